This is an optimization exercise on Yosys and OpenROAD, whose aim is small area, not a production implementation.
RTL that was checked went through simulation tests only; none was proved equivalent to the original.
Order is by start time. A run may have started before the one above it ended, and the first run may already hold edits.
Some runs may be left out. An edit can pass the tests and still lose a function that they never use.
Only the layout flow was run in run 5; the RTL was not checked for function there.
Power figures rest on the tool's default switching activity, not on a simulated workload.

==> flow/config.mk <==
export PLATFORM = sky130hd
export DESIGN_NAME = SemaforoDePrueba
export DESIGN_NICKNAME = SemaforoDePrueba
export VERILOG_FILES = /design/flow/design.v
export SDC_FILE = /design/flow/constraint.sdc
export NUM_CORES = 4
export LEC_CHECK = 0
export CAP_MARGIN = 20
export CORE_MARGIN = 2
export CORE_UTILIZATION = 40
export SLEW_MARGIN = 20
==> flow/constraint.sdc <==
create_clock -name core_clock -period 10.0 [get_ports {clk}]
set_input_delay 2.0000 -clock core_clock [delete_from_list [all_inputs] [get_ports {clk}]]
set_output_delay 2.0000 -clock core_clock [all_outputs]
set_load 0.01 [all_outputs]
==> flow/design.v <==
`timescale 1ns / 1ps
module FFT(
    input clk,
	 input data,
	 input rst,
    output reg sal
    );
   always @(posedge clk, posedge rst) begin
		if (rst)
			sal <= 1'b0;
		else if (data)
			sal <= !sal;
		else
			sal <= sal;
   end
endmodule
`timescale 1ns / 1ps
module Counter10bits(
    input clk,
    input rst1,
	 input rst2,
    output reg [9:0] cuenta,
    input enable
    );
always @(posedge clk, posedge rst2)
	if(rst2)
	cuenta<=10'b0;
	else if(enable)
			cuenta<= rst1 ? 10'b0 : cuenta+10'd1;
		else	
			cuenta<=cuenta;
endmodule
`timescale 1ns / 1ps
module Counter_HReal(clk,rst1,rst2,cuenta,enable,sal);
input clk, rst1, rst2,enable;
output [9:0] cuenta;
output sal;
FFT FT(clk, enable,rst2,sal);
Counter10bits CC(clk,rst1,rst2,cuenta, sal);
endmodule
`timescale 1ns / 1ps
module Up_Counte_12bitsNegEdge(
    input clk,
    input rst1,
	 input rst2,
    output reg [9:0] cuenta,
    input enable
    );
always @(posedge clk, posedge rst2)
	if(rst2)
	cuenta<=10'b0;
	else if(enable)
			cuenta<= rst1 ? 10'b0 : cuenta+10'd1;
		else	
			cuenta<=cuenta;
endmodule
`timescale 1ns / 1ps
module FFJK( input CLK, input RST, input J, input K, output reg Q);
	wire D;
	assign D = ( J& ~Q ) | ( ~K & Q);
	always @ (posedge CLK, posedge RST)
		if (RST)
			Q <= 1'b1;
		else
			Q <= D;
endmodule
`timescale 1ns / 1ps
module VGA_Controller(input rst, input clk,output [9:0] X_Axis, output [9:0] Y_Axis, output H_SYNC, output V_SYNC);
wire RS_V, RSP_V, RSPQ_V;
wire DE_H, DEB_H, DEBC_H;
wire enable;
assign enable = !rst;
wire sal;
Counter_HReal  Counter_H(clk , DEBC_H, rst, X_Axis,enable,sal);
Up_Counte_12bitsNegEdge   Counter_V(clk , RSPQ_V, rst, Y_Axis,DE_H);
assign RS_V = (Y_Axis == 493);
assign RSP_V = (Y_Axis == 497);
assign RSPQ_V = (Y_Axis == 528);
assign DE_H = (X_Axis == 661)&&sal;
assign DEB_H = (X_Axis == 756);
assign DEBC_H = (X_Axis == 800);
FFJK  HSYNC(clk,rst,DEB_H,DE_H,H_SYNC);
FFJK  VSYNC(clk,rst,RSP_V,RS_V,V_SYNC);
endmodule
`timescale 1ns / 1ps
module Mux16x1(input [15:0]Ent, input [3:0] Sel, output reg Sal);
   always @(Sel or Ent)
      case (Sel)
         4'b0000: Sal = Ent[15];
         4'b0001: Sal = Ent[14];
         4'b0010: Sal = Ent[13];
         4'b0011: Sal = Ent[12];
         4'b0100: Sal = Ent[11];
         4'b0101: Sal = Ent[10];
         4'b0110: Sal = Ent[9];
         4'b0111: Sal = Ent[8];
         4'b1000: Sal = Ent[7];
         4'b1001: Sal = Ent[6];
         4'b1010: Sal = Ent[5];
         4'b1011: Sal = Ent[4];
         4'b1100: Sal = Ent[3];
         4'b1101: Sal = Ent[2];
         4'b1110: Sal = Ent[1];
         4'b1111: Sal = Ent[0];
      endcase
endmodule
`timescale 1ns / 1ps
module FontRomNum16x16(input wire [7:0]Address,output [15:0]DataOut);
reg [15:0] MemoryRom [255:0];
initial $readmemh("NumFontRom16x16.hex", MemoryRom, 0,255);
assign DataOut = MemoryRom[Address];
endmodule
`timescale 1ns / 1ps
module NumerosTiempo(PosV, PosH, Numero, RojoA, RojoB, EnaTimerA, EnaTimerB);
input [3:0] Numero;
input [9:0]PosV,PosH;
input RojoA, RojoB;
output EnaTimerA, EnaTimerB;
wire [15:0]DataOut;
wire SalMux;
FontRomNum16x16 Tipografia({Numero, PosV[3:0]}, DataOut);
Mux16x1 Mux(DataOut, PosH[3:0], SalMux);
assign PosH5 = (PosH[9:4] == 6'd5);
assign PosH24 = (PosH[9:4] == 6'd24);
assign PosV28 = (PosV[9:4] == 6'd28);
assign EnaTimerA = PosH5&&SalMux&&PosV28&&RojoB;
assign EnaTimerB = PosH24&&SalMux&&PosV28&&RojoA;
endmodule
`timescale 1ns / 1ps
module ObjetosTipografiaNoIcono(input [3:0]Numero,  input [9:0] x, input [9:0] y, input VA, input AA, input RA, input VB, input AB, input RB,output wire R ,output wire G, output wire B);
reg [2:0] RGB;
wire EnaTimerA, EnaTimerB;
NumerosTiempo Numeros(y, x, Numero, RA, RB, EnaTimerA, EnaTimerB);
assign R = RGB[2];
assign G = RGB[1];
assign B = RGB[0];
parameter [9:0] 
	x1 = 10'd70,
	x2 = 10'd80,
	x3 = 10'd120,
	x4 = 10'd130,
	x5 = 10'd210,
	x6 = 10'd220,
	x7 = 10'd260,
	x8 = 10'd270,
	x9 = 10'd374,
	x10 = 10'd384,
	x11 = 10'd424,
	x12 = 10'd434,
	x13 = 10'd514,
	x14 = 10'd524,
	x15 = 10'd564,
	x16 = 10'd574,
	y1 = 10'd50,
	y2 = 10'd60,
	y3 = 10'd100,
	y4 = 10'd110,
	y5 = 10'd190,
	y6 = 10'd200,
	y7 = 10'd280,
	y8 = 10'd290,
	y9 = 10'd370,
	y10 = 10'd380,
	y11 = 10'd420,
	y12 = 10'd430,
	ya = 10'd20,
	yb = 10'd40;
assign SemaforoA = ((y>y1)&&(y<y12)&&(((x>=x1)&&(x<=x2 ))||((x>x7 )&&(x<x8 ))))||((y>y3)&&(y<y10)&&(((x>x3 )&&(x<x4 ))||((x>x5 )&&(x<x6 ))))||((x>x2 )&&(x<x7 )&&(((y>y1)&&(y<y2))||((y>y11)&&(y<y12))))||((x>=x4 )&&(x<=x5 )&&(((y>y3)&&(y<y4))||((y>y5)&&(y<y6))||((y>y7)&&(y<y8))||((y>y9)&&(y<y10))));
assign SemaforoB = ((y>y1)&&(y<y12)&&(((x>=x9)&&(x<=x10))||((x>x15)&&(x<x16))))||((y>y3)&&(y<y10)&&(((x>x11)&&(x<x12))||((x>x13)&&(x<x14))))||((x>x10)&&(x<x15)&&(((y>y1)&&(y<y2))||((y>y11)&&(y<y12))))||((x>=x12)&&(x<=x13)&&(((y>y3)&&(y<y4))||((y>y5)&&(y<y6))||((y>y7)&&(y<y8))||((y>y9)&&(y<y10))));
assign VerdeA = (x>x4)&&(x<x5)&&(y>y4)&&(y<y5)&&VA;
assign AmarilloA = (x>x4)&&(x<x5)&&(y>y6)&&(y<y7)&&AA;
assign RojoA = (x>x4)&&(x<x5)&&(y>y8)&&(y<y9)&&RA;
assign VerdeB = (x>x12)&&(x<x13)&&(y>y4)&&(y<y5)&&VB;
assign AmarilloB = (x>x12)&&(x<x13)&&(y>y6)&&(y<y7)&&AB;
assign RojoB = (x>x12)&&(x<x13)&&(y>y8)&&(y<y9)&&RB;
assign Boton1 = (x>x2)&&(x<x7)&&(y>ya)&&(y<yb);
assign Boton2 = (x>x10)&&(x<x15)&&(y>ya)&&(y<yb);
always @*
if (SemaforoA)
	RGB <= 3'b101;
else if (SemaforoB)
	RGB <= 3'b110;
else if (VerdeA)
	RGB <= 3'b010;
else if (AmarilloA)
	RGB <= 3'b011;
else if (RojoA)
	RGB <= 3'b100;
else if (VerdeB)
	RGB <= 3'b010;
else if (AmarilloB)
	RGB <= 3'b011;
else if (RojoB)
	RGB <= 3'b100;
else if (Boton1)
	RGB <= 3'b001;
else if (Boton2)
	RGB <= 3'b001;
else if (EnaTimerA)
	RGB <= 3'b001;
else if (EnaTimerB)
	RGB <= 3'b001;
else
	RGB <= 3'b000;
endmodule
`timescale 1ns / 1ps
module Pantalla1 (clk,rst,VSYNC, HSYNC, R, G, B, VA, AA, RA, VB, AB, RB, Numero);
input  VA, AA, RA, VB, AB, RB;
input [3:0]Numero;
input clk, rst;
output wire VSYNC, HSYNC, R, G, B;
wire [9:0] CONTH, CONTV;
VGA_Controller VGAC(rst, clk, CONTH,CONTV,HSYNC,VSYNC);
ObjetosTipografiaNoIcono Semaforos(Numero,CONTH,CONTV,VA,AA,RA,VB,AB,RB,R,G,B);
endmodule
`timescale 1ns / 1ps
module CDescent(clk,rst,sel,ena,salidaz2,datos, cuenta);
input clk,rst,ena,sel;
output wire salidaz2;
input [3:0] datos;
output reg [3:0] cuenta;
always @(posedge clk, posedge rst)
	if(rst)
		cuenta<=4'b0000;
	else if(ena)
		cuenta<=cuenta-4'b001;
	else if(sel)
		cuenta <= datos;
	else
		cuenta<=cuenta;
assign salidaz2=~|cuenta;
endmodule
`timescale 1ns / 1ps
module FSMContador(
    input INICIO,
    input Z,
	 input reset,
	 input clk,
    output wire  ENA,
    output wire SET,
    output wire FIN
    );
parameter[1:0] 
	S0 = 2'b00,
	S1 = 2'b01,
	S2 = 2'b10,
	S3 = 2'b11;
reg [1:0] E_Presente, E_Siguiente;
assign ENA = (E_Presente == S2);
assign SET = (E_Presente == S1);
assign FIN = (E_Presente == S3);
always @(posedge clk, posedge reset)
	if (reset)
		E_Presente <= S0;
	else
		E_Presente <= E_Siguiente;
always @*
	begin
		case (E_Presente)
			S0: begin
				if (INICIO)
					E_Siguiente <= S1;
				else
					E_Siguiente <= S0;
				end
			S1: begin	
					E_Siguiente <= S2;
				end
			S2: begin
					if (Z)
						E_Siguiente <= S3;
					else
						E_Siguiente <= S2;
				  end
			S3: begin
					E_Siguiente <= S0;
				end
		endcase
	end
endmodule
`timescale 1ns / 1ps
module ContSegund(clk,rst1,ena1,salidaz1);
input clk,rst1,ena1;
output wire salidaz1;
reg [25:0] cuenta;
always @(posedge clk, posedge rst1)
	if(rst1)
		cuenta<=26'b0;
	else if(salidaz1)
		cuenta<=26'b0;
	else if (ena1)
		cuenta<=cuenta+26'b1;
			else 
		cuenta<=cuenta;
assign salidaz1=(cuenta==26'd24999);
endmodule
`timescale 1ns / 1ps
module ContadorFSM(clk, rst, inicio, fin, datos, cuenta);
output wire [3:0] cuenta;
input clk, rst, inicio;
input [3:0] datos;
output fin;
wire ZDesce, ZSec, enable, set;
CDescent CFSM(clk,rst,set,ZSec,ZDesce,datos, cuenta);
FSMContador FSMC(inicio,ZDesce,rst,clk,enable, set, fin);
ContSegund CPV(clk,rst,enable,ZSec);
endmodule
`timescale 1ns / 1ps
 module MacroFSM(
    input clk,
    input rst,
	 input FIN,
	 input iFFT,
    input SensorA,
    input SensorB,
    input PasoA,
    input PasoB,
	 output reg [3:0] data,
	 output wire oFFT,
    output wire VerdeA,
    output wire VerdeB,
    output wire AmarilloA,
    output wire AmarilloB,
    output wire RojoA,
    output wire RojoB,
	 output wire INICIO
    );
parameter[2:0] 
	S0 = 3'b000,
	S1 = 3'b001,
	S2 = 3'b010,
	S3 = 3'b011,
	S4 = 3'b100,
	S5 = 3'b101,
	S6 = 3'b110,
	S7 = 3'b111;
reg [2:0] E_Presente, E_Siguiente;
wire AVerde;
wire BVerde;
assign AVerde = iFFT&&(~PasoA && SensorA);
assign BVerde = iFFT&&(~PasoB && SensorB && ~SensorA)&&!(~PasoA && SensorA);
	always @(E_Presente)
	case (E_Presente)
		3'b001: data=4'b1010;
		3'b011: data=4'b0010;
		3'b101: data=4'b1010;
		3'b111: data=4'b0010;
	  default: data=4'b0000;
	endcase
assign oFFT = ((E_Presente == S1)||(E_Presente == S5))||(((E_Presente == S3)||(E_Presente == S7))&&iFFT);
assign INICIO = (E_Presente == S1)||(E_Presente == S5)||(E_Presente == S3)||(E_Presente == S7);
assign VerdeA = (E_Presente == S1);
assign VerdeB = (E_Presente == S5);
assign AmarilloA = (E_Presente == S3);
assign AmarilloB = (E_Presente == S7);
assign RojoA = (E_Presente == S0)||(E_Presente == S4)||(E_Presente == S5)||(E_Presente == S7);
assign RojoB = (E_Presente == S0)||(E_Presente == S4)||(E_Presente == S1)||(E_Presente == S3);
always @(posedge clk, posedge rst)
	if (rst)
		E_Presente <= S0;
	else
		E_Presente <= E_Siguiente;
always @*
	begin
		case (E_Presente)
			S0: begin 
					E_Siguiente <= S1;
					end
			S1: begin
				if (FIN)
					begin
					E_Siguiente <= S2;
					end
				else
					E_Siguiente <= S1;
					end
			S2: begin
					if (AVerde)
						begin
						E_Siguiente <= S1;
						end
					else
						E_Siguiente <= S3;
				  end
			S3: begin
					if (FIN)
						E_Siguiente <= S4;
					else
						E_Siguiente <= S3;
				end
			S4: begin
						E_Siguiente <= S5;
					end
			S5: begin
					if (FIN)
						begin
						E_Siguiente <= S6;
						end
					else
						E_Siguiente <= S5;
					end
			S6: begin
					if (BVerde)
						begin 
						E_Siguiente <= S5;
						end
					else
						begin
						E_Siguiente <= S7;	
						end
				  end
			S7: begin
					if (FIN)
						E_Siguiente <= S0;
					else
						begin
						E_Siguiente <= S7;
						end
				end
		endcase
	end
endmodule
`timescale 1ns / 1ps
module SemaforoGrande(clk,rst,enable,SensorA, SensorB, PasoA, PasoB, VerdeA, VerdeB,AmarilloA,AmarilloB, RojoA,RojoB, cuenta);
input clk, rst, enable,SensorA, SensorB, PasoA, PasoB;
output VerdeA, VerdeB, AmarilloA, AmarilloB, RojoA, RojoB;
wire [3:0] datos;
wire oFFT, FIN, INICIO;
reg iFFT, oFFT_d;
output [3:0] cuenta;
always @(posedge clk, posedge rst)
	if (rst)
		begin
			iFFT <= 1'b0;
			oFFT_d <= 1'b0;
		end
	else
		begin
			oFFT_d <= oFFT;
			if (enable && oFFT && !oFFT_d)
				iFFT <= !iFFT;
		end
ContadorFSM ContadorTodo(clk, rst, INICIO, FIN, datos, cuenta);
MacroFSM FSM(clk,rst,FIN,iFFT,SensorA,SensorB,PasoA,PasoB,datos,oFFT,VerdeA,VerdeB,AmarilloA,AmarilloB,RojoA,RojoB,INICIO);
endmodule
`timescale 1ns / 1ps
module SemaforoDePrueba(clk,rst,VSYNC, HSYNC, R, G, B,SensorA,SensorB,PasoA,PasoB);
wire VA, AA, RA, VB, AB, RB;
input clk, rst;
wire enable;
assign enable = 1'b1;
input SensorA,SensorB,PasoA,PasoB;
output VSYNC, HSYNC;
output R, G, B;
wire [3:0]Numero;
Pantalla1 VGA(clk,rst,VSYNC, HSYNC, R, G, B, VA, AA, RA, VB, AB, RB, Numero);
SemaforoGrande LightBox(clk,rst,enable,SensorA,SensorB,PasoA,PasoB,VA,VB,AA,AB,RA,RB,Numero);
endmodule
==> flow/NumFontRom16x16.hex <==

0000
0000
7c7c
c6c6
c6c6
cece
dede
f6f6
e6e6
c6c6
c6c6
7c7c
0000
0000
0000
0000

0000
0000
7c7c
c6c6
c6c6
cece
dede
f6f6
e6e6
c6c6
c6c6
7c7c
0000
0000
0000
0000

0000
0000
7c18
c638
c678
ce18
de18
f618
e618
c618
c618
7c7e
0000
0000
0000
0000

0000
0000
7c7c
c6c6
c606
ce0c
de18
f630
e660
c6c0
c6c6
7cfe
0000
0000
0000
0000

0000
0000
7c7c
c6c6
c606
ce06
de3c
f606
e606
c606
c6c6
7c7c
0000
0000
0000
0000

0000
0000
7c0c
c61c
c63c
ce6c
decc
f6fe
e60c
c60c
c60c
7c1e
0000
0000
0000
0000

0000
0000
7cfe
c6c0
c6c0
cec0
defc
f606
e606
c606
c6c6
7c7c
0000
0000
0000
0000

0000
0000
7c38
c660
c6c0
cec0
defc
f6c6
e6c6
c6c6
c6c6
7c7c
0000
0000
0000
0000

0000
0000
7cfe
c6c6
c606
ce06
de0c
f618
e630
c630
c630
7c30
0000
0000
0000
0000

0000
0000
7c7c
c6c6
c6c6
cec6
de7c
f6c6
e6c6
c6c6
c6c6
7c7c
0000
0000
0000
0000

0000
0000
7c7c
c6c6
c6c6
cec6
de7e
f606
e606
c606
c60c
7c78
0000
0000
0000
0000

0000
0000
187c
38c6
78c6
18ce
18de
18f6
18e6
18c6
18c6
7e7c
0000
0000
0000
0000

0000
0000
187c
38c6
78c6
18ce
18de
18f6
18e6
18c6
18c6
7e7c
0000
0000
0000
0000

0000
0000
187c
38c6
78c6
18ce
18de
18f6
18e6
18c6
18c6
7e7c
0000
0000
0000
0000

0000
0000
187c
38c6
78c6
18ce
18de
18f6
18e6
18c6
18c6
7e7c
0000
0000
0000
0000

0000
0000
187c
38c6
78c6
18ce
18de
18f6
18e6
18c6
18c6
7e7c
0000
0000
0000
0000
==> flow/run.sh <==
#!/bin/bash
# synth_recipe.tcl (not shown) runs the flow's synth.tcl, then flattens the netlist and writes it again
# the make line also repeats each setting of config.mk as NAME=value (left out here)
make -C /OpenROAD-flow-scripts/flow DESIGN_CONFIG=/design/flow/config.mk WORK_HOME=/design/flow/orfs CLKGATE_MAP_FILE= SYNTH_SCRIPT=/design/flow/synth_recipe.tcl finish
==> results.sh, run 1 <==
export IMPL_status="no timing/DRC/antenna violations"
export IMPL_vias_per_cell=6.278
export IMPL_synth_area_um2=5350
export IMPL_wl_per_cell_um=18.13
export IMPL_synth_common_cells="nor2_1 (67), nand2_1 (65), dfrtp_1 (58)"
export IMPL_drtAntennaViolNets=0
export IMPL_p_clk_frac=0.429
export IMPL_start_util=0.4072
export IMPL_synth_top_area_share=0.2713
export IMPL_gr_usage_met1=0.2721
export IMPL_fp_dieW_um=119.7
export IMPL_rows=42
export IMPL_drt_pass1_iterations=5
export IMPL_seqPwrFrac=0.380
export IMPL_htreeDepth=3
export IMPL_p_leak_uw=0.002208
export IMPL_clk_latency_ns=0.34
export IMPL_cp_start_kind="flip-flop"
export IMPL_synth_area_leaders="dfrtp_1 (27%), ha_1 (5.6%), nor2_1 (4.7%)"
export IMPL_drive_gt1_frac=0.06184
export IMPL_core_area_um2=13140
export IMPL_worstPathArrival_ns=4.66
export IMPL_setup_tns_ns=0
export IMPL_max_cap_violations=0
export IMPL_min_path_type="reg -> reg"
export IMPL_crit_type="reg -> out"
export IMPL_cts_clk_slew_worst_paths_ns=0.05
export IMPL_die_h_um=119.7
export IMPL_setup_viol=0
export IMPL_drt_iter0_drc=549
export IMPL_p_per_area_nw_per_um2=137.3
export IMPL_critical_path_top_delay_family="compound AO/OA/AOI/OAI gates"
export IMPL_syn_inst=681
export IMPL_power_total_uw=795.0
export IMPL_ioPinCount=11
export IMPL_synthArstFlopShare=1.000
export IMPL_rsz0062_at_grt="false"
export IMPL_ys_ff_latch=60
export IMPL_overflow=0
export IMPL_synth_fp_nets=711
export IMPL_grt_pass1_vias=4918
export IMPL_top_usage_layer="met2"
export IMPL_ir_drop_mv=0.1160
export IMPL_vias=5267
export IMPL_worstMarginPinSlew_ns=1.069
export IMPL_syn_area_per_cell_um2=7.856
export IMPL_fin_crit_sh=0.6659
export IMPL_die_area_um2=14320
export IMPL_synth_area_leader_cell="dfrtp_1"
export IMPL_grt_max_degree=61
export IMPL_grt_usage=0.2153
export IMPL_slew_headroom=0.2871
export IMPL_cp_max_fo=39
export IMPL_fmax_ghz=0.1502
export IMPL_cp_slowest_stage_delay_ns=1.04
export IMPL_synthFlopType="dfrtp_1"
export IMPL_cts_tree="done"
export IMPL_cts_made_buffers=9
export IMPL_cts_setup_buffers=0
export IMPL_synth_edf_count=0
export IMPL_port_buffers=10
export IMPL_gp_congestion=0.9565
export IMPL_yosys_cell_count_top_type="nor2_1"
export IMPL_hold_buffers=0
export IMPL_skew_ns=0.004851
export IMPL_root_buffer="clkbuf_16"
export IMPL_diodes=0
export IMPL_p_int_uw=537.9
export IMPL_yosys_warnings=25
export IMPL_cp_num_buf_inv=2
export IMPL_hold_viol=0
export IMPL_fin_crit_ns=6.659
export IMPL_clockBufferDepth=2
export IMPL_grt_pass1_wl_um=24940
export IMPL_hpwl_um=10680
export IMPL_drv_slew=0
export IMPL_cp_cell_sequence="inv_1 -> ha_1 -> nor2b_1 -> a311oi_1 -> a2111oi_0 -> o311a_1 -> a221oi_2 -> a41oi_1 -> or4b_1 -> clkdlybuf4s50_1"
export IMPL_worstSetupEndpointType="output port"
export IMPL_synth_seq_area_share=0.2811
export IMPL_drc=0
export IMPL_worst_path_max_delay_cell="dfrtp_1"
export IMPL_swShare=0.3234
export IMPL_area_delta_synth_final_pct=8.185
export IMPL_post_cts_resized=0
export IMPL_clock_sinks=60
export IMPL_share_comb_of_total_power=0.191
export IMPL_wl_um=15210
export IMPL_critPathRequiredTime_ns=8.00
export IMPL_ys_types=82
export IMPL_fin_nets=688
export IMPL_grt_met2_usage=0.3461
export IMPL_antenna_found_initial=0
export IMPL_use_met3=0.05133
export IMPL_power_switching_uw=257.1
==> logic make-up after synthesis <==
| kind of cell | count (synthesis) | synth area share |
|---|---|---|
| fa+ha+maj | 25 | 0.05823 |
| mux | 10 | 0.01964 |
| buf+inv | 74 | 0.06291 |
| compound gates | 187 | 0.2409 |
| simple gates | 289 | 0.2783 |
| flops | 60 | 0.2811 |
| xor+xnor | 36 | 0.05893 |
==> cell usage in the layout (no fill, tap or decap), drive strengths merged, types with 4 or more instances in the layout <==
master / synthesis / final
nor3b: 4 / 4
xnor2: 22 / 22
nor2b: 18 / 18
xor2: 14 / 14
o2111ai: 4 / 4
clkdlybuf4s50: 0 / 10
nor4: 11 / 11
or2: 5 / 5
mux2i: 6 / 6
nor2: 68 / 68
nand3: 31 / 31
and3: 4 / 4
a211oi: 7 / 7
or3: 6 / 6
nand2: 65 / 65
nand4: 20 / 20
a311oi: 5 / 5
mux2: 4 / 4
a21oi: 29 / 29
ha: 24 / 24
nand3b: 6 / 6
or4: 6 / 6
o31ai: 7 / 7
clkbuf: 30 / 11
buf: 18 / 4
a2111oi: 6 / 6
nand2b: 13 / 13
o211ai: 6 / 6
a31oi: 10 / 10
nor4b: 6 / 6
inv: 25 / 26
nor3: 15 / 15
o21ai: 51 / 51
a41oi: 4 / 4
a21o: 6 / 6
dfrtp: 58 / 58
and2: 4 / 4
o311ai: 8 / 8
==> state kept, by name (all words and copies together), names as in the netlist <==
register and flops:
VGA.VGAC.Counter_V.cuenta 10, LightBox.ContadorTodo.FSMC.E_Presente 2, LightBox.FSM.E_Presente 3, LightBox.ContadorTodo.CPV.cuenta 26, VGA.VGAC.HSYNC.Q 1, VGA.VGAC.Counter_H.CC.cuenta 10, LightBox.oFFT_d 1, VGA.VGAC.Counter_H.FT.sal 1
LightBox.ContadorTodo.CFSM.cuenta 4, LightBox.iFFT 1, VGA.VGAC.VSYNC.Q 1
==> layer usage <==
metal  part of all wire  wire, um
met3              0.067      1013
met5                  0         0
met4              0.039       593
met1               0.42      6445
met2               0.47      7155
==> final cells by class <==
type,count,area (um^2)
Fill cell,1332,7350
Multi-Input combinational cell,547,3510
Sequential cell,60,1504
Clock buffer,11,242.7
Tap cell,176,220.2
Timing Repair Buffer,14,130.1
Inverter,26,97.59
Clock inverter,5,83.83
==> path summary, 6_finish.rpt <==
path	startpoint	endpoint	slack, ns	depth (start not counted)
max in group asynchronous	rst	VGA.VGAC.Counter_V.cuenta[2]	7.24	3
setup / recovery	VGA.VGAC.Counter_V.cuenta[2]	B	3.34	10
setup reg to reg	VGA.VGAC.Counter_V.cuenta[2]	VGA.VGAC.Counter_V.cuenta[9]	7.17	6
hold / removal	LightBox.ContadorTodo.CPV.cuenta[25]	LightBox.ContadorTodo.CPV.cuenta[25]	0.47	1
hold reg to reg	LightBox.ContadorTodo.CPV.cuenta[25]	LightBox.ContadorTodo.CPV.cuenta[25]	0.47	1
min in group asynchronous	rst	LightBox.ContadorTodo.FSMC.E_Presente[1]	2.27	3
==> power by group through the flow <==
stage	Clock [uW]	Combinational, uW	Sequential [uW]
after global placement	0	148	304
final	341	152	302
after global routing	359	167	307
after detailed placement	0	148	305
after floorplan	0	136	273
after CTS	351	149	301
==> per-stage QoR <==
| step | util | setup slack (ns) | hold slack, ns | cells | area, um^2 |
|---|---|---|---|---|---|
| 3_3_place_gp | 0.4157 | 3.941 | 0.4626 | 823 | 5461 |
| 3_5_place_dp | 0.4157 | 3.774 | 0.4668 | 823 | 5461 |
| 6_report | 0.4406 | 3.341 | 0.4710 | 839 | 5788 |
| 2_1_floorplan | - | 5.308 | 0.4465 | 681 | 5350 |
| 5_1_grt | 0.4406 | 3.097 | 0.4936 | 839 | 5788 |
| 4_1_cts | 0.4406 | 3.410 | 0.4766 | 839 | 5788 |
==> inputs of run 2 (changes only) <==
==> flow/design.v (replaced) <==
`timescale 1ns / 1ps
module SemaforoDePrueba(clk,rst,VSYNC, HSYNC, R, G, B,SensorA,SensorB,PasoA,PasoB);
input clk, rst;
input SensorA,SensorB,PasoA,PasoB;
output VSYNC, HSYNC;
output R, G, B;
reg [10:0] H;
reg [9:0] Y;
reg hs, vs;
wire [9:0] x = H[10:1];
wire hwrap = H[10] & H[9] & H[6] & H[0];    
wire hline = (H == 11'd1323);               
wire ywrap = Y[9] & Y[4];                   
wire hset  = (x == 10'd756);
always @(posedge clk, posedge rst)
  if (rst) begin
    H <= 11'd0; Y <= 10'd0; hs <= 1'b1; vs <= 1'b1;
  end else begin
    H <= hwrap ? 11'd0 : H + 11'd1;
    if (hline) Y <= ywrap ? 10'd0 : Y + 10'd1;
    if (hline) hs <= 1'b0; else if (hset) hs <= 1'b1;
    if (Y == 10'd493) vs <= 1'b0; else if (Y == 10'd497) vs <= 1'b1;
  end
assign HSYNC = hs;
assign VSYNC = vs;
reg [1:0] p;
reg F;
reg [3:0] K;
reg [14:0] cnt;
wire digit = ~K[3] | (~K[2] & ~K[1]);       
wire zsec = cnt[14] & cnt[13] & cnt[8] & cnt[7] & cnt[5] & cnt[2] & cnt[1] & cnt[0];  
wire cen = digit | (K == 4'd15);
wire betw = (K == 4'd13);
wire ext = F & (p[1] ? (~PasoB & SensorB & ~SensorA) : (~PasoA & SensorA));
always @(posedge clk, posedge rst)
  if (rst) begin
    p <= 2'b11; F <= 1'b0; K <= 4'd13; cnt <= 15'd0;
  end else begin
    cnt <= zsec ? 15'd0 : cnt + {14'd0, cen};
    if (digit) begin
      if (zsec) K <= K - 4'd1;
    end else if (K == 4'd11)
      K <= p[0] ? 4'd1 : 4'd9;
    else
      K <= K - 4'd1;
    if (betw) begin
      F <= p[0];
      if (p[0]) p <= {~p[1], 1'b0};
      else p[0] <= ~ext;
    end
  end
wire VA = ~betw & ~p[1] & ~p[0];
wire AA = ~betw & ~p[1] & p[0];
wire VB = ~betw & p[1] & ~p[0];
wire AB = ~betw & p[1] & p[0];
wire RA = betw ? p[0] : p[1];
wire RB = betw ? p[0] : ~p[1];
wire [3:0] d = digit ? K : 4'd0;
function [7:0] lrow; input [3:0] r;
  case (r)
    4'd2: lrow = 8'h7c;
    4'd3: lrow = 8'hc6;
    4'd4: lrow = 8'hc6;
    4'd5: lrow = 8'hce;
    4'd6: lrow = 8'hde;
    4'd7: lrow = 8'hf6;
    4'd8: lrow = 8'he6;
    4'd9: lrow = 8'hc6;
    4'd10: lrow = 8'hc6;
    4'd11: lrow = 8'h7c;
    default: lrow = 8'h00;
  endcase
endfunction
function [7:0] rrow; input [3:0] d; input [3:0] r;
  case ({d,r})
    8'h02: rrow = 8'h7c;
    8'h03: rrow = 8'hc6;
    8'h04: rrow = 8'hc6;
    8'h05: rrow = 8'hce;
    8'h06: rrow = 8'hde;
    8'h07: rrow = 8'hf6;
    8'h08: rrow = 8'he6;
    8'h09: rrow = 8'hc6;
    8'h0a: rrow = 8'hc6;
    8'h0b: rrow = 8'h7c;
    8'h12: rrow = 8'h18;
    8'h13: rrow = 8'h38;
    8'h14: rrow = 8'h78;
    8'h15: rrow = 8'h18;
    8'h16: rrow = 8'h18;
    8'h17: rrow = 8'h18;
    8'h18: rrow = 8'h18;
    8'h19: rrow = 8'h18;
    8'h1a: rrow = 8'h18;
    8'h1b: rrow = 8'h7e;
    8'h22: rrow = 8'h7c;
    8'h23: rrow = 8'hc6;
    8'h24: rrow = 8'h06;
    8'h25: rrow = 8'h0c;
    8'h26: rrow = 8'h18;
    8'h27: rrow = 8'h30;
    8'h28: rrow = 8'h60;
    8'h29: rrow = 8'hc0;
    8'h2a: rrow = 8'hc6;
    8'h2b: rrow = 8'hfe;
    8'h32: rrow = 8'h7c;
    8'h33: rrow = 8'hc6;
    8'h34: rrow = 8'h06;
    8'h35: rrow = 8'h06;
    8'h36: rrow = 8'h3c;
    8'h37: rrow = 8'h06;
    8'h38: rrow = 8'h06;
    8'h39: rrow = 8'h06;
    8'h3a: rrow = 8'hc6;
    8'h3b: rrow = 8'h7c;
    8'h42: rrow = 8'h0c;
    8'h43: rrow = 8'h1c;
    8'h44: rrow = 8'h3c;
    8'h45: rrow = 8'h6c;
    8'h46: rrow = 8'hcc;
    8'h47: rrow = 8'hfe;
    8'h48: rrow = 8'h0c;
    8'h49: rrow = 8'h0c;
    8'h4a: rrow = 8'h0c;
    8'h4b: rrow = 8'h1e;
    8'h52: rrow = 8'hfe;
    8'h53: rrow = 8'hc0;
    8'h54: rrow = 8'hc0;
    8'h55: rrow = 8'hc0;
    8'h56: rrow = 8'hfc;
    8'h57: rrow = 8'h06;
    8'h58: rrow = 8'h06;
    8'h59: rrow = 8'h06;
    8'h5a: rrow = 8'hc6;
    8'h5b: rrow = 8'h7c;
    8'h62: rrow = 8'h38;
    8'h63: rrow = 8'h60;
    8'h64: rrow = 8'hc0;
    8'h65: rrow = 8'hc0;
    8'h66: rrow = 8'hfc;
    8'h67: rrow = 8'hc6;
    8'h68: rrow = 8'hc6;
    8'h69: rrow = 8'hc6;
    8'h6a: rrow = 8'hc6;
    8'h6b: rrow = 8'h7c;
    8'h72: rrow = 8'hfe;
    8'h73: rrow = 8'hc6;
    8'h74: rrow = 8'h06;
    8'h75: rrow = 8'h06;
    8'h76: rrow = 8'h0c;
    8'h77: rrow = 8'h18;
    8'h78: rrow = 8'h30;
    8'h79: rrow = 8'h30;
    8'h7a: rrow = 8'h30;
    8'h7b: rrow = 8'h30;
    8'h82: rrow = 8'h7c;
    8'h83: rrow = 8'hc6;
    8'h84: rrow = 8'hc6;
    8'h85: rrow = 8'hc6;
    8'h86: rrow = 8'h7c;
    8'h87: rrow = 8'hc6;
    8'h88: rrow = 8'hc6;
    8'h89: rrow = 8'hc6;
    8'h8a: rrow = 8'hc6;
    8'h8b: rrow = 8'h7c;
    8'h92: rrow = 8'h7c;
    8'h93: rrow = 8'hc6;
    8'h94: rrow = 8'hc6;
    8'h95: rrow = 8'hc6;
    8'h96: rrow = 8'h7e;
    8'h97: rrow = 8'h06;
    8'h98: rrow = 8'h06;
    8'h99: rrow = 8'h06;
    8'h9a: rrow = 8'h0c;
    8'h9b: rrow = 8'h78;
    8'ha2: rrow = 8'h7c;
    8'ha3: rrow = 8'hc6;
    8'ha4: rrow = 8'hc6;
    8'ha5: rrow = 8'hce;
    8'ha6: rrow = 8'hde;
    8'ha7: rrow = 8'hf6;
    8'ha8: rrow = 8'he6;
    8'ha9: rrow = 8'hc6;
    8'haa: rrow = 8'hc6;
    8'hab: rrow = 8'h7c;
    8'hb2: rrow = 8'h7c;
    8'hb3: rrow = 8'hc6;
    8'hb4: rrow = 8'hc6;
    8'hb5: rrow = 8'hce;
    8'hb6: rrow = 8'hde;
    8'hb7: rrow = 8'hf6;
    8'hb8: rrow = 8'he6;
    8'hb9: rrow = 8'hc6;
    8'hba: rrow = 8'hc6;
    8'hbb: rrow = 8'h7c;
    8'hc2: rrow = 8'h7c;
    8'hc3: rrow = 8'hc6;
    8'hc4: rrow = 8'hc6;
    8'hc5: rrow = 8'hce;
    8'hc6: rrow = 8'hde;
    8'hc7: rrow = 8'hf6;
    8'hc8: rrow = 8'he6;
    8'hc9: rrow = 8'hc6;
    8'hca: rrow = 8'hc6;
    8'hcb: rrow = 8'h7c;
    8'hd2: rrow = 8'h7c;
    8'hd3: rrow = 8'hc6;
    8'hd4: rrow = 8'hc6;
    8'hd5: rrow = 8'hce;
    8'hd6: rrow = 8'hde;
    8'hd7: rrow = 8'hf6;
    8'hd8: rrow = 8'he6;
    8'hd9: rrow = 8'hc6;
    8'hda: rrow = 8'hc6;
    8'hdb: rrow = 8'h7c;
    8'he2: rrow = 8'h7c;
    8'he3: rrow = 8'hc6;
    8'he4: rrow = 8'hc6;
    8'he5: rrow = 8'hce;
    8'he6: rrow = 8'hde;
    8'he7: rrow = 8'hf6;
    8'he8: rrow = 8'he6;
    8'he9: rrow = 8'hc6;
    8'hea: rrow = 8'hc6;
    8'heb: rrow = 8'h7c;
    8'hf2: rrow = 8'h7c;
    8'hf3: rrow = 8'hc6;
    8'hf4: rrow = 8'hc6;
    8'hf5: rrow = 8'hce;
    8'hf6: rrow = 8'hde;
    8'hf7: rrow = 8'hf6;
    8'hf8: rrow = 8'he6;
    8'hf9: rrow = 8'hc6;
    8'hfa: rrow = 8'hc6;
    8'hfb: rrow = 8'h7c;
    default: rrow = 8'h00;
  endcase
endfunction
wire [9:0] y = Y;
wire [7:0] lr = lrow(y[3:0]);
wire [7:0] rr = rrow(d, y[3:0]);
wire fpix = x[3] ? rr[~x[2:0]] : lr[~x[2:0]];
wire timA = (x[9:4] == 6'd5) & (y[9:4] == 6'd28) & fpix & RB;
wire timB = (x[9:4] == 6'd24) & (y[9:4] == 6'd28) & fpix & RA;
wire SemA = ((y>50)&&(y<430)&&(((x>=70)&&(x<=80))||((x>260)&&(x<270))))||((y>100)&&(y<380)&&(((x>120)&&(x<130))||((x>210)&&(x<220))))||((x>80)&&(x<260)&&(((y>50)&&(y<60))||((y>420)&&(y<430))))||((x>=130)&&(x<=210)&&(((y>100)&&(y<110))||((y>190)&&(y<200))||((y>280)&&(y<290))||((y>370)&&(y<380))));
wire SemB = ((y>50)&&(y<430)&&(((x>=374)&&(x<=384))||((x>564)&&(x<574))))||((y>100)&&(y<380)&&(((x>424)&&(x<434))||((x>514)&&(x<524))))||((x>384)&&(x<564)&&(((y>50)&&(y<60))||((y>420)&&(y<430))))||((x>=434)&&(x<=514)&&(((y>100)&&(y<110))||((y>190)&&(y<200))||((y>280)&&(y<290))||((y>370)&&(y<380))));
wire LVA = (x>130)&&(x<210)&&(y>110)&&(y<190)&&VA;
wire LAA = (x>130)&&(x<210)&&(y>200)&&(y<280)&&AA;
wire LRA = (x>130)&&(x<210)&&(y>290)&&(y<370)&&RA;
wire LVB = (x>434)&&(x<514)&&(y>110)&&(y<190)&&VB;
wire LAB = (x>434)&&(x<514)&&(y>200)&&(y<280)&&AB;
wire LRB = (x>434)&&(x<514)&&(y>290)&&(y<370)&&RB;
wire Bot = (y>20)&&(y<40)&&(((x>80)&&(x<260))||((x>384)&&(x<564)));
assign R = SemA | SemB | LRA | LRB;
assign G = SemB | LVA | LAA | LVB | LAB;
assign B = SemA | LAA | LAB | Bot | timA | timB;
endmodule
removed: flow/NumFontRom16x16.hex
==> results.sh, run 2 <==
export IMPL_status="no timing/DRC/antenna violations"
export IMPL_hpwl_um=9832
export IMPL_min_path_type="reg -> reg"
export IMPL_crit_type="reg -> out"
export IMPL_diodes=0
export IMPL_yosys_warnings=1
export IMPL_drtAntennaViolNets=0
export IMPL_fmax_ghz=0.1601
export IMPL_ys_ff_latch=45
export IMPL_grt_max_degree=55
export IMPL_synth_top_area_share=0.2030
export IMPL_clock_sinks=45
export IMPL_synthArstFlopShare=1.000
export IMPL_slew_headroom=0.2847
export IMPL_ys_types=82
export IMPL_synth_fp_nets=646
export IMPL_synth_area_leaders="dfrtp_1 (20%), ha_1 (5.3%), o21ai_0 (4.7%)"
export IMPL_fin_crit_sh=0.6248
export IMPL_largestRegisters="cnt (15), H (11), Y (10)"
export IMPL_cts_setup_buffers=0
export IMPL_worstPathArrival_ns=4.25
export IMPL_setup_viol=0
export IMPL_final_cell_mix="nand2_1 (57), nor2_1 (54), o21ai_0 (44)"
export IMPL_start_util=0.4103
export IMPL_synth_seq_area_share=0.2423
export IMPL_wl_um=14220
export IMPL_max_cap_violations=0
export IMPL_synth_area_leader_cell="dfrtp_1"
export IMPL_vias=4787
export IMPL_grt_pass1_wl_um=23470
export IMPL_worstMarginPinSlew_ns=1.073
export IMPL_syn_inst=620
export IMPL_overflow=0
export IMPL_synthFlopType="dfrtp_1"
export IMPL_synth_area_um2=4684
export IMPL_synth_edf_count=0
export IMPL_drc=0
export IMPL_post_cts_resized=0
export IMPL_grt_usage=0.2273
export IMPL_worstSetupEndpointType="output port"
export IMPL_cp_start_kind="flip-flop"
export IMPL_antenna_found_initial=0
export IMPL_vias_per_cell=6.540
export IMPL_fin_util=0.4277
export IMPL_setup_tns_ns=0
export IMPL_fin_nets=614
export IMPL_largest_register="cnt"
export IMPL_drt_iter0_drc=563
export IMPL_gp_congestion=0.8921
export IMPL_wl_per_cell_um=19.42
export IMPL_grt_pass1_vias=4483
export IMPL_area_delta_synth_final_pct=4.247
export IMPL_r2r_slack_ns=7.21
export IMPL_syn_area_per_cell_um2=7.556
export IMPL_drt_pass1_iterations=5
export IMPL_core_area_um2=11420
export IMPL_rows=39
export IMPL_hold_viol=0
export IMPL_mostFrequentLayoutCell="nand2_1"
export IMPL_cts_clk_slew_worst_paths_ns=0.07
export IMPL_yosys_cell_count_top_type="nand2_1"
export IMPL_fp_dieW_um=112.2
export IMPL_hold_buffers=0
export IMPL_rr_worst_depth=8
export IMPL_htreeDepth=2
export IMPL_drv_slew=0
export IMPL_port_buffers=10
export IMPL_skew_ns=0.007586
export IMPL_root_buffer="clkbuf_16"
export IMPL_cts_made_buffers=5
export IMPL_die_h_um=112.2
export IMPL_die_area_um2=12590
export IMPL_largest_reg_flops=15
export IMPL_ioPinCount=11
export IMPL_fin_crit_ns=6.248
export IMPL_rsz0062_at_grt="false"
export IMPL_clk_latency_ns=0.30
export IMPL_synth_common_cells="nand2_1 (57), nor2_1 (54), o21ai_0 (44)"
export IMPL_cts_tree="done"
export IMPL_drive_gt1_frac=0.06452
export IMPL_clockBufferDepth=2
export IMPL_critPathRequiredTime_ns=8.00
export IMPL_holdPathStages=2
export IMPL_cp_max_fo=36
[run 2: metrics by stage]
step / std cells / hold slack [ns] / worst slack (ns) / instance area, um^2
CTS: 732 / 0.4855 / 3.794 / 4877
global placement: 724 / 0.4611 / 4.200 / 4722
global route: 732 / 0.5154 / 3.484 / 4883
finish: 732 / 0.4862 / 3.752 / 4883
floorplan: 620 / 0.4384 / 5.645 / 4684
detailed placement: 724 / 0.4683 / 4.144 / 4722
[run 2: cell type report]
type                       count  area (um^2)
clock buffer                   6        138.9
clock inverter                 2        16.27
fill                        1173         6535
inverter                      20        76.32
multi-input combinational    503         3216
sequential                    45         1135
tap                          143        178.9
timing repair buffer          13        122.6
[run 2: cells by family after synthesis]
family	after synthesis	share of synthesized area
mux	10	0.02190
xor+xnor	19	0.03552
flops	45	0.2423
simple gates	259	0.2837
fa+ha+maj	20	0.05342
compound gates	195	0.2898
buf+inv	72	0.07345
[run 2: layer usage]
layer	vias up	GRT usage	share of wire
met1	2296	0.3096	0.45
met5	-	0	0
met4	0	0.08943	0.029
met3	36	0.03348	0.050
met2	203	0.3647	0.47
li1	2252	-	-
[run 2: worst max-delay path: stages (launching register included)]
cell and delay [ns]:
dfrtp_1 1.06, inv_2 0.32, ha_1 0.31, mux2_2 0.32, nand2_1 0.09, a21oi_1 0.07
a2bb2oi_1 0.13, o31ai_1 0.37, a2111oi_0 0.21, o41ai_2 0.45, clkdlybuf4s50_1 0.60
[run 2: worst paths after layout]
path                       start  endpoint
min                            F         F
max                         Y[2]         B
max in group asynchronous    rst   cnt[10]
max reg2reg                 K[0]   cnt[13]
min in group asynchronous    rst      H[2]
min reg2reg                    F         F
Power of run 2 is not shown: the default activity estimate is doubtful for this run.
==> inputs of run 3 (changes only) <==
==> flow/flow/run.sh (new file) <==
#!/bin/bash
# Standard ORFS flow, with the combinational logic of the standard synthesis
# re-mapped for area by a stronger ABC script (registers are left untouched).
set -euo pipefail
HERE=$(pwd)
R=$HERE/orfs/results/$FLOW_PLATFORM/SemaforoDePrueba/base
LIBF=$FLOW_HOME/platforms/$FLOW_PLATFORM/lib/sky130_fd_sc_hd__tt_025C_1v80.lib
bash standard.sh synth > std_synth.log 2>&1
cp $R/1_2_yosys.v std_1_2_yosys.v
LIBF=$LIBF INV=$HERE/std_1_2_yosys.v ABCS=$HERE/flow/area.abc OUTV=$HERE/resynth_1_2_yosys.v \
  yosys -c flow/resynth.tcl > resynth.log 2>&1
# prove the re-mapped netlist equal to the standard one; keep the standard one otherwise
if LIBF=$LIBF A=$HERE/std_1_2_yosys.v B=$HERE/resynth_1_2_yosys.v yosys -c flow/eq.tcl > eq.log 2>&1; then
  cp resynth_1_2_yosys.v $R/1_2_yosys.v
fi
touch $R/1_2_yosys.v
bash standard.sh finish > std_finish.log 2>&1
==> flow/flow/area.abc (new file) <==
strash
&get -n
&deepsyn -T 30
&put
dch -f
amap
==> flow/flow/eq.tcl (new file) <==
yosys -import
set LIB $::env(LIBF)
read_liberty -ignore_miss_func $LIB
read_verilog -overwrite $::env(A)
yosys rename SemaforoDePrueba gold
read_verilog -overwrite $::env(B)
yosys rename SemaforoDePrueba gate
hierarchy -check
flatten gold gate
opt_clean
async2sync
yosys rename -hide w:_*
opt_clean -purge
equiv_make gold gate equiv
hierarchy -top equiv
equiv_simple -seq 2
equiv_induct
equiv_status -assert
==> flow/flow/resynth.tcl (new file) <==
yosys -import
set LIB $::env(LIBF)
read_liberty -ignore_miss_func $LIB
foreach c {dfrtp_1 dfrtp_2 dfrtp_4 dfstp_1 dfstp_2 dfstp_4 dfxtp_1 dfxtp_2 dfxtp_4 dfrbp_1 dfrbp_2 dfsbp_1 dfsbp_2 dfbbp_1 dfbbn_1 dfbbn_2 dfrtn_1 dfxbp_1 dfxbp_2 edfxtp_1 edfxbp_1 conb_1} {
  catch {blackbox sky130_fd_sc_hd__$c}
}
read_verilog -overwrite $::env(INV)
hierarchy -top SemaforoDePrueba
flatten
read_liberty -lib -overwrite -ignore_miss_func $LIB
opt_clean
techmap
opt_clean
abc -liberty $LIB -dont_use sky130_fd_sc_hd__probe_p_8 -dont_use sky130_fd_sc_hd__probec_p_8 -dont_use sky130_fd_sc_hd__lpflow_* -script $::env(ABCS)
opt_clean -purge
setundef -zero
hilomap -singleton -hicell sky130_fd_sc_hd__conb_1 HI -locell sky130_fd_sc_hd__conb_1 LO
insbuf -buf sky130_fd_sc_hd__buf_4 A X
opt_clean -purge
yosys rename -hide w:*:* w:*/*
stat -liberty $LIB
check -assert
write_verilog -noattr -nohex -nodec $::env(OUTV)
==> flow/standard.sh (new file) <==
#!/bin/bash
# synth_recipe.tcl (not shown) runs the flow's synth.tcl, then flattens the netlist and writes it again
# the make line also repeats each setting of config.mk as NAME=value (left out here)
make -C /OpenROAD-flow-scripts/flow DESIGN_CONFIG=/design/flow/config.mk WORK_HOME=/design/flow/orfs CLKGATE_MAP_FILE= SYNTH_SCRIPT=/design/flow/synth_recipe.tcl "${@:-finish}"
removed: flow/run.sh
==> results.sh, run 3 <==
export IMPL_fin_crit_ns=7.001
export IMPL_ioPinCount=11
export IMPL_dp_cells=600
export IMPL_root_buffer="clkbuf_8"
export IMPL_setup_viol=0
export IMPL_drt_iter0_drc=391
export IMPL_drive_gt1_frac=0.03380
export IMPL_clk_latency_ns=0.31
export IMPL_drv_slew=0
export IMPL_core_area_um2=8134
export IMPL_fin_cells=608
export IMPL_hold_buffers=0
export IMPL_gp_congestion=0.9945
export IMPL_drt_pass1_iterations=6
export IMPL_fp_dieW_um=94.98
export IMPL_r2r_slack_ns=6.14
export IMPL_drtAntennaViolNets=0
export IMPL_die_h_um=94.98
export IMPL_rsz0062_at_grt="false"
export IMPL_rr_worst_depth=17
export IMPL_r2r_start="K[0]"
export IMPL_post_cts_resized=0
export IMPL_vias=3688
export IMPL_final_cell_mix="nor2_1 (127), clkinv_1 (62), nand2_1 (43)"
export IMPL_cts_tree="done"
export IMPL_port_buffers=10
export IMPL_largest_reg_flops=15
export IMPL_cts_clk_slew_worst_paths_ns=0.10
export IMPL_area_delta_synth_final_pct=10.73
export IMPL_max_cap_violations=0
export IMPL_slew_headroom=0.3008
export IMPL_cp_start_kind="flip-flop"
export IMPL_fmax_ghz=0.1428
export IMPL_fin_crit_sh=0.7001
export IMPL_synth_area_um2=3311
export IMPL_status="no timing/DRC/antenna violations"
export IMPL_antenna_found_initial=0
export IMPL_start_util=0.4070
export IMPL_worstSetupEndpointType="output port"
export IMPL_hp_start="H[0]"
export IMPL_crit_type="reg -> out"
export IMPL_critPathRequiredTime_ns=8.00
export IMPL_min_path_type="reg -> reg"
export IMPL_synth_fp_nets=490
export IMPL_hold_viol=0
export IMPL_die_area_um2=9020
export IMPL_clockBufferDepth=2
export IMPL_largestRegisters="cnt (15), H (11), Y (10)"
export IMPL_vias_per_cell=6.066
export IMPL_setup_tns_ns=0
export IMPL_cp_max_fo=9
export IMPL_grt_pass1_wl_um=16650
export IMPL_worstMarginPinSlew_ns=1.038
export IMPL_holdPathStages=1
export IMPL_r2r_end="cnt[13]"
export IMPL_hpwl_um=7818
export IMPL_htreeDepth=2
export IMPL_fin_nets=508
export IMPL_wl_per_cell_um=17.00
export IMPL_cts_setup_buffers=0
export IMPL_worstPathArrival_ns=5.00
export IMPL_drc=0
export IMPL_mostFrequentLayoutCell="nor2_1"
export IMPL_overflow=0
export IMPL_grt_max_degree=46
export IMPL_largest_register="cnt"
export IMPL_holdWs_ns=0.4917
export IMPL_grt_pass1_vias=3333
export IMPL_wl_um=10330
export IMPL_yosys_warnings=1
export IMPL_syn_area_per_cell_um2=6.840
export IMPL_min_to="H[0]"
export IMPL_diodes=0
export IMPL_cts_made_buffers=5
export IMPL_syn_inst=484
export IMPL_grt_usage=0.2367
export IMPL_skew_ns=0.01259
export IMPL_rows=33
export IMPL_clock_sinks=45
run 3: through the flow:
| stage | setup slack, ns | instance area, um^2 | util |
|---|---|---|---|
| 3_3_place_gp | 3.383 | 3550 | 0.4364 |
| 4_1_cts | 3.219 | 3665 | 0.4505 |
| 2_1_floorplan | 5.073 | 3311 | - |
| 6_report | 2.999 | 3666 | 0.4507 |
| 3_5_place_dp | 3.584 | 3550 | 0.4364 |
| 5_1_grt | 2.650 | 3666 | 0.4507 |
run 3: layout make-up:
| cell class | instances | area (um^2) |
|---|---|---|
| clock inverters | 3 | 46.29 |
| repair buffers | 11 | 107.6 |
| clock buffers | 5 | 68.82 |
| fillers | 852 | 4468 |
| flip-flops and latches | 45 | 1135 |
| inverters | 63 | 237.7 |
| multi-input cells | 376 | 1939 |
| well taps | 105 | 131.4 |
run 3: worst max-delay path by stage:
stage / start / endpoint / depth (start not counted) / slack, ns
after floorplan: Y[1] / B / 16 / 5.07
after global placement: Y[1] / B / 17 / 3.38
after detailed placement: Y[1] / B / 17 / 3.58
after CTS: Y[1] / B / 17 / 3.22
after global routing: Y[1] / B / 17 / 2.65
final: Y[1] / B / 17 / 3.00
run 3: layer usage:
metal / GRT usage / vias to the layer above / part of all wire
met4: 0.08575 / 0 / 0.036
met3: 0.04389 / 48 / 0.087
met2: 0.3534 / 216 / 0.43
met1: 0.3401 / 1659 / 0.45
met5: 0 / - / 0
li1: - / 1765 / -
run 3: critical path, cell delays in order, from the launching register on:
cell and delay (ns):
dfrtp_1 0.47, clkinv_1 0.26, nor2_1 0.36, clkinv_1 0.23
nor2_1 0.23, clkinv_1 0.12, o21ai_0 0.82, o21ai_0 0.38
nor3_1 0.24, o22ai_1 0.12, a31oi_1 0.23, o221a_1 0.21
nor3_1 0.05, o21ai_0 0.19, nand2_1 0.06, nand2b_1 0.14
nand2_1 0.08, clkdlybuf4s50_1 0.53
Power of run 3 is not shown: the default activity estimate is doubtful for this run.
==> inputs of run 4 (changes only) <==
==> flow/design.v (replaced) <==
`timescale 1ns / 1ps
module SemaforoDePrueba(clk,rst,VSYNC, HSYNC, R, G, B,SensorA,SensorB,PasoA,PasoB);
input clk, rst;
input SensorA,SensorB,PasoA,PasoB;
output VSYNC, HSYNC;
output R, G, B;
reg [10:0] H;
reg [9:0] Y;
reg hs, vs;
wire [9:0] x = H[10:1];
wire hwrap = H[10] & H[9] & H[6] & H[0];    
wire hline = (H == 11'd1323);               
wire ywrap = Y[9] & Y[4];                   
wire hset  = (x == 10'd756);
always @(posedge clk, posedge rst)
  if (rst) begin
    H <= 11'd0; Y <= 10'd0; hs <= 1'b1; vs <= 1'b1;
  end else begin
    H <= hwrap ? 11'd0 : H + 11'd1;
    if (hline) Y <= ywrap ? 10'd0 : Y + 10'd1;
    if (hline) hs <= 1'b0; else if (hset) hs <= 1'b1;
    if (Y == 10'd493) vs <= 1'b0; else if (Y == 10'd497) vs <= 1'b1;
  end
assign HSYNC = hs;
assign VSYNC = vs;
localparam [14:0] T = 15'h77b9;
reg [1:0] p;
reg F;
reg [3:0] K;
reg [14:0] cnt;
wire digit = ~K[3] | (~K[2] & ~K[1]);       
wire isT = (cnt[14:8] == T[14:8]) && (cnt[6:0] == T[6:0]);   
wire [14:0] nx = {cnt[13:0], ~(cnt[14] ^ cnt[13])};
wire betw = (K == 4'd13);
wire betl = betw | (K == 4'd10);
wire ext = F & (p[1] ? (~PasoB & SensorB & ~SensorA) : (~PasoA & SensorA));
always @(posedge clk, posedge rst)
  if (rst) begin
    p <= 2'b11; F <= 1'b0; K <= 4'd10; cnt <= 15'd0;
  end else begin
    cnt <= betw ? T : (isT ? 15'd0 : nx);
    if (digit) begin
      if (isT) K <= K - 4'd1;
    end else if (K == 4'd11)
      K <= p[0] ? 4'd1 : 4'd9;
    else if (K == 4'd10)
      K <= 4'd13;
    else
      K <= K - 4'd1;
    if (betw) begin
      F <= p[0];
      if (p[0]) p <= {~p[1], 1'b0};
      else p[0] <= ~ext;
    end
  end
wire VA = ~betl & ~p[1] & ~p[0];
wire AA = ~betl & ~p[1] & p[0];
wire VB = ~betl & p[1] & ~p[0];
wire AB = ~betl & p[1] & p[0];
wire RA = betl ? p[0] : p[1];
wire RB = betl ? p[0] : ~p[1];
wire [3:0] d = digit ? K : 4'd0;
function [7:0] grow; input [3:0] dd; input [3:0] r;
  case ({dd,r})
    8'h02: grow = 8'h7c;
    8'h03: grow = 8'hc6;
    8'h04: grow = 8'hc6;
    8'h05: grow = 8'hce;
    8'h06: grow = 8'hde;
    8'h07: grow = 8'hf6;
    8'h08: grow = 8'he6;
    8'h09: grow = 8'hc6;
    8'h0a: grow = 8'hc6;
    8'h0b: grow = 8'h7c;
    8'h12: grow = 8'h18;
    8'h13: grow = 8'h38;
    8'h14: grow = 8'h78;
    8'h15: grow = 8'h18;
    8'h16: grow = 8'h18;
    8'h17: grow = 8'h18;
    8'h18: grow = 8'h18;
    8'h19: grow = 8'h18;
    8'h1a: grow = 8'h18;
    8'h1b: grow = 8'h7e;
    8'h22: grow = 8'h7c;
    8'h23: grow = 8'hc6;
    8'h24: grow = 8'h06;
    8'h25: grow = 8'h0c;
    8'h26: grow = 8'h18;
    8'h27: grow = 8'h30;
    8'h28: grow = 8'h60;
    8'h29: grow = 8'hc0;
    8'h2a: grow = 8'hc6;
    8'h2b: grow = 8'hfe;
    8'h32: grow = 8'h7c;
    8'h33: grow = 8'hc6;
    8'h34: grow = 8'h06;
    8'h35: grow = 8'h06;
    8'h36: grow = 8'h3c;
    8'h37: grow = 8'h06;
    8'h38: grow = 8'h06;
    8'h39: grow = 8'h06;
    8'h3a: grow = 8'hc6;
    8'h3b: grow = 8'h7c;
    8'h42: grow = 8'h0c;
    8'h43: grow = 8'h1c;
    8'h44: grow = 8'h3c;
    8'h45: grow = 8'h6c;
    8'h46: grow = 8'hcc;
    8'h47: grow = 8'hfe;
    8'h48: grow = 8'h0c;
    8'h49: grow = 8'h0c;
    8'h4a: grow = 8'h0c;
    8'h4b: grow = 8'h1e;
    8'h52: grow = 8'hfe;
    8'h53: grow = 8'hc0;
    8'h54: grow = 8'hc0;
    8'h55: grow = 8'hc0;
    8'h56: grow = 8'hfc;
    8'h57: grow = 8'h06;
    8'h58: grow = 8'h06;
    8'h59: grow = 8'h06;
    8'h5a: grow = 8'hc6;
    8'h5b: grow = 8'h7c;
    8'h62: grow = 8'h38;
    8'h63: grow = 8'h60;
    8'h64: grow = 8'hc0;
    8'h65: grow = 8'hc0;
    8'h66: grow = 8'hfc;
    8'h67: grow = 8'hc6;
    8'h68: grow = 8'hc6;
    8'h69: grow = 8'hc6;
    8'h6a: grow = 8'hc6;
    8'h6b: grow = 8'h7c;
    8'h72: grow = 8'hfe;
    8'h73: grow = 8'hc6;
    8'h74: grow = 8'h06;
    8'h75: grow = 8'h06;
    8'h76: grow = 8'h0c;
    8'h77: grow = 8'h18;
    8'h78: grow = 8'h30;
    8'h79: grow = 8'h30;
    8'h7a: grow = 8'h30;
    8'h7b: grow = 8'h30;
    8'h82: grow = 8'h7c;
    8'h83: grow = 8'hc6;
    8'h84: grow = 8'hc6;
    8'h85: grow = 8'hc6;
    8'h86: grow = 8'h7c;
    8'h87: grow = 8'hc6;
    8'h88: grow = 8'hc6;
    8'h89: grow = 8'hc6;
    8'h8a: grow = 8'hc6;
    8'h8b: grow = 8'h7c;
    8'h92: grow = 8'h7c;
    8'h93: grow = 8'hc6;
    8'h94: grow = 8'hc6;
    8'h95: grow = 8'hc6;
    8'h96: grow = 8'h7e;
    8'h97: grow = 8'h06;
    8'h98: grow = 8'h06;
    8'h99: grow = 8'h06;
    8'h9a: grow = 8'h0c;
    8'h9b: grow = 8'h78;
    8'ha2: grow = 8'h7c;
    8'ha3: grow = 8'hc6;
    8'ha4: grow = 8'hc6;
    8'ha5: grow = 8'hce;
    8'ha6: grow = 8'hde;
    8'ha7: grow = 8'hf6;
    8'ha8: grow = 8'he6;
    8'ha9: grow = 8'hc6;
    8'haa: grow = 8'hc6;
    8'hab: grow = 8'h7c;
    8'hb2: grow = 8'h7c;
    8'hb3: grow = 8'hc6;
    8'hb4: grow = 8'hc6;
    8'hb5: grow = 8'hce;
    8'hb6: grow = 8'hde;
    8'hb7: grow = 8'hf6;
    8'hb8: grow = 8'he6;
    8'hb9: grow = 8'hc6;
    8'hba: grow = 8'hc6;
    8'hbb: grow = 8'h7c;
    8'hc2: grow = 8'h7c;
    8'hc3: grow = 8'hc6;
    8'hc4: grow = 8'hc6;
    8'hc5: grow = 8'hce;
    8'hc6: grow = 8'hde;
    8'hc7: grow = 8'hf6;
    8'hc8: grow = 8'he6;
    8'hc9: grow = 8'hc6;
    8'hca: grow = 8'hc6;
    8'hcb: grow = 8'h7c;
    8'hd2: grow = 8'h7c;
    8'hd3: grow = 8'hc6;
    8'hd4: grow = 8'hc6;
    8'hd5: grow = 8'hce;
    8'hd6: grow = 8'hde;
    8'hd7: grow = 8'hf6;
    8'hd8: grow = 8'he6;
    8'hd9: grow = 8'hc6;
    8'hda: grow = 8'hc6;
    8'hdb: grow = 8'h7c;
    8'he2: grow = 8'h7c;
    8'he3: grow = 8'hc6;
    8'he4: grow = 8'hc6;
    8'he5: grow = 8'hce;
    8'he6: grow = 8'hde;
    8'he7: grow = 8'hf6;
    8'he8: grow = 8'he6;
    8'he9: grow = 8'hc6;
    8'hea: grow = 8'hc6;
    8'heb: grow = 8'h7c;
    8'hf2: grow = 8'h7c;
    8'hf3: grow = 8'hc6;
    8'hf4: grow = 8'hc6;
    8'hf5: grow = 8'hce;
    8'hf6: grow = 8'hde;
    8'hf7: grow = 8'hf6;
    8'hf8: grow = 8'he6;
    8'hf9: grow = 8'hc6;
    8'hfa: grow = 8'hc6;
    8'hfb: grow = 8'h7c;
    default: grow = 8'h00;
  endcase
endfunction
wire [9:0] y = Y;
wire [3:0] dd = x[3] ? d : 4'd0;
wire [7:0] gr = grow(dd, y[3:0]);
wire fpix = gr[~x[2:0]];
wire isB = x[9] | (x[8] & (x[7] | x[6]));             
wire [5:0] lh = isB ? x[9:4] - 6'd19 : x[9:4];
wire [9:0] xl = {lh, x[3:0]};
wire Sem = ((y>50)&&(y<430)&&(((xl>=70)&&(xl<=80))||((xl>260)&&(xl<270))))||((y>100)&&(y<380)&&(((xl>120)&&(xl<130))||((xl>210)&&(xl<220))))||((xl>80)&&(xl<260)&&(((y>50)&&(y<60))||((y>420)&&(y<430))))||((xl>=130)&&(xl<=210)&&(((y>100)&&(y<110))||((y>190)&&(y<200))||((y>280)&&(y<290))||((y>370)&&(y<380))));
wire lampx = (xl>130)&&(xl<210);
wire LV = lampx && (y>110)&&(y<190) && (isB ? VB : VA);
wire LA = lampx && (y>200)&&(y<280) && (isB ? AB : AA);
wire LR = lampx && (y>290)&&(y<370) && (isB ? RB : RA);
wire Bot = (y>20)&&(y<40)&&(xl>80)&&(xl<260);
wire Tim = (lh == 6'd5) && (y[9:4] == 6'd28) && fpix && (isB ? RA : RB);
assign R = Sem | LR;
assign G = (Sem & isB) | LV | LA;
assign B = (Sem & ~isB) | LA | Bot | Tim;
endmodule
==> flow/flow/area.abc (replaced) <==
strash
&get -n
&deepsyn -T 60
&put
dch -f
amap
==> results.sh, run 4 <==
export IMPL_core_area_um2=7292
export IMPL_fin_util=0.4660
export IMPL_drive_gt1_frac=0.04045
export IMPL_rsz0062_at_grt="false"
export IMPL_pre_cts_slack_ns=3.627
export IMPL_antenna_found_initial=0
export IMPL_cp_max_fo=9
export IMPL_gp_congestion=0.9921
export IMPL_clockBufferDepth=2
export IMPL_drtAntennaViolNets=0
export IMPL_hp_start="cnt[11]"
export IMPL_skew_ns=0.008705
export IMPL_hpwl_um=6698
export IMPL_hold_viol=0
export IMPL_rows=31
export IMPL_crit_type="reg -> out"
export IMPL_die_h_um=91.08
export IMPL_setup_tns_ns=0
export IMPL_hold_buffers=0
export IMPL_largest_register="cnt"
export IMPL_cp_start_kind="flip-flop"
export IMPL_grt_pass1_vias=2950
export IMPL_diodes=0
export IMPL_synth_fp_nets=430
export IMPL_overflow=0
export IMPL_cts_tree="done"
export IMPL_cts_made_buffers=5
export IMPL_slew_headroom=0.3630
export IMPL_cts_setup_buffers=0
export IMPL_vias=3148
export IMPL_area_delta_synth_final_pct=12.05
export IMPL_vias_per_cell=5.787
export IMPL_fin_nets=450
export IMPL_fin_crit_ns=6.840
export IMPL_grt_usage=0.2151
export IMPL_syn_area_per_cell_um2=7.153
export IMPL_worstPathArrival_ns=4.84
export IMPL_post_cts_resized=0
export IMPL_die_area_um2=8295
export IMPL_final_cell_mix="nor2_1 (94), clkinv_1 (74), dfrtp_1 (39), o21ai_0 (39), nor3_1 (25)"
export IMPL_drv_slew=0
export IMPL_max_cap_violations=0
export IMPL_mostFrequentLayoutCell="nor2_1"
export IMPL_critPathRequiredTime_ns=8.00
export IMPL_ioPinCount=11
export IMPL_yosys_warnings=1
export IMPL_worstSetupEndpointType="output port"
export IMPL_setup_viol=0
export IMPL_largestRegisters="cnt (15), H (11), Y (10)"
export IMPL_r2r_slack_ns=7.29
export IMPL_cts_clk_slew_worst_paths_ns=0.10
export IMPL_fp_dieW_um=91.08
export IMPL_rr_worst_depth=10
export IMPL_syn_inst=424
export IMPL_grt_max_degree=46
export IMPL_min_path_type="reg -> reg"
export IMPL_holdPathStages=1
export IMPL_start_util=0.4159
export IMPL_drt_iter0_drc=184
export IMPL_root_buffer="clkbuf_8"
export IMPL_drt_pass1_iterations=4
export IMPL_status="no timing/DRC/antenna violations"
export IMPL_wl_per_cell_um=16.15
export IMPL_r2r_end="Y[7]"
export IMPL_htreeDepth=2
export IMPL_drc=0
export IMPL_min_to="cnt[12]"
export IMPL_wl_um=8784
export IMPL_grt_pass1_wl_um=14630
export IMPL_largest_reg_flops=15
export IMPL_clk_latency_ns=0.31
export IMPL_r2r_start="H[5]"
export IMPL_fin_ws_ns=3.160
export IMPL_clock_sinks=45
export IMPL_synth_area_um2=3033
export IMPL_port_buffers=10
export IMPL_fmax_ghz=0.1462
export IMPL_worstMarginPinSlew_ns=0.9468
export IMPL_fin_crit_sh=0.6840
## run 4: area by class of cell
type	instances	area, um^2
Multi-Input combinational cell	304	1618
Sequential cell	45	1134
Fill cell	754	3894
Timing Repair Buffer	13	122.6
Tap cell	99	123.9
Clock buffer	5	68.82
Inverter	75	282.8
Clock inverter	3	48.80
## run 4: how the worst max path moves through the flow
stage / end / start / depth (start not counted) / slack, ns
2_1_floorplan: B / Y[2] / 17 / 4.77
3_3_place_gp: B / H[4] / 18 / 3.59
3_5_place_dp: B / Y[2] / 18 / 3.63
4_1_cts: B / H[4] / 18 / 3.25
5_1_grt: B / Y[2] / 18 / 2.77
6_report: B / Y[2] / 18 / 3.16
## run 4: metal layers
layer	GRT usage	wire, um	vias up	part of all wire
li1	-	-	1540	-
met1	0.2971	4053	1469	0.46
met2	0.3506	4084	117	0.46
met3	0.02905	414	22	0.047
met4	0.06566	231	0	0.026
met5	0	0	-	0
## run 4: per-stage QoR
stage	instances	cell area (um^2)	hold slack, ns
global placement	536	3279	0.4452
global route	544	3398	0.5090
floorplan	424	3033	0.4348
detailed placement	536	3279	0.4523
CTS	544	3397	0.4760
finish	544	3398	0.4688
## run 4: worst max-delay path, stage by stage, from the launching register on
cell and delay [ns]:
dfrtp_1 0.52, clkinv_1 0.32, nor2_1 0.24, clkinv_1 0.15
o21ai_0 0.19, nor2_1 0.06, o21ai_0 0.27, nand2_1 0.14
o211ai_1 0.18, nand4_1 0.16, or2_0 0.23, o21ai_0 0.39
o22ai_1 0.19, o221ai_1 0.12, o311ai_0 0.18, a311oi_1 0.30
o22a_1 0.19, o221ai_1 0.16, clkdlybuf4s50_1 0.53
Power of run 4 is not shown: the default activity estimate is doubtful for this run.
==> inputs of run 5 (changes only) <==
==> flow/design.v (replaced) <==
`timescale 1ns / 1ps
module SemaforoDePrueba(clk,rst,VSYNC, HSYNC, R, G, B,SensorA,SensorB,PasoA,PasoB);
input clk, rst;
input SensorA,SensorB,PasoA,PasoB;
output VSYNC, HSYNC;
output R, G, B;
reg [10:0] H;
reg [9:0] Y;
reg hs, vs;
wire [9:0] x = H[10:1];
wire hwrap = H[10] & H[9] & H[6] & H[0];    
wire hline = (H == 11'd1323);               
wire ywrap = Y[9] & Y[4];                   
wire hset  = (x == 10'd756);
always @(posedge clk, posedge rst)
  if (rst) begin
    H <= 11'd0; Y <= 10'd0; hs <= 1'b1; vs <= 1'b1;
  end else begin
    H <= hwrap ? 11'd0 : H + 11'd1;
    if (hline) Y <= ywrap ? 10'd0 : Y + 10'd1;
    if (hline) hs <= 1'b0; else if (hset) hs <= 1'b1;
    if (Y == 10'd493) vs <= 1'b0; else if (Y == 10'd497) vs <= 1'b1;
  end
assign HSYNC = hs;
assign VSYNC = vs;
localparam [14:0] T = 15'h77b9;
reg [1:0] p;
reg F;
reg [3:0] K;
reg [14:0] cnt;
reg digit;
reg [3:0] Kn;
wire isT = (cnt[14:8] == T[14:8]) && (cnt[6:0] == T[6:0]);   
wire [14:0] nx = {cnt[13:0], ~(cnt[14] ^ cnt[13])};
wire betw = (K == 4'd13);
wire betl = betw | (K == 4'd10);
wire ext = F & (p[1] ? (~PasoB & SensorB & ~SensorA) : (~PasoA & SensorA));
always @* begin
  digit = 1'b0;
  case (K)
    4'd0: begin digit = 1'b1; Kn = 4'd15; end    
    4'd1: begin digit = 1'b1; Kn = 4'd0; end    
    4'd2: begin digit = 1'b1; Kn = 4'd1; end    
    4'd3: begin digit = 1'b1; Kn = 4'd2; end    
    4'd4: begin digit = 1'b1; Kn = 4'd3; end    
    4'd5: begin digit = 1'b1; Kn = 4'd4; end    
    4'd6: begin digit = 1'b1; Kn = 4'd5; end    
    4'd7: begin digit = 1'b1; Kn = 4'd6; end    
    4'd8: begin digit = 1'b1; Kn = 4'd7; end    
    4'd9: begin digit = 1'b1; Kn = 4'd8; end    
    4'd15: Kn = 4'd14;
    4'd14: Kn = 4'd13;
    4'd13: Kn = 4'd12;
    4'd10: Kn = 4'd13;
    4'd12: Kn = 4'd11;
    default: Kn = p[0] ? 4'd1 : 4'd9;
  endcase
end
always @(posedge clk, posedge rst)
  if (rst) begin
    p <= 2'b11; F <= 1'b0; K <= 4'd10; cnt <= 15'd0;
  end else begin
    cnt <= betw ? T : (isT ? 15'd0 : nx);
    if (~digit | isT) K <= Kn;
    if (betw) begin
      F <= p[0];
      if (p[0]) p <= {~p[1], 1'b0};
      else p[0] <= ~ext;
    end
  end
wire VA = ~betl & ~p[1] & ~p[0];
wire AA = ~betl & ~p[1] & p[0];
wire VB = ~betl & p[1] & ~p[0];
wire AB = ~betl & p[1] & p[0];
wire RA = betl ? p[0] : p[1];
wire RB = betl ? p[0] : ~p[1];
wire [9:0] y = Y;
reg fpix;
always @* begin
  case ({x[3], K, y[3:0], x[2:0]})
    12'd17: fpix = 1'b1;
    12'd18: fpix = 1'b1;
    12'd19: fpix = 1'b1;
    12'd20: fpix = 1'b1;
    12'd21: fpix = 1'b1;
    12'd24: fpix = 1'b1;
    12'd25: fpix = 1'b1;
    12'd29: fpix = 1'b1;
    12'd30: fpix = 1'b1;
    12'd32: fpix = 1'b1;
    12'd33: fpix = 1'b1;
    12'd37: fpix = 1'b1;
    12'd38: fpix = 1'b1;
    12'd40: fpix = 1'b1;
    12'd41: fpix = 1'b1;
    12'd44: fpix = 1'b1;
    12'd45: fpix = 1'b1;
    12'd46: fpix = 1'b1;
    12'd48: fpix = 1'b1;
    12'd49: fpix = 1'b1;
    12'd51: fpix = 1'b1;
    12'd52: fpix = 1'b1;
    12'd53: fpix = 1'b1;
    12'd54: fpix = 1'b1;
    12'd56: fpix = 1'b1;
    12'd57: fpix = 1'b1;
    12'd58: fpix = 1'b1;
    12'd59: fpix = 1'b1;
    12'd61: fpix = 1'b1;
    12'd62: fpix = 1'b1;
    12'd64: fpix = 1'b1;
    12'd65: fpix = 1'b1;
    12'd66: fpix = 1'b1;
    12'd69: fpix = 1'b1;
    12'd70: fpix = 1'b1;
    12'd72: fpix = 1'b1;
    12'd73: fpix = 1'b1;
    12'd77: fpix = 1'b1;
    12'd78: fpix = 1'b1;
    12'd80: fpix = 1'b1;
    12'd81: fpix = 1'b1;
    12'd85: fpix = 1'b1;
    12'd86: fpix = 1'b1;
    12'd89: fpix = 1'b1;
    12'd90: fpix = 1'b1;
    12'd91: fpix = 1'b1;
    12'd92: fpix = 1'b1;
    12'd93: fpix = 1'b1;
    12'd145: fpix = 1'b1;
    12'd146: fpix = 1'b1;
    12'd147: fpix = 1'b1;
    12'd148: fpix = 1'b1;
    12'd149: fpix = 1'b1;
    12'd152: fpix = 1'b1;
    12'd153: fpix = 1'b1;
    12'd157: fpix = 1'b1;
    12'd158: fpix = 1'b1;
    12'd160: fpix = 1'b1;
    12'd161: fpix = 1'b1;
    12'd165: fpix = 1'b1;
    12'd166: fpix = 1'b1;
    12'd168: fpix = 1'b1;
    12'd169: fpix = 1'b1;
    12'd172: fpix = 1'b1;
    12'd173: fpix = 1'b1;
    12'd174: fpix = 1'b1;
    12'd176: fpix = 1'b1;
    12'd177: fpix = 1'b1;
    12'd179: fpix = 1'b1;
    12'd180: fpix = 1'b1;
    12'd181: fpix = 1'b1;
    12'd182: fpix = 1'b1;
    12'd184: fpix = 1'b1;
    12'd185: fpix = 1'b1;
    12'd186: fpix = 1'b1;
    12'd187: fpix = 1'b1;
    12'd189: fpix = 1'b1;
    12'd190: fpix = 1'b1;
    12'd192: fpix = 1'b1;
    12'd193: fpix = 1'b1;
    12'd194: fpix = 1'b1;
    12'd197: fpix = 1'b1;
    12'd198: fpix = 1'b1;
    12'd200: fpix = 1'b1;
    12'd201: fpix = 1'b1;
    12'd205: fpix = 1'b1;
    12'd206: fpix = 1'b1;
    12'd208: fpix = 1'b1;
    12'd209: fpix = 1'b1;
    12'd213: fpix = 1'b1;
    12'd214: fpix = 1'b1;
    12'd217: fpix = 1'b1;
    12'd218: fpix = 1'b1;
    12'd219: fpix = 1'b1;
    12'd220: fpix = 1'b1;
    12'd221: fpix = 1'b1;
    12'd273: fpix = 1'b1;
    12'd274: fpix = 1'b1;
    12'd275: fpix = 1'b1;
    12'd276: fpix = 1'b1;
    12'd277: fpix = 1'b1;
    12'd280: fpix = 1'b1;
    12'd281: fpix = 1'b1;
    12'd285: fpix = 1'b1;
    12'd286: fpix = 1'b1;
    12'd288: fpix = 1'b1;
    12'd289: fpix = 1'b1;
    12'd293: fpix = 1'b1;
    12'd294: fpix = 1'b1;
    12'd296: fpix = 1'b1;
    12'd297: fpix = 1'b1;
    12'd300: fpix = 1'b1;
    12'd301: fpix = 1'b1;
    12'd302: fpix = 1'b1;
    12'd304: fpix = 1'b1;
    12'd305: fpix = 1'b1;
    12'd307: fpix = 1'b1;
    12'd308: fpix = 1'b1;
    12'd309: fpix = 1'b1;
    12'd310: fpix = 1'b1;
    12'd312: fpix = 1'b1;
    12'd313: fpix = 1'b1;
    12'd314: fpix = 1'b1;
    12'd315: fpix = 1'b1;
    12'd317: fpix = 1'b1;
    12'd318: fpix = 1'b1;
    12'd320: fpix = 1'b1;
    12'd321: fpix = 1'b1;
    12'd322: fpix = 1'b1;
    12'd325: fpix = 1'b1;
    12'd326: fpix = 1'b1;
    12'd328: fpix = 1'b1;
    12'd329: fpix = 1'b1;
    12'd333: fpix = 1'b1;
    12'd334: fpix = 1'b1;
    12'd336: fpix = 1'b1;
    12'd337: fpix = 1'b1;
    12'd341: fpix = 1'b1;
    12'd342: fpix = 1'b1;
    12'd345: fpix = 1'b1;
    12'd346: fpix = 1'b1;
    12'd347: fpix = 1'b1;
    12'd348: fpix = 1'b1;
    12'd349: fpix = 1'b1;
    12'd401: fpix = 1'b1;
    12'd402: fpix = 1'b1;
    12'd403: fpix = 1'b1;
    12'd404: fpix = 1'b1;
    12'd405: fpix = 1'b1;
    12'd408: fpix = 1'b1;
    12'd409: fpix = 1'b1;
    12'd413: fpix = 1'b1;
    12'd414: fpix = 1'b1;
    12'd416: fpix = 1'b1;
    12'd417: fpix = 1'b1;
    12'd421: fpix = 1'b1;
    12'd422: fpix = 1'b1;
    12'd424: fpix = 1'b1;
    12'd425: fpix = 1'b1;
    12'd428: fpix = 1'b1;
    12'd429: fpix = 1'b1;
    12'd430: fpix = 1'b1;
    12'd432: fpix = 1'b1;
    12'd433: fpix = 1'b1;
    12'd435: fpix = 1'b1;
    12'd436: fpix = 1'b1;
    12'd437: fpix = 1'b1;
    12'd438: fpix = 1'b1;
    12'd440: fpix = 1'b1;
    12'd441: fpix = 1'b1;
    12'd442: fpix = 1'b1;
    12'd443: fpix = 1'b1;
    12'd445: fpix = 1'b1;
    12'd446: fpix = 1'b1;
    12'd448: fpix = 1'b1;
    12'd449: fpix = 1'b1;
    12'd450: fpix = 1'b1;
    12'd453: fpix = 1'b1;
    12'd454: fpix = 1'b1;
    12'd456: fpix = 1'b1;
    12'd457: fpix = 1'b1;
    12'd461: fpix = 1'b1;
    12'd462: fpix = 1'b1;
    12'd464: fpix = 1'b1;
    12'd465: fpix = 1'b1;
    12'd469: fpix = 1'b1;
    12'd470: fpix = 1'b1;
    12'd473: fpix = 1'b1;
    12'd474: fpix = 1'b1;
    12'd475: fpix = 1'b1;
    12'd476: fpix = 1'b1;
    12'd477: fpix = 1'b1;
    12'd529: fpix = 1'b1;
    12'd530: fpix = 1'b1;
    12'd531: fpix = 1'b1;
    12'd532: fpix = 1'b1;
    12'd533: fpix = 1'b1;
    12'd536: fpix = 1'b1;
    12'd537: fpix = 1'b1;
    12'd541: fpix = 1'b1;
    12'd542: fpix = 1'b1;
    12'd544: fpix = 1'b1;
    12'd545: fpix = 1'b1;
    12'd549: fpix = 1'b1;
    12'd550: fpix = 1'b1;
    12'd552: fpix = 1'b1;
    12'd553: fpix = 1'b1;
    12'd556: fpix = 1'b1;
    12'd557: fpix = 1'b1;
    12'd558: fpix = 1'b1;
    12'd560: fpix = 1'b1;
    12'd561: fpix = 1'b1;
    12'd563: fpix = 1'b1;
    12'd564: fpix = 1'b1;
    12'd565: fpix = 1'b1;
    12'd566: fpix = 1'b1;
    12'd568: fpix = 1'b1;
    12'd569: fpix = 1'b1;
    12'd570: fpix = 1'b1;
    12'd571: fpix = 1'b1;
    12'd573: fpix = 1'b1;
    12'd574: fpix = 1'b1;
    12'd576: fpix = 1'b1;
    12'd577: fpix = 1'b1;
    12'd578: fpix = 1'b1;
    12'd581: fpix = 1'b1;
    12'd582: fpix = 1'b1;
    12'd584: fpix = 1'b1;
    12'd585: fpix = 1'b1;
    12'd589: fpix = 1'b1;
    12'd590: fpix = 1'b1;
    12'd592: fpix = 1'b1;
    12'd593: fpix = 1'b1;
    12'd597: fpix = 1'b1;
    12'd598: fpix = 1'b1;
    12'd601: fpix = 1'b1;
    12'd602: fpix = 1'b1;
    12'd603: fpix = 1'b1;
    12'd604: fpix = 1'b1;
    12'd605: fpix = 1'b1;
    12'd657: fpix = 1'b1;
    12'd658: fpix = 1'b1;
    12'd659: fpix = 1'b1;
    12'd660: fpix = 1'b1;
    12'd661: fpix = 1'b1;
    12'd664: fpix = 1'b1;
    12'd665: fpix = 1'b1;
    12'd669: fpix = 1'b1;
    12'd670: fpix = 1'b1;
    12'd672: fpix = 1'b1;
    12'd673: fpix = 1'b1;
    12'd677: fpix = 1'b1;
    12'd678: fpix = 1'b1;
    12'd680: fpix = 1'b1;
    12'd681: fpix = 1'b1;
    12'd684: fpix = 1'b1;
    12'd685: fpix = 1'b1;
    12'd686: fpix = 1'b1;
    12'd688: fpix = 1'b1;
    12'd689: fpix = 1'b1;
    12'd691: fpix = 1'b1;
    12'd692: fpix = 1'b1;
    12'd693: fpix = 1'b1;
    12'd694: fpix = 1'b1;
    12'd696: fpix = 1'b1;
    12'd697: fpix = 1'b1;
    12'd698: fpix = 1'b1;
    12'd699: fpix = 1'b1;
    12'd701: fpix = 1'b1;
    12'd702: fpix = 1'b1;
    12'd704: fpix = 1'b1;
    12'd705: fpix = 1'b1;
    12'd706: fpix = 1'b1;
    12'd709: fpix = 1'b1;
    12'd710: fpix = 1'b1;
    12'd712: fpix = 1'b1;
    12'd713: fpix = 1'b1;
    12'd717: fpix = 1'b1;
    12'd718: fpix = 1'b1;
    12'd720: fpix = 1'b1;
    12'd721: fpix = 1'b1;
    12'd725: fpix = 1'b1;
    12'd726: fpix = 1'b1;
    12'd729: fpix = 1'b1;
    12'd730: fpix = 1'b1;
    12'd731: fpix = 1'b1;
    12'd732: fpix = 1'b1;
    12'd733: fpix = 1'b1;
    12'd785: fpix = 1'b1;
    12'd786: fpix = 1'b1;
    12'd787: fpix = 1'b1;
    12'd788: fpix = 1'b1;
    12'd789: fpix = 1'b1;
    12'd792: fpix = 1'b1;
    12'd793: fpix = 1'b1;
    12'd797: fpix = 1'b1;
    12'd798: fpix = 1'b1;
    12'd800: fpix = 1'b1;
    12'd801: fpix = 1'b1;
    12'd805: fpix = 1'b1;
    12'd806: fpix = 1'b1;
    12'd808: fpix = 1'b1;
    12'd809: fpix = 1'b1;
    12'd812: fpix = 1'b1;
    12'd813: fpix = 1'b1;
    12'd814: fpix = 1'b1;
    12'd816: fpix = 1'b1;
    12'd817: fpix = 1'b1;
    12'd819: fpix = 1'b1;
    12'd820: fpix = 1'b1;
    12'd821: fpix = 1'b1;
    12'd822: fpix = 1'b1;
    12'd824: fpix = 1'b1;
    12'd825: fpix = 1'b1;
    12'd826: fpix = 1'b1;
    12'd827: fpix = 1'b1;
    12'd829: fpix = 1'b1;
    12'd830: fpix = 1'b1;
    12'd832: fpix = 1'b1;
    12'd833: fpix = 1'b1;
    12'd834: fpix = 1'b1;
    12'd837: fpix = 1'b1;
    12'd838: fpix = 1'b1;
    12'd840: fpix = 1'b1;
    12'd841: fpix = 1'b1;
    12'd845: fpix = 1'b1;
    12'd846: fpix = 1'b1;
    12'd848: fpix = 1'b1;
    12'd849: fpix = 1'b1;
    12'd853: fpix = 1'b1;
    12'd854: fpix = 1'b1;
    12'd857: fpix = 1'b1;
    12'd858: fpix = 1'b1;
    12'd859: fpix = 1'b1;
    12'd860: fpix = 1'b1;
    12'd861: fpix = 1'b1;
    12'd913: fpix = 1'b1;
    12'd914: fpix = 1'b1;
    12'd915: fpix = 1'b1;
    12'd916: fpix = 1'b1;
    12'd917: fpix = 1'b1;
    12'd920: fpix = 1'b1;
    12'd921: fpix = 1'b1;
    12'd925: fpix = 1'b1;
    12'd926: fpix = 1'b1;
    12'd928: fpix = 1'b1;
    12'd929: fpix = 1'b1;
    12'd933: fpix = 1'b1;
    12'd934: fpix = 1'b1;
    12'd936: fpix = 1'b1;
    12'd937: fpix = 1'b1;
    12'd940: fpix = 1'b1;
    12'd941: fpix = 1'b1;
    12'd942: fpix = 1'b1;
    12'd944: fpix = 1'b1;
    12'd945: fpix = 1'b1;
    12'd947: fpix = 1'b1;
    12'd948: fpix = 1'b1;
    12'd949: fpix = 1'b1;
    12'd950: fpix = 1'b1;
    12'd952: fpix = 1'b1;
    12'd953: fpix = 1'b1;
    12'd954: fpix = 1'b1;
    12'd955: fpix = 1'b1;
    12'd957: fpix = 1'b1;
    12'd958: fpix = 1'b1;
    12'd960: fpix = 1'b1;
    12'd961: fpix = 1'b1;
    12'd962: fpix = 1'b1;
    12'd965: fpix = 1'b1;
    12'd966: fpix = 1'b1;
    12'd968: fpix = 1'b1;
    12'd969: fpix = 1'b1;
    12'd973: fpix = 1'b1;
    12'd974: fpix = 1'b1;
    12'd976: fpix = 1'b1;
    12'd977: fpix = 1'b1;
    12'd981: fpix = 1'b1;
    12'd982: fpix = 1'b1;
    12'd985: fpix = 1'b1;
    12'd986: fpix = 1'b1;
    12'd987: fpix = 1'b1;
    12'd988: fpix = 1'b1;
    12'd989: fpix = 1'b1;
    12'd1041: fpix = 1'b1;
    12'd1042: fpix = 1'b1;
    12'd1043: fpix = 1'b1;
    12'd1044: fpix = 1'b1;
    12'd1045: fpix = 1'b1;
    12'd1048: fpix = 1'b1;
    12'd1049: fpix = 1'b1;
    12'd1053: fpix = 1'b1;
    12'd1054: fpix = 1'b1;
    12'd1056: fpix = 1'b1;
    12'd1057: fpix = 1'b1;
    12'd1061: fpix = 1'b1;
    12'd1062: fpix = 1'b1;
    12'd1064: fpix = 1'b1;
    12'd1065: fpix = 1'b1;
    12'd1068: fpix = 1'b1;
    12'd1069: fpix = 1'b1;
    12'd1070: fpix = 1'b1;
    12'd1072: fpix = 1'b1;
    12'd1073: fpix = 1'b1;
    12'd1075: fpix = 1'b1;
    12'd1076: fpix = 1'b1;
    12'd1077: fpix = 1'b1;
    12'd1078: fpix = 1'b1;
    12'd1080: fpix = 1'b1;
    12'd1081: fpix = 1'b1;
    12'd1082: fpix = 1'b1;
    12'd1083: fpix = 1'b1;
    12'd1085: fpix = 1'b1;
    12'd1086: fpix = 1'b1;
    12'd1088: fpix = 1'b1;
    12'd1089: fpix = 1'b1;
    12'd1090: fpix = 1'b1;
    12'd1093: fpix = 1'b1;
    12'd1094: fpix = 1'b1;
    12'd1096: fpix = 1'b1;
    12'd1097: fpix = 1'b1;
    12'd1101: fpix = 1'b1;
    12'd1102: fpix = 1'b1;
    12'd1104: fpix = 1'b1;
    12'd1105: fpix = 1'b1;
    12'd1109: fpix = 1'b1;
    12'd1110: fpix = 1'b1;
    12'd1113: fpix = 1'b1;
    12'd1114: fpix = 1'b1;
    12'd1115: fpix = 1'b1;
    12'd1116: fpix = 1'b1;
    12'd1117: fpix = 1'b1;
    12'd1169: fpix = 1'b1;
    12'd1170: fpix = 1'b1;
    12'd1171: fpix = 1'b1;
    12'd1172: fpix = 1'b1;
    12'd1173: fpix = 1'b1;
    12'd1176: fpix = 1'b1;
    12'd1177: fpix = 1'b1;
    12'd1181: fpix = 1'b1;
    12'd1182: fpix = 1'b1;
    12'd1184: fpix = 1'b1;
    12'd1185: fpix = 1'b1;
    12'd1189: fpix = 1'b1;
    12'd1190: fpix = 1'b1;
    12'd1192: fpix = 1'b1;
    12'd1193: fpix = 1'b1;
    12'd1196: fpix = 1'b1;
    12'd1197: fpix = 1'b1;
    12'd1198: fpix = 1'b1;
    12'd1200: fpix = 1'b1;
    12'd1201: fpix = 1'b1;
    12'd1203: fpix = 1'b1;
    12'd1204: fpix = 1'b1;
    12'd1205: fpix = 1'b1;
    12'd1206: fpix = 1'b1;
    12'd1208: fpix = 1'b1;
    12'd1209: fpix = 1'b1;
    12'd1210: fpix = 1'b1;
    12'd1211: fpix = 1'b1;
    12'd1213: fpix = 1'b1;
    12'd1214: fpix = 1'b1;
    12'd1216: fpix = 1'b1;
    12'd1217: fpix = 1'b1;
    12'd1218: fpix = 1'b1;
    12'd1221: fpix = 1'b1;
    12'd1222: fpix = 1'b1;
    12'd1224: fpix = 1'b1;
    12'd1225: fpix = 1'b1;
    12'd1229: fpix = 1'b1;
    12'd1230: fpix = 1'b1;
    12'd1232: fpix = 1'b1;
    12'd1233: fpix = 1'b1;
    12'd1237: fpix = 1'b1;
    12'd1238: fpix = 1'b1;
    12'd1241: fpix = 1'b1;
    12'd1242: fpix = 1'b1;
    12'd1243: fpix = 1'b1;
    12'd1244: fpix = 1'b1;
    12'd1245: fpix = 1'b1;
    12'd1297: fpix = 1'b1;
    12'd1298: fpix = 1'b1;
    12'd1299: fpix = 1'b1;
    12'd1300: fpix = 1'b1;
    12'd1301: fpix = 1'b1;
    12'd1304: fpix = 1'b1;
    12'd1305: fpix = 1'b1;
    12'd1309: fpix = 1'b1;
    12'd1310: fpix = 1'b1;
    12'd1312: fpix = 1'b1;
    12'd1313: fpix = 1'b1;
    12'd1317: fpix = 1'b1;
    12'd1318: fpix = 1'b1;
    12'd1320: fpix = 1'b1;
    12'd1321: fpix = 1'b1;
    12'd1324: fpix = 1'b1;
    12'd1325: fpix = 1'b1;
    12'd1326: fpix = 1'b1;
    12'd1328: fpix = 1'b1;
    12'd1329: fpix = 1'b1;
    12'd1331: fpix = 1'b1;
    12'd1332: fpix = 1'b1;
    12'd1333: fpix = 1'b1;
    12'd1334: fpix = 1'b1;
    12'd1336: fpix = 1'b1;
    12'd1337: fpix = 1'b1;
    12'd1338: fpix = 1'b1;
    12'd1339: fpix = 1'b1;
    12'd1341: fpix = 1'b1;
    12'd1342: fpix = 1'b1;
    12'd1344: fpix = 1'b1;
    12'd1345: fpix = 1'b1;
    12'd1346: fpix = 1'b1;
    12'd1349: fpix = 1'b1;
    12'd1350: fpix = 1'b1;
    12'd1352: fpix = 1'b1;
    12'd1353: fpix = 1'b1;
    12'd1357: fpix = 1'b1;
    12'd1358: fpix = 1'b1;
    12'd1360: fpix = 1'b1;
    12'd1361: fpix = 1'b1;
    12'd1365: fpix = 1'b1;
    12'd1366: fpix = 1'b1;
    12'd1369: fpix = 1'b1;
    12'd1370: fpix = 1'b1;
    12'd1371: fpix = 1'b1;
    12'd1372: fpix = 1'b1;
    12'd1373: fpix = 1'b1;
    12'd1425: fpix = 1'b1;
    12'd1426: fpix = 1'b1;
    12'd1427: fpix = 1'b1;
    12'd1428: fpix = 1'b1;
    12'd1429: fpix = 1'b1;
    12'd1432: fpix = 1'b1;
    12'd1433: fpix = 1'b1;
    12'd1437: fpix = 1'b1;
    12'd1438: fpix = 1'b1;
    12'd1440: fpix = 1'b1;
    12'd1441: fpix = 1'b1;
    12'd1445: fpix = 1'b1;
    12'd1446: fpix = 1'b1;
    12'd1448: fpix = 1'b1;
    12'd1449: fpix = 1'b1;
    12'd1452: fpix = 1'b1;
    12'd1453: fpix = 1'b1;
    12'd1454: fpix = 1'b1;
    12'd1456: fpix = 1'b1;
    12'd1457: fpix = 1'b1;
    12'd1459: fpix = 1'b1;
    12'd1460: fpix = 1'b1;
    12'd1461: fpix = 1'b1;
    12'd1462: fpix = 1'b1;
    12'd1464: fpix = 1'b1;
    12'd1465: fpix = 1'b1;
    12'd1466: fpix = 1'b1;
    12'd1467: fpix = 1'b1;
    12'd1469: fpix = 1'b1;
    12'd1470: fpix = 1'b1;
    12'd1472: fpix = 1'b1;
    12'd1473: fpix = 1'b1;
    12'd1474: fpix = 1'b1;
    12'd1477: fpix = 1'b1;
    12'd1478: fpix = 1'b1;
    12'd1480: fpix = 1'b1;
    12'd1481: fpix = 1'b1;
    12'd1485: fpix = 1'b1;
    12'd1486: fpix = 1'b1;
    12'd1488: fpix = 1'b1;
    12'd1489: fpix = 1'b1;
    12'd1493: fpix = 1'b1;
    12'd1494: fpix = 1'b1;
    12'd1497: fpix = 1'b1;
    12'd1498: fpix = 1'b1;
    12'd1499: fpix = 1'b1;
    12'd1500: fpix = 1'b1;
    12'd1501: fpix = 1'b1;
    12'd1553: fpix = 1'b1;
    12'd1554: fpix = 1'b1;
    12'd1555: fpix = 1'b1;
    12'd1556: fpix = 1'b1;
    12'd1557: fpix = 1'b1;
    12'd1560: fpix = 1'b1;
    12'd1561: fpix = 1'b1;
    12'd1565: fpix = 1'b1;
    12'd1566: fpix = 1'b1;
    12'd1568: fpix = 1'b1;
    12'd1569: fpix = 1'b1;
    12'd1573: fpix = 1'b1;
    12'd1574: fpix = 1'b1;
    12'd1576: fpix = 1'b1;
    12'd1577: fpix = 1'b1;
    12'd1580: fpix = 1'b1;
    12'd1581: fpix = 1'b1;
    12'd1582: fpix = 1'b1;
    12'd1584: fpix = 1'b1;
    12'd1585: fpix = 1'b1;
    12'd1587: fpix = 1'b1;
    12'd1588: fpix = 1'b1;
    12'd1589: fpix = 1'b1;
    12'd1590: fpix = 1'b1;
    12'd1592: fpix = 1'b1;
    12'd1593: fpix = 1'b1;
    12'd1594: fpix = 1'b1;
    12'd1595: fpix = 1'b1;
    12'd1597: fpix = 1'b1;
    12'd1598: fpix = 1'b1;
    12'd1600: fpix = 1'b1;
    12'd1601: fpix = 1'b1;
    12'd1602: fpix = 1'b1;
    12'd1605: fpix = 1'b1;
    12'd1606: fpix = 1'b1;
    12'd1608: fpix = 1'b1;
    12'd1609: fpix = 1'b1;
    12'd1613: fpix = 1'b1;
    12'd1614: fpix = 1'b1;
    12'd1616: fpix = 1'b1;
    12'd1617: fpix = 1'b1;
    12'd1621: fpix = 1'b1;
    12'd1622: fpix = 1'b1;
    12'd1625: fpix = 1'b1;
    12'd1626: fpix = 1'b1;
    12'd1627: fpix = 1'b1;
    12'd1628: fpix = 1'b1;
    12'd1629: fpix = 1'b1;
    12'd1681: fpix = 1'b1;
    12'd1682: fpix = 1'b1;
    12'd1683: fpix = 1'b1;
    12'd1684: fpix = 1'b1;
    12'd1685: fpix = 1'b1;
    12'd1688: fpix = 1'b1;
    12'd1689: fpix = 1'b1;
    12'd1693: fpix = 1'b1;
    12'd1694: fpix = 1'b1;
    12'd1696: fpix = 1'b1;
    12'd1697: fpix = 1'b1;
    12'd1701: fpix = 1'b1;
    12'd1702: fpix = 1'b1;
    12'd1704: fpix = 1'b1;
    12'd1705: fpix = 1'b1;
    12'd1708: fpix = 1'b1;
    12'd1709: fpix = 1'b1;
    12'd1710: fpix = 1'b1;
    12'd1712: fpix = 1'b1;
    12'd1713: fpix = 1'b1;
    12'd1715: fpix = 1'b1;
    12'd1716: fpix = 1'b1;
    12'd1717: fpix = 1'b1;
    12'd1718: fpix = 1'b1;
    12'd1720: fpix = 1'b1;
    12'd1721: fpix = 1'b1;
    12'd1722: fpix = 1'b1;
    12'd1723: fpix = 1'b1;
    12'd1725: fpix = 1'b1;
    12'd1726: fpix = 1'b1;
    12'd1728: fpix = 1'b1;
    12'd1729: fpix = 1'b1;
    12'd1730: fpix = 1'b1;
    12'd1733: fpix = 1'b1;
    12'd1734: fpix = 1'b1;
    12'd1736: fpix = 1'b1;
    12'd1737: fpix = 1'b1;
    12'd1741: fpix = 1'b1;
    12'd1742: fpix = 1'b1;
    12'd1744: fpix = 1'b1;
    12'd1745: fpix = 1'b1;
    12'd1749: fpix = 1'b1;
    12'd1750: fpix = 1'b1;
    12'd1753: fpix = 1'b1;
    12'd1754: fpix = 1'b1;
    12'd1755: fpix = 1'b1;
    12'd1756: fpix = 1'b1;
    12'd1757: fpix = 1'b1;
    12'd1809: fpix = 1'b1;
    12'd1810: fpix = 1'b1;
    12'd1811: fpix = 1'b1;
    12'd1812: fpix = 1'b1;
    12'd1813: fpix = 1'b1;
    12'd1816: fpix = 1'b1;
    12'd1817: fpix = 1'b1;
    12'd1821: fpix = 1'b1;
    12'd1822: fpix = 1'b1;
    12'd1824: fpix = 1'b1;
    12'd1825: fpix = 1'b1;
    12'd1829: fpix = 1'b1;
    12'd1830: fpix = 1'b1;
    12'd1832: fpix = 1'b1;
    12'd1833: fpix = 1'b1;
    12'd1836: fpix = 1'b1;
    12'd1837: fpix = 1'b1;
    12'd1838: fpix = 1'b1;
    12'd1840: fpix = 1'b1;
    12'd1841: fpix = 1'b1;
    12'd1843: fpix = 1'b1;
    12'd1844: fpix = 1'b1;
    12'd1845: fpix = 1'b1;
    12'd1846: fpix = 1'b1;
    12'd1848: fpix = 1'b1;
    12'd1849: fpix = 1'b1;
    12'd1850: fpix = 1'b1;
    12'd1851: fpix = 1'b1;
    12'd1853: fpix = 1'b1;
    12'd1854: fpix = 1'b1;
    12'd1856: fpix = 1'b1;
    12'd1857: fpix = 1'b1;
    12'd1858: fpix = 1'b1;
    12'd1861: fpix = 1'b1;
    12'd1862: fpix = 1'b1;
    12'd1864: fpix = 1'b1;
    12'd1865: fpix = 1'b1;
    12'd1869: fpix = 1'b1;
    12'd1870: fpix = 1'b1;
    12'd1872: fpix = 1'b1;
    12'd1873: fpix = 1'b1;
    12'd1877: fpix = 1'b1;
    12'd1878: fpix = 1'b1;
    12'd1881: fpix = 1'b1;
    12'd1882: fpix = 1'b1;
    12'd1883: fpix = 1'b1;
    12'd1884: fpix = 1'b1;
    12'd1885: fpix = 1'b1;
    12'd1937: fpix = 1'b1;
    12'd1938: fpix = 1'b1;
    12'd1939: fpix = 1'b1;
    12'd1940: fpix = 1'b1;
    12'd1941: fpix = 1'b1;
    12'd1944: fpix = 1'b1;
    12'd1945: fpix = 1'b1;
    12'd1949: fpix = 1'b1;
    12'd1950: fpix = 1'b1;
    12'd1952: fpix = 1'b1;
    12'd1953: fpix = 1'b1;
    12'd1957: fpix = 1'b1;
    12'd1958: fpix = 1'b1;
    12'd1960: fpix = 1'b1;
    12'd1961: fpix = 1'b1;
    12'd1964: fpix = 1'b1;
    12'd1965: fpix = 1'b1;
    12'd1966: fpix = 1'b1;
    12'd1968: fpix = 1'b1;
    12'd1969: fpix = 1'b1;
    12'd1971: fpix = 1'b1;
    12'd1972: fpix = 1'b1;
    12'd1973: fpix = 1'b1;
    12'd1974: fpix = 1'b1;
    12'd1976: fpix = 1'b1;
    12'd1977: fpix = 1'b1;
    12'd1978: fpix = 1'b1;
    12'd1979: fpix = 1'b1;
    12'd1981: fpix = 1'b1;
    12'd1982: fpix = 1'b1;
    12'd1984: fpix = 1'b1;
    12'd1985: fpix = 1'b1;
    12'd1986: fpix = 1'b1;
    12'd1989: fpix = 1'b1;
    12'd1990: fpix = 1'b1;
    12'd1992: fpix = 1'b1;
    12'd1993: fpix = 1'b1;
    12'd1997: fpix = 1'b1;
    12'd1998: fpix = 1'b1;
    12'd2000: fpix = 1'b1;
    12'd2001: fpix = 1'b1;
    12'd2005: fpix = 1'b1;
    12'd2006: fpix = 1'b1;
    12'd2009: fpix = 1'b1;
    12'd2010: fpix = 1'b1;
    12'd2011: fpix = 1'b1;
    12'd2012: fpix = 1'b1;
    12'd2013: fpix = 1'b1;
    12'd2065: fpix = 1'b1;
    12'd2066: fpix = 1'b1;
    12'd2067: fpix = 1'b1;
    12'd2068: fpix = 1'b1;
    12'd2069: fpix = 1'b1;
    12'd2072: fpix = 1'b1;
    12'd2073: fpix = 1'b1;
    12'd2077: fpix = 1'b1;
    12'd2078: fpix = 1'b1;
    12'd2080: fpix = 1'b1;
    12'd2081: fpix = 1'b1;
    12'd2085: fpix = 1'b1;
    12'd2086: fpix = 1'b1;
    12'd2088: fpix = 1'b1;
    12'd2089: fpix = 1'b1;
    12'd2092: fpix = 1'b1;
    12'd2093: fpix = 1'b1;
    12'd2094: fpix = 1'b1;
    12'd2096: fpix = 1'b1;
    12'd2097: fpix = 1'b1;
    12'd2099: fpix = 1'b1;
    12'd2100: fpix = 1'b1;
    12'd2101: fpix = 1'b1;
    12'd2102: fpix = 1'b1;
    12'd2104: fpix = 1'b1;
    12'd2105: fpix = 1'b1;
    12'd2106: fpix = 1'b1;
    12'd2107: fpix = 1'b1;
    12'd2109: fpix = 1'b1;
    12'd2110: fpix = 1'b1;
    12'd2112: fpix = 1'b1;
    12'd2113: fpix = 1'b1;
    12'd2114: fpix = 1'b1;
    12'd2117: fpix = 1'b1;
    12'd2118: fpix = 1'b1;
    12'd2120: fpix = 1'b1;
    12'd2121: fpix = 1'b1;
    12'd2125: fpix = 1'b1;
    12'd2126: fpix = 1'b1;
    12'd2128: fpix = 1'b1;
    12'd2129: fpix = 1'b1;
    12'd2133: fpix = 1'b1;
    12'd2134: fpix = 1'b1;
    12'd2137: fpix = 1'b1;
    12'd2138: fpix = 1'b1;
    12'd2139: fpix = 1'b1;
    12'd2140: fpix = 1'b1;
    12'd2141: fpix = 1'b1;
    12'd2195: fpix = 1'b1;
    12'd2196: fpix = 1'b1;
    12'd2202: fpix = 1'b1;
    12'd2203: fpix = 1'b1;
    12'd2204: fpix = 1'b1;
    12'd2209: fpix = 1'b1;
    12'd2210: fpix = 1'b1;
    12'd2211: fpix = 1'b1;
    12'd2212: fpix = 1'b1;
    12'd2219: fpix = 1'b1;
    12'd2220: fpix = 1'b1;
    12'd2227: fpix = 1'b1;
    12'd2228: fpix = 1'b1;
    12'd2235: fpix = 1'b1;
    12'd2236: fpix = 1'b1;
    12'd2243: fpix = 1'b1;
    12'd2244: fpix = 1'b1;
    12'd2251: fpix = 1'b1;
    12'd2252: fpix = 1'b1;
    12'd2259: fpix = 1'b1;
    12'd2260: fpix = 1'b1;
    12'd2265: fpix = 1'b1;
    12'd2266: fpix = 1'b1;
    12'd2267: fpix = 1'b1;
    12'd2268: fpix = 1'b1;
    12'd2269: fpix = 1'b1;
    12'd2270: fpix = 1'b1;
    12'd2321: fpix = 1'b1;
    12'd2322: fpix = 1'b1;
    12'd2323: fpix = 1'b1;
    12'd2324: fpix = 1'b1;
    12'd2325: fpix = 1'b1;
    12'd2328: fpix = 1'b1;
    12'd2329: fpix = 1'b1;
    12'd2333: fpix = 1'b1;
    12'd2334: fpix = 1'b1;
    12'd2341: fpix = 1'b1;
    12'd2342: fpix = 1'b1;
    12'd2348: fpix = 1'b1;
    12'd2349: fpix = 1'b1;
    12'd2355: fpix = 1'b1;
    12'd2356: fpix = 1'b1;
    12'd2362: fpix = 1'b1;
    12'd2363: fpix = 1'b1;
    12'd2369: fpix = 1'b1;
    12'd2370: fpix = 1'b1;
    12'd2376: fpix = 1'b1;
    12'd2377: fpix = 1'b1;
    12'd2384: fpix = 1'b1;
    12'd2385: fpix = 1'b1;
    12'd2389: fpix = 1'b1;
    12'd2390: fpix = 1'b1;
    12'd2392: fpix = 1'b1;
    12'd2393: fpix = 1'b1;
    12'd2394: fpix = 1'b1;
    12'd2395: fpix = 1'b1;
    12'd2396: fpix = 1'b1;
    12'd2397: fpix = 1'b1;
    12'd2398: fpix = 1'b1;
    12'd2449: fpix = 1'b1;
    12'd2450: fpix = 1'b1;
    12'd2451: fpix = 1'b1;
    12'd2452: fpix = 1'b1;
    12'd2453: fpix = 1'b1;
    12'd2456: fpix = 1'b1;
    12'd2457: fpix = 1'b1;
    12'd2461: fpix = 1'b1;
    12'd2462: fpix = 1'b1;
    12'd2469: fpix = 1'b1;
    12'd2470: fpix = 1'b1;
    12'd2477: fpix = 1'b1;
    12'd2478: fpix = 1'b1;
    12'd2482: fpix = 1'b1;
    12'd2483: fpix = 1'b1;
    12'd2484: fpix = 1'b1;
    12'd2485: fpix = 1'b1;
    12'd2493: fpix = 1'b1;
    12'd2494: fpix = 1'b1;
    12'd2501: fpix = 1'b1;
    12'd2502: fpix = 1'b1;
    12'd2509: fpix = 1'b1;
    12'd2510: fpix = 1'b1;
    12'd2512: fpix = 1'b1;
    12'd2513: fpix = 1'b1;
    12'd2517: fpix = 1'b1;
    12'd2518: fpix = 1'b1;
    12'd2521: fpix = 1'b1;
    12'd2522: fpix = 1'b1;
    12'd2523: fpix = 1'b1;
    12'd2524: fpix = 1'b1;
    12'd2525: fpix = 1'b1;
    12'd2580: fpix = 1'b1;
    12'd2581: fpix = 1'b1;
    12'd2587: fpix = 1'b1;
    12'd2588: fpix = 1'b1;
    12'd2589: fpix = 1'b1;
    12'd2594: fpix = 1'b1;
    12'd2595: fpix = 1'b1;
    12'd2596: fpix = 1'b1;
    12'd2597: fpix = 1'b1;
    12'd2601: fpix = 1'b1;
    12'd2602: fpix = 1'b1;
    12'd2604: fpix = 1'b1;
    12'd2605: fpix = 1'b1;
    12'd2608: fpix = 1'b1;
    12'd2609: fpix = 1'b1;
    12'd2612: fpix = 1'b1;
    12'd2613: fpix = 1'b1;
    12'd2616: fpix = 1'b1;
    12'd2617: fpix = 1'b1;
    12'd2618: fpix = 1'b1;
    12'd2619: fpix = 1'b1;
    12'd2620: fpix = 1'b1;
    12'd2621: fpix = 1'b1;
    12'd2622: fpix = 1'b1;
    12'd2628: fpix = 1'b1;
    12'd2629: fpix = 1'b1;
    12'd2636: fpix = 1'b1;
    12'd2637: fpix = 1'b1;
    12'd2644: fpix = 1'b1;
    12'd2645: fpix = 1'b1;
    12'd2651: fpix = 1'b1;
    12'd2652: fpix = 1'b1;
    12'd2653: fpix = 1'b1;
    12'd2654: fpix = 1'b1;
    12'd2704: fpix = 1'b1;
    12'd2705: fpix = 1'b1;
    12'd2706: fpix = 1'b1;
    12'd2707: fpix = 1'b1;
    12'd2708: fpix = 1'b1;
    12'd2709: fpix = 1'b1;
    12'd2710: fpix = 1'b1;
    12'd2712: fpix = 1'b1;
    12'd2713: fpix = 1'b1;
    12'd2720: fpix = 1'b1;
    12'd2721: fpix = 1'b1;
    12'd2728: fpix = 1'b1;
    12'd2729: fpix = 1'b1;
    12'd2736: fpix = 1'b1;
    12'd2737: fpix = 1'b1;
    12'd2738: fpix = 1'b1;
    12'd2739: fpix = 1'b1;
    12'd2740: fpix = 1'b1;
    12'd2741: fpix = 1'b1;
    12'd2749: fpix = 1'b1;
    12'd2750: fpix = 1'b1;
    12'd2757: fpix = 1'b1;
    12'd2758: fpix = 1'b1;
    12'd2765: fpix = 1'b1;
    12'd2766: fpix = 1'b1;
    12'd2768: fpix = 1'b1;
    12'd2769: fpix = 1'b1;
    12'd2773: fpix = 1'b1;
    12'd2774: fpix = 1'b1;
    12'd2777: fpix = 1'b1;
    12'd2778: fpix = 1'b1;
    12'd2779: fpix = 1'b1;
    12'd2780: fpix = 1'b1;
    12'd2781: fpix = 1'b1;
    12'd2834: fpix = 1'b1;
    12'd2835: fpix = 1'b1;
    12'd2836: fpix = 1'b1;
    12'd2841: fpix = 1'b1;
    12'd2842: fpix = 1'b1;
    12'd2848: fpix = 1'b1;
    12'd2849: fpix = 1'b1;
    12'd2856: fpix = 1'b1;
    12'd2857: fpix = 1'b1;
    12'd2864: fpix = 1'b1;
    12'd2865: fpix = 1'b1;
    12'd2866: fpix = 1'b1;
    12'd2867: fpix = 1'b1;
    12'd2868: fpix = 1'b1;
    12'd2869: fpix = 1'b1;
    12'd2872: fpix = 1'b1;
    12'd2873: fpix = 1'b1;
    12'd2877: fpix = 1'b1;
    12'd2878: fpix = 1'b1;
    12'd2880: fpix = 1'b1;
    12'd2881: fpix = 1'b1;
    12'd2885: fpix = 1'b1;
    12'd2886: fpix = 1'b1;
    12'd2888: fpix = 1'b1;
    12'd2889: fpix = 1'b1;
    12'd2893: fpix = 1'b1;
    12'd2894: fpix = 1'b1;
    12'd2896: fpix = 1'b1;
    12'd2897: fpix = 1'b1;
    12'd2901: fpix = 1'b1;
    12'd2902: fpix = 1'b1;
    12'd2905: fpix = 1'b1;
    12'd2906: fpix = 1'b1;
    12'd2907: fpix = 1'b1;
    12'd2908: fpix = 1'b1;
    12'd2909: fpix = 1'b1;
    12'd2960: fpix = 1'b1;
    12'd2961: fpix = 1'b1;
    12'd2962: fpix = 1'b1;
    12'd2963: fpix = 1'b1;
    12'd2964: fpix = 1'b1;
    12'd2965: fpix = 1'b1;
    12'd2966: fpix = 1'b1;
    12'd2968: fpix = 1'b1;
    12'd2969: fpix = 1'b1;
    12'd2973: fpix = 1'b1;
    12'd2974: fpix = 1'b1;
    12'd2981: fpix = 1'b1;
    12'd2982: fpix = 1'b1;
    12'd2989: fpix = 1'b1;
    12'd2990: fpix = 1'b1;
    12'd2996: fpix = 1'b1;
    12'd2997: fpix = 1'b1;
    12'd3003: fpix = 1'b1;
    12'd3004: fpix = 1'b1;
    12'd3010: fpix = 1'b1;
    12'd3011: fpix = 1'b1;
    12'd3018: fpix = 1'b1;
    12'd3019: fpix = 1'b1;
    12'd3026: fpix = 1'b1;
    12'd3027: fpix = 1'b1;
    12'd3034: fpix = 1'b1;
    12'd3035: fpix = 1'b1;
    12'd3089: fpix = 1'b1;
    12'd3090: fpix = 1'b1;
    12'd3091: fpix = 1'b1;
    12'd3092: fpix = 1'b1;
    12'd3093: fpix = 1'b1;
    12'd3096: fpix = 1'b1;
    12'd3097: fpix = 1'b1;
    12'd3101: fpix = 1'b1;
    12'd3102: fpix = 1'b1;
    12'd3104: fpix = 1'b1;
    12'd3105: fpix = 1'b1;
    12'd3109: fpix = 1'b1;
    12'd3110: fpix = 1'b1;
    12'd3112: fpix = 1'b1;
    12'd3113: fpix = 1'b1;
    12'd3117: fpix = 1'b1;
    12'd3118: fpix = 1'b1;
    12'd3121: fpix = 1'b1;
    12'd3122: fpix = 1'b1;
    12'd3123: fpix = 1'b1;
    12'd3124: fpix = 1'b1;
    12'd3125: fpix = 1'b1;
    12'd3128: fpix = 1'b1;
    12'd3129: fpix = 1'b1;
    12'd3133: fpix = 1'b1;
    12'd3134: fpix = 1'b1;
    12'd3136: fpix = 1'b1;
    12'd3137: fpix = 1'b1;
    12'd3141: fpix = 1'b1;
    12'd3142: fpix = 1'b1;
    12'd3144: fpix = 1'b1;
    12'd3145: fpix = 1'b1;
    12'd3149: fpix = 1'b1;
    12'd3150: fpix = 1'b1;
    12'd3152: fpix = 1'b1;
    12'd3153: fpix = 1'b1;
    12'd3157: fpix = 1'b1;
    12'd3158: fpix = 1'b1;
    12'd3161: fpix = 1'b1;
    12'd3162: fpix = 1'b1;
    12'd3163: fpix = 1'b1;
    12'd3164: fpix = 1'b1;
    12'd3165: fpix = 1'b1;
    12'd3217: fpix = 1'b1;
    12'd3218: fpix = 1'b1;
    12'd3219: fpix = 1'b1;
    12'd3220: fpix = 1'b1;
    12'd3221: fpix = 1'b1;
    12'd3224: fpix = 1'b1;
    12'd3225: fpix = 1'b1;
    12'd3229: fpix = 1'b1;
    12'd3230: fpix = 1'b1;
    12'd3232: fpix = 1'b1;
    12'd3233: fpix = 1'b1;
    12'd3237: fpix = 1'b1;
    12'd3238: fpix = 1'b1;
    12'd3240: fpix = 1'b1;
    12'd3241: fpix = 1'b1;
    12'd3245: fpix = 1'b1;
    12'd3246: fpix = 1'b1;
    12'd3249: fpix = 1'b1;
    12'd3250: fpix = 1'b1;
    12'd3251: fpix = 1'b1;
    12'd3252: fpix = 1'b1;
    12'd3253: fpix = 1'b1;
    12'd3254: fpix = 1'b1;
    12'd3261: fpix = 1'b1;
    12'd3262: fpix = 1'b1;
    12'd3269: fpix = 1'b1;
    12'd3270: fpix = 1'b1;
    12'd3277: fpix = 1'b1;
    12'd3278: fpix = 1'b1;
    12'd3284: fpix = 1'b1;
    12'd3285: fpix = 1'b1;
    12'd3289: fpix = 1'b1;
    12'd3290: fpix = 1'b1;
    12'd3291: fpix = 1'b1;
    12'd3292: fpix = 1'b1;
    12'd3345: fpix = 1'b1;
    12'd3346: fpix = 1'b1;
    12'd3347: fpix = 1'b1;
    12'd3348: fpix = 1'b1;
    12'd3349: fpix = 1'b1;
    12'd3352: fpix = 1'b1;
    12'd3353: fpix = 1'b1;
    12'd3357: fpix = 1'b1;
    12'd3358: fpix = 1'b1;
    12'd3360: fpix = 1'b1;
    12'd3361: fpix = 1'b1;
    12'd3365: fpix = 1'b1;
    12'd3366: fpix = 1'b1;
    12'd3368: fpix = 1'b1;
    12'd3369: fpix = 1'b1;
    12'd3372: fpix = 1'b1;
    12'd3373: fpix = 1'b1;
    12'd3374: fpix = 1'b1;
    12'd3376: fpix = 1'b1;
    12'd3377: fpix = 1'b1;
    12'd3379: fpix = 1'b1;
    12'd3380: fpix = 1'b1;
    12'd3381: fpix = 1'b1;
    12'd3382: fpix = 1'b1;
    12'd3384: fpix = 1'b1;
    12'd3385: fpix = 1'b1;
    12'd3386: fpix = 1'b1;
    12'd3387: fpix = 1'b1;
    12'd3389: fpix = 1'b1;
    12'd3390: fpix = 1'b1;
    12'd3392: fpix = 1'b1;
    12'd3393: fpix = 1'b1;
    12'd3394: fpix = 1'b1;
    12'd3397: fpix = 1'b1;
    12'd3398: fpix = 1'b1;
    12'd3400: fpix = 1'b1;
    12'd3401: fpix = 1'b1;
    12'd3405: fpix = 1'b1;
    12'd3406: fpix = 1'b1;
    12'd3408: fpix = 1'b1;
    12'd3409: fpix = 1'b1;
    12'd3413: fpix = 1'b1;
    12'd3414: fpix = 1'b1;
    12'd3417: fpix = 1'b1;
    12'd3418: fpix = 1'b1;
    12'd3419: fpix = 1'b1;
    12'd3420: fpix = 1'b1;
    12'd3421: fpix = 1'b1;
    12'd3473: fpix = 1'b1;
    12'd3474: fpix = 1'b1;
    12'd3475: fpix = 1'b1;
    12'd3476: fpix = 1'b1;
    12'd3477: fpix = 1'b1;
    12'd3480: fpix = 1'b1;
    12'd3481: fpix = 1'b1;
    12'd3485: fpix = 1'b1;
    12'd3486: fpix = 1'b1;
    12'd3488: fpix = 1'b1;
    12'd3489: fpix = 1'b1;
    12'd3493: fpix = 1'b1;
    12'd3494: fpix = 1'b1;
    12'd3496: fpix = 1'b1;
    12'd3497: fpix = 1'b1;
    12'd3500: fpix = 1'b1;
    12'd3501: fpix = 1'b1;
    12'd3502: fpix = 1'b1;
    12'd3504: fpix = 1'b1;
    12'd3505: fpix = 1'b1;
    12'd3507: fpix = 1'b1;
    12'd3508: fpix = 1'b1;
    12'd3509: fpix = 1'b1;
    12'd3510: fpix = 1'b1;
    12'd3512: fpix = 1'b1;
    12'd3513: fpix = 1'b1;
    12'd3514: fpix = 1'b1;
    12'd3515: fpix = 1'b1;
    12'd3517: fpix = 1'b1;
    12'd3518: fpix = 1'b1;
    12'd3520: fpix = 1'b1;
    12'd3521: fpix = 1'b1;
    12'd3522: fpix = 1'b1;
    12'd3525: fpix = 1'b1;
    12'd3526: fpix = 1'b1;
    12'd3528: fpix = 1'b1;
    12'd3529: fpix = 1'b1;
    12'd3533: fpix = 1'b1;
    12'd3534: fpix = 1'b1;
    12'd3536: fpix = 1'b1;
    12'd3537: fpix = 1'b1;
    12'd3541: fpix = 1'b1;
    12'd3542: fpix = 1'b1;
    12'd3545: fpix = 1'b1;
    12'd3546: fpix = 1'b1;
    12'd3547: fpix = 1'b1;
    12'd3548: fpix = 1'b1;
    12'd3549: fpix = 1'b1;
    12'd3601: fpix = 1'b1;
    12'd3602: fpix = 1'b1;
    12'd3603: fpix = 1'b1;
    12'd3604: fpix = 1'b1;
    12'd3605: fpix = 1'b1;
    12'd3608: fpix = 1'b1;
    12'd3609: fpix = 1'b1;
    12'd3613: fpix = 1'b1;
    12'd3614: fpix = 1'b1;
    12'd3616: fpix = 1'b1;
    12'd3617: fpix = 1'b1;
    12'd3621: fpix = 1'b1;
    12'd3622: fpix = 1'b1;
    12'd3624: fpix = 1'b1;
    12'd3625: fpix = 1'b1;
    12'd3628: fpix = 1'b1;
    12'd3629: fpix = 1'b1;
    12'd3630: fpix = 1'b1;
    12'd3632: fpix = 1'b1;
    12'd3633: fpix = 1'b1;
    12'd3635: fpix = 1'b1;
    12'd3636: fpix = 1'b1;
    12'd3637: fpix = 1'b1;
    12'd3638: fpix = 1'b1;
    12'd3640: fpix = 1'b1;
    12'd3641: fpix = 1'b1;
    12'd3642: fpix = 1'b1;
    12'd3643: fpix = 1'b1;
    12'd3645: fpix = 1'b1;
    12'd3646: fpix = 1'b1;
    12'd3648: fpix = 1'b1;
    12'd3649: fpix = 1'b1;
    12'd3650: fpix = 1'b1;
    12'd3653: fpix = 1'b1;
    12'd3654: fpix = 1'b1;
    12'd3656: fpix = 1'b1;
    12'd3657: fpix = 1'b1;
    12'd3661: fpix = 1'b1;
    12'd3662: fpix = 1'b1;
    12'd3664: fpix = 1'b1;
    12'd3665: fpix = 1'b1;
    12'd3669: fpix = 1'b1;
    12'd3670: fpix = 1'b1;
    12'd3673: fpix = 1'b1;
    12'd3674: fpix = 1'b1;
    12'd3675: fpix = 1'b1;
    12'd3676: fpix = 1'b1;
    12'd3677: fpix = 1'b1;
    12'd3729: fpix = 1'b1;
    12'd3730: fpix = 1'b1;
    12'd3731: fpix = 1'b1;
    12'd3732: fpix = 1'b1;
    12'd3733: fpix = 1'b1;
    12'd3736: fpix = 1'b1;
    12'd3737: fpix = 1'b1;
    12'd3741: fpix = 1'b1;
    12'd3742: fpix = 1'b1;
    12'd3744: fpix = 1'b1;
    12'd3745: fpix = 1'b1;
    12'd3749: fpix = 1'b1;
    12'd3750: fpix = 1'b1;
    12'd3752: fpix = 1'b1;
    12'd3753: fpix = 1'b1;
    12'd3756: fpix = 1'b1;
    12'd3757: fpix = 1'b1;
    12'd3758: fpix = 1'b1;
    12'd3760: fpix = 1'b1;
    12'd3761: fpix = 1'b1;
    12'd3763: fpix = 1'b1;
    12'd3764: fpix = 1'b1;
    12'd3765: fpix = 1'b1;
    12'd3766: fpix = 1'b1;
    12'd3768: fpix = 1'b1;
    12'd3769: fpix = 1'b1;
    12'd3770: fpix = 1'b1;
    12'd3771: fpix = 1'b1;
    12'd3773: fpix = 1'b1;
    12'd3774: fpix = 1'b1;
    12'd3776: fpix = 1'b1;
    12'd3777: fpix = 1'b1;
    12'd3778: fpix = 1'b1;
    12'd3781: fpix = 1'b1;
    12'd3782: fpix = 1'b1;
    12'd3784: fpix = 1'b1;
    12'd3785: fpix = 1'b1;
    12'd3789: fpix = 1'b1;
    12'd3790: fpix = 1'b1;
    12'd3792: fpix = 1'b1;
    12'd3793: fpix = 1'b1;
    12'd3797: fpix = 1'b1;
    12'd3798: fpix = 1'b1;
    12'd3801: fpix = 1'b1;
    12'd3802: fpix = 1'b1;
    12'd3803: fpix = 1'b1;
    12'd3804: fpix = 1'b1;
    12'd3805: fpix = 1'b1;
    12'd3857: fpix = 1'b1;
    12'd3858: fpix = 1'b1;
    12'd3859: fpix = 1'b1;
    12'd3860: fpix = 1'b1;
    12'd3861: fpix = 1'b1;
    12'd3864: fpix = 1'b1;
    12'd3865: fpix = 1'b1;
    12'd3869: fpix = 1'b1;
    12'd3870: fpix = 1'b1;
    12'd3872: fpix = 1'b1;
    12'd3873: fpix = 1'b1;
    12'd3877: fpix = 1'b1;
    12'd3878: fpix = 1'b1;
    12'd3880: fpix = 1'b1;
    12'd3881: fpix = 1'b1;
    12'd3884: fpix = 1'b1;
    12'd3885: fpix = 1'b1;
    12'd3886: fpix = 1'b1;
    12'd3888: fpix = 1'b1;
    12'd3889: fpix = 1'b1;
    12'd3891: fpix = 1'b1;
    12'd3892: fpix = 1'b1;
    12'd3893: fpix = 1'b1;
    12'd3894: fpix = 1'b1;
    12'd3896: fpix = 1'b1;
    12'd3897: fpix = 1'b1;
    12'd3898: fpix = 1'b1;
    12'd3899: fpix = 1'b1;
    12'd3901: fpix = 1'b1;
    12'd3902: fpix = 1'b1;
    12'd3904: fpix = 1'b1;
    12'd3905: fpix = 1'b1;
    12'd3906: fpix = 1'b1;
    12'd3909: fpix = 1'b1;
    12'd3910: fpix = 1'b1;
    12'd3912: fpix = 1'b1;
    12'd3913: fpix = 1'b1;
    12'd3917: fpix = 1'b1;
    12'd3918: fpix = 1'b1;
    12'd3920: fpix = 1'b1;
    12'd3921: fpix = 1'b1;
    12'd3925: fpix = 1'b1;
    12'd3926: fpix = 1'b1;
    12'd3929: fpix = 1'b1;
    12'd3930: fpix = 1'b1;
    12'd3931: fpix = 1'b1;
    12'd3932: fpix = 1'b1;
    12'd3933: fpix = 1'b1;
    12'd3985: fpix = 1'b1;
    12'd3986: fpix = 1'b1;
    12'd3987: fpix = 1'b1;
    12'd3988: fpix = 1'b1;
    12'd3989: fpix = 1'b1;
    12'd3992: fpix = 1'b1;
    12'd3993: fpix = 1'b1;
    12'd3997: fpix = 1'b1;
    12'd3998: fpix = 1'b1;
    12'd4000: fpix = 1'b1;
    12'd4001: fpix = 1'b1;
    12'd4005: fpix = 1'b1;
    12'd4006: fpix = 1'b1;
    12'd4008: fpix = 1'b1;
    12'd4009: fpix = 1'b1;
    12'd4012: fpix = 1'b1;
    12'd4013: fpix = 1'b1;
    12'd4014: fpix = 1'b1;
    12'd4016: fpix = 1'b1;
    12'd4017: fpix = 1'b1;
    12'd4019: fpix = 1'b1;
    12'd4020: fpix = 1'b1;
    12'd4021: fpix = 1'b1;
    12'd4022: fpix = 1'b1;
    12'd4024: fpix = 1'b1;
    12'd4025: fpix = 1'b1;
    12'd4026: fpix = 1'b1;
    12'd4027: fpix = 1'b1;
    12'd4029: fpix = 1'b1;
    12'd4030: fpix = 1'b1;
    12'd4032: fpix = 1'b1;
    12'd4033: fpix = 1'b1;
    12'd4034: fpix = 1'b1;
    12'd4037: fpix = 1'b1;
    12'd4038: fpix = 1'b1;
    12'd4040: fpix = 1'b1;
    12'd4041: fpix = 1'b1;
    12'd4045: fpix = 1'b1;
    12'd4046: fpix = 1'b1;
    12'd4048: fpix = 1'b1;
    12'd4049: fpix = 1'b1;
    12'd4053: fpix = 1'b1;
    12'd4054: fpix = 1'b1;
    12'd4057: fpix = 1'b1;
    12'd4058: fpix = 1'b1;
    12'd4059: fpix = 1'b1;
    12'd4060: fpix = 1'b1;
    12'd4061: fpix = 1'b1;
    default: fpix = 1'b0;
  endcase
end
wire isB = x[9] | (x[8] & (x[7] | x[6]));             
wire [5:0] lh = isB ? x[9:4] - 6'd19 : x[9:4];
wire [9:0] xl = {lh, x[3:0]};
wire Sem = ((y>50)&&(y<430)&&(((xl>=70)&&(xl<=80))||((xl>260)&&(xl<270))))||((y>100)&&(y<380)&&(((xl>120)&&(xl<130))||((xl>210)&&(xl<220))))||((xl>80)&&(xl<260)&&(((y>50)&&(y<60))||((y>420)&&(y<430))))||((xl>=130)&&(xl<=210)&&(((y>100)&&(y<110))||((y>190)&&(y<200))||((y>280)&&(y<290))||((y>370)&&(y<380))));
wire lampx = (xl>130)&&(xl<210);
wire LV = lampx && (y>110)&&(y<190) && (isB ? VB : VA);
wire LA = lampx && (y>200)&&(y<280) && (isB ? AB : AA);
wire LR = lampx && (y>290)&&(y<370) && (isB ? RB : RA);
wire Bot = (y>20)&&(y<40)&&(xl>80)&&(xl<260);
wire Tim = (lh == 6'd5) && (y[9:4] == 6'd28) && fpix && (isB ? RA : RB);
assign R = Sem | LR;
assign G = (Sem & isB) | LV | LA;
assign B = (Sem & ~isB) | LA | Bot | Tim;
endmodule
--- a/flow/flow/run.sh
+++ b/flow/flow/run.sh
@@ -14,4 +14,4 @@
   cp resynth_1_2_yosys.v $R/1_2_yosys.v
 fi
 touch $R/1_2_yosys.v
-bash standard.sh finish > std_finish.log 2>&1
+BUFFER_PORTS_ARGS="-buffer_cell sky130_fd_sc_hd__buf_1" bash standard.sh finish > std_finish.log 2>&1
--- a/flow/config.mk
+++ b/flow/config.mk
@@ -7,5 +7,6 @@
 export LEC_CHECK = 0
 export CAP_MARGIN = 20
 export CORE_MARGIN = 2
-export CORE_UTILIZATION = 40
+export CORE_UTILIZATION = 70
+export CTS_BUF_LIST = sky130_fd_sc_hd__clkbuf_8
 export SLEW_MARGIN = 20
==> results.sh, run 5 <==
export IMPL_antenna_found_initial=0
export IMPL_fin_crit_ns=6.359
export IMPL_hpwl_um=6437
export IMPL_rsz0062_at_grt="false"
export IMPL_grt_pass1_vias=3161
export IMPL_setup_viol=0
export IMPL_min_path_type="reg -> reg"
export IMPL_hold_viol=0
export IMPL_clk_latency_ns=0.31
export IMPL_setup_tns_ns=0
export IMPL_htreeDepth=2
export IMPL_cts_tree="done"
export IMPL_largest_reg_flops=15
export IMPL_root_buffer="clkbuf_8"
export IMPL_vias=3438
export IMPL_cpMostUsedCell="nor2_1"
export IMPL_cp_start_kind="flip-flop"
export IMPL_fp_dieW_um=69.33
export IMPL_worstPathArrival_ns=4.36
export IMPL_worst_path_max_delay_cell="o311ai_0"
export IMPL_cts_clk_slew_worst_paths_ns=0.09
export IMPL_largest_register="cnt"
export IMPL_fmax_ghz=0.1573
export IMPL_slew_headroom=0.3058
export IMPL_grt_max_degree=46
export IMPL_syn_inst=417
export IMPL_rows=23
export IMPL_crit_type="reg -> out"
export IMPL_yosys_warnings=1
export IMPL_grt_usage=0.3823
export IMPL_drt_pass1_iterations=8
export IMPL_final_cell_mix="nor2_1 (101), clkinv_1 (68), dfrtp_1 (39)"
export IMPL_cts_setup_buffers=0
export IMPL_ioPinCount=11
export IMPL_grt_pass1_wl_um=14770
export IMPL_port_buffers=10
export IMPL_cp_num_buf_inv=3
export IMPL_mostFrequentLayoutCell="nor2_1"
export IMPL_synth_fp_nets=423
export IMPL_clockBufferDepth=2
export IMPL_drive_gt1_frac=0.03670
export IMPL_cp_cell_sequence="clkinv_1 -> nor2_1 -> nor2_1 -> a21oi_1 -> o31ai_1 -> and3_1 -> nor2_1 -> clkinv_1 -> o311a_1 -> or3b_1 -> o311ai_0 -> o311ai_0 -> a21o_1 -> buf_1"
export IMPL_drt_iter0_drc=677
export IMPL_clock_sinks=45
export IMPL_status="no timing/DRC/antenna violations"
export IMPL_die_h_um=69.33
export IMPL_rr_worst_depth=12
export IMPL_skew_ns=0.006140
export IMPL_drv_slew=0
export IMPL_fin_crit_sh=0.6359
export IMPL_largestRegisters="cnt (15), H (11), Y (10)"
export IMPL_worstSetupEndpointType="output port"
export IMPL_drtAntennaViolNets=0
export IMPL_core_area_um2=4058
export IMPL_syn_area_per_cell_um2=7.165
export IMPL_worstMarginPinSlew_ns=1.033
export IMPL_start_util=0.7364
export IMPL_holdPathStages=2
export IMPL_cts_made_buffers=5
export IMPL_gp_congestion=1.007
export IMPL_fin_nets=441
export IMPL_critPathRequiredTime_ns=8.00
export IMPL_cp_slowest_stage_delay_ns=0.52
export IMPL_overflow=0
export IMPL_max_cap_violations=0
export IMPL_diodes=0
export IMPL_post_cts_resized=0
export IMPL_wl_um=8913
export IMPL_wl_per_cell_um=18.34
export IMPL_worst_path_stages=14
export IMPL_area_delta_synth_final_pct=7.496
export IMPL_drc=0
export IMPL_vias_per_cell=7.074
export IMPL_cp_max_fo=8
export IMPL_die_area_um2=4807
export IMPL_synth_area_um2=2988
export IMPL_hold_buffers=0
export IMPL_critical_path_top_delay_family="compound AO/OA/AOI/OAI gates"
[run 5: metal layers]
metal / up-vias / track usage / routed length [um]
li1: 1525 / - / -
met3: 82 / 0.09738 / 1064
met2: 313 / 0.5951 / 3898
met4: 0 / 0.1895 / 549
met1: 1518 / 0.4967 / 3402
met5: - / 0 / 0
[run 5: metrics by stage]
step                cell area (um^2)  cells  hold slack, ns  setup slack (ns)  utilization
floorplan                       2988    417          0.4340             5.020            -
global placement                3095    478          0.4532             4.497       0.7629
detailed placement              3095    478          0.4514             4.283       0.7629
CTS                             3212    486          0.4750             3.915       0.7916
global route                    3212    486          0.4917             3.553       0.7916
finish                          3212    486          0.4766             3.641       0.7916
[run 5: layout make-up]
class	count	area [um^2]
multi-input cells	303	1595
flip-flops and latches	45	1134
fillers	262	845.8
inverters	69	259.0
clock buffers	5	68.82
well taps	50	62.56
clock inverters	3	47.55
repair buffers	11	45.04
[run 5: final timing paths]
path / startpoint / end / slack (ns)
worst max register to register: H[3] / Y[8] / 6.92
max in group asynchronous: rst / Y[6] / 7.55
worst min-delay path: hs / hs / 0.48
worst min register to register: hs / hs / 0.48
min in group asynchronous: rst / H[9] / 1.86
worst max-delay path: H[3] / B / 3.64
[run 5: tightest hold or removal path, stage by stage (launching register included)]
cell and delay (ns):
dfstp_2 0.38, clkinv_1 0.04, o32ai_1 0.06
Power of run 5 is not shown: the default activity estimate is doubtful for this run.
==> inputs of run 6 (changes only) <==
--- a/flow/design.v
+++ b/flow/design.v
@@ -9,9 +9,11 @@
 reg hs, vs;
 wire [9:0] x = H[10:1];
 wire hwrap = H[10] & H[9] & H[6] & H[0];    
-wire hline = (H == 11'd1323);               
+wire hline = H[10] & H[8] & ~H[7] & ~H[6] & H[5] & ~H[4] & H[3] & ~H[2] & H[1] & H[0];   
 wire ywrap = Y[9] & Y[4];                   
-wire hset  = (x == 10'd756);
+wire hset  = H[7] & H[6] & H[5] & H[3];
+wire vclr  = Y[8] & Y[7] & Y[6] & Y[5] & ~Y[4] & Y[3] & Y[2] & Y[0];    
+wire vset  = Y[0] & ~Y[2];
 always @(posedge clk, posedge rst)
   if (rst) begin
     H <= 11'd0; Y <= 10'd0; hs <= 1'b1; vs <= 1'b1;
@@ -19,11 +21,12 @@
     H <= hwrap ? 11'd0 : H + 11'd1;
     if (hline) Y <= ywrap ? 10'd0 : Y + 10'd1;
     if (hline) hs <= 1'b0; else if (hset) hs <= 1'b1;
-    if (Y == 10'd493) vs <= 1'b0; else if (Y == 10'd497) vs <= 1'b1;
+    if (vclr) vs <= 1'b0; else if (vset) vs <= 1'b1;
   end
 assign HSYNC = hs;
 assign VSYNC = vs;
 localparam [14:0] T = 15'h77b9;
+localparam [14:0] T1 = 15'h7bdc;
 reg [1:0] p;
 reg F;
 reg [3:0] K;
@@ -33,7 +36,7 @@
 wire isT = (cnt[14:8] == T[14:8]) && (cnt[6:0] == T[6:0]);   
 wire [14:0] nx = {cnt[13:0], ~(cnt[14] ^ cnt[13])};
 wire betw = (K == 4'd13);
-wire betl = betw | (K == 4'd10);
+wire betl = betw;
 wire ext = F & (p[1] ? (~PasoB & SensorB & ~SensorA) : (~PasoA & SensorA));
 always @* begin
   digit = 1'b0;
@@ -51,16 +54,15 @@
     4'd15: Kn = 4'd14;
     4'd14: Kn = 4'd13;
     4'd13: Kn = 4'd12;
-    4'd10: Kn = 4'd13;
     4'd12: Kn = 4'd11;
     default: Kn = p[0] ? 4'd1 : 4'd9;
   endcase
 end
 always @(posedge clk, posedge rst)
   if (rst) begin
-    p <= 2'b11; F <= 1'b0; K <= 4'd10; cnt <= 15'd0;
+    p <= 2'b11; F <= 1'b1; K <= 4'd13; cnt <= 15'd0;
   end else begin
-    cnt <= betw ? T : (isT ? 15'd0 : nx);
+    cnt <= betw ? ((F & p[0]) ? T1 : T) : (isT ? 15'd0 : nx);
     if (~digit | isT) K <= Kn;
     if (betw) begin
       F <= p[0];
==> flow/flow/run.sh (replaced) <==
#!/bin/bash
# Standard ORFS flow, with the combinational logic of the standard synthesis
# re-mapped for area by a stronger ABC script (registers are left untouched).
# Four ABC seeds run side by side; the smallest netlist that is proven equal
# to the standard one is laid out.
set -euo pipefail
HERE=$(pwd)
R=$HERE/orfs/results/$FLOW_PLATFORM/SemaforoDePrueba/base
LIBF=$FLOW_HOME/platforms/$FLOW_PLATFORM/lib/sky130_fd_sc_hd__tt_025C_1v80.lib
bash standard.sh synth > std_synth.log 2>&1
cp $R/1_2_yosys.v std_1_2_yosys.v
for S in 1 2 3 4; do
  sed "s/-S 1/-S $S/" flow/area.abc > area_$S.abc
  ( LIBF=$LIBF INV=$HERE/std_1_2_yosys.v ABCS=$HERE/area_$S.abc OUTV=$HERE/resynth_$S.v \
      yosys -c flow/resynth.tcl > resynth_$S.log 2>&1 || true ) &
done
wait
best=""; besta=""
for S in 1 2 3 4; do
  [[ -f resynth_$S.v ]] || continue
  if LIBF=$LIBF A=$HERE/std_1_2_yosys.v B=$HERE/resynth_$S.v yosys -c flow/eq.tcl > eq_$S.log 2>&1; then
    a=$(grep "Chip area" resynth_$S.log | tail -1 | awk '{print $NF}')
    echo "seed $S: area $a, proven equal" >> pick.log
    if [[ -z "$besta" ]] || awk "BEGIN{exit !($a < $besta)}"; then best=$S; besta=$a; fi
  else
    echo "seed $S: not proven equal" >> pick.log
  fi
done
if [[ -n "$best" ]]; then
  echo "using seed $best" >> pick.log
  cp resynth_$best.v $R/1_2_yosys.v
else
  echo "using the standard netlist" >> pick.log
fi
touch $R/1_2_yosys.v
BUFFER_PORTS_ARGS="-buffer_cell sky130_fd_sc_hd__buf_1" bash standard.sh finish > std_finish.log 2>&1
==> flow/flow/area.abc (replaced) <==
strash
&get -n
&deepsyn -T 40 -S 1
&put
dch -f
amap
==> results.sh, run 6 <==
export IMPL_clk_latency_ns=0.31
export IMPL_max_cap_violations=0
export IMPL_multi_input_area_um2=1560
export IMPL_worstSetupEndpointType="output port"
export IMPL_dp_cells=468
export IMPL_drc=0
export IMPL_skew_ns=0.01427
export IMPL_dpl_cell_area_um2=3033
export IMPL_cts_made_buffers=5
export IMPL_die_area_um2=4703
export IMPL_synth_fp_nets=413
export IMPL_gr_usage_met1=0.4968
export IMPL_die_h_um=68.58
export IMPL_area_delta_synth_final_pct=7.887
export IMPL_worstPathArrival_ns=3.88
export IMPL_setup_viol=0
export IMPL_clock_sinks=45
export IMPL_worstMarginPinSlew_ns=0.9938
export IMPL_yosys_warnings=1
export IMPL_grt_usage=0.3788
export IMPL_r2r_slack_ns=7.19
export IMPL_use_met3=0.08117
export IMPL_core_area_um2=4000
export IMPL_holdWs_ns=0.4674
export IMPL_hold_buffers=0
export IMPL_rows=23
export IMPL_grt_pass1_vias=2916
export IMPL_fill_cells=308
export IMPL_crit_type="reg -> out"
export IMPL_vias=3185
export IMPL_fin_crit_sh=0.5877
export IMPL_top_usage_layer="met2"
export IMPL_largestRegisters="cnt (15), H (11), Y (10)"
export IMPL_wl_um=8058
export IMPL_critPathRequiredTime_ns=8.00
export IMPL_post_cts_resized=0
export IMPL_htreeDepth=2
export IMPL_vias_per_cell=6.691
export IMPL_drt_iter0_drc=485
export IMPL_cts_setup_buffers=0
export IMPL_r2r_end="Y[1]"
export IMPL_final_area_um2=3149
export IMPL_drt_pass1_iterations=7
export IMPL_rr_worst_depth=7
export IMPL_ioPinCount=11
export IMPL_port_buffers=10
export IMPL_grt_met2_usage=0.5986
export IMPL_grt_pass1_wl_um=13190
export IMPL_drv_slew=0
export IMPL_cp_start_kind="flip-flop"
export IMPL_drtAntennaViolNets=0
export IMPL_start_util=0.7297
export IMPL_root_buffer="clkbuf_8"
export IMPL_r2r_start="H[1]"
export IMPL_critical_path_startpoint="H[3]"
export IMPL_final_cell_mix="nor2_1 (86), clkinv_1 (61), nand2_1 (48)"
export IMPL_syn_area_per_cell_um2=7.172
export IMPL_wl_per_cell_um=16.93
export IMPL_endpoint="B"
export IMPL_antenna_found_initial=0
export IMPL_overflow=0
export IMPL_cp_max_fo=12
export IMPL_fin_crit_ns=5.877
export IMPL_diodes=0
export IMPL_hpwl_um=6020
export IMPL_mostFrequentLayoutCell="nor2_1"
export IMPL_largest_reg_flops=15
export IMPL_slew_headroom=0.3320
export IMPL_fin_nets=431
export IMPL_setup_tns_ns=0
export IMPL_syn_inst=407
export IMPL_gp_congestion=1.057
export IMPL_fin_cells=476
export IMPL_rsz0062_at_grt="false"
export IMPL_cts_clk_slew_worst_paths_ns=0.10
export IMPL_cts_tree="done"
export IMPL_largest_register="cnt"
export IMPL_clockBufferDepth=2
export IMPL_grt_max_degree=46
export IMPL_drive_gt1_frac=0.04225
export IMPL_synth_area_um2=2919
export IMPL_seqCellArea_um2=1136
export IMPL_fmax_ghz=0.1702
export IMPL_status="no timing/DRC/antenna violations"
export IMPL_fp_dieW_um=68.58
export IMPL_min_path_type="reg -> reg"
export IMPL_hold_viol=0
-- run 6: critical path, stage by stage (launching register included) --
cell	delay, ns
dfrtp_1	0.53
clkinv_1	0.35
nor2_1	0.28
nor2_1	0.12
a221oi_1	0.41
nor2_1	0.12
o311ai_0	0.39
o21ai_0	0.19
o21ai_0	0.21
nor4b_1	0.26
o221ai_1	0.17
o2111a_1	0.18
o221ai_1	0.20
buf_1	0.17
-- run 6: how the worst min path moves through the flow --
stage,depth (start not counted),end,startpoint,slack (ns)
4_1_cts,2,cnt[8],cnt[7],0.47
6_report,2,cnt[8],cnt[7],0.47
3_3_place_gp,2,cnt[8],cnt[7],0.42
2_1_floorplan,2,cnt[8],cnt[7],0.42
5_1_grt,2,cnt[4],cnt[3],0.51
3_5_place_dp,2,cnt[8],cnt[7],0.44
-- run 6: layout make-up --
cell class                 count  area share
clock buffer                   5     0.02185
clock inverter                 3     0.01510
inverter                      61     0.07271
multi-input combinational    301      0.4954
sequential                    45      0.3607
tap                           50     0.01986
timing repair buffer          11     0.01430
-- run 6: through the flow --
step	utilization	setup WS, ns
after floorplan	-	5.176
after global placement	0.7582	4.729
after detailed placement	0.7582	4.644
after CTS	0.7873	4.274
after global routing	0.7873	3.820
final	0.7873	4.123
-- run 6: metal layers --
layer  part of all wire  vias to the layer above
li1                   -                     1492
met1               0.40                     1421
met2               0.45                      229
met3               0.11                       43
met4              0.035                        0
met5                  0                        -
Power of run 6 is not shown: the default activity estimate is doubtful for this run.
==> inputs of run 7 (changes only) <==
--- a/flow/design.v
+++ b/flow/design.v
@@ -58,11 +58,12 @@
     default: Kn = p[0] ? 4'd1 : 4'd9;
   endcase
 end
+always @(posedge clk)
+  cnt <= betw ? ((F & p[0]) ? T1 : T) : (isT ? 15'd0 : nx);
 always @(posedge clk, posedge rst)
   if (rst) begin
-    p <= 2'b11; F <= 1'b1; K <= 4'd13; cnt <= 15'd0;
+    p <= 2'b11; F <= 1'b1; K <= 4'd13;
   end else begin
-    cnt <= betw ? ((F & p[0]) ? T1 : T) : (isT ? 15'd0 : nx);
     if (~digit | isT) K <= Kn;
     if (betw) begin
       F <= p[0];
--- a/flow/config.mk
+++ b/flow/config.mk
@@ -7,6 +7,8 @@
 export LEC_CHECK = 0
 export CAP_MARGIN = 20
 export CORE_MARGIN = 2
-export CORE_UTILIZATION = 70
-export CTS_BUF_LIST = sky130_fd_sc_hd__clkbuf_8
+export CORE_UTILIZATION = 80
+export CTS_BUF_LIST = sky130_fd_sc_hd__clkbuf_16
+export CTS_CLUSTER_DIAMETER = 200
+export CTS_CLUSTER_SIZE = 50
 export SLEW_MARGIN = 20
==> results.sh, run 7 <==
export IMPL_synth_area_um2=2925
export IMPL_syn_inst=421
export IMPL_yosys_warnings=1
export IMPL_die_h_um=64.47
export IMPL_lastStage="global placement without I/O (3_1_place_gp_skip_io)"
export IMPL_start_util=0.8564
export IMPL_status="stopped before the end"
export IMPL_rows=21
export IMPL_error_message="[ERROR GPL-0301] Utilization 102.111 % exceeds 100%."
export IMPL_fp_dieW_um=64.47
export IMPL_syn_area_per_cell_um2=6.948
export IMPL_synth_fp_nets=427
==> inputs of run 8 (changes only) <==
--- a/flow/config.mk
+++ b/flow/config.mk
@@ -7,8 +7,6 @@
 export LEC_CHECK = 0
 export CAP_MARGIN = 20
 export CORE_MARGIN = 2
-export CORE_UTILIZATION = 80
-export CTS_BUF_LIST = sky130_fd_sc_hd__clkbuf_16
-export CTS_CLUSTER_DIAMETER = 200
-export CTS_CLUSTER_SIZE = 50
+export CORE_UTILIZATION = 70
+export CTS_BUF_LIST = sky130_fd_sc_hd__clkbuf_8
 export SLEW_MARGIN = 20
==> results.sh, run 8 <==
export IMPL_drt_pass1_iterations=8
export IMPL_fp_dieW_um=68.18
export IMPL_fmax_ghz=0.1606
export IMPL_worstMarginPinSlew_ns=0.7726
export IMPL_cts_made_buffers=5
export IMPL_synth_area_um2=2883
export IMPL_overflow=0
export IMPL_dp_cells=469
export IMPL_cp_slowest_stage_delay_ns=0.62
export IMPL_vias_per_cell=6.964
export IMPL_final_area_um2=3104
export IMPL_rows=23
export IMPL_setup_viol=0
export IMPL_grt_max_degree=31
export IMPL_clk_latency_ns=0.31
export IMPL_setup_tns_ns=0
export IMPL_largest_reg_flops=15
export IMPL_drc=0
export IMPL_syn_inst=408
export IMPL_mostFrequentLayoutCell="nor2_1"
export IMPL_hold_buffers=0
export IMPL_fill_cells=298
export IMPL_pre_cts_slack_ns=4.275
export IMPL_wl_per_cell_um=17.40
export IMPL_hpwl_um=5991
export IMPL_drv_slew=0
export IMPL_cts_setup_buffers=0
export IMPL_cts_clk_slew_worst_paths_ns=0.09
export IMPL_drive_gt1_frac=0.04215
export IMPL_slew_headroom=0.4777
export IMPL_cp_start_kind="flip-flop"
export IMPL_die_h_um=68.18
export IMPL_start_util=0.7259
export IMPL_grt_usage=0.3729
export IMPL_cp_max_fo=13
export IMPL_post_cts_resized=0
export IMPL_fin_nets=432
export IMPL_grt_pass1_vias=2921
export IMPL_cpMostUsedCell="nor2_1"
export IMPL_rsz0062_at_grt="false"
export IMPL_fin_crit_sh=0.6227
export IMPL_largestRegisters="cnt (15), H (11), Y (10)"
export IMPL_diodes=0
export IMPL_wl_um=8301
export IMPL_worst_path_max_delay_cell="dfrtp_1"
export IMPL_root_buffer="clkbuf_8"
export IMPL_largest_register="cnt"
export IMPL_final_cell_mix="nor2_1 (84), clkinv_1 (52), nand2_1 (52)"
export IMPL_worstSetupEndpointType="output port"
export IMPL_clock_sinks=45
export IMPL_syn_area_per_cell_um2=7.066
export IMPL_vias=3322
export IMPL_grt_pass1_wl_um=13080
export IMPL_min_path_type="reg -> reg"
export IMPL_area_delta_synth_final_pct=7.682
export IMPL_gp_congestion=1.076
export IMPL_drt_iter0_drc=662
export IMPL_hold_viol=0
export IMPL_worstPathArrival_ns=4.23
export IMPL_fin_crit_ns=6.227
export IMPL_antenna_found_initial=0
export IMPL_yosys_warnings=1
export IMPL_max_cap_violations=0
export IMPL_htreeDepth=2
export IMPL_drtAntennaViolNets=0
export IMPL_ioPinCount=11
export IMPL_crit_type="reg -> out"
export IMPL_cp_cell_sequence="clkinv_1 -> nor2_1 -> clkinv_1 -> nor2_1 -> nor3_1 -> a211oi_1 -> nor3_1 -> nor3_1 -> o21ai_0 -> a2111oi_0 -> o31ai_1 -> nand3_1 -> nor2_1 -> nand2_1 -> o221a_1 -> nor2_1 -> nand2b_1 -> buf_1"
export IMPL_dpl_cell_area_um2=2990
export IMPL_synth_fp_nets=414
export IMPL_port_buffers=10
export IMPL_skew_ns=0.005556
export IMPL_core_area_um2=3971
export IMPL_fin_ws_ns=3.773
export IMPL_fin_cells=477
export IMPL_clockBufferDepth=2
export IMPL_status="no timing/DRC/antenna violations"
export IMPL_cts_tree="done"
export IMPL_critPathRequiredTime_ns=8.00
export IMPL_die_area_um2=4648
[run 8: through the flow]
stage / util / hold WS, ns
finish: 0.7817 / 0.4309
detailed placement: 0.7530 / 0.4161
CTS: 0.7817 / 0.4268
global route: 0.7817 / 0.4720
global placement: 0.7530 / 0.4051
floorplan: - / 0.4002
[run 8: worst max-delay path: cells and delay by family (launching register included)]
kind / cells / cell delay [ns]
simple gates: 10 / 1.29
compound gates: 5 / 1.33
buf+inv: 3 / 0.66
flops: 1 / 0.62
[run 8: worst paths after layout]
kind | start | end | slack [ns] | depth (start not counted)
worst max-delay path | Y[1] | B | 3.77 | 18
worst min-delay path | cnt[7] | cnt[8] | 0.43 | 2
worst max register to register | H[3] | Y[9] | 6.27 | 10
worst min register to register | cnt[7] | cnt[8] | 0.43 | 2
max in group asynchronous | rst | Y[5] | 7.85 | 2
min in group asynchronous | rst | Y[3] | 1.75 | 2
[run 8: layout make-up]
class / instances / area (um^2) / share of cell area
repair buffers: 11 / 45.04 / 0.01451
well taps: 50 / 62.56 / 0.02015
clock inverters: 3 / 45.04 / 0.01451
flip-flops and latches: 45 / 1061 / 0.3418
clock buffers: 5 / 68.82 / 0.02217
multi-input cells: 310 / 1623 / 0.5228
inverters: 53 / 198.9 / 0.06409
[run 8: metal layers]
layer,wire (um),share of wire,global-route usage
met5,0,0,0.02500
met4,386,0.047,0.1500
met3,990,0.12,0.1003
met2,3718,0.45,0.6019
met1,3206,0.39,0.4708
Power of run 8 is not shown: the default activity estimate is doubtful for this run.
==> inputs of run 9 (changes only) <==
--- a/flow/config.mk
+++ b/flow/config.mk
@@ -8,5 +8,7 @@
 export CAP_MARGIN = 20
 export CORE_MARGIN = 2
 export CORE_UTILIZATION = 70
-export CTS_BUF_LIST = sky130_fd_sc_hd__clkbuf_8
+export CTS_BUF_LIST = sky130_fd_sc_hd__clkbuf_16
+export CTS_CLUSTER_DIAMETER = 200
+export CTS_CLUSTER_SIZE = 50
 export SLEW_MARGIN = 20
==> results.sh, run 9 <==
export IMPL_status="no timing/DRC/antenna violations"
export IMPL_antenna_found_initial=0
export IMPL_dpl_cell_area_um2=3033
export IMPL_cts_clk_slew_worst_paths_ns=0.07
export IMPL_holdPathStages=1
export IMPL_min_path_type="reg -> reg"
export IMPL_clockBufferDepth=2
export IMPL_vias_per_cell=6.855
export IMPL_drv_slew=0
export IMPL_syn_inst=421
export IMPL_hold_viol=0
export IMPL_cts_made_buffers=5
export IMPL_hpwl_um=6115
export IMPL_synth_area_um2=2925
export IMPL_rows=23
export IMPL_grt_pass1_wl_um=13590
export IMPL_post_cts_resized=0
export IMPL_wl_per_cell_um=16.94
export IMPL_fin_cells=490
export IMPL_grt_max_degree=31
export IMPL_largest_reg_flops=15
export IMPL_fin_nets=445
export IMPL_syn_area_per_cell_um2=6.948
export IMPL_slew_headroom=0.5768
export IMPL_rsz0062_at_grt="false"
export IMPL_core_area_um2=4000
export IMPL_setup_viol=0
export IMPL_fin_crit_ns=5.854
export IMPL_diodes=0
export IMPL_start_util=0.7313
export IMPL_setup_tns_ns=0
export IMPL_final_cell_mix="nor2_1 (97), clkinv_1 (59), nand2_1 (47)"
export IMPL_htreeDepth=2
export IMPL_crit_type="reg -> out"
export IMPL_overflow=0
export IMPL_synth_fp_nets=427
export IMPL_port_buffers=10
export IMPL_fin_util=0.8008
export IMPL_skew_ns=0.006053
export IMPL_fmax_ghz=0.1708
export IMPL_die_area_um2=4712
export IMPL_drive_gt1_frac=0.04091
export IMPL_r2r_start="Y[2]"
export IMPL_dp_cells=482
export IMPL_r2r_slack_ns=7.30
export IMPL_max_cap_violations=0
export IMPL_drc=0
export IMPL_worstSetupEndpointType="output port"
export IMPL_mostFrequentLayoutCell="nor2_1"
export IMPL_largest_register="cnt"
export IMPL_drt_pass1_iterations=8
export IMPL_fp_dieW_um=68.65
export IMPL_wl_um=8300
export IMPL_die_h_um=68.65
export IMPL_hp_start="cnt[2]"
export IMPL_vias=3359
export IMPL_clock_sinks=45
export IMPL_gp_congestion=1.082
export IMPL_grt_pass1_vias=2972
export IMPL_area_delta_synth_final_pct=9.495
export IMPL_root_buffer="clkbuf_16"
export IMPL_worstPathArrival_ns=3.85
export IMPL_clk_latency_ns=0.28
export IMPL_fill_cells=270
export IMPL_fin_crit_sh=0.5854
export IMPL_grt_usage=0.3799
export IMPL_cp_start_kind="flip-flop"
export IMPL_ioPinCount=11
export IMPL_largestRegisters="cnt (15), H (11), Y (10)"
export IMPL_min_to="cnt[3]"
export IMPL_cts_setup_buffers=0
export IMPL_yosys_warnings=1
export IMPL_cp_max_fo=10
export IMPL_drt_iter0_drc=395
export IMPL_critPathRequiredTime_ns=8.00
export IMPL_cts_tree="done"
export IMPL_rr_worst_depth=10
export IMPL_drtAntennaViolNets=0
export IMPL_hold_buffers=0
export IMPL_final_area_um2=3203
export IMPL_worstMarginPinSlew_ns=0.6314
export IMPL_r2r_end="Y[8]"
==> run 9: final cells by class <==
cell class	instances	area (um^2)	area share
Timing Repair Buffer	11	45.04	0.01406
Multi-Input combinational cell	317	1648	0.5145
Clock buffer	5	125.1	0.03906
Inverter	59	221.5	0.06914
Clock inverter	3	40.04	0.01250
Sequential cell	45	1061	0.3313
Tap cell	50	62.56	0.01953
==> run 9: worst max-delay path by stage <==
stage	from	cells past startpoint	slack [ns]	endpoint
2_1_floorplan	H[2]	16	5.29	B
3_3_place_gp	H[2]	17	4.81	B
3_5_place_dp	H[2]	17	4.58	B
4_1_cts	H[2]	17	4.26	B
5_1_grt	H[2]	18	3.78	B
6_report	H[2]	17	4.15	B
==> run 9: metal layers <==
metal,up-vias,track usage,share of wire
li1,1556,-,-
met1,1517,0.4872,0.40
met2,241,0.6274,0.46
met3,45,0.07305,0.10
met4,0,0.1525,0.035
met5,-,0,0
==> run 9: through the flow <==
step           hold slack (ns)  worst slack (ns)
2_1_floorplan           0.4002             5.285
3_3_place_gp            0.4090             4.811
3_5_place_dp            0.4369             4.582
4_1_cts                 0.4601             4.255
5_1_grt                 0.4678             3.780
6_report                0.4635             4.146
==> run 9: critical path, cell delays in order (launching register included) <==
cell,delay [ns]
dfrtp_1,0.51
clkinv_1,0.23
nor2_1,0.44
a21oi_1,0.14
o32ai_1,0.32
nor2_1,0.12
a21oi_1,0.24
nor2_1,0.11
a2111oi_0,0.33
a211oi_1,0.13
o21ai_0,0.14
o21ai_0,0.14
a31oi_1,0.17
o21ai_0,0.10
nand3_1,0.10
nand2_1,0.08
o2111ai_1,0.09
buf_1,0.18
Power of run 9 is not shown: the default activity estimate is doubtful for this run.
==> inputs of run 10 (changes only) <==
==> flow/config.mk (replaced) <==
export PLATFORM = sky130hd
export DESIGN_NAME = SemaforoDePrueba
export DESIGN_NICKNAME = SemaforoDePrueba
export VERILOG_FILES = /design/flow/design.v
export SDC_FILE = /design/flow/constraint.sdc
export NUM_CORES = 4
export LEC_CHECK = 0
export CAP_MARGIN = 10
export CORE_MARGIN = 2
export CORE_UTILIZATION = 70
export CTS_BUF_LIST = sky130_fd_sc_hd__clkbuf_4 sky130_fd_sc_hd__clkbuf_8
export SLEW_MARGIN = 10
==> results.sh, run 10 <==
export IMPL_wl_um=8168
export IMPL_grt_pass1_vias=2972
export IMPL_syn_area_per_cell_um2=6.948
export IMPL_rows=23
export IMPL_yosys_warnings=1
export IMPL_synth_fp_nets=427
export IMPL_worstMarginPinSlew_ns=1.118
export IMPL_syn_inst=421
export IMPL_antenna_found_initial=0
export IMPL_die_area_um2=4712
export IMPL_area_delta_synth_final_pct=7.742
export IMPL_drt_pass1_iterations=7
export IMPL_r2r_start="H[1]"
export IMPL_crit_type="reg -> out"
export IMPL_clockBufferDepth=2
export IMPL_mostFrequentLayoutCell="nor2_1"
export IMPL_vias_per_cell=6.751
export IMPL_fill_cells=270
export IMPL_max_cap_violations=0
export IMPL_wl_per_cell_um=16.67
export IMPL_grt_pass1_wl_um=13510
export IMPL_fmax_ghz=0.1713
export IMPL_synth_area_um2=2925
export IMPL_min_path_type="reg -> reg"
export IMPL_rr_worst_depth=5
export IMPL_r2r_slack_ns=7.27
export IMPL_setup_viol=0
export IMPL_cts_made_buffers=5
export IMPL_drt_iter0_drc=402
export IMPL_htreeDepth=2
export IMPL_gp_congestion=1.082
export IMPL_status="no timing/DRC/antenna violations"
export IMPL_drtAntennaViolNets=0
export IMPL_fin_nets=445
export IMPL_wl_met2_um=3820
export IMPL_clock_sinks=45
export IMPL_drc=0
export IMPL_setup_tns_ns=0
export IMPL_r2r_end="Y[6]"
export IMPL_drive_gt1_frac=0.04091
export IMPL_core_area_um2=4000
export IMPL_ioPinCount=11
export IMPL_hold_buffers=0
export IMPL_final_cell_mix="nor2_1 (97), clkinv_1 (58), nand2_1 (47)"
export IMPL_seqCellArea_um2=1061
export IMPL_largestRegisters="cnt (15), H (11), Y (10)"
export IMPL_fp_dieW_um=68.65
export IMPL_hold_viol=0
export IMPL_fin_crit_sh=0.5838
export IMPL_drv_slew=0
export IMPL_largest_reg_flops=15
export IMPL_holdPathStages=2
export IMPL_hpwl_um=6115
export IMPL_vias=3308
export IMPL_slew_headroom=0.2491
export IMPL_wirelength_met1_um=3264
export IMPL_clk_latency_ns=0.30
export IMPL_highest_layer="met4"
export IMPL_worstSetupEndpointType="output port"
export IMPL_worstPathArrival_ns=3.84
export IMPL_cts_setup_buffers=0
export IMPL_start_util=0.7313
export IMPL_multi_input_area_um2=1643
export IMPL_cts_tree="done"
export IMPL_min_to="cnt[9]"
export IMPL_port_buffers=10
export IMPL_wl_met3_um=840
export IMPL_critPathRequiredTime_ns=8.00
export IMPL_die_h_um=68.65
export IMPL_cp_max_fo=10
export IMPL_post_cts_resized=0
export IMPL_hp_start="cnt[8]"
export IMPL_cts_clk_slew_worst_paths_ns=0.09
export IMPL_overflow=0
export IMPL_diodes=0
export IMPL_skew_ns=0.007850
export IMPL_grt_max_degree=31
export IMPL_largest_register="cnt"
export IMPL_fin_crit_ns=5.838
export IMPL_cp_start_kind="flip-flop"
export IMPL_rsz0062_at_grt="false"
export IMPL_root_buffer="clkbuf_8"
export IMPL_grt_usage=0.3785
==> run 10: changes by cell type in the layout (fill, tap and decap cells not counted) <==
cell       before  now
clkinv_1       59   58
nor3_2          1    0
nor3_1         22   23
clkbuf_8        0    6
clkbuf_16       5    0
==> run 10: how the worst max path moves through the flow <==
stage	startpoint	cells after the start	endpoint	slack, ns
after floorplan	H[2]	16	B	5.29
after global placement	H[2]	17	B	4.81
after detailed placement	H[2]	17	B	4.58
after CTS	H[2]	17	B	4.24
after global routing	H[2]	18	B	3.75
final	H[2]	17	B	4.16
==> run 10: critical path, stage by stage (launching register included) <==
cell       delay, ns
dfrtp_1         0.51
clkinv_1        0.22
nor2_1          0.45
a21oi_1         0.14
o32ai_1         0.32
nor2_1          0.13
a21oi_1         0.23
nor2_1          0.11
a2111oi_0       0.33
a211oi_1        0.13
o21ai_0         0.14
o21ai_0         0.14
a31oi_1         0.17
o21ai_0         0.10
nand3_1         0.10
nand2_1         0.08
o2111ai_1       0.08
buf_1           0.18
==> run 10: area by class of cell <==
| class | count | share of cell area |
|---|---|---|
| repair buffers | 11 | 0.01429 |
| well taps | 50 | 0.01985 |
| flip-flops and latches | 45 | 0.3366 |
| clock buffers | 6 | 0.02620 |
| multi-input cells | 317 | 0.5212 |
| inverters | 59 | 0.07027 |
| clock inverters | 2 | 0.01151 |
==> run 10: stage by stage <==
| step | cells | worst slack [ns] | hold slack [ns] | area [um^2] | utilization |
|---|---|---|---|---|---|
| detailed placement | 482 | 4.582 | 0.4369 | 3033 | 0.7582 |
| floorplan | 421 | 5.285 | 0.4002 | 2925 | - |
| CTS | 490 | 4.235 | 0.4474 | 3152 | 0.7879 |
| global placement | 482 | 4.811 | 0.4090 | 3033 | 0.7582 |
| finish | 490 | 4.162 | 0.4470 | 3152 | 0.7879 |
| global route | 490 | 3.752 | 0.4714 | 3152 | 0.7879 |
==> run 10: routing by layer <==
layer	vias to the layer above	GRT usage
met5	-	0
met1	1490	0.4769
met4	0	0.1400
met3	37	0.07305
met2	228	0.6406
li1	1553	-
Power of run 10 is not shown: the default activity estimate is doubtful for this run.
==> inputs of run 11 (changes only) <==
--- a/flow/design.v
+++ b/flow/design.v
@@ -26,7 +26,6 @@
 assign HSYNC = hs;
 assign VSYNC = vs;
 localparam [14:0] T = 15'h77b9;
-localparam [14:0] T1 = 15'h7bdc;
 reg [1:0] p;
 reg F;
 reg [3:0] K;
@@ -58,15 +57,16 @@
     default: Kn = p[0] ? 4'd1 : 4'd9;
   endcase
 end
-always @(posedge clk)
-  cnt <= betw ? ((F & p[0]) ? T1 : T) : (isT ? 15'd0 : nx);
+always @(posedge clk) begin
+  cnt <= (isT | (K == 4'd12)) ? 15'd0 : nx;
+  if (betw) F <= p[0];
+end
 always @(posedge clk, posedge rst)
   if (rst) begin
-    p <= 2'b11; F <= 1'b1; K <= 4'd13;
+    p <= 2'b11; K <= 4'd14;
   end else begin
     if (~digit | isT) K <= Kn;
     if (betw) begin
-      F <= p[0];
       if (p[0]) p <= {~p[1], 1'b0};
       else p[0] <= ~ext;
     end
--- a/flow/flow/run.sh
+++ b/flow/flow/run.sh
@@ -1,7 +1,7 @@
 #!/bin/bash
 # Standard ORFS flow, with the combinational logic of the standard synthesis
 # re-mapped for area by a stronger ABC script (registers are left untouched).
-# Four ABC seeds run side by side; the smallest netlist that is proven equal
+# Eight ABC seeds run, four at a time; the smallest netlist that is proven equal
 # to the standard one is laid out.
 set -euo pipefail
 HERE=$(pwd)
@@ -9,14 +9,16 @@
 LIBF=$FLOW_HOME/platforms/$FLOW_PLATFORM/lib/sky130_fd_sc_hd__tt_025C_1v80.lib
 bash standard.sh synth > std_synth.log 2>&1
 cp $R/1_2_yosys.v std_1_2_yosys.v
-for S in 1 2 3 4; do
-  sed "s/-S 1/-S $S/" flow/area.abc > area_$S.abc
-  ( LIBF=$LIBF INV=$HERE/std_1_2_yosys.v ABCS=$HERE/area_$S.abc OUTV=$HERE/resynth_$S.v \
-      yosys -c flow/resynth.tcl > resynth_$S.log 2>&1 || true ) &
+for B in "1 2 3 4" "5 6 7 8"; do
+  for S in $B; do
+    sed "s/-S 1/-S $S/" flow/area.abc > area_$S.abc
+    ( LIBF=$LIBF INV=$HERE/std_1_2_yosys.v ABCS=$HERE/area_$S.abc OUTV=$HERE/resynth_$S.v \
+        yosys -c flow/resynth.tcl > resynth_$S.log 2>&1 || true ) &
+  done
+  wait
 done
-wait
 best=""; besta=""
-for S in 1 2 3 4; do
+for S in 1 2 3 4 5 6 7 8; do
   [[ -f resynth_$S.v ]] || continue
   if LIBF=$LIBF A=$HERE/std_1_2_yosys.v B=$HERE/resynth_$S.v yosys -c flow/eq.tcl > eq_$S.log 2>&1; then
     a=$(grep "Chip area" resynth_$S.log | tail -1 | awk '{print $NF}')
==> flow/config.mk (replaced) <==
export PLATFORM = sky130hd
export DESIGN_NAME = SemaforoDePrueba
export DESIGN_NICKNAME = SemaforoDePrueba
export VERILOG_FILES = /design/flow/design.v
export SDC_FILE = /design/flow/constraint.sdc
export NUM_CORES = 4
export LEC_CHECK = 0
export CAP_MARGIN = 20
export CORE_MARGIN = 2
export CORE_UTILIZATION = 70
export CTS_BUF_LIST = sky130_fd_sc_hd__clkbuf_8
export SLEW_MARGIN = 20
==> results.sh, run 11 <==
export IMPL_critPathRequiredTime_ns=8.00
export IMPL_yosys_warnings=1
export IMPL_worstSetupEndpointType="output port"
export IMPL_largest_register="cnt"
export IMPL_max_cap_violations=0
export IMPL_cp_cell_sequence="inv_1 -> ha_1 -> nand2_1 -> a32o_1 -> or3_1 -> a41oi_1 -> a31oi_1 -> a311o_1 -> nand4_1 -> buf_1"
export IMPL_skew_ns=0.008935
export IMPL_r2r_start="H[3]"
export IMPL_largest_reg_flops=15
export IMPL_cp_slowest_stage_delay_ns=0.63
export IMPL_final_cell_mix="nand2_1 (40), o21ai_0 (40), nor2_1 (40)"
export IMPL_overflow=0
export IMPL_syn_inst=524
export IMPL_grt_usage=0.3387
export IMPL_cts_setup_buffers=0
export IMPL_endpoint="B"
export IMPL_synth_seq_area_share=0.2653
export IMPL_drive_gt1_frac=0.06200
export IMPL_port_buffers=10
export IMPL_setup_tns_ns=0
export IMPL_cp_max_fo=15
export IMPL_clock_sinks=45
export IMPL_wl_per_cell_um=18.40
export IMPL_fin_crit_ns=5.488
export IMPL_drc=0
export IMPL_clk_latency_ns=0.31
export IMPL_seqCellArea_um2=1065
export IMPL_hold_buffers=0
export IMPL_synth_area_um2=4014
export IMPL_drt_pass1_iterations=6
export IMPL_gp_congestion=1.068
export IMPL_min_path_type="reg -> reg"
export IMPL_status="no timing/DRC/antenna violations"
export IMPL_core_area_um2=5507
export IMPL_cts_clk_slew_worst_paths_ns=0.09
export IMPL_hpwl_um=7489
export IMPL_r2r_end="Y[7]"
export IMPL_post_cts_resized=0
export IMPL_synth_common_cells="nand2_1 (40), nor2_1 (40), o21ai_0 (40)"
export IMPL_fmax_ghz=0.1822
export IMPL_rows=27
export IMPL_fin_crit_sh=0.5488
export IMPL_rr_worst_depth=5
export IMPL_cp_start_kind="flip-flop"
export IMPL_grt_max_degree=38
export IMPL_htreeDepth=2
export IMPL_worst_path_stages=10
export IMPL_cts_tree="done"
export IMPL_grt_pass1_wl_um=17270
export IMPL_syn_area_per_cell_um2=7.660
export IMPL_drv_slew=0
export IMPL_die_area_um2=6356
export IMPL_area_delta_synth_final_pct=1.060
export IMPL_grt_pass1_vias=3605
export IMPL_synth_top_area_share=0.1372
export IMPL_clockBufferDepth=2
export IMPL_fill_cells=435
export IMPL_synth_fp_nets=543
export IMPL_setup_viol=0
export IMPL_worst_path_max_delay_cell="dfrtp_1"
export IMPL_drtAntennaViolNets=0
export IMPL_ioPinCount=11
export IMPL_synth_edf_count=1
export IMPL_rsz0062_at_grt="false"
export IMPL_die_h_um=79.73
export IMPL_synth_area_leader_cell="dfrtp_1"
export IMPL_slew_headroom=0.3132
export IMPL_synth_area_leaders="dfrtp_1 (14%), dfxtp_1 (7.5%), o21ai_0 (5.0%)"
export IMPL_worstMarginPinSlew_ns=1.030
export IMPL_synthFlopType="dfrtp_1"
export IMPL_diodes=0
export IMPL_vias_per_cell=6.998
export IMPL_ys_types=83
export IMPL_ys_ff_latch=45
export IMPL_critical_path_startpoint="H[2]"
export IMPL_wl_um=10520
export IMPL_fin_nets=518
export IMPL_cp_num_buf_inv=2
export IMPL_root_buffer="clkbuf_8"
export IMPL_worstPathArrival_ns=3.49
export IMPL_cts_made_buffers=5
export IMPL_largestRegisters="cnt (15), H (11), Y (10)"
export IMPL_crit_type="reg -> out"
export IMPL_start_util=0.7289
export IMPL_antenna_found_initial=0
export IMPL_synthArstFlopShare=0.6444
export IMPL_fp_dieW_um=79.73
export IMPL_vias=4003
export IMPL_multi_input_area_um2=2676
export IMPL_critical_path_top_delay_family="compound AO/OA/AOI/OAI gates"
export IMPL_hold_viol=0
export IMPL_r2r_slack_ns=7.01
export IMPL_drt_iter0_drc=479
==> run 11: kinds of logic after synthesis <==
group,synth area share
flops,0.2653
mux,0.01870
simple gates,0.3055
compound gates,0.2802
xor+xnor,0.02182
fa+ha+maj,0.04052
buf+inv,0.06795
==> run 11: how the worst min path moves through the flow <==
stage                      start     end  slack, ns  cells after the start
final                     cnt[7]  cnt[8]       0.45                      1
after global routing      cnt[4]  cnt[5]       0.48                      1
after CTS                 cnt[7]  cnt[8]       0.45                      1
after detailed placement  cnt[7]  cnt[8]       0.42                      1
after global placement    cnt[7]  cnt[8]       0.42                      1
after floorplan           cnt[7]  cnt[8]       0.41                      1
==> run 11: routing by layer <==
metal	share of wire	global-route usage
met3	0.080	0.05090
met1	0.44	0.4683
met2	0.43	0.5084
met4	0.046	0.1793
met5	0	0
==> run 11: final cells by class <==
type                    count  share of cell area
clock buffers               5             0.01696
clock inverters             3            0.007094
inverters                  20             0.01851
multi-input cells         415              0.6598
flip-flops and latches     45              0.2625
well taps                  72             0.02221
repair buffers             12             0.01295
==> run 11: stage by stage <==
| stage | hold slack, ns | setup slack (ns) | area, um^2 | instances | util |
|---|---|---|---|---|---|
| 3_5_place_dp | 0.4245 | 4.930 | 3959 | 564 | 0.7189 |
| 6_report | 0.4487 | 4.512 | 4056 | 572 | 0.7367 |
| 3_3_place_gp | 0.4218 | 5.006 | 3959 | 564 | 0.7189 |
| 4_1_cts | 0.4529 | 4.564 | 4056 | 572 | 0.7367 |
| 2_1_floorplan | 0.4057 | 5.444 | 4014 | 524 | - |
| 5_1_grt | 0.4832 | 4.291 | 4056 | 572 | 0.7367 |
==> run 11: worst register-to-register path, cell delays in order, from the launching register on <==
cell      delay [ns]
dfrtp_1         1.03
nand4b_1        0.25
or4_1           0.77
or3_4           0.45
o31a_1          0.31
o21ai_2         0.12
Power of run 11 is not shown: the default activity estimate is doubtful for this run.
==> inputs of run 12 (changes only) <==
--- a/flow/design.v
+++ b/flow/design.v
@@ -57,16 +57,15 @@
     default: Kn = p[0] ? 4'd1 : 4'd9;
   endcase
 end
-always @(posedge clk) begin
+always @(posedge clk)
   cnt <= (isT | (K == 4'd12)) ? 15'd0 : nx;
-  if (betw) F <= p[0];
-end
 always @(posedge clk, posedge rst)
   if (rst) begin
-    p <= 2'b11; K <= 4'd14;
+    p <= 2'b11; F <= 1'b0; K <= 4'd14;
   end else begin
     if (~digit | isT) K <= Kn;
     if (betw) begin
+      F <= p[0];
       if (p[0]) p <= {~p[1], 1'b0};
       else p[0] <= ~ext;
     end
==> results.sh, run 12 <==
export IMPL_hold_viol=0
export IMPL_diodes=0
export IMPL_cp_max_fo=13
export IMPL_fp_dieW_um=67.69
export IMPL_clk_latency_ns=0.31
export IMPL_hold_buffers=0
export IMPL_wl_per_cell_um=17.09
export IMPL_cts_made_buffers=5
export IMPL_drv_slew=0
export IMPL_fmax_ghz=0.1697
export IMPL_cts_clk_slew_worst_paths_ns=0.09
export IMPL_skew_ns=0.01340
export IMPL_clock_sinks=45
export IMPL_syn_area_per_cell_um2=7.062
export IMPL_crit_type="reg -> out"
export IMPL_vias_per_cell=6.631
export IMPL_min_path_type="reg -> reg"
export IMPL_fin_crit_sh=0.5892
export IMPL_die_h_um=67.69
export IMPL_fin_nets=426
export IMPL_mostFrequentLayoutCell="nor2_1"
export IMPL_cp_slowest_stage_delay_ns=0.58
export IMPL_drc=0
export IMPL_drtAntennaViolNets=0
export IMPL_rr_worst_depth=13
export IMPL_cpMostUsedCell="nor2_1"
export IMPL_syn_inst=402
export IMPL_grt_usage=0.3840
export IMPL_ioPinCount=11
export IMPL_grt_pass1_wl_um=13190
export IMPL_slew_headroom=0.5148
export IMPL_drt_iter0_drc=502
export IMPL_largest_reg_flops=15
export IMPL_wl_met2_um=3745
export IMPL_holdPathStages=2
export IMPL_largest_register="cnt"
export IMPL_wl_um=8049
export IMPL_wl_met3_um=762
export IMPL_fin_ws_ns=4.108
export IMPL_yosys_warnings=1
export IMPL_htreeDepth=2
export IMPL_root_buffer="clkbuf_8"
export IMPL_core_area_um2=3943
export IMPL_drt_pass1_iterations=7
export IMPL_cp_start_kind="flip-flop"
export IMPL_synth_area_um2=2839
export IMPL_die_area_um2=4581
export IMPL_vias=3123
export IMPL_rsz0062_at_grt="false"
export IMPL_clockBufferDepth=2
export IMPL_grt_max_degree=31
export IMPL_setup_tns_ns=0
export IMPL_synth_fp_nets=408
export IMPL_pre_cts_slack_ns=4.604
export IMPL_overflow=0
export IMPL_rows=23
export IMPL_worstSetupEndpointType="output port"
export IMPL_fin_crit_ns=5.892
export IMPL_max_cap_violations=0
export IMPL_port_buffers=10
export IMPL_critical_path_startpoint="H[2]"
export IMPL_hpwl_um=5928
export IMPL_status="no timing/DRC/antenna violations"
export IMPL_wirelength_met1_um=3279
export IMPL_antenna_found_initial=0
export IMPL_hp_start="cnt[10]"
export IMPL_worstPathArrival_ns=3.89
export IMPL_worst_path_max_delay_cell="dfrtp_1"
export IMPL_highest_layer="met4"
export IMPL_cts_tree="done"
export IMPL_gp_congestion=1.027
export IMPL_largestRegisters="cnt (15), H (11), Y (10)"
export IMPL_start_util=0.7201
export IMPL_drive_gt1_frac=0.04038
export IMPL_r2r_start="H[5]"
export IMPL_cp_cell_sequence="clkinv_1 -> nor2_1 -> clkinv_1 -> o21ai_0 -> a21oi_1 -> nor2_1 -> o32ai_1 -> o21ai_0 -> o21ai_0 -> o32a_1 -> nor2_1 -> a311oi_1 -> nor4_1 -> nor2_1 -> or4_1 -> buf_1"
export IMPL_area_delta_synth_final_pct=7.889
export IMPL_final_cell_mix="nor2_1 (106), clkinv_1 (55), nand2_1 (34)"
export IMPL_grt_pass1_vias=2831
export IMPL_setup_viol=0
export IMPL_critPathRequiredTime_ns=8.00
export IMPL_post_cts_resized=0
export IMPL_cts_setup_buffers=0
export IMPL_worstMarginPinSlew_ns=0.7278
## run 12: area by class of cell
type	instances	area, um^2
Fill cell	282	879.6
Timing Repair Buffer	11	45.04
Inverter	56	210.2
Clock inverter	3	42.54
Multi-Input combinational cell	301	1574
Sequential cell	45	1060
Clock buffer	5	68.82
Tap cell	50	62.56
## run 12: critical path, delay by kind of cell (launching register included)
family	cells	cell delay [ns]
AO/OA/AOI/OAI	7	1.15
buffers and inverters	3	0.59
flip-flops	1	0.58
AND/OR/NAND/NOR	6	1.25
## run 12: per-layer routing
| layer | global-route usage | vias up |
|---|---|---|
| li1 | - | 1481 |
| met1 | 0.4848 | 1412 |
| met2 | 0.6029 | 192 |
| met3 | 0.1067 | 38 |
| met4 | 0.1862 | 0 |
| met5 | 0 | - |
## run 12: per-stage QoR
step	instance area [um^2]	instances	utilization	hold slack (ns)
4_1_cts	3058	471	0.7756	0.4296
3_5_place_dp	2947	463	0.7474	0.4168
6_report	3063	471	0.7769	0.4274
2_1_floorplan	2839	402	-	0.3979
3_3_place_gp	2947	463	0.7474	0.4126
5_1_grt	3063	471	0.7769	0.4557
## run 12: worst paths after layout
check | to | slack, ns
worst min-delay path | cnt[11] | 0.43
min in group asynchronous | H[9] | 1.74
worst max register to register | Y[8] | 6.84
worst min register to register | cnt[11] | 0.43
worst max-delay path | B | 4.11
max in group asynchronous | Y[7] | 7.85
Power of run 12 is not shown: the default activity estimate is doubtful for this run.
==> inputs of run 13 (changes only) <==
--- a/flow/flow/run.sh
+++ b/flow/flow/run.sh
@@ -1,7 +1,7 @@
 #!/bin/bash
 # Standard ORFS flow, with the combinational logic of the standard synthesis
 # re-mapped for area by a stronger ABC script (registers are left untouched).
-# Eight ABC seeds run, four at a time; the smallest netlist that is proven equal
+# Twelve ABC seeds run, four at a time; the smallest netlist that is proven equal
 # to the standard one is laid out.
 set -euo pipefail
 HERE=$(pwd)
@@ -9,7 +9,7 @@
 LIBF=$FLOW_HOME/platforms/$FLOW_PLATFORM/lib/sky130_fd_sc_hd__tt_025C_1v80.lib
 bash standard.sh synth > std_synth.log 2>&1
 cp $R/1_2_yosys.v std_1_2_yosys.v
-for B in "1 2 3 4" "5 6 7 8"; do
+for B in "1 2 3 4" "5 6 7 8" "9 10 11 12"; do
   for S in $B; do
     sed "s/-S 1/-S $S/" flow/area.abc > area_$S.abc
     ( LIBF=$LIBF INV=$HERE/std_1_2_yosys.v ABCS=$HERE/area_$S.abc OUTV=$HERE/resynth_$S.v \
@@ -18,7 +18,7 @@
   wait
 done
 best=""; besta=""
-for S in 1 2 3 4 5 6 7 8; do
+for S in 1 2 3 4 5 6 7 8 9 10 11 12; do
   [[ -f resynth_$S.v ]] || continue
   if LIBF=$LIBF A=$HERE/std_1_2_yosys.v B=$HERE/resynth_$S.v yosys -c flow/eq.tcl > eq_$S.log 2>&1; then
     a=$(grep "Chip area" resynth_$S.log | tail -1 | awk '{print $NF}')
==> results.sh, run 13 <==
export IMPL_cts_made_buffers=5
export IMPL_max_cap_violations=0
export IMPL_die_area_um2=4503
export IMPL_largestRegisters="cnt (15), H (11), Y (10)"
export IMPL_setup_viol=0
export IMPL_syn_area_per_cell_um2=7.057
export IMPL_multi_input_area_um2=1511
export IMPL_setup_tns_ns=0
export IMPL_min_to="cnt[11]"
export IMPL_grt_usage=0.3762
export IMPL_drive_gt1_frac=0.04348
export IMPL_cp_start_kind="flip-flop"
export IMPL_diodes=0
export IMPL_crit_type="reg -> out"
export IMPL_mostFrequentLayoutCell="nor2_1"
export IMPL_grt_pass1_wl_um=12750
export IMPL_gp_congestion=1.088
export IMPL_synth_fp_nets=401
export IMPL_syn_inst=395
export IMPL_dp_cells=454
export IMPL_root_buffer="clkbuf_8"
export IMPL_ioPinCount=11
export IMPL_hold_buffers=0
export IMPL_core_area_um2=3744
export IMPL_antenna_found_initial=0
export IMPL_fin_nets=419
export IMPL_largest_register="cnt"
export IMPL_fin_cells=462
export IMPL_drtAntennaViolNets=0
export IMPL_wl_per_cell_um=16.97
export IMPL_fin_crit_sh=0.6777
export IMPL_holdPathStages=2
export IMPL_drv_slew=0
export IMPL_clk_latency_ns=0.31
export IMPL_cp_max_fo=11
export IMPL_drt_iter0_drc=373
export IMPL_r2r_slack_ns=6.40
export IMPL_rsz0062_at_grt="false"
export IMPL_drc=0
export IMPL_holdWs_ns=0.4308
export IMPL_wl_um=7840
export IMPL_drt_pass1_iterations=8
export IMPL_cts_tree="done"
export IMPL_htreeDepth=2
export IMPL_final_cell_mix="nor2_1 (105), clkinv_1 (58), nand2_1 (28)"
export IMPL_rr_worst_depth=12
export IMPL_post_cts_resized=0
export IMPL_overflow=0
export IMPL_critPathRequiredTime_ns=8.00
export IMPL_cts_setup_buffers=0
export IMPL_seqCellArea_um2=1060
export IMPL_port_buffers=10
export IMPL_synth_area_um2=2788
export IMPL_cts_clk_slew_worst_paths_ns=0.09
export IMPL_rows=22
export IMPL_grt_pass1_vias=2701
export IMPL_min_path_type="reg -> reg"
export IMPL_hpwl_um=5849
export IMPL_worstMarginPinSlew_ns=0.8160
export IMPL_fmax_ghz=0.1476
export IMPL_die_h_um=67.11
export IMPL_hp_start="cnt[10]"
export IMPL_status="no timing/DRC/antenna violations"
export IMPL_fin_crit_ns=6.777
export IMPL_start_util=0.7447
export IMPL_fp_dieW_um=67.11
export IMPL_vias_per_cell=6.641
export IMPL_r2r_start="H[3]"
export IMPL_largest_reg_flops=15
export IMPL_slew_headroom=0.4502
export IMPL_worstSetupEndpointType="output port"
export IMPL_worstPathArrival_ns=4.78
export IMPL_vias=3068
export IMPL_clock_sinks=45
export IMPL_area_delta_synth_final_pct=7.271
export IMPL_grt_max_degree=31
export IMPL_skew_ns=0.01119
export IMPL_clockBufferDepth=2
export IMPL_yosys_warnings=1
export IMPL_fill_cells=274
export IMPL_r2r_end="Y[8]"
export IMPL_hold_viol=0
[run 13: metrics by stage]
stage	utilization	setup slack [ns]	cell area (um^2)
floorplan	-	4.860	2788
global placement	0.7727	4.193	2893
detailed placement	0.7727	3.999	2893
CTS	0.7975	3.633	2985
global route	0.7988	3.113	2990
finish	0.7988	3.223	2990
[run 13: how the worst max path moves through the flow]
stage / start / endpoint / slack [ns] / depth (start not counted)
floorplan: H[3] / B / 4.86 / 18
detailed placement: H[3] / B / 4.00 / 19
CTS: H[3] / B / 3.63 / 19
global route: H[3] / B / 3.11 / 19
global placement: H[3] / B / 4.19 / 19
finish: H[3] / B / 3.22 / 19
[run 13: critical path: stages, from the launching register on]
cell	delay, ns
dfrtp_1	0.56
clkinv_1	0.31
nor2_1	0.34
nor2_1	0.18
a22oi_1	0.38
nor2_1	0.17
nor2_1	0.19
nor2_1	0.11
nor4_1	0.26
nor4_1	0.12
a21oi_1	0.21
o21ai_0	0.11
o21ai_0	0.13
nor2_1	0.09
o31a_1	0.24
a2111oi_0	0.34
nor4_1	0.11
nor3_1	0.31
a211o_1	0.15
buf_1	0.14
[run 13: final cells by class]
type | count | share of cell area
clock buffers | 5 | 0.02301
clock inverters | 3 | 0.007950
inverters | 59 | 0.07406
multi-input cells | 291 | 0.5054
flip-flops and latches | 45 | 0.3544
well taps | 48 | 0.02008
repair buffers | 11 | 0.01506
[run 13: per-layer routing]
layer  global-route usage  vias up  routed length [um]
li1                     -     1426                   -
met4               0.1582        0                 314
met1               0.4837     1355                3020
met3              0.08784       51                 898
met2               0.6077      236                3606
met5                    0        -                   0
Power of run 13 is not shown: the default activity estimate is doubtful for this run.
==> inputs of run 14 (changes only) <==
--- a/flow/flow/run.sh
+++ b/flow/flow/run.sh
@@ -1,24 +1,30 @@
 #!/bin/bash
 # Standard ORFS flow, with the combinational logic of the standard synthesis
 # re-mapped for area by a stronger ABC script (registers are left untouched).
-# Twelve ABC seeds run, four at a time; the smallest netlist that is proven equal
-# to the standard one is laid out.
+# Twelve ABC seeds, each with two mapping efforts (flow/area.abc, flow/area2.abc),
+# run four at a time; the smallest netlist that is proven equal to the
+# standard one is laid out.
 set -euo pipefail
 HERE=$(pwd)
 R=$HERE/orfs/results/$FLOW_PLATFORM/SemaforoDePrueba/base
 LIBF=$FLOW_HOME/platforms/$FLOW_PLATFORM/lib/sky130_fd_sc_hd__tt_025C_1v80.lib
 bash standard.sh synth > std_synth.log 2>&1
 cp $R/1_2_yosys.v std_1_2_yosys.v
-for B in "1 2 3 4" "5 6 7 8" "9 10 11 12"; do
-  for S in $B; do
-    sed "s/-S 1/-S $S/" flow/area.abc > area_$S.abc
+RUNS="1 2 3 4 5 6 7 8 9 10 11 12 1m 2m 3m 4m 5m 6m 7m 8m 9m 10m 11m 12m"
+set -- $RUNS
+while [[ $# -gt 0 ]]; do
+  for S in "$1" "${2:-}" "${3:-}" "${4:-}"; do
+    [[ -n "$S" ]] || continue
+    if [[ "$S" == *m ]]; then src=flow/area2.abc; else src=flow/area.abc; fi
+    sed "s/-S 1/-S ${S%m}/" $src > area_$S.abc
     ( LIBF=$LIBF INV=$HERE/std_1_2_yosys.v ABCS=$HERE/area_$S.abc OUTV=$HERE/resynth_$S.v \
         yosys -c flow/resynth.tcl > resynth_$S.log 2>&1 || true ) &
   done
   wait
+  shift $(( $# < 4 ? $# : 4 ))
 done
 best=""; besta=""
-for S in 1 2 3 4 5 6 7 8 9 10 11 12; do
+for S in $RUNS; do
   [[ -f resynth_$S.v ]] || continue
   if LIBF=$LIBF A=$HERE/std_1_2_yosys.v B=$HERE/resynth_$S.v yosys -c flow/eq.tcl > eq_$S.log 2>&1; then
     a=$(grep "Chip area" resynth_$S.log | tail -1 | awk '{print $NF}')
==> flow/flow/area2.abc (new file) <==
strash
&get -n
&deepsyn -T 40 -S 1
&put
dch -f
amap -F 4 -A 12 -C 2000
==> results.sh, run 14 <==
export IMPL_holdPathStages=2
export IMPL_largest_register="cnt"
export IMPL_yosys_warnings=1
export IMPL_drc=0
export IMPL_drive_gt1_frac=0.04250
export IMPL_pre_cts_slack_ns=3.733
export IMPL_endpoint="B"
export IMPL_post_cts_resized=0
export IMPL_fin_ws_ns=3.013
export IMPL_worstSetupEndpointType="output port"
export IMPL_status="no timing/DRC/antenna violations"
export IMPL_port_buffers=10
export IMPL_fmax_ghz=0.1431
export IMPL_gp_congestion=1.017
export IMPL_vias=3104
export IMPL_r2r_start="H[6]"
export IMPL_area_delta_synth_final_pct=7.977
export IMPL_fin_nets=405
export IMPL_vias_per_cell=6.929
export IMPL_grt_pass1_wl_um=13460
export IMPL_htreeDepth=2
export IMPL_clockBufferDepth=2
export IMPL_die_area_um2=4486
export IMPL_rr_worst_depth=15
export IMPL_core_area_um2=3744
export IMPL_mostFrequentLayoutCell="nor2_1"
export IMPL_cts_made_buffers=5
export IMPL_cp_start_kind="flip-flop"
export IMPL_hold_buffers=0
export IMPL_slew_headroom=0.2415
export IMPL_worstPathArrival_ns=4.99
export IMPL_wl_um=8024
export IMPL_rows=22
export IMPL_setup_tns_ns=0
export IMPL_drv_slew=0
export IMPL_wl_per_cell_um=17.91
export IMPL_die_h_um=66.98
export IMPL_overflow=0
export IMPL_cp_max_fo=11
export IMPL_diodes=0
export IMPL_fin_crit_sh=0.6987
export IMPL_worstMarginPinSlew_ns=1.129
export IMPL_r2r_slack_ns=6.31
export IMPL_clock_sinks=45
export IMPL_final_cell_mix="nor2_1 (80), clkinv_1 (61), o21ai_0 (28)"
export IMPL_critical_path_startpoint="H[3]"
export IMPL_min_path_type="reg -> reg"
export IMPL_skew_ns=0.006223
export IMPL_ioPinCount=11
export IMPL_synth_fp_nets=387
export IMPL_cts_setup_buffers=0
export IMPL_grt_usage=0.3995
export IMPL_largestRegisters="cnt (15), H (11), Y (10)"
export IMPL_largest_reg_flops=15
export IMPL_drt_pass1_iterations=6
export IMPL_crit_type="reg -> out"
export IMPL_rsz0062_at_grt="false"
export IMPL_hpwl_um=5709
export IMPL_max_cap_violations=0
export IMPL_drt_iter0_drc=839
export IMPL_r2r_end="Y[8]"
export IMPL_syn_inst=381
export IMPL_hold_viol=0
export IMPL_root_buffer="clkbuf_8"
export IMPL_grt_max_degree=31
export IMPL_fin_crit_ns=6.987
export IMPL_antenna_found_initial=0
export IMPL_critPathRequiredTime_ns=8.00
export IMPL_cts_clk_slew_worst_paths_ns=0.09
export IMPL_drtAntennaViolNets=0
export IMPL_syn_area_per_cell_um2=7.287
export IMPL_setup_viol=0
export IMPL_clk_latency_ns=0.31
export IMPL_synth_area_um2=2776
export IMPL_grt_pass1_vias=2813
export IMPL_fp_dieW_um=66.98
export IMPL_cts_tree="done"
export IMPL_start_util=0.7416
## run 14: per-layer routing
layer,GRT usage,share of wire
met5,0,0
met3,0.1047,0.11
met1,0.5366,0.40
met4,0.1301,0.031
met2,0.6263,0.46
## run 14: worst min-delay path by stage
| stage | from | to | slack [ns] |
|---|---|---|---|
| after global placement | cnt[2] | cnt[3] | 0.41 |
| after floorplan | cnt[11] | cnt[12] | 0.40 |
| after detailed placement | cnt[1] | cnt[2] | 0.43 |
| after CTS | cnt[6] | cnt[7] | 0.44 |
| after global routing | cnt[7] | cnt[8] | 0.46 |
| final | cnt[6] | cnt[7] | 0.45 |
## run 14: per-stage QoR
step / cells / utilization / hold WS [ns] / instance area, um^2
after floorplan: 381 / - / 0.4030 / 2776
after global placement: 440 / 0.7697 / 0.4083 / 2882
after detailed placement: 440 / 0.7697 / 0.4256 / 2882
after CTS: 448 / 0.8008 / 0.4449 / 2998
after global routing: 448 / 0.8008 / 0.4603 / 2998
final: 448 / 0.8008 / 0.4450 / 2998
## run 14: final cells by class
cell class / count / area, um^2
Multi-Input combinational cell: 274 / 1484
Sequential cell: 45 / 1060
Fill cell: 255 / 745.7
Inverter: 62 / 232.7
Clock buffer: 5 / 68.82
Tap cell: 48 / 60.06
Clock inverter: 3 / 47.55
Timing Repair Buffer: 11 / 45.04
## run 14: worst max-delay path, cell delays in order, from the launching register on
cell       delay [ns]
dfrtp_1          0.56
clkinv_1         0.35
nor2_1           0.35
nor2_1           0.17
a31oi_1          0.26
clkinv_1         0.16
nand2_1          0.14
clkinv_1         0.15
nor2_1           0.22
nor2_1           0.10
nor4_1           0.17
nor4b_1          0.10
a221oi_1         0.31
o21ai_0          0.17
o21ai_0          0.14
or2_0            0.19
a31oi_1          0.10
o311ai_0         0.31
a21oi_1          0.07
or3_1            0.35
o2111ai_1        0.10
buf_1            0.18
Power of run 14 is not shown: the default activity estimate is doubtful for this run.

## port drivers added, routing unchanged
No port has a modelled driver above. Below, the same layouts with a new extraction and two added sets of constraints.
Step 1 (the two cells are an assumption about what drives the block):
set clk [get_ports {clk}]
set_driving_cell -lib_cell sky130_fd_sc_hd__clkbuf_16 $clk
set_driving_cell -lib_cell sky130_fd_sc_hd__buf_2 [delete_from_list [all_inputs] $clk]
Step 2 times the ports against the registers' clock, not the clock port: input delays grow and output delays shrink by t, the midpoint of the rising clock arrivals with the driver on.
a / b / c = ideal ports / drivers / drivers and shift; a / b = the first two.
| run | shift t [ns] | slack for setup (ns) | worst setup path at the end |
|---|---|---|---|
| run 1 | 0.380 | 3.341 / 3.301 / 3.681 | register to output |
| run 2 | 0.336 | 3.752 / 3.715 / 4.051 | register to output |
| run 3 | 0.340 | 2.999 / 2.966 / 3.306 | register to output |
| run 4 | 0.334 | 3.160 / 3.129 / 3.463 | register to output |
| run 5 | 0.335 | 3.641 / 3.612 / 3.947 | register to output |
| run 6 | 0.330 | 4.123 / 4.095 / 4.425 | register to output |
| run 8 | 0.340 | 3.773 / 3.741 / 4.081 | register to output |
| run 9 | 0.315 | 4.146 / 4.111 / 4.426 | register to output |
| run 10 | 0.321 | 4.162 / 4.133 / 4.454 | register to output |
| run 11 | 0.340 | 4.512 / 4.481 / 4.821 | register to output |
| run 12 | 0.336 | 4.108 / 4.080 / 4.416 | register to output |
| run 13 | 0.332 | 3.223 / 3.194 / 3.526 | register to output |
| run 14 | 0.340 | 3.013 / 2.985 / 3.325 | register to output |
After both steps setup and hold are still met in every run listed.
